What follows belongs to an exercise in optimizing a design on an open flow for small area; a production flow would make more cautious choices. The RTL was checked by simulation tests, not by an equivalence proof against the original design. The runs stand in the order in which they began. Some may have run side by side, so a run need not build on the results above it, and the first need not be the original design. Some runs may be left out. An edit can pass the tests and still lose a function that they never use. In runs 17 to 21 the design's own scripts or RTL, not TritonCTS, make the clock network. No driver is modelled on the clock port, so clock power and skew are understated where the tree is cut down; a real chip needs a root buffer or a tree.

**design/flow/config.mk**
```make
export PLATFORM = sky130hd
export DESIGN_NAME = ChipInterface
export DESIGN_NICKNAME = ChipInterface
export VERILOG_FILES = /design/flow/design.v
export SDC_FILE = /design/flow/constraint.sdc
export NUM_CORES = 4
export LEC_CHECK = 0
export CAP_MARGIN = 20
export CORE_MARGIN = 2
export CORE_UTILIZATION = 40
export SLEW_MARGIN = 20
```
**design/flow/constraint.sdc**
```tcl
create_clock -name core_clock -period 12.0 [get_ports {CLOCK_50}]
set_input_delay 2.4000 -clock core_clock [delete_from_list [all_inputs] [get_ports {CLOCK_50}]]
set_output_delay 2.4000 -clock core_clock [all_outputs]
set_load 0.01 [all_outputs]
```
**design/flow/design.v**
```verilog
`default_nettype none
module BCDOneDigitAdd
  (input logic [3:0] A, B,
  input logic Cin,
  output logic [3:0] Sum,
  output logic Cout);
  logic [4:0] temp_sum;
  assign temp_sum = A + B + Cin;
  always_comb begin
    if (temp_sum >= 10) begin
      Sum = temp_sum - 4'd10;  
      Cout = 1'b1;  
    end
    else begin
      Sum = temp_sum;  
      Cout = 1'b0;  
    end
  end
endmodule
module BCDThreeDigitAdd
  (input logic [3:0] A, B, C,
  output logic [7:0] Sum);
  logic [3:0] ab, abc_no_carry;
  logic temp_carry1, temp_carry2;
  BCDOneDigitAdd ad0(.A, .B, .Sum(ab), .Cin('0), .Cout(temp_carry1));
  BCDOneDigitAdd ad1(.A(ab), .B(C), .Cin('0),
                .Sum(abc_no_carry), .Cout(temp_carry2));
  logic [3:0] tens;
  assign tens = temp_carry1 + temp_carry2;
  assign Sum = {tens,abc_no_carry};
  endmodule
module Comparator
  (input logic [7:0] A, B,
  output logic equal);
  assign equal = (A == B);
  endmodule
module ThreeValueComparator
  (input logic [7:0] A, B, C,
  output logic equal);
  always_comb begin
    if(A==B && A==C) begin
      equal = 1;
    end
    else begin
      equal = 0;
    end
  end
endmodule
module FullComparator
  (input logic [7:0] c1,c2,c3,
  input logic [7:0] r1,r2,r3,
  input logic [7:0] d1,d2,
  output logic equal);
  logic c,r,d,cdr;
  ThreeValueComparator col(.equal(c),.A(c1),.B(c2),.C(c3));
  ThreeValueComparator row(.equal(r),.A(r1),.B(r2),.C(r3));
  Comparator diag(.equal(d),.A(d1),.B(d2));
  ThreeValueComparator all(.equal(cdr),.A(c1),.B(r1),.C(d1));
  always_comb begin
    if(cdr && r && c && d)begin
      equal = 1'b1;
    end
    else begin
      equal = 1'b0;
    end
  end
endmodule
module EquivalenceChecker
  (input logic [35:0] values,
  output logic [7:0] magic_constant,
  output logic equal);
  logic [7:0] r1, r2, r3, c1, c2, c3, d1, d2;
  logic carry1, carry2, carry3, carry4, carry5, carry6, carry7, carry8;
  BCDThreeDigitAdd row1(.A(values[3:0]), .B(values[7:4]),
  .C(values[11:8]), .Sum(magic_constant));
  BCDThreeDigitAdd row2(.A(values[15:12]), .B(values[19:16]),
  .C(values[23:20]), .Sum(r2));
  BCDThreeDigitAdd row3(.A(values[27:24]), .B(values[31:28]),
  .C(values[35:32]), .Sum(r3));
  BCDThreeDigitAdd col1(.A(values[3:0]), .B(values[15:12]),
  .C(values[27:24]), .Sum(c1));
  BCDThreeDigitAdd col2(.A(values[7:4]), .B(values[19:16]),
  .C(values[31:28]), .Sum(c2));
  BCDThreeDigitAdd col3(.A(values[11:8]), .B(values[23:20]),
  .C(values[35:32]), .Sum(c3));
  BCDThreeDigitAdd diag1(.A(values[3:0]), .B(values[19:16]),
  .C(values[35:32]), .Sum(d1));
  BCDThreeDigitAdd diag2(.A(values[27:24]), .B(values[19:16]),
  .C(values[11:8]), .Sum(d2));
  FullComparator fc0(.r1(magic_constant), .r2, .r3, .c1, .c2,
  .c3, .d1, .d2, .equal);
  endmodule
module OneDigitInputValidator
  (input logic [3:0]D,
  input logic [8:0] found_in,
  output logic [8:0] found_out);
    always_comb begin
    case (D)
      4'd1: begin
        if (found_in[0] == 1) begin
          found_out=found_in;
        end
        else begin
        found_out = found_in+9'b000_000_001;
        end
      end
      4'd2: begin
        if (found_in[1] == 1) begin
          found_out=found_in;
        end
        else begin
          found_out = found_in+9'b000_000_010;
        end
      end
      4'd3: begin
        if (found_in[2] == 1)begin
          found_out=found_in;
        end
        else begin
          found_out = found_in+9'b000_000_100;
        end
      end
      4'd4: begin
        if (found_in[3] == 1)begin
          found_out=found_in;
        end
        else begin
          found_out = found_in+9'b000_001_000;
        end
      end
      4'd5: begin
        if (found_in[4] == 1)begin
          found_out=found_in;
        end
        else begin
          found_out = found_in+9'b000_010_000;
        end
      end
      4'd6: begin
        if (found_in[5] == 1)begin
          found_out=found_in;
        end
        else begin
          found_out = found_in+9'b000_100_000;
        end
      end
      4'd7: begin
        if (found_in[6] == 1)begin
          found_out=found_in;
        end
        else begin
          found_out = found_in+9'b001_000_000;
        end
      end
      4'd8: begin
        if (found_in[7] == 1)begin
          found_out=found_in;
        end
        else begin
          found_out = found_in+9'b010_000_000;
        end
      end
      4'd9: begin
        if (found_in[8] == 1)begin
          found_out=found_in;
        end
        else begin
          found_out = found_in+9'b100_000_000;
        end
      end
      default: begin
        found_out = found_in;
      end
    endcase
  end
endmodule
module InputValidator
  (input logic [35:0] values,
  output logic invalid);
  logic [8:0] found1, found2, found3, found4, found5, found6, found7,
              found8, found9;
  OneDigitInputValidator iv0(
                            .D(values[3:0]),
                            .found_in('0),
                            .found_out(found1)
                            );
  OneDigitInputValidator iv1(
                            .D(values[7:4]),
                            .found_in(found1),
                            .found_out(found2)
                            );
  OneDigitInputValidator iv2(
                            .D(values[11:8]),
                            .found_in(found2),
                            .found_out(found3)
                            );
  OneDigitInputValidator iv3(
                            .D(values[15:12]),
                            .found_in(found3),
                            .found_out(found4)
                            );
  OneDigitInputValidator iv4(
                            .D(values[19:16]),
                            .found_in(found4),
                            .found_out(found5)
                            );
OneDigitInputValidator iv5(
                            .D(values[23:20]),
                            .found_in(found5),
                            .found_out(found6)
                            );
  OneDigitInputValidator iv6(
                            .D(values[27:24]),
                            .found_in(found6),
                            .found_out(found7)
                            );
  OneDigitInputValidator iv7(
                            .D(values[31:28]),
                            .found_in(found7),
                            .found_out(found8)
                            );
  OneDigitInputValidator iv8(
                            .D(values[35:32]),
                            .found_in(found8),
                            .found_out(found9)
                            );
  assign invalid =(found9===9'b111_111_111) ? 0:1;
endmodule
module IsMagic
  (input logic [3:0] num1, num2, num3,  
  input logic [3:0] num4, num5, num6,  
  input logic [3:0] num7, num8, num9,  
  output logic [7:0] magic_constant,  
  output logic it_is_magic);
  logic equal, invalid;
  logic [35:0] values;
  assign values = ({num1, num2, num3, num4, num5, num6, num7, num8, num9});
  EquivalenceChecker ec0(.values, .equal, .magic_constant);
  InputValidator iv0(.values, .invalid);
  assign it_is_magic = (~invalid) & (equal);
  endmodule
module MagicLEDs
  (input logic it_is_magic,
  output logic [7:0] LEDG);
  always_comb begin
    if (it_is_magic) LEDG = 8'b1111_1111;
    else LEDG = 8'b0000_0000;
  end
endmodule
module BCDToSevenSegment
  (input logic [3:0] BCD,
  output logic [6:0] seg);
  always_comb begin
    case (BCD)
      4'd0: seg = 7'b100_0000;
      4'd1: seg = 7'b111_1001;
      4'd2: seg = 7'b010_0100;
      4'd3: seg = 7'b011_0000;
      4'd4: seg = 7'b001_1001;
      4'd5: seg = 7'b001_0010;
      4'd6: seg = 7'b000_0010;
      4'd7: seg = 7'b111_1000;
      4'd8: seg = 7'b000_0000;
      4'd9: seg = 7'b001_1000;
      default: seg = 7'b111_1111;
    endcase
  end
endmodule
module ChipInterface
  (output logic [6:0] HEX7, HEX6,  
  output logic [7:0] LEDG,
  input logic [17:0] SW,
  input logic [3:0] KEY,
  input logic CLOCK_50);  
  logic [3:0] num1, num2, num3,
  num4, num5, num6,
  num7, num8, num9;
  logic [7:0] magic_constant;
  logic it_is_magic;
  enter_9_bcd e(.entry(SW[3:0]),
  .selector(SW[7:4]),
  .enableL(KEY[0]),
  .zeroL(KEY[2]),
  .set_defaultL(KEY[1]),
  .clock(CLOCK_50),
  .*);
  IsMagic im(.*);
  MagicLEDs ml0(.it_is_magic, .LEDG);
  BCDToSevenSegment b0(.BCD(magic_constant[3:0]), .seg(HEX6));  
  BCDToSevenSegment b1(.BCD(magic_constant[7:4]), .seg(HEX7));  
endmodule
module enter_9_bcd
  (input logic [3:0] entry,
  input logic [3:0] selector,
  input logic enableL, zeroL, set_defaultL, clock,
  output logic [3:0] num1, num2, num3, num4, num5, num6, num7, num8, num9);
  logic enableL_async, enableL_sync;
  logic zeroL_async, zeroL_sync;
  logic set_defaultL_async, set_defaultL_sync;
  always_ff @(posedge clock) begin
    enableL_async <= enableL;
    enableL_sync <= enableL_async;
    zeroL_async <= zeroL;
    zeroL_sync <= zeroL_async;
    set_defaultL_async <= set_defaultL;
    set_defaultL_sync <= set_defaultL_async;
  end
  always_ff @(posedge clock) begin
    if (~zeroL_sync) begin
      num1 <= 4'b0000;
      num2 <= 4'b0000;
      num3 <= 4'b0000;
      num4 <= 4'b0000;
      num5 <= 4'b0000;
      num6 <= 4'b0000;
      num7 <= 4'b0000;
      num8 <= 4'b0000;
      num9 <= 4'b0000;
    end
    else if (~set_defaultL_sync) begin
      num1 <= 4'b1000;
      num2 <= 4'b0001;
      num3 <= 4'b0110;
      num4 <= 4'b0011;
      num5 <= 4'b0101;
      num6 <= 4'b0111;
      num7 <= 4'b0100;
      num8 <= 4'b1001;
      num9 <= 4'b0010;
    end
    else if (~enableL_sync)
      case (selector)
        4'b0001: num1 <= entry;
        4'b0010: num2 <= entry;
        4'b0011: num3 <= entry;
        4'b0100: num4 <= entry;
        4'b0101: num5 <= entry;
        4'b0110: num6 <= entry;
        4'b0111: num7 <= entry;
        4'b1000: num8 <= entry;
        4'b1001: num9 <= entry;
        default: ;
      endcase
  end
endmodule
```
**design/flow/run.sh**
```bash
#!/bin/bash
# synth_recipe.tcl (not shown) runs the flow's synth.tcl, then flattens the netlist and writes it again
# the make line also repeats each setting of config.mk as NAME=value (left out here)
make -C /OpenROAD-flow-scripts/flow DESIGN_CONFIG=/design/flow/config.mk WORK_HOME=/design/flow/orfs CLKGATE_MAP_FILE= SYNTH_SCRIPT=/design/flow/synth_recipe.tcl finish
```
==> results.txt, run 1 <==
upper clock frequency limit=between 0.09 and 0.1 GHz; hold path start=e.zeroL_async; asr flop ratio synth=0%; crit path launch=e.num9[0]; RSZ-0062 raised after global routing=false; ranking of synthesized cells by area=ha_1, dfxtp_1, mux2i_1; Startpoint Class=flip-flop; Fin Clk Skew=6.71 ps; CTS Buffer Depth=2; WHS Endpoint=e.zeroL_sync; Worst Tran Pin Value=763 ps; HP Class=flip-flop to flip-flop; layout cells sized above 1=4.66%; Crit path required time=9600 ps; DP Cell Count=a little over 1,000; slowest cell on the critical path=dfxtp_1; sequential fraction of the synthesis area=12.5%; vias in the first global route=5,641; largest net degree at the start of global routing=22; drt via density=5.71; clock-pin transition on the worst setup and hold timing paths=60 ps; GRT Total Usage=20.8%; max_slew headroom=49.1%; # nets final=948; hold depth=0; syn_area_per_cell=8.25 um2; most common library cells after synthesis=ha_1, inv_1, nor2_1; Post-DP HPWL=13.9 mm; yosys warns=7; FF-to-FF setup slack=between 10,000 and 15,000 ps; FP Rows=47; fillers=1,666; die area=17,900 um2; share of the synthesized area in the top cell type=17.7%; post-synth cell types=78; router iterations before antenna repair=8; setup tns final=0 ps; post-route ant nets=0; Detailed Route WL=between 15 and 20 mm; period utilization=87.4%; # Max-Cap Violations=0; Setup Buffers After CTS=0; R2R cell count=2; mean routed wirelength per cell=17.8 um; r2r startpoint=e.set_defaultL_sync; commonest register cell after synthesis=dfxtp_1; area growth from synthesis to layout=8.42%; overflow left after global routing=0; PortBufs=32; 1st-iter DRT viols=450; count leader, synth=ha_1; core box area=approximately 17,000 um2; crit path capture type=primary output; # IOs=45; Mapped Nets=between 900 and 1,000; Clk Latency, worst-skew pair=~280 ps; Post-Syn Area=just under 7000 um2; DRC=0; Clock Sinks=42; Die Y=between 100 and 150 um; routed via count=5,908; Seq cells post-synth=42; diodes inserted=0; first-pass GRT wire length=~30 mm; Num CTS Buffers=5; Die W=134 um; WP data arrival=between 8000 and 9000 ps; CTS resizes=0; initial antenna violation count=0; non-filler cells, final=1,035; root buf cell=clkbuf_16; Hold Buf Count CTS=0; CTS tree=done; Final setup viols=0; WS Path Type=flip-flop to primary output; reg2reg end=e.num1[0]; # H-tree levels=2; Post-synth EDFFs=0; GPL Wtd Cong=roughly 0.86; Synth Instances=816; Crit Path Max Fanout=13; final hold vios=0; leading area contributor after synthesis=ha_1; Slew Limit Fails=0; Initial Util=between 40% and 50%; fin crit period=10,490 ps; critical path's largest stage delay=700 ps; status=timing/DRC/antenna clean
==> routing by layer <==
metal  GRT usage (%)  up-vias  wire (um)
li1                -     2999          -
met5               0        -          0
met1            28.6     2711       8850
met2            34.8      173       8420
met4            4.43        0        204
met3            2.78       25        984
==> area by class of cell <==
type / instances / area (um2) / area share [%]
Clock inverter: 2 / 37.5 / 0.514
Tap cell: 220 / 275 / 3.77
Inverter: 61 / 231 / 3.17
Clock buffer: 6 / 129 / 1.77
Multi-Input combinational cell: 662 / 5390 / 73.9
Timing Repair Buffer: 42 / 393 / 5.38
Sequential cell: 42 / 841 / 11.5
==> registers in the layout, summed over array words and instances (netlist names) <==
name,flops
e.enableL_sync,1
e.num1,4
e.num4,4
e.num5,4
e.zeroL_async,1
e.num9,4
e.set_defaultL_async,1
e.num2,4
e.num3,4
e.num8,4
e.set_defaultL_sync,1
e.num6,4
e.num7,4
e.zeroL_sync,1
e.enableL_async,1
==> logic make-up after synthesis <==
family / after synthesis / synth area share, %
AO/OA/AOI/OAI: 170 / 17.2
flip-flops: 42 / 12.5
multiplexers: 55 / 8.27
buffers and inverters: 112 / 7.51
AND/OR/NAND/NOR: 276 / 25.6
XOR/XNOR: 49 / 6.49
adder cells (fa/ha/maj): 111 / 22.4
other: 1 / 0.0557
==> cells in the final DEF (no fill, tap or decap), types with 6 or more instances in the layout <==
| cell type | Yosys | routed |
|---|---|---|
| a21boi_0 | 22 | 22 |
| a31oi_1 | 8 | 8 |
| nor4_1 | 12 | 11 |
| mux2i_1 | 50 | 50 |
| clkdlybuf4s50_1 | 0 | 32 |
| o211ai_1 | 7 | 7 |
| nand4_1 | 8 | 8 |
| a21o_1 | 24 | 24 |
| nor4bb_1 | 25 | 25 |
| nand2_1 | 34 | 34 |
| a21boi_1 | 6 | 6 |
| nor2_1 | 58 | 58 |
| fa_1 | 16 | 16 |
| nand3b_1 | 9 | 9 |
| nand2b_1 | 10 | 10 |
| dfxtp_1 | 42 | 42 |
| nor4b_1 | 31 | 31 |
| nand3_1 | 14 | 14 |
| inv_1 | 59 | 59 |
| nor2b_1 | 13 | 13 |
| buf_4 | 11 | 9 |
| xnor2_1 | 31 | 31 |
| nor3_1 | 21 | 21 |
| o21ai_0 | 22 | 22 |
| nand4b_1 | 6 | 6 |
| a21oi_1 | 39 | 39 |
| ha_1 | 95 | 95 |
| xor2_1 | 17 | 17 |
==> worst max-delay path by stage <==
stage	end	slack, ps	depth (start not counted)
2_1_floorplan	LEDG[0]	3130	25
3_3_place_gp	LEDG[6]	1590	25
3_5_place_dp	LEDG[5]	1540	25
4_1_cts	LEDG[5]	1190	25
5_1_grt	LEDG[3]	830	26
6_report	LEDG[5]	1510	26
==> per-stage QoR <==
stage               worst slack, ps  cell area [um2]  utilization (%)  hold WS (ps)
floorplan                      3130             6730                -           310
global placement               1590             7120             43.1           310
detailed placement             1540             7120             43.1           312
CTS                            1190             7290             44.1           326
global route                    835             7300             44.2           334
finish                         1510             7300             44.2           326
==> critical path: cells and delay by family (launching register included) <==
family	cells	cell delay [ps]
simple gates	6	1950
compound gates	5	1300
fa+ha+maj	6	1960
flops	1	700
buf+inv	6	1140
xor+xnor	3	760
Power of run 1 is not shown: the default activity estimate is doubtful for this run.
==> inputs of run 2 (changes only) <==
==> design/flow/design.v (replaced) <==
`default_nettype none
module ChipInterface
  (output logic [6:0] HEX7, HEX6,
  output logic [7:0] LEDG,
  input logic [17:0] SW,
  input logic [3:0] KEY,
  input logic CLOCK_50);
  logic [1:0] act_a, act_s;
  always_ff @(posedge CLOCK_50) begin
    act_a <= {~(KEY[2] & KEY[1]), (KEY[2] & KEY[1]) ? ~KEY[0] : KEY[2]};
    act_s <= act_a;
  end
  logic force_s, y_s;
  assign force_s = act_s[1];
  assign y_s = act_s[0];
  function automatic logic [2:0] corner_code(input logic [3:0] v);
    case (v)
      4'd2: corner_code = 3'b101;
      4'd4: corner_code = 3'b100;
      4'd6: corner_code = 3'b110;
      4'd8: corner_code = 3'b111;
      default: corner_code = 3'b000;
    endcase
  endfunction
  function automatic logic [2:0] edge_code(input logic [3:0] v);
    case (v)
      4'd1: edge_code = 3'b101;
      4'd3: edge_code = 3'b100;
      4'd7: edge_code = 3'b110;
      4'd9: edge_code = 3'b111;
      default: edge_code = 3'b000;
    endcase
  endfunction
  logic [2:0] c1, c3, e2, e4, e6;
  logic m5;
  logic [3:0] n7, n8, n9;
  logic [3:0] entry, sel;
  assign entry = SW[3:0];
  assign sel = SW[7:4];
  logic [2:0] entry_c, entry_e;
  assign entry_c = corner_code(entry);
  assign entry_e = edge_code(entry);
  always_ff @(posedge CLOCK_50) begin
    if (force_s) begin
      if (y_s) begin
        c1 <= corner_code(4'd8);
        e2 <= edge_code(4'd1);
        c3 <= corner_code(4'd6);
        e4 <= edge_code(4'd3);
        m5 <= 1'b1;
        e6 <= edge_code(4'd7);
        n7 <= 4'd4;
        n8 <= 4'd9;
        n9 <= 4'd2;
      end
      else begin
        c1 <= 3'b000;
        e2 <= 3'b000;
        c3 <= 3'b000;
        e4 <= 3'b000;
        m5 <= 1'b0;
        e6 <= 3'b000;
        n7 <= 4'd0;
        n8 <= 4'd0;
        n9 <= 4'd0;
      end
    end
    else if (y_s) begin
      case (sel)
        4'd1: c1 <= entry_c;
        4'd2: e2 <= entry_e;
        4'd3: c3 <= entry_c;
        4'd4: e4 <= entry_e;
        4'd5: m5 <= (entry == 4'd5);
        4'd6: e6 <= entry_e;
        4'd7: n7 <= entry;
        4'd8: n8 <= entry;
        4'd9: n9 <= entry;
        default: ;
      endcase
    end
  end
  logic [2:0] c7, c9, e8;
  assign c7 = corner_code(n7);
  assign c9 = corner_code(n9);
  assign e8 = edge_code(n8);
  logic s1, g1, s3, g3;
  assign {s1, g1} = c1[1:0];
  assign {s3, g3} = c3[1:0];
  logic [1:0] want2, want4;
  assign want2 = {~(g1 ? s1 : s3), ~(s1 ^ s3)};
  assign want4 = {~(g1 ? s1 : ~s3), s1 ^ s3};
  logic it_is_magic;
  assign it_is_magic = m5 & c1[2] & c3[2] & (g1 != g3)
                     & (c9 == {1'b1, ~s1, g1})
                     & (c7 == {1'b1, ~s3, g3})
                     & (e2 == {1'b1, want2})
                     & (e8 == {1'b1, ~want2[1], want2[0]})
                     & (e4 == {1'b1, want4})
                     & (e6 == {1'b1, ~want4[1], want4[0]});
  assign LEDG = {8{it_is_magic}};
  function automatic logic [4:0] bcd_add(input logic [3:0] a, b);
    logic [3:0] t;
    logic c, ge10;
    c = 1'b0;
    for (int i = 0; i < 4; i++) begin
      t[i] = a[i] ^ b[i] ^ c;
      c = (a[i] & b[i]) | (c & (a[i] ^ b[i]));
    end
    ge10 = c | (t[3] & (t[2] | t[1]));
    if (ge10) bcd_add = {1'b1, t[3] ^ (t[2] | t[1]), ~(t[2] ^ t[1]), ~t[1], t[0]};
    else bcd_add = {1'b0, t};
  endfunction
  function automatic logic [6:0] seg7(input logic [3:0] d);
    case (d)
      4'd0: seg7 = 7'b100_0000;
      4'd1: seg7 = 7'b111_1001;
      4'd2: seg7 = 7'b010_0100;
      4'd3: seg7 = 7'b011_0000;
      4'd4: seg7 = 7'b001_1001;
      4'd5: seg7 = 7'b001_0010;
      4'd6: seg7 = 7'b000_0010;
      4'd7: seg7 = 7'b111_1000;
      4'd8: seg7 = 7'b000_0000;
      4'd9: seg7 = 7'b001_1000;
      default: seg7 = 7'b111_1111;
    endcase
  endfunction
  logic [4:0] s98, s987;
  assign s98 = bcd_add(n9, n8);
  assign s987 = bcd_add(s98[3:0], n7);
  assign HEX6 = seg7(s987[3:0]);
  assign HEX7 = seg7({2'b00, s98[4] & s987[4], s98[4] ^ s987[4]});
endmodule
==> run 2 against run 1 <==
Wire length is 79% lower. Worst hold slack improved by 1.8 ps. Synthesized cell count fell by 75%. Synthesized area shrank 68%. Clock skew decreased by 2.4 ps. Critical endpoint is now HEX6[4].
==> results.txt, run 2 <==
layout cells sized above 1=7.08% (+2.4 points); WS Path Type=flip-flop to primary output; Clk Latency, worst-skew pair=280 ps (about the same); vias in the first global route=1,458 (-74%); crit path capture type=primary output; Detailed Route WL=3.91 mm (-79%); max_slew headroom=44.8% (-4.3 points); period utilization=71.0% (-16 points); core box area=5170 um2 (-69%); Seq cells post-synth=32 (-24%); Final setup viols=0 (unchanged); Synth Area in Adders=13.6% (-8.8 points); largest family of logic cells by synthesized area=adder cells; asr flop ratio synth=0% (unchanged); clock-pin transition on the worst setup and hold timing paths=60 ps (about the same); commonest register cell after synthesis=edfxtp_1; CTS resizes=0 (unchanged); Synth Area in Simple Gates=13.1% (-12 points); largest net degree at the start of global routing=21 (-4.5%); router iterations before antenna repair=4 (-4); Post-synth EDFFs=28 (+28); GRT Total Usage=14.4% (-6.4 points); Clock Sinks=32 (-24%); die area=6040 um2 (-66%); Crit path required time=9600 ps (about the same); count leader, synth=edfxtp_1; setup tns final=0 ps (unchanged); FP Rows=26 (-45%); root buf cell=clkbuf_8; Mapped Nets=246 (-74%); Num CTS Buffers=5 (unchanged); Crit Path Max Fanout=7 (-6); first-pass GRT wire length=6.76 mm (-78%); diodes inserted=0 (unchanged); syn_area_per_cell=10.7 um2 (+30%); routed via count=1,494 (-75%); hold depth=0 (unchanged); Fin Clk Skew=4.32 ps (-2.39 ps); # Max-Cap Violations=0 (unchanged); area growth from synthesis to layout=17.4%; drt via density=5.05 (-12%); leading area contributor after synthesis=edfxtp_1; GPL Wtd Cong=0.824 (-4.0%); share of the synthesized area in the top cell type=38.7% (+21 points); largest registers=n7 x4, n8 x4, n9 x4; Die W=77.7 um (-42%); status=timing/DRC/antenna clean; Die Y=77.7 um (-42%); CTS Buffer Depth=2 (unchanged); sequential fraction of the synthesis area=42.3% (+30 points); PortBufs=32 (unchanged); CTS tree=done; most common library cells after synthesis=edfxtp_1, inv_1, ha_1; Startpoint Class=flip-flop; Hold Buf Count CTS=0 (unchanged); Synth Instances=203 (-75%); 1st-iter DRT viols=64 (-86%); post-route ant nets=0 (unchanged); DRC=0 (unchanged); mux cell area share after synthesis=5.35% (-2.9 points); post-synth cell types=47 (-40%); mean routed wirelength per cell=13.2 um (-26%); Slew Limit Fails=0 (unchanged); Post-Syn Area=2170 um2 (-68%); # H-tree levels=2 (unchanged); upper clock frequency limit=0.117 GHz (+23%); commonest non-fill, non-tap cell in the layout=clkdlybuf4s50_1; Post-DP HPWL=3.11 mm (-78%); # IOs=45 (unchanged); Worst Tran Pin Value=829 ps (+65.8 ps); Synth Area in XOR/XNOR=2.76% (-3.7 points); WP data arrival=6120 ps (-1970 ps); RSZ-0062 raised after global routing=false; HP Class=flip-flop to flip-flop; fin crit period=8520 ps (-1980 ps); Initial Util=42.0% (+1.3 points); # nets final=268 (-72%); R2R cell count=3 (+1); overflow left after global routing=0 (unchanged); ranking of synthesized cells by area=edfxtp_1, ha_1, fa_1; most frequent cells in the layout=clkdlybuf4s50_1, edfxtp_1, inv_1; Setup Buffers After CTS=0 (unchanged); Synth Area in Compound Gates=12.1% (-5.0 points); initial antenna violation count=0 (unchanged); final hold vios=0 (unchanged); yosys warns=1 (-6)
==> run 2: cell type report <==
cell class	count	area, um2
clock buffers	8	100
multi-input cells	129	1020
flip-flops and latches	32	921
inverters	25	98.8
well taps	70	87.6
repair buffers	32	320
fillers	472	2620
==> run 2: worst paths after layout <==
check,startpoint,endpoint,slack (ps)
hold reg to reg,act_a[1],act_s[1],330
setup / recovery,n8[0],HEX6[4],3480
setup reg to reg,act_s[1],e2[0],10430
hold / removal,act_a[1],act_s[1],330
==> run 2: cell families after synthesis <==
group	Yosys count
xor gates and xnor gates	6
DFF	32
adders and majority gates	20
AOI/OAI and AO/OA	39
muxes	11
buffers and inverters	42
and+or+nand+nor	52
other	1
==> run 2: per-layer routing <==
metal	vias to the layer above	routed length (um)	track usage, %
li1	744	-	-
met1	701	1780	18.1
met2	42	1880	24.1
met3	7	169	2.91
met4	0	76	6.07
met5	-	0	0
==> run 2: metrics by stage <==
stage / std cells / hold slack [ps] / setup slack [ps] / cell area [um2] / util [%]
4_1_cts: 296 / 330 / 3470 / 2550 / 49.3
3_5_place_dp: 288 / 315 / 3790 / 2450 / 47.4
6_report: 296 / 328 / 3480 / 2550 / 49.3
3_3_place_gp: 288 / 311 / 3810 / 2450 / 47.4
5_1_grt: 296 / 334 / 3100 / 2550 / 49.3
2_1_floorplan: 203 / 310 / 4740 / 2170 / -
==> run 2: critical path, cell delays in order, from the launching register on <==
cell and delay, ps:
edfxtp_1 400, ha_1 220, fa_1 190, inv_1 50
fa_1 380, fa_1 510, inv_1 40, ha_1 170
nand2b_1 270, xnor2_1 250, fa_1 200, inv_1 50
fa_1 380, fa_1 500, ha_1 230, or2_1 330
xnor2_2 380, inv_1 170, ha_1 210, inv_1 100
mux2i_1 80, a22oi_1 150, clkdlybuf4s50_1 570
Power of run 2 is not shown: the default activity estimate is doubtful for this run.
==> inputs of run 3 (changes only) <==
==> design/flow/flow/run.sh (new file) <==
#!/bin/bash
# Own layout flow: the standard flow, with
#  - synthesis mapped by an area-oriented abc script and no adder-cell extraction
#    (registers are mapped exactly as in the standard synthesis, before abc),
#  - port buffers made of buf_1 cells,
#  - clock tree synthesis without dummy loads.
set -euo pipefail
W=$PWD
export ADDER_MAP_FILE=
export AREA_ABC_SCRIPT=$W/flow/area.abc
export BUFFER_PORTS_ARGS="-buffer_cell sky130_fd_sc_hd__buf_1"
export CTS_ARGS="-sink_clustering_enable -repair_clock_nets -dont_use_dummy_load"
cat flow/abc_override.tcl synth_recipe.tcl > own_synth.tcl
sed "s#SYNTH_SCRIPT=[^ ']*#SYNTH_SCRIPT=$W/own_synth.tcl#" standard.sh > own_standard.sh
grep -q "SYNTH_SCRIPT=$W/own_synth.tcl" own_standard.sh
bash own_standard.sh > own_flow.log 2>&1
==> design/flow/flow/abc_override.tcl (new file) <==
# Run Yosys's abc with an area-oriented script (flow/area.abc) in place of ORFS's speed script.
proc abc {args} {
  set i [lsearch -exact $args -script]
  if { $i >= 0 } {
    lset args [expr { $i + 1 }] $::env(AREA_ABC_SCRIPT)
  }
  yosys abc {*}$args
}
==> design/flow/flow/area.abc (new file) <==
strash
&get -n
&st
&dch -f
&nf -R 1000
&put
topo
==> design/flow/standard.sh (new file) <==
#!/bin/bash
# synth_recipe.tcl (not shown) runs the flow's synth.tcl, then flattens the netlist and writes it again
# the make line also repeats each setting of config.mk as NAME=value (left out here)
make -C /OpenROAD-flow-scripts/flow DESIGN_CONFIG=/design/flow/config.mk WORK_HOME=/design/flow/orfs CLKGATE_MAP_FILE= SYNTH_SCRIPT=/design/flow/synth_recipe.tcl "${@:-finish}"
removed: design/flow/run.sh
==> run 3 against run 2 <==
Still clean. Clock-buffer cell count is 3 lower. Synthesized area down 11%. Worst hold slack worse by 1.5 ps. Via count rose by 0.74%. Worst setup slack improved by 1600 ps. Clock skew increased by 7.4 ps. Cell count is 3.4% lower. Maximum frequency rose by 24%. Highest routed layer unchanged.
==> results.txt, run 3 <==
area growth from synthesis to layout=9.27%; Multi-input gate area=886 um2 (-14%); slowest cell on the critical path=edfxtp_1; reg2reg end=e4[2]; Clock Sinks=32 (unchanged); hold depth=0 (unchanged); # H-tree levels=2 (unchanged); mean routed wirelength per cell=12.8 um (-3.5%); Die Y=73.7 um (-5.2%); Post-DP HPWL=2.92 mm (-6.4%); Top cell by count, worst path=xnor2_1; Startpoint Class=flip-flop; crit path capture type=primary output; post-route ant nets=0 (unchanged); ranking of synthesized cells by area=edfxtp_1, xnor2_1, nand2_1; share of the synthesized area in the top cell type=43.3% (+4.6 points); Die W=73.7 um (-5.2%); Synth Instances=206 (+1.5%); Layout Cell Area excl Fill=2120 um2 (-17%); FF-to-FF setup slack=10,240 ps (-190 ps); root buf cell=clkbuf_8; post-synth cell types=35 (-26%); largest net degree at the start of global routing=21 (unchanged); Mapped Nets=229 (-6.9%); Initial Util=41.4% (-0.63 points); Detailed Route WL=3.65 mm (-6.8%); die area=5430 um2 (-10%); Final setup viols=0 (unchanged); GPL Wtd Cong=0.842 (+2.2%); # Max-Cap Violations=0 (unchanged); Slew Limit Fails=0 (unchanged); CP cell instances=xnor2_1 > o21ai_0 > maj3_1 > xnor2_1 > nand2b_1 > nand3_1 > xnor2_1 > maj3_1 > a21oi_1 > xor2_1 > nand2_1 > a21oi_1 > xnor2_1 > o21ai_0 > o311ai_0 > buf_1; PortBufs=32 (unchanged); stages on the worst setup path=16 (-27%); fin crit period=6890 ps (-1630 ps); critical path's largest stage delay=470 ps (-100 ps); most frequent cells in the layout=buf_1, edfxtp_1, nand2_1; CTS tree=done; diodes inserted=0 (unchanged); asr flop ratio synth=0% (unchanged); DRC=0 (unchanged); commonest non-fill, non-tap cell in the layout=buf_1; # nets final=257 (-4.1%); max_slew headroom=60.9% (+16 points); Clk Latency, worst-skew pair=280 ps (about the same); syn_area_per_cell=9.43 um2 (-12%); CTS Buffer Depth=2 (unchanged); drt via density=5.26 (+4.3%); Hold Buf Count CTS=0 (unchanged); r2r startpoint=act_s[1]; WP data arrival=4490 ps (-1630 ps); initial antenna violation count=0 (unchanged); setup tns final=0 ps (unchanged); count leader, synth=edfxtp_1; yosys warns=1 (unchanged); first-pass GRT wire length=5.87 mm (-13%); Post-synth EDFFs=28 (unchanged); R2R cell count=3 (unchanged); commonest register cell after synthesis=edfxtp_1; sequential fraction of the synthesis area=47.4% (+5.0 points); Num CTS Buffers=5 (unchanged); largest registers=n7 x4, n8 x4, n9 x4; # IOs=45 (unchanged); Worst Tran Pin Value=586 ps (-243 ps); CTS resizes=0 (unchanged); GRT Total Usage=14.3% (-0.13 points); Reg area=921 um2 (unchanged); layout cells sized above 1=2.59% (-4.5 points); FP Rows=25 (-3.8%); hold path start=act_a[0]; router iterations before antenna repair=4 (unchanged); overflow left after global routing=0 (unchanged); final hold vios=0 (unchanged); RSZ-0062 raised after global routing=false; upper clock frequency limit=0.145 GHz (+24%); core box area=4690 um2 (-9.3%); dpl cell area=2050 um2 (-16%); cell family with the largest share of critical-path delay=compound AO/OA/AOI/OAI gates; Crit path required time=9600 ps (about the same); CP bufs+invs=1 (-5); vias in the first global route=1,332 (-8.6%); Seq cells post-synth=32 (unchanged); WHS Endpoint=act_s[0]; clock-pin transition on the worst setup and hold timing paths=60 ps (about the same); WS Path Type=flip-flop to primary output; leading area contributor after synthesis=edfxtp_1; Setup Buffers After CTS=0 (unchanged); 1st-iter DRT viols=50 (-22%); Crit Path Max Fanout=6 (-1); period utilization=57.4% (-14 points); HP Class=flip-flop to flip-flop; status=timing/DRC/antenna clean; most common library cells after synthesis=edfxtp_1, nand2_1, nor2_1; fillers=464 (-1.7%); Fin Clk Skew=11.8 ps (+7.44 ps); Post-Syn Area=1940 um2 (-11%); routed via count=1,505 (+0.74%)
==> run 3: how the worst max path moves through the flow <==
stage | start | end
3_3_place_gp | n8[1] | HEX6[3]
4_1_cts | n8[1] | HEX6[3]
2_1_floorplan | n8[1] | HEX6[3]
6_report | n8[1] | HEX6[3]
5_1_grt | n8[1] | HEX6[3]
3_5_place_dp | n8[1] | HEX6[3]
==> run 3: through the flow <==
stage	worst slack, ps	utilization (%)	hold WS [ps]	instances
2_1_floorplan	5770	-	310	206
3_3_place_gp	5400	43.7	310	281
3_5_place_dp	5370	43.7	315	281
4_1_cts	5070	45.1	329	286
5_1_grt	4560	45.3	332	286
6_report	5110	45.3	327	286
==> run 3: area by class of cell <==
class | instances | area share, %
multi-input combinational | 147 | 41.7
clock buffer | 5 | 3.24
tap | 54 | 3.18
sequential | 32 | 43.4
inverter | 16 | 2.83
timing repair buffer | 32 | 5.66
==> run 3: layer usage <==
| metal | vias up | share of wire, % | GRT usage [%] |
|---|---|---|---|
| met2 | 46 | 47 | 23.8 |
| li1 | 783 | - | - |
| met4 | 0 | 3.2 | 7.47 |
| met3 | 10 | 3.9 | 3.02 |
| met5 | - | 0 | 0 |
| met1 | 666 | 46 | 17.3 |
==> run 3: cells by family after synthesis <==
logic type	count (synthesis)	synth area share [%]
simple gates	73	17.1
compound gates	51	17.8
flops	32	47.4
buf+inv	27	7.34
xor+xnor	19	8.56
fa+ha+maj	3	1.55
other cells	1	0.193
Power of run 3 is not shown: the default activity estimate is doubtful for this run.
==> inputs of run 4 (changes only) <==
--- a/design/flow/flow/run.sh
+++ b/design/flow/flow/run.sh
@@ -11,3 +11,3 @@
 export BUFFER_PORTS_ARGS="-buffer_cell sky130_fd_sc_hd__buf_1"
-export CTS_ARGS="-sink_clustering_enable -repair_clock_nets -dont_use_dummy_load"
+export CTS_ARGS="-sink_clustering_enable -repair_clock_nets -dont_use_dummy_load -sink_clustering_size 40 -sink_clustering_max_diameter 300 -buf_list sky130_fd_sc_hd__clkbuf_8"
 cat flow/abc_override.tcl synth_recipe.tcl > own_synth.tcl
==> run 4 against run 3 <==
Non-clock buffer count did not move. Cell area did not move. Clock-buffer cell count did not move. Wire length did not move. Clock skew did not move. Synthesized area did not move. Worst setup slack did not move. Highest routed layer unchanged.
==> results.txt, run 4 <==
status=timing/DRC/antenna clean; crit path capture type=primary output; RSZ-0062 raised after global routing=false; Clock Sinks=32 (unchanged); CP bufs+invs=1 (unchanged); first-pass GRT wire length=5.87 mm (unchanged); Initial Util=41.4% (unchanged); Slew Limit Fails=0 (unchanged); Hold Buf Count CTS=0 (unchanged); router iterations before antenna repair=4 (unchanged); Crit Path Max Fanout=6 (unchanged); reg2reg end=e4[2]; leading area contributor after synthesis=edfxtp_1; Die W=73.7 um (unchanged); Mapped Nets=229 (unchanged); die area=5430 um2 (unchanged); most frequent cells in the layout=buf_1, edfxtp_1, nand2_1; yosys warns=1 (unchanged); Detailed Route WL=3.65 mm (unchanged); Startpoint Class=flip-flop; Fin Clk Skew=11.8 ps (unchanged); count leader, synth=edfxtp_1; drt via density=5.26 (unchanged); # IOs=45 (unchanged); setup tns final=0 ps (unchanged); # Max-Cap Violations=0 (unchanged); root buf cell=clkbuf_8; GRT Total Usage=14.3% (unchanged); final hold vios=0 (unchanged); stages on the worst setup path=16 (unchanged); PortBufs=32 (unchanged); critical path's largest stage delay=470 ps (about the same); Reg area=921 um2 (unchanged); upper clock frequency limit=0.145 GHz (unchanged); vias in the first global route=1,332 (unchanged); Crit path required time=9600 ps (about the same); slowest cell on the critical path=edfxtp_1; Num CTS Buffers=5 (unchanged); Post-Syn Area=1940 um2 (unchanged); non-filler cells, final=286 (unchanged); post-route ant nets=0 (unchanged); routed via count=1,505 (unchanged); hold depth=0 (unchanged); commonest non-fill, non-tap cell in the layout=buf_1; WS Path Type=flip-flop to primary output; cell family with the largest share of critical-path delay=compound AO/OA/AOI/OAI gates; # H-tree levels=2 (unchanged); Synth Instances=206 (unchanged); hold path start=act_a[0]; FF-to-FF setup slack=10,240 ps (about the same); WHS Endpoint=act_s[0]; overflow left after global routing=0 (unchanged); Seq cells post-synth=32 (unchanged); FP Rows=25 (unchanged); period utilization=57.4% (unchanged); area growth from synthesis to layout=9.27% (unchanged); max_slew headroom=60.9% (unchanged); Post-synth EDFFs=28 (unchanged); HP Class=flip-flop to flip-flop; asr flop ratio synth=0% (unchanged); post-synth cell types=35 (unchanged); Clk Latency, worst-skew pair=280 ps (about the same); DRC=0 (unchanged); largest registers=n7 x4, n8 x4, n9 x4; Final setup viols=0 (unchanged); diodes inserted=0 (unchanged); pre-CTS setup slack=5370 ps (unchanged); DP Cell Count=281 (unchanged); Top cell by count, worst path=xnor2_1; CTS resizes=0 (unchanged); R2R cell count=3 (unchanged); Setup Buffers After CTS=0 (unchanged); most common library cells after synthesis=edfxtp_1, nand2_1, nor2_1; worst setup margin=5110 ps (unchanged); mean routed wirelength per cell=12.8 um (unchanged); syn_area_per_cell=9.43 um2 (unchanged); WP data arrival=4490 ps (about the same); CP cell instances=xnor2_1 > o21ai_0 > maj3_1 > xnor2_1 > nand2b_1 > nand3_1 > xnor2_1 > maj3_1 > a21oi_1 > xor2_1 > nand2_1 > a21oi_1 > xnor2_1 > o21ai_0 > o311ai_0 > buf_1; 1st-iter DRT viols=50 (unchanged); initial antenna violation count=0 (unchanged); Die Y=73.7 um (unchanged); CTS Buffer Depth=2 (unchanged); GPL Wtd Cong=0.842 (unchanged); Multi-input gate area=886 um2 (unchanged); clock-pin transition on the worst setup and hold timing paths=60 ps (about the same); Worst Tran Pin Value=586 ps (unchanged); CTS tree=done; fin crit period=6890 ps (unchanged); core box area=4690 um2 (unchanged); Post-DP HPWL=2.92 mm (unchanged); ranking of synthesized cells by area=edfxtp_1, xnor2_1, nand2_1; dpl cell area=2050 um2 (unchanged); Layout Cell Area excl Fill=2120 um2 (unchanged); fillers=464 (unchanged); layout cells sized above 1=2.59% (unchanged); share of the synthesized area in the top cell type=43.3% (unchanged); sequential fraction of the synthesis area=47.4% (unchanged); # nets final=257 (unchanged); largest net degree at the start of global routing=21 (unchanged); commonest register cell after synthesis=edfxtp_1; r2r startpoint=act_s[1]
-- run 4: cell counts in the layout (fill, tap and decap cells not counted) --
No cell type changed its count.
-- run 4: worst register-to-register path, cell delays in order (launching register included) --
cell	delay, ps
dfxtp_1	690
nand2b_1	330
clkinv_1	190
a31o_1	280
-- run 4: final cells by class --
| cell class | count | share of cell area, % |
|---|---|---|
| sequential | 32 | 43.4 |
| clock buffer | 5 | 3.24 |
| inverter | 16 | 2.83 |
| timing repair buffer | 32 | 5.66 |
| multi-input combinational | 147 | 41.7 |
| tap | 54 | 3.18 |
-- run 4: worst max path at each step --
stage	slack (ps)	end	from
floorplan	5770	HEX6[3]	n8[1]
global placement	5400	HEX6[3]	n8[1]
detailed placement	5370	HEX6[3]	n8[1]
CTS	5070	HEX6[3]	n8[1]
global route	4560	HEX6[3]	n8[1]
finish	5110	HEX6[3]	n8[1]
-- run 4: metrics by stage --
| stage | hold slack [ps] | utilization (%) |
|---|---|---|
| floorplan | 310 | - |
| global placement | 310 | 43.7 |
| detailed placement | 315 | 43.7 |
| CTS | 329 | 45.1 |
| global route | 332 | 45.3 |
| finish | 327 | 45.3 |
-- run 4: logic make-up after synthesis --
kind of cell,Yosys count,share of synthesized area (%)
AOI/OAI and AO/OA,51,17.8
xor gates and xnor gates,19,8.56
adders and majority gates,3,1.55
buffers and inverters,27,7.34
DFF,32,47.4
other,1,0.193
and+or+nand+nor,73,17.1
-- run 4: per-layer routing --
| layer | vias up | wire length [um] | global-route usage, % |
|---|---|---|---|
| met1 | 666 | 1670 | 17.3 |
| met2 | 46 | 1720 | 23.8 |
| met5 | - | 0 | 0 |
| met3 | 10 | 143 | 3.02 |
| met4 | 0 | 116 | 7.47 |
| li1 | 783 | - | - |
Power of run 4 is not shown: the default activity estimate is doubtful for this run.
==> inputs of run 5 (changes only) <==
--- a/design/flow/flow/run.sh
+++ b/design/flow/flow/run.sh
@@ -11,3 +11,3 @@
 export BUFFER_PORTS_ARGS="-buffer_cell sky130_fd_sc_hd__buf_1"
-export CTS_ARGS="-sink_clustering_enable -repair_clock_nets -dont_use_dummy_load -sink_clustering_size 40 -sink_clustering_max_diameter 300 -buf_list sky130_fd_sc_hd__clkbuf_8"
+export CTS_ARGS="-repair_clock_nets -dont_use_dummy_load -buf_list sky130_fd_sc_hd__clkbuf_8 -root_buf sky130_fd_sc_hd__clkbuf_8"
 cat flow/abc_override.tcl synth_recipe.tcl > own_synth.tcl
==> run 5 against run 4 <==
Clock-buffer cell count did not move. Critical path depth did not move. Synthesized area did not move. Wire length did not move. Cell count did not move. Global-route usage did not move. Sequential cell count did not move. Utilization did not move. Cell area did not move. Non-clock buffer count did not move. Clock skew did not move. Worst setup slack did not move.
==> results.txt, run 5 <==
period utilization=57.4% (unchanged); Initial Util=41.4% (unchanged); Setup Buffers After CTS=0 (unchanged); core box area=4690 um2 (unchanged); WS Path Type=flip-flop to primary output; most frequent cells in the layout=buf_1, edfxtp_1, nand2_1; Post-Syn Area=1940 um2 (unchanged); WP data arrival=4490 ps (about the same); mean routed wirelength per cell=12.8 um (unchanged); Clk Latency, worst-skew pair=280 ps (about the same); Synth Instances=206 (unchanged); drt via density=5.26 (unchanged); Fin Clk Skew=11.8 ps (unchanged); Die Y=73.7 um (unchanged); Top cell by count, worst path=xnor2_1; final hold vios=0 (unchanged); Die W=73.7 um (unchanged); Post-synth EDFFs=28 (unchanged); diodes inserted=0 (unchanged); vias in the first global route=1,332 (unchanged); GPL Wtd Cong=0.842 (unchanged); 1st-iter DRT viols=50 (unchanged); crit path capture type=primary output; RSZ-0062 raised after global routing=false; CP bufs+invs=1 (unchanged); leading area contributor after synthesis=edfxtp_1; area growth from synthesis to layout=9.27% (unchanged); cell family with the largest share of critical-path delay=compound AO/OA/AOI/OAI gates; Final setup viols=0 (unchanged); HP Class=flip-flop to flip-flop; status=timing/DRC/antenna clean; post-synth cell types=35 (unchanged); router iterations before antenna repair=4 (unchanged); upper clock frequency limit=0.145 GHz (unchanged); Post-DP HPWL=2.92 mm (unchanged); overflow left after global routing=0 (unchanged); Mapped Nets=229 (unchanged); Reg area=921 um2 (unchanged); setup tns final=0 ps (unchanged); commonest non-fill, non-tap cell in the layout=buf_1; Seq cells post-synth=32 (unchanged); clock-pin transition on the worst setup and hold timing paths=60 ps (about the same); Crit path required time=9600 ps (about the same); ranking of synthesized cells by area=edfxtp_1, xnor2_1, nand2_1; largest registers=n7 x4, n8 x4, n9 x4; sequential fraction of the synthesis area=47.4% (unchanged); CTS resizes=0 (unchanged); asr flop ratio synth=0% (unchanged); count leader, synth=edfxtp_1; post-route ant nets=0 (unchanged); # nets final=257 (unchanged); most common library cells after synthesis=edfxtp_1, nand2_1, nor2_1; CP cell instances=xnor2_1 > o21ai_0 > maj3_1 > xnor2_1 > nand2b_1 > nand3_1 > xnor2_1 > maj3_1 > a21oi_1 > xor2_1 > nand2_1 > a21oi_1 > xnor2_1 > o21ai_0 > o311ai_0 > buf_1; FP Rows=25 (unchanged); slowest cell on the critical path=edfxtp_1; Multi-input gate area=886 um2 (unchanged); layout cells sized above 1=2.59% (unchanged); Crit Path Max Fanout=6 (unchanged); CTS tree=done; # IOs=45 (unchanged); die area=5430 um2 (unchanged); # Max-Cap Violations=0 (unchanged); Startpoint Class=flip-flop; GRT Total Usage=14.3% (unchanged); commonest register cell after synthesis=edfxtp_1; Hold Buf Count CTS=0 (unchanged); first-pass GRT wire length=5.87 mm (unchanged); fillers=464 (unchanged); Worst Tran Pin Value=586 ps (unchanged); Slew Limit Fails=0 (unchanged); PortBufs=32 (unchanged); Num CTS Buffers=5 (unchanged); critical path's largest stage delay=470 ps (about the same); initial antenna violation count=0 (unchanged); routed via count=1,505 (unchanged); Clock Sinks=32 (unchanged); DRC=0 (unchanged); FF-to-FF setup slack=10,240 ps (about the same); share of the synthesized area in the top cell type=43.3% (unchanged); max_slew headroom=60.9% (unchanged); syn_area_per_cell=9.43 um2 (unchanged); CTS Buffer Depth=2 (unchanged); # H-tree levels=2 (unchanged); root buf cell=clkbuf_8; largest net degree at the start of global routing=21 (unchanged); Detailed Route WL=3.65 mm (unchanged); yosys warns=1 (unchanged); fin crit period=6890 ps (unchanged)
## run 5: cell counts after synthesis
No cell type changed its count.
## run 5: path summary, 6_finish.rpt
path / from / to / cells after the start
max: n8[1] / HEX6[3] / 16
min: act_a[0] / act_s[0] / 0
max reg2reg: act_s[1] / e4[2] / 3
min reg2reg: act_a[0] / act_s[0] / 0
## run 5: worst register-to-register path: stages, from the launching register on
cell      delay [ps]
dfxtp_1          690
nand2b_1         330
clkinv_1         190
a31o_1           280
## run 5: metal layers
| metal | GRT usage, % | vias to the layer above | wire length (um) |
|---|---|---|---|
| met1 | 17.3 | 666 | 1670 |
| met3 | 3.02 | 10 | 143 |
| met2 | 23.8 | 46 | 1720 |
| met5 | 0 | - | 0 |
| met4 | 7.47 | 0 | 116 |
| li1 | - | 783 | - |
## run 5: cell families after synthesis
kind of cell    after synthesis  synth area share, %
compound gates               51                 17.8
xor+xnor                     19                 8.56
fa+ha+maj                     3                 1.55
buf+inv                      27                 7.34
flops                        32                 47.4
other cells                   1                0.193
simple gates                 73                 17.1
## run 5: cell type report
cell class	count	area share, %
Timing Repair Buffer	32	5.66
Tap cell	54	3.18
Multi-Input combinational cell	147	41.7
Sequential cell	32	43.4
Inverter	16	2.83
Clock buffer	5	3.24
## run 5: metrics by stage
stage                     utilization, %  setup slack, ps  hold WS [ps]  instances  instance area (um2)
final                               45.3             5110           327        286                 2120
after global routing                45.3             4560           332        286                 2120
after detailed placement            43.7             5370           315        281                 2050
after global placement              43.7             5400           310        281                 2050
after floorplan                        -             5770           310        206                 1940
after CTS                           45.1             5070           329        286                 2120
Power of run 5 is not shown: the default activity estimate is doubtful for this run.
==> inputs of run 6 (changes only) <==
--- a/design/flow/flow/run.sh
+++ b/design/flow/flow/run.sh
@@ -11,3 +11,3 @@
 export BUFFER_PORTS_ARGS="-buffer_cell sky130_fd_sc_hd__buf_1"
-export CTS_ARGS="-repair_clock_nets -dont_use_dummy_load -buf_list sky130_fd_sc_hd__clkbuf_8 -root_buf sky130_fd_sc_hd__clkbuf_8"
+export CTS_ARGS="-sink_clustering_enable -repair_clock_nets -dont_use_dummy_load -buf_list sky130_fd_sc_hd__clkbuf_4"
 cat flow/abc_override.tcl synth_recipe.tcl > own_synth.tcl
==> design/flow/flow/abc_override.tcl (replaced) <==
# Run Yosys's abc with an area-oriented script (flow/area.abc) in place of ORFS's speed script,
# and without a delay target, so that abc maps for area.
proc abc {args} {
  set i [lsearch -exact $args -script]
  if { $i >= 0 } {
    lset args [expr { $i + 1 }] $::env(AREA_ABC_SCRIPT)
  }
  set i [lsearch -exact $args -D]
  if { $i >= 0 } {
    set args [lreplace $args $i [expr { $i + 1 }]]
  }
  puts "abc override: $args"
  yosys abc {*}$args
}
==> run 6 against run 5 <==
Critical endpoint unchanged. Die area did not move. Clock skew up 3.4 ps. Cell area down 1.5%. Critical path depth unchanged. Non-clock buffer count unchanged. First-iteration DRC count up 8.0%. Still clean. Synthesized area unchanged. Global-route usage is essentially flat. Register-to-register slack about the same. Clock-buffer cell count unchanged.
==> results.txt, run 6 <==
status=timing/DRC/antenna clean; largest registers=n7 x4, n8 x4, n9 x4; PortBufs=32 (unchanged); vias in the first global route=1,324 (-0.60%); initial antenna violation count=0 (unchanged); Crit Path Max Fanout=6 (unchanged); Detailed Route WL=3.64 mm (-0.25%); leading area contributor after synthesis=edfxtp_1; root buf cell=clkbuf_4; Initial Util=41.4% (unchanged); WP data arrival=4560 ps (+70 ps); Post-Syn Area=1940 um2 (unchanged); FF-to-FF setup slack=10,250 ps (about the same); GRT Total Usage=14.3% (-0.029 points); upper clock frequency limit=0.144 GHz (-1.1%); DRC=0 (unchanged); area growth from synthesis to layout=7.66%; max_slew headroom=61.6% (+0.69 points); diodes inserted=0 (unchanged); crit path capture type=primary output; Die W=73.7 um (unchanged); CTS tree=done; CTS resizes=0 (unchanged); Clk Latency, worst-skew pair=330 ps (+50 ps); stages on the worst setup path=16 (unchanged); share of the synthesized area in the top cell type=43.3% (unchanged); Post-DP HPWL=2.92 mm (unchanged); # H-tree levels=2 (unchanged); Mapped Nets=229 (unchanged); commonest non-fill, non-tap cell in the layout=buf_1; # IOs=45 (unchanged); Setup crit end=HEX6[3]; # Max-Cap Violations=0 (unchanged); worst setup margin=5040 ps (-76.3 ps); setup tns final=0 ps (unchanged); most frequent cells in the layout=buf_1, edfxtp_1, nand2_1; die area=5430 um2 (unchanged); cell family with the largest share of critical-path delay=compound AO/OA/AOI/OAI gates; period utilization=58.0% (+0.64 points); crit path launch=n8[1]; R2R cell count=3 (unchanged); Setup Buffers After CTS=0 (unchanged); Startpoint Class=flip-flop; critical path's largest stage delay=470 ps (about the same); # nets final=257 (unchanged); most common library cells after synthesis=edfxtp_1, nand2_1, nor2_1; Die Y=73.7 um (unchanged); commonest register cell after synthesis=edfxtp_1; largest net degree at the start of global routing=21 (unchanged); Slew Limit Fails=0 (unchanged); fin crit period=6960 ps (+76.3 ps); CP bufs+invs=1 (unchanged); Clock Sinks=32 (unchanged); HP Class=flip-flop to flip-flop; Fin Clk Skew=15.2 ps (+3.42 ps); yosys warns=1 (unchanged); Synth Instances=206 (unchanged); FP Rows=25 (unchanged); mean routed wirelength per cell=12.7 um (-0.25%); router iterations before antenna repair=5 (+1); Post-synth EDFFs=28 (unchanged); ranking of synthesized cells by area=edfxtp_1, xnor2_1, nand2_1; Seq cells post-synth=32 (unchanged); slowest cell on the critical path=edfxtp_1; clock-pin transition on the worst setup and hold timing paths=80 ps (+20 ps); CP cell instances=xnor2_1 > o21ai_0 > maj3_1 > xnor2_1 > nand2b_1 > nand3_1 > xnor2_1 > maj3_1 > a21oi_1 > xor2_1 > nand2_1 > a21oi_1 > xnor2_1 > o21ai_0 > o311ai_0 > buf_1; syn_area_per_cell=9.43 um2 (unchanged); RSZ-0062 raised after global routing=false; Final setup viols=0 (unchanged); post-route ant nets=0 (unchanged); Top cell by count, worst path=xnor2_1; overflow left after global routing=0 (unchanged); sequential fraction of the synthesis area=47.4% (unchanged); post-synth cell types=35 (unchanged); count leader, synth=edfxtp_1; first-pass GRT wire length=5.87 mm (unchanged); asr flop ratio synth=0% (unchanged); hold depth=0 (unchanged); Num CTS Buffers=5 (unchanged); CTS Buffer Depth=2 (unchanged); Hold Buf Count CTS=0 (unchanged); reg2reg end=e4[2]; drt via density=5.31 (+0.86%); final hold vios=0 (unchanged); pre-CTS setup slack=5370 ps (unchanged); 1st-iter DRT viols=54 (+8.0%); core box area=4690 um2 (unchanged); layout cells sized above 1=2.59% (unchanged); r2r startpoint=act_s[1]; routed via count=1,518 (+0.86%); Crit path required time=9600 ps (about the same); GPL Wtd Cong=0.842 (unchanged); Worst Tran Pin Value=576 ps (-10.3 ps); WS Path Type=flip-flop to primary output
-- run 6: cell counts after synthesis --
Identical to the previous run, type by type.
-- run 6: through the flow --
step                utilization [%]  hold slack (ps)  cells  cell area [um2]
floorplan                         -              310    206             1940
global placement               43.7              310    281             2050
detailed placement             43.7              315    281             2050
CTS                            44.5              336    286             2090
global route                   44.6              340    286             2090
finish                         44.6              333    286             2090
-- run 6: how the worst min path moves through the flow --
| stage | from | endpoint | slack [ps] |
|---|---|---|---|
| finish | act_a[0] | act_s[0] | 330 |
| global route | act_a[1] | act_s[1] | 340 |
| CTS | act_a[0] | act_s[0] | 340 |
| detailed placement | act_a[0] | act_s[0] | 310 |
| global placement | act_a[0] | act_s[0] | 310 |
| floorplan | act_a[0] | act_s[0] | 310 |
-- run 6: worst register-to-register path: stages, from the launching register on --
cell and delay [ps]:
dfxtp_1 690, nand2b_1 330, clkinv_1 190, a31o_1 280
-- run 6: cell families after synthesis --
logic type                 count (synthesis)  share of synthesized area (%)
AOI/OAI and AO/OA                         51                           17.8
xor gates and xnor gates                  19                           8.56
DFF                                       32                           47.4
buffers and inverters                     27                           7.34
other                                      1                          0.193
adders and majority gates                  3                           1.55
and+or+nand+nor                           73                           17.1
-- run 6: final cells by class --
| type | instances | area (um2) |
|---|---|---|
| sequential | 32 | 921 |
| tap | 54 | 67.6 |
| inverter | 16 | 60.1 |
| timing repair buffer | 32 | 120 |
| clock buffer | 5 | 37.5 |
| fill | 473 | 2600 |
| multi-input combinational | 147 | 886 |
-- run 6: layer usage --
metal / wire length, um / track usage, %
met4: 81 / 6.26
met1: 1660 / 17.4
met5: 0 / 0
met2: 1770 / 24.5
met3: 133 / 2.61
Power of run 6 is not shown: the default activity estimate is doubtful for this run.
==> inputs of run 7 (changes only) <==
--- a/design/flow/design.v
+++ b/design/flow/design.v
@@ -16,18 +16,10 @@
   function automatic logic [2:0] corner_code(input logic [3:0] v);
-    case (v)
-      4'd2: corner_code = 3'b101;
-      4'd4: corner_code = 3'b100;
-      4'd6: corner_code = 3'b110;
-      4'd8: corner_code = 3'b111;
-      default: corner_code = 3'b000;
-    endcase
+    corner_code[2] = (v == 4'd2) | (v == 4'd4) | (v == 4'd6) | (v == 4'd8);
+    corner_code[1] = v[3] | (v[2] & v[1]);    
+    corner_code[0] = v[3] | ~v[2];            
   endfunction
   function automatic logic [2:0] edge_code(input logic [3:0] v);
-    case (v)
-      4'd1: edge_code = 3'b101;
-      4'd3: edge_code = 3'b100;
-      4'd7: edge_code = 3'b110;
-      4'd9: edge_code = 3'b111;
-      default: edge_code = 3'b000;
-    endcase
+    edge_code[2] = (v == 4'd1) | (v == 4'd3) | (v == 4'd7) | (v == 4'd9);
+    edge_code[1] = v[3] | v[2];               
+    edge_code[0] = ~v[1];                     
   endfunction
@@ -56,8 +48,8 @@
       else begin
-        c1 <= 3'b000;
-        e2 <= 3'b000;
-        c3 <= 3'b000;
-        e4 <= 3'b000;
+        c1 <= {1'b0, corner_code(4'd8) & 2'b11};
+        e2 <= {1'b0, edge_code(4'd1) & 2'b11};
+        c3 <= {1'b0, corner_code(4'd6) & 2'b11};
+        e4 <= {1'b0, edge_code(4'd3) & 2'b11};
         m5 <= 1'b0;
-        e6 <= 3'b000;
+        e6 <= {1'b0, edge_code(4'd7) & 2'b11};
         n7 <= 4'd0;
@@ -82,6 +74,24 @@
   end
+  function automatic logic [2:0] corner_class(input logic [3:0] v);
+    case (v)
+      4'd2: corner_class = 3'b101;
+      4'd4: corner_class = 3'b100;
+      4'd6: corner_class = 3'b110;
+      4'd8: corner_class = 3'b111;
+      default: corner_class = 3'b000;
+    endcase
+  endfunction
+  function automatic logic [2:0] edge_class(input logic [3:0] v);
+    case (v)
+      4'd1: edge_class = 3'b101;
+      4'd3: edge_class = 3'b100;
+      4'd7: edge_class = 3'b110;
+      4'd9: edge_class = 3'b111;
+      default: edge_class = 3'b000;
+    endcase
+  endfunction
   logic [2:0] c7, c9, e8;
-  assign c7 = corner_code(n7);
-  assign c9 = corner_code(n9);
-  assign e8 = edge_code(n8);
+  assign c7 = corner_class(n7);
+  assign c9 = corner_class(n9);
+  assign e8 = edge_class(n8);
   logic s1, g1, s3, g3;
==> design/flow/flow/area.abc (replaced) <==
strash
&get -n
&st
&deepsyn -T 120
&dch -f
&nf -R 1000
&put
topo
==> run 7 against run 6 <==
Still clean on timing, DRC and antenna. Wire length fell by 4.4%. Sequential share of layout area rose by 2.8 points. Utilization grew 0.25 points. Clock-buffer cell count is the same. First-iteration DRC count up 31%. Synthesized cell count shrank 8.3%. Cell count fell by 6.6%. Worst setup slack worse by 200 ps. Critical path type unchanged. Largest cell class unchanged.
==> results.txt, run 7 <==
max_slew headroom=62.1% (+0.59 points); period utilization=59.7% (+1.7 points); root buf cell=clkbuf_4; Mapped Nets=212 (-7.4%); worst setup margin=4830 ps (-203 ps); Setup Buffers After CTS=0 (unchanged); GRT Total Usage=15.0% (+0.69 points); drt via density=5.33 (+0.48%); count leader, synth=edfxtp_1; fillers=438 (-7.4%); WP data arrival=4770 ps (+210 ps); commonest register cell after synthesis=edfxtp_1; hold slack=332 ps (-0.275 ps); overflow left after global routing=0 (unchanged); routed via count=1,424 (-6.2%); Post-Syn Area=1830 um2 (-6.1%); Clock Sinks=32 (unchanged); fin crit period=7170 ps (+203 ps); GPL Wtd Cong=0.776 (-7.9%); commonest non-fill, non-tap cell in the layout=buf_1; Fin Clk Skew=14.5 ps (-0.659 ps); Post-DP HPWL=2.76 mm (-5.2%); clock-pin transition on the worst setup and hold timing paths=90 ps (about the same); mean routed wirelength per cell=13.0 um (+2.4%); CTS tree=done; Multi-input gate area=781 um2 (-12%); area growth from synthesis to layout=7.68% (about the same); Seq cells post-synth=32 (unchanged); Hold Buf Count CTS=0 (unchanged); setup tns final=0 ps (unchanged); 1st-iter DRT viols=71 (+31%); FP Rows=24 (-4.0%); RSZ-0062 raised after global routing=false; most common library cells after synthesis=edfxtp_1, nor2_1, nand2_1; Die Y=71.6 um (-2.9%); asr flop ratio synth=0% (unchanged); router iterations before antenna repair=5 (unchanged); upper clock frequency limit=0.140 GHz (-2.8%); Clk Latency, worst-skew pair=320 ps (about the same); syn_area_per_cell=9.66 um2 (+2.4%); post-synth cell types=36 (+2.9%); diodes inserted=0 (unchanged); Worst Tran Pin Value=567 ps (-8.86 ps); Die W=71.6 um (-2.9%); die area=5120 um2 (-5.7%); PortBufs=32 (unchanged); Startpoint Class=flip-flop; crit path capture type=primary output; status=timing/DRC/antenna clean; Final setup viols=0 (unchanged); # H-tree levels=2 (unchanged); # nets final=240 (-6.6%); # Max-Cap Violations=0 (unchanged); core box area=4380 um2 (-6.6%); Detailed Route WL=3.48 mm (-4.4%); Slew Limit Fails=0 (unchanged); sequential fraction of the synthesis area=50.4% (+3.1 points); CTS resizes=0 (unchanged); WS Path Type=flip-flop to primary output; Synth Instances=189 (-8.3%); # IOs=45 (unchanged); Num CTS Buffers=5 (unchanged); pre-CTS setup slack=5160 ps (-207 ps); post-route ant nets=0 (unchanged); largest net degree at the start of global routing=20 (-4.8%); largest registers=n7 x4, n8 x4, n9 x4; CTS Buffer Depth=2 (unchanged); Post-synth EDFFs=28 (unchanged); HP Class=flip-flop to flip-flop; first-pass GRT wire length=5.88 mm (+0.22%); vias in the first global route=1,295 (-2.2%); most frequent cells in the layout=buf_1, edfxtp_1, nor2_1; Initial Util=41.6% (+0.22 points); ranking of synthesized cells by area=edfxtp_1, a21oi_1, buf_4; DRC=0 (unchanged); yosys warns=1 (unchanged); Crit Path Max Fanout=5 (-1); leading area contributor after synthesis=edfxtp_1; share of the synthesized area in the top cell type=46.1% (+2.8 points); Reg area=921 um2 (unchanged); Crit path required time=9600 ps (about the same); layout cells sized above 1=2.33% (-0.26 points); final hold vios=0 (unchanged); initial antenna violation count=0 (unchanged)
-- run 7: worst max-delay path, cell delays in order, from the launching register on --
cell and delay (ps):
edfxtp_1 500, a211oi_1 450, and2_0 210, nor2_1 60, and2_0 160, o21ai_0 410
a21boi_0 160, a21oi_1 210, xor2_1 270, xnor2_1 120, o21ai_0 140, a21oi_1 130
a21oi_1 320, nand2b_1 90, a21o_1 220, nand2b_1 190, a211o_1 320, nor2b_1 160
a21oi_1 160, buf_1 160
-- run 7: cell families (layout without fill, tap and decap cells) --
logic type	count (synthesis)	after routing	share of synthesized area, %
simple gates	73	73	19.7
compound gates	53	53	19.1
flops	32	32	50.4
buf+inv	22	48	6.79
xor+xnor	8	8	3.84
other cells	1	1	0.205
-- run 7: area by class of cell --
type	count	area share [%]
flip-flops and latches	32	46.8
multi-input cells	135	39.7
repair buffers	32	6.11
well taps	52	3.31
inverters	11	2.10
clock buffers	5	1.91
-- run 7: final timing paths --
path,from,slack [ps],depth (start not counted),to
setup / recovery,n8[0],4830,19,HEX6[6]
hold reg to reg,act_a[1],330,0,act_s[1]
hold / removal,act_a[1],330,0,act_s[1]
setup reg to reg,act_s[1],10260,5,c3[2]
-- run 7: routing by layer --
| layer | part of all wire (%) | GRT usage (%) |
|---|---|---|
| met5 | 0 | 0 |
| met4 | 1.0 | 7.34 |
| met3 | 5.6 | 3.38 |
| met2 | 48 | 24.2 |
| met1 | 45 | 19.0 |
-- run 7: per-stage QoR --
step	util (%)	cells	instance area, um2
after floorplan	-	189	1830
after global placement	44.0	262	1930
after detailed placement	44.0	262	1930
after CTS	44.8	267	1970
after global routing	44.8	267	1970
final	44.8	267	1970
Power of run 7 is not shown: the default activity estimate is doubtful for this run.
==> inputs of run 8 (changes only) <==
--- a/design/flow/flow/run.sh
+++ b/design/flow/flow/run.sh
@@ -2,6 +2,7 @@
 # Own layout flow: the standard flow, with
-#  - synthesis mapped by an area-oriented abc script and no adder-cell extraction
-#    (registers are mapped exactly as in the standard synthesis, before abc),
+#  - synthesis mapped by several area-oriented abc scripts (flow/cand*.abc), keeping the
+#    smallest mapping, and no adder-cell extraction; registers are mapped exactly as in the
+#    standard synthesis, before abc runs,
 #  - port buffers made of buf_1 cells,
-#  - clock tree synthesis without dummy loads.
+#  - clock tree synthesis without dummy loads, with clkbuf_4 buffers.
 set -euo pipefail
@@ -9,3 +10,3 @@
 export ADDER_MAP_FILE=
-export AREA_ABC_SCRIPT=$W/flow/area.abc
+export OWN_ABC_DIR=$W/flow
 export BUFFER_PORTS_ARGS="-buffer_cell sky130_fd_sc_hd__buf_1"
==> design/flow/flow/abc_override.tcl (replaced) <==
# Map with several area-oriented abc scripts (flow/cand*.abc) in place of ORFS's speed script,
# without a delay target, and keep the mapping with the smallest cell area.
proc abc {args} {
  set i [lsearch -exact $args -D]
  if { $i >= 0 } {
    set args [lreplace $args $i [expr { $i + 1 }]]
  }
  set si [lsearch -exact $args -script]
  set lib [lindex $args [expr { [lsearch -exact $args -liberty] + 1 }]]
  yosys design -save own_pre_abc
  set best ""
  foreach script [lsort [glob $::env(OWN_ABC_DIR)/cand*.abc]] {
    yosys design -load own_pre_abc
    lset args [expr { $si + 1 }] $script
    yosys abc {*}$args
    set out [yosys tee -q -s result.string stat -liberty $lib]
    regexp {Chip area for module[^:]*:\s*([0-9.]+)} $out -> area
    puts "abc candidate $script: area $area"
    if { $best eq "" || $area < $best } {
      set best $area
      yosys design -save own_best_abc
    }
  }
  yosys design -load own_best_abc
  puts "abc best area: $best"
}
==> design/flow/flow/cand00.abc (new file) <==
strash
&get -n
&st
&deepsyn -T 60 -S 0
&put
dch -f
amap
topo
==> design/flow/flow/cand01.abc (new file) <==
strash
&get -n
&st
&deepsyn -T 60 -S 1
&put
dch -f
amap
topo
==> design/flow/flow/cand02.abc (new file) <==
strash
&get -n
&st
&deepsyn -T 60 -S 2
&put
dch -f
amap
topo
==> design/flow/flow/cand03.abc (new file) <==
strash
&get -n
&st
&deepsyn -T 60 -S 3
&put
dch -f
amap
topo
==> design/flow/flow/cand04.abc (new file) <==
strash
&get -n
&st
&deepsyn -T 60 -S 4
&put
dch -f
amap
topo
==> design/flow/flow/cand05.abc (new file) <==
strash
&get -n
&st
&deepsyn -T 60 -S 5
&put
dch -f
amap
topo
==> design/flow/flow/cand06.abc (new file) <==
strash
&get -n
&st
&deepsyn -T 60 -S 6
&put
dch -f
amap
topo
==> design/flow/flow/cand07.abc (new file) <==
strash
&get -n
&st
&deepsyn -T 60 -S 7
&put
dch -f
amap
topo
==> design/flow/flow/cand08.abc (new file) <==
strash
&get -n
&st
&deepsyn -T 60 -S 11
&dch -f
&nf -R 1000
&put
topo
==> design/flow/flow/cand09.abc (new file) <==
strash
dch -f
amap
topo
removed: design/flow/flow/area.abc
==> run 8 against run 7 <==
Critical path depth grew 8. First-iteration DRC count grew 20%. Sequential share of layout area increased by 1.1 points. Critical path type unchanged. Critical endpoint is now LEDG[6]. Worst hold slack got worse by 1.3 ps.
==> results.txt, run 8 <==
status=timing/DRC/antenna clean; area growth from synthesis to layout=8.25%; Slew Limit Fails=0 (unchanged); Die W=70.6 um (-1.3%); yosys warns=1 (unchanged); Post-synth EDFFs=28 (unchanged); Crit path required time=9600 ps (about the same); share of the synthesized area in the top cell type=47.4% (+1.3 points); layout cells sized above 1=2.67% (+0.34 points); diodes inserted=0 (unchanged); Clk Latency, worst-skew pair=310 ps (about the same); drt via density=5.21 (-2.4%); Num CTS Buffers=5 (unchanged); setup tns final=0 ps (unchanged); vias in the first global route=1,298 (+0.23%); WP data arrival=5640 ps (+870 ps); post-synth cell types=32 (-11%); # Max-Cap Violations=0 (unchanged); Seq cells post-synth=32 (unchanged); Startpoint Class=flip-flop; Die Y=70.6 um (-1.3%); GRT Total Usage=15.1% (+0.089 points); CTS resizes=0 (unchanged); routed via count=1,442 (+1.3%); Hold Buf Count CTS=0 (unchanged); Synth Instances=199 (+5.3%); clock-pin transition on the worst setup and hold timing paths=80 ps (about the same); Setup Buffers After CTS=0 (unchanged); fin crit period=8040 ps (+874 ps); 1st-iter DRT viols=85 (+20%); largest registers=n7 x4, n8 x4, n9 x4; CTS Buffer Depth=2 (unchanged); Post-DP HPWL=2.77 mm (about the same); core box area=4320 um2 (-1.4%); crit path capture type=primary output; non-filler cells, final=277 (+3.7%); sequential fraction of the synthesis area=51.9% (+1.4 points); upper clock frequency limit=0.124 GHz (-11%); GPL Wtd Cong=0.788 (+1.6%); count leader, synth=edfxtp_1; CTS tree=done; largest net degree at the start of global routing=18 (-10%); overflow left after global routing=0 (unchanged); Mapped Nets=222 (+4.7%); final hold vios=0 (unchanged); commonest register cell after synthesis=edfxtp_1; asr flop ratio synth=0% (unchanged); # H-tree levels=2 (unchanged); RSZ-0062 raised after global routing=false; post-route ant nets=0 (unchanged); initial antenna violation count=0 (unchanged); Crit Path Max Fanout=8 (+3); ranking of synthesized cells by area=edfxtp_1, o21ai_0, nor2_1; Fin Clk Skew=9.71 ps (-4.81 ps); Post-Syn Area=1780 um2 (-2.7%); root buf cell=clkbuf_4; die area=4990 um2 (-2.6%); leading area contributor after synthesis=edfxtp_1; max_slew headroom=47.0% (-15 points); most frequent cells in the layout=buf_1, edfxtp_1, nor2_1, o21ai_0, clkinv_1; Worst Tran Pin Value=788 ps (+221 ps); most common library cells after synthesis=edfxtp_1, nor2_1, o21ai_0; PortBufs=32 (unchanged); mean routed wirelength per cell=12.4 um (-4.9%); Clock Sinks=32 (unchanged); Initial Util=41.1% (-0.58 points); DP Cell Count=272 (+3.8%); Final setup viols=0 (unchanged); # IOs=45 (unchanged); Detailed Route WL=3.43 mm (-1.4%); FP Rows=24 (unchanged); period utilization=67.0% (+7.3 points); DRC=0 (unchanged); WS Path Type=flip-flop to primary output; # nets final=250 (+4.2%); router iterations before antenna repair=5 (unchanged); syn_area_per_cell=8.92 um2 (-7.6%); first-pass GRT wire length=5.87 mm (-0.12%); commonest non-fill, non-tap cell in the layout=buf_1; HP Class=flip-flop to flip-flop
[run 8: logic make-up (layout without fill, tap and decap cells)]
kind of cell	count (synthesis)	count (layout)	share of synthesized area [%]
AO/OA/AOI/OAI	63	63	20.9
buffers and inverters	35	61	9.73
AND/OR/NAND/NOR	68	68	17.3
flip-flops	32	32	51.9
other	1	1	0.211
[run 8: worst paths after layout]
check,startpoint,end,slack [ps],cells after the start
hold / removal,act_a[0],act_s[0],330,0
setup reg to reg,act_s[0],n7[2],9960,3
setup / recovery,n9[1],LEDG[6],3960,27
hold reg to reg,act_a[0],act_s[0],330,0
[run 8: area by class of cell]
type,instances,area [um2]
clock buffers,5,37.5
fillers,443,2400
inverters,24,90.1
multi-input cells,132,688
flip-flops and latches,32,921
well taps,52,65.1
repair buffers,32,120
[run 8: layer usage]
layer	vias to the layer above	GRT usage, %	wire (um)
li1	763	-	-
met2	47	25.5	1580
met1	626	19.5	1620
met5	-	0	0
met4	0	4.40	44
met3	6	3.42	185
[run 8: metrics by stage]
stage / setup WS (ps) / cell area (um2) / hold slack (ps) / util (%)
2_1_floorplan: 4400 / 1780 / 310 / -
3_3_place_gp: 4050 / 1880 / 310 / 43.5
3_5_place_dp: 3980 / 1880 / 315 / 43.5
4_1_cts: 3620 / 1920 / 334 / 44.3
5_1_grt: 3160 / 1920 / 341 / 44.4
6_report: 3960 / 1920 / 331 / 44.4
[run 8: critical path, stage by stage, from the launching register on]
cell,delay [ps]
edfxtp_1,470
nor2_1,140
a21oi_1,50
nand2_1,80
o21ai_0,140
a21oi_1,250
o21ai_0,140
and2_0,240
nor2_1,150
o22ai_1,110
nor2_1,170
a21oi_1,70
o21ai_0,360
nor2_1,140
nand2_1,110
clkinv_1,60
o21ai_0,290
nand3_1,140
o21ai_0,230
nand2_1,150
o21ai_0,200
o21ai_0,230
nor2_1,230
a21oi_1,60
a21oi_1,220
clkinv_1,170
a2111oi_2,530
buf_1,210
Power of run 8 is not shown: the default activity estimate is doubtful for this run.
==> inputs of run 9 (changes only) <==
--- a/design/flow/flow/run.sh
+++ b/design/flow/flow/run.sh
@@ -12,3 +12,3 @@
 export BUFFER_PORTS_ARGS="-buffer_cell sky130_fd_sc_hd__buf_1"
-export CTS_ARGS="-sink_clustering_enable -repair_clock_nets -dont_use_dummy_load -buf_list sky130_fd_sc_hd__clkbuf_4"
+export CTS_ARGS="-sink_clustering_enable -repair_clock_nets -dont_use_dummy_load -buf_list {sky130_fd_sc_hd__clkbuf_2 sky130_fd_sc_hd__clkbuf_4}"
 cat flow/abc_override.tcl synth_recipe.tcl > own_synth.tcl
removed: design/flow/flow/cand00.abc
removed: design/flow/flow/cand01.abc
removed: design/flow/flow/cand02.abc
removed: design/flow/flow/cand03.abc
removed: design/flow/flow/cand04.abc
removed: design/flow/flow/cand05.abc
removed: design/flow/flow/cand06.abc
removed: design/flow/flow/cand07.abc
removed: design/flow/flow/cand08.abc
==> run 9 against run 8 <==
Still clean. Utilization decreased by 0.55 points. Register-to-register slack improved by 160 ps. Via count increased by 13%. Die area increased by 6.8%. Sequential cell count unchanged. Non-clock buffer count unchanged. Synthesized cell count increased by 11%. First-iteration DRC count decreased by 29%. Clock-buffer cell count unchanged. Cell area increased by 6.4%. Wire length increased by 9.9%. Critical endpoint is now HEX6[3]. Largest cell class unchanged. Highest routed layer unchanged.
==> results.txt, run 9 <==
# nets final=272 (+8.8%); first-pass GRT wire length=6.44 mm (+9.8%); Num CTS Buffers=5 (unchanged); Reg area=921 um2 (unchanged); commonest register cell after synthesis=edfxtp_1; leading area contributor after synthesis=edfxtp_1; 1st-iter DRT viols=60 (-29%); clock-pin transition on the worst setup and hold timing paths=70 ps (about the same); CP bufs+invs=7 (+4); non-filler cells, final=301 (+8.7%); Fin Clk Skew=16.8 ps (+7.10 ps); Clk Latency, worst-skew pair=330 ps (+20 ps); mean routed wirelength per cell=12.5 um (+1.2%); worst setup margin=4630 ps (+670 ps); yosys warns=1 (unchanged); Initial Util=40.8% (-0.23 points); Mapped Nets=244 (+9.9%); area growth from synthesis to layout=7.49%; largest net degree at the start of global routing=13 (-5); routed via count=1,625 (+13%); PortBufs=32 (unchanged); core box area=4660 um2 (+7.8%); WP data arrival=4970 ps (-670 ps); root buf cell=clkbuf_4; DRT met1 WL=1.74 mm (+7.5%); routed wl met2=1.82 mm (+15%); commonest non-fill, non-tap cell in the layout=clkinv_1; Setup Buffers After CTS=0 (unchanged); # H-tree levels=2 (unchanged); # IOs=45 (unchanged); upper clock frequency limit=0.136 GHz (+9.1%); cell family with the largest share of critical-path delay=compound AO/OA/AOI/OAI gates; critical path's largest stage delay=390 ps (-140 ps); CTS resizes=0 (unchanged); most frequent cells in the layout=clkinv_1, buf_1, nor2_1; CTS tree=done; Crit Path Max Fanout=6 (-2); HP Class=flip-flop to flip-flop; GPL Wtd Cong=0.861 (+9.3%); Multi-input gate area=776 um2 (+13%); slowest cell on the critical path=edfxtp_1; # Max-Cap Violations=0 (unchanged); router iterations before antenna repair=4 (-1); initial antenna violation count=0 (unchanged); sequential fraction of the synthesis area=48.4% (-3.5 points); period utilization=61.4% (-5.6 points); pre-CTS setup slack=4990 ps (+1010 ps); WS Path Type=flip-flop to primary output; FP Rows=25 (+4.2%); Startpoint Class=flip-flop; Die Y=73.0 um (+3.3%); Post-DP HPWL=3.06 mm (+10%); GRT Total Usage=15.8% (+0.72 points); syn_area_per_cell=8.61 um2 (-3.5%); RSZ-0062 raised after global routing=false; overflow left after global routing=0 (unchanged); setup tns final=0 ps (unchanged); count leader, synth=clkinv_1; Detailed Route WL=3.77 mm (+9.9%); Hold Buf Count CTS=0 (unchanged); fillers=464 (+4.7%); Seq cells post-synth=32 (unchanged); metal3 WL=140 um (-24%); Post-synth EDFFs=28 (unchanged); layout cells sized above 1=2.02% (-0.64 points); CTS Buffer Depth=2 (unchanged); max_slew headroom=30.3% (-17 points); fin crit period=7370 ps (-670 ps); DRC=0 (unchanged); top layer in use=met4; Die W=73.0 um (+3.3%); Clock Sinks=32 (unchanged); share of the synthesized area in the top cell type=44.2% (-3.2 points); post-synth cell types=33 (+3.1%); DP Cell Count=296 (+8.8%); status=timing/DRC/antenna clean; diodes inserted=0 (unchanged); crit path capture type=primary output; Slew Limit Fails=0 (unchanged); asr flop ratio synth=0% (unchanged); post-route ant nets=0 (unchanged); most common library cells after synthesis=clkinv_1, nor2_1, edfxtp_1; Worst Tran Pin Value=1030 ps (+244 ps); Post-Syn Area=1900 um2 (+7.2%); Crit path required time=9600 ps (about the same); Final setup viols=0 (unchanged); ranking of synthesized cells by area=edfxtp_1, o21ai_0, clkinv_1; Synth Instances=221 (+11%); final hold vios=0 (unchanged); drt via density=5.40 (+3.7%); hold slack=329 ps (-2.31 ps); vias in the first global route=1,443 (+11%); die area=5330 um2 (+6.8%); largest registers=n7 x4, n8 x4, n9 x4
==> run 9: cell count changes in the layout (fill, tap and decap cells not counted), moves of 2 or more <==
cell,before,now
nor3_1,3,1
o41ai_1,0,4
nor2_1,26,29
o21a_1,0,3
nor4b_1,2,0
clkinv_1,24,33
a31oi_1,1,4
a22oi_1,1,4
a221oi_1,2,0
nor2b_1,1,3
==> run 9: cell type report <==
type,instances,area share (%)
inverters,33,6.06
multi-input cells,145,37.9
repair buffers,32,5.87
flip-flops and latches,32,45.0
well taps,54,3.30
clock buffers,5,1.83
==> run 9: metal layers <==
layer	vias to the layer above	track usage (%)
met5	-	0
met2	35	26.2
met4	0	5.76
li1	852	-
met1	730	20.6
met3	8	2.90
==> run 9: cells by family (layout without fill, tap and decap cells) <==
group / count (synthesis) / count (layout) / synth area share (%)
AOI/OAI and AO/OA: 75 / 75 / 24.3
and+or+nand+nor: 68 / 68 / 15.8
buffers and inverters: 44 / 70 / 10.8
DFF: 32 / 32 / 48.4
other: 1 / 1 / 0.197
xor gates and xnor gates: 1 / 1 / 0.460
==> run 9: worst paths after layout <==
path,startpoint,to,slack [ps],cells past startpoint
max reg2reg,act_s[1],e6[2],10120,4
max,n8[1],HEX6[3],4630,25
min,act_a[0],act_s[0],330,0
min reg2reg,act_a[0],act_s[0],330,0
==> run 9: metrics by stage <==
stage	area [um2]	util (%)
6_report	2050	43.9
5_1_grt	2050	43.9
4_1_cts	2050	43.9
3_5_place_dp	2010	43.1
3_3_place_gp	2010	43.1
2_1_floorplan	1900	-
Power of run 9 is not shown: the default activity estimate is doubtful for this run.
==> inputs of run 10 (changes only) <==
--- a/design/flow/flow/run.sh
+++ b/design/flow/flow/run.sh
@@ -12,3 +12,3 @@
 export BUFFER_PORTS_ARGS="-buffer_cell sky130_fd_sc_hd__buf_1"
-export CTS_ARGS="-sink_clustering_enable -repair_clock_nets -dont_use_dummy_load -buf_list {sky130_fd_sc_hd__clkbuf_2 sky130_fd_sc_hd__clkbuf_4}"
+export CTS_ARGS="-sink_clustering_enable -repair_clock_nets -dont_use_dummy_load -buf_list sky130_fd_sc_hd__clkbuf_4"
 cat flow/abc_override.tcl synth_recipe.tcl > own_synth.tcl
==> run 10 against run 9 <==
Global-route usage did not move. Die area unchanged. Clock-buffer cell count unchanged. Synthesized cell count unchanged. Cell area stayed put. Sequential share of layout area did not move. Highest routed layer unchanged.
==> results.txt, run 10 <==
mean routed wirelength per cell=12.5 um (unchanged); diodes inserted=0 (unchanged); Fin Clk Skew=16.8 ps (unchanged); final hold vios=0 (unchanged); setup tns final=0 ps (unchanged); drt via density=5.40 (unchanged); CP bufs+invs=7 (unchanged); non-filler cells, final=301 (unchanged); crit path capture type=primary output; CTS resizes=0 (unchanged); HP Class=flip-flop to flip-flop; CTS Buffer Depth=2 (unchanged); post-synth cell types=33 (unchanged); largest registers=n7 x4, n8 x4, n9 x4; ranking of synthesized cells by area=edfxtp_1, o21ai_0, clkinv_1; largest net degree at the start of global routing=13 (unchanged); post-route ant nets=0 (unchanged); FP Rows=25 (unchanged); GPL Wtd Cong=0.861 (unchanged); most common library cells after synthesis=clkinv_1, nor2_1, edfxtp_1; RSZ-0062 raised after global routing=false; Initial Util=40.8% (unchanged); Num CTS Buffers=5 (unchanged); Post-Syn Area=1900 um2 (unchanged); # IOs=45 (unchanged); overflow left after global routing=0 (unchanged); commonest non-fill, non-tap cell in the layout=clkinv_1; Slew Limit Fails=0 (unchanged); first-pass GRT wire length=6.44 mm (unchanged); yosys warns=1 (unchanged); final core occ=43.9% (unchanged); slowest cell on the critical path=edfxtp_1; router iterations before antenna repair=4 (unchanged); commonest register cell after synthesis=edfxtp_1; CTS tree=done; Detailed Route WL=3.77 mm (unchanged); Startpoint Class=flip-flop; period utilization=61.4% (unchanged); # Max-Cap Violations=0 (unchanged); Mapped Nets=244 (unchanged); most frequent cells in the layout=clkinv_1, buf_1, nor2_1; Die Y=73.0 um (unchanged); Synth Instances=221 (unchanged); upper clock frequency limit=0.136 GHz (unchanged); leading area contributor after synthesis=edfxtp_1; die area=5330 um2 (unchanged); asr flop ratio synth=0% (unchanged); Worst Tran Pin Value=1030 ps (unchanged); fin crit period=7370 ps (unchanged); DRC=0 (unchanged); vias in the first global route=1,443 (unchanged); Hold Buf Count CTS=0 (unchanged); Crit path required time=9600 ps (about the same); critical path's largest stage delay=390 ps (about the same); status=timing/DRC/antenna clean; Die W=73.0 um (unchanged); area growth from synthesis to layout=7.49% (unchanged); clock-pin transition on the worst setup and hold timing paths=70 ps (about the same); cell family with the largest share of critical-path delay=compound AO/OA/AOI/OAI gates; WP data arrival=4970 ps (about the same); Post-DP HPWL=3.06 mm (unchanged); syn_area_per_cell=8.61 um2 (unchanged); share of the synthesized area in the top cell type=44.2% (unchanged); DP Cell Count=296 (unchanged); core box area=4660 um2 (unchanged); initial antenna violation count=0 (unchanged); Seq cells post-synth=32 (unchanged); Clk Latency, worst-skew pair=330 ps (about the same); sequential fraction of the synthesis area=48.4% (unchanged); layout cells sized above 1=2.02% (unchanged); count leader, synth=clkinv_1; GRT Total Usage=15.8% (unchanged); hold slack=329 ps (unchanged); # nets final=272 (unchanged); Clock Sinks=32 (unchanged); Crit Path Max Fanout=6 (unchanged); root buf cell=clkbuf_4; Setup Buffers After CTS=0 (unchanged); PortBufs=32 (unchanged); # H-tree levels=2 (unchanged); Final setup viols=0 (unchanged); Post-synth EDFFs=28 (unchanged); WS Path Type=flip-flop to primary output; 1st-iter DRT viols=60 (unchanged); max_slew headroom=30.3% (unchanged); routed via count=1,625 (unchanged)
## run 10: cell counts after synthesis
No cell type changed its count.
## run 10: final cells by class
class	instances	area, um2
sequential	32	921
tap	54	67.6
timing repair buffer	32	120
inverter	33	124
clock buffer	5	37.5
multi-input combinational	145	776
fill	464	2620
## run 10: final timing paths
check	startpoint	end	slack, ps	cells after the start
min reg2reg	act_a[0]	act_s[0]	330	0
max reg2reg	act_s[1]	e6[2]	10120	4
max	n8[1]	HEX6[3]	4630	25
min	act_a[0]	act_s[0]	330	0
## run 10: metal layers
metal | part of all wire (%) | track usage (%) | vias up
met4 | 1.9 | 5.76 | 0
met2 | 48 | 26.2 | 35
met1 | 46 | 20.6 | 730
met5 | 0 | 0 | -
met3 | 3.7 | 2.90 | 8
li1 | - | - | 852
## run 10: stage by stage
step | area, um2 | worst slack (ps)
2_1_floorplan | 1900 | 5520
3_3_place_gp | 2010 | 5040
3_5_place_dp | 2010 | 4990
4_1_cts | 2050 | 4630
5_1_grt | 2050 | 3780
6_report | 2050 | 4630
## run 10: cells by family after synthesis
group                  share of synthesized area [%]
other                                          0.197
flip-flops                                      48.4
AND/OR/NAND/NOR                                 15.8
buffers and inverters                           10.8
AO/OA/AOI/OAI                                   24.3
XOR/XNOR                                       0.460
Power of run 10 is not shown: the default activity estimate is doubtful for this run.
==> inputs of run 11 (changes only) <==
--- a/design/flow/flow/run.sh
+++ b/design/flow/flow/run.sh
@@ -12,3 +12,3 @@
 export BUFFER_PORTS_ARGS="-buffer_cell sky130_fd_sc_hd__buf_1"
-export CTS_ARGS="-sink_clustering_enable -repair_clock_nets -dont_use_dummy_load -buf_list sky130_fd_sc_hd__clkbuf_4"
+export CTS_ARGS="-repair_clock_nets -dont_use_dummy_load -buf_list sky130_fd_sc_hd__clkbuf_16 -root_buf sky130_fd_sc_hd__clkbuf_16 -sink_clustering_enable -sink_clustering_size 40 -sink_clustering_max_diameter 2000 -sink_clustering_levels 1"
 cat flow/abc_override.tcl synth_recipe.tcl > own_synth.tcl
==> run 11 against run 10 <==
Via count up 0.12%. Wire length up 1.1%. Worst hold slack worse by 7.2 ps. Maximum frequency up 0.63%. Cell area up 4.3%. First-iteration DRC count up 32%. Register-to-register slack about the same. Synthesized area unchanged. Cell count unchanged. Sequential share of layout area down 1.8 points. Synthesized cell count unchanged. Worst setup slack better by 46 ps.
==> results.txt, run 11 <==
PortBufs=32 (unchanged); DRC=0 (unchanged); status=timing/DRC/antenna clean; drt via density=5.41 (+0.12%); GRT Total Usage=16.0% (+0.23 points); Mapped Nets=244 (unchanged); GPL Wtd Cong=0.861 (unchanged); root buf cell=clkbuf_16; Fin Clk Skew=7.01 ps (-9.80 ps); overflow left after global routing=0 (unchanged); CP cell instances=clkinv_1 > o22ai_1 > o22ai_1 > o21ai_0 > clkinv_1 > o21ai_0 > nand2_1 > clkinv_1 > o22ai_1 > o21ai_0 > o21ai_0 > nand2_1 > nand2_1 > o21ai_0 > o221ai_1 > clkinv_1 > nor2_1 > a21oi_1 > clkinv_1 > o21ai_0 > o21ai_0 > clkinv_1 > o211ai_1 > buf_1; most common library cells after synthesis=clkinv_1, nor2_1, edfxtp_1; area growth from synthesis to layout=12.1%; Top cell by count, worst path=o21ai_0; asr flop ratio synth=0% (unchanged); fillers=453 (-2.4%); max_slew headroom=32.0% (+1.7 points); Startpoint Class=flip-flop; # nets final=272 (unchanged); FF-to-FF setup slack=10,110 ps (about the same); post-synth cell types=33 (unchanged); crit path capture type=primary output; Die Y=73.0 um (unchanged); CTS Buffer Depth=2 (unchanged); first-pass GRT wire length=6.47 mm (+0.33%); Worst Tran Pin Value=1010 ps (-25.4 ps); largest net degree at the start of global routing=13 (unchanged); CTS resizes=0 (unchanged); clock-pin transition on the worst setup and hold timing paths=40 ps (-30 ps); setup tns final=0 ps (unchanged); core box area=4660 um2 (unchanged); yosys warns=1 (unchanged); period utilization=61.0% (-0.38 points); R2R cell count=4 (unchanged); Clk Latency, worst-skew pair=270 ps (-60 ps); vias in the first global route=1,450 (+0.49%); # Max-Cap Violations=0 (unchanged); CTS tree=done; Synth Instances=221 (unchanged); Crit Path Max Fanout=6 (unchanged); Clock Sinks=32 (unchanged); WP data arrival=4930 ps (-40 ps); router iterations before antenna repair=5 (+1); Detailed Route WL=3.81 mm (+1.1%); diodes inserted=0 (unchanged); 1st-iter DRT viols=79 (+32%); upper clock frequency limit=0.137 GHz (+0.63%); die area=5330 um2 (unchanged); # IOs=45 (unchanged); mean routed wirelength per cell=12.7 um (+1.1%); Final setup viols=0 (unchanged); leading area contributor after synthesis=edfxtp_1; Crit path required time=9600 ps (about the same); Setup crit end=HEX6[3]; ranking of synthesized cells by area=edfxtp_1, o21ai_0, clkinv_1; Post-Syn Area=1900 um2 (unchanged); crit path launch=n8[1]; hold slack=322 ps (-7.24 ps); slowest cell on the critical path=o21ai_0; FP Rows=25 (unchanged); reg2reg end=e6[2]; Hold Buf Count CTS=0 (unchanged); share of the synthesized area in the top cell type=44.2% (unchanged); Post-DP HPWL=3.06 mm (unchanged); Seq cells post-synth=32 (unchanged); Die W=73.0 um (unchanged); commonest register cell after synthesis=edfxtp_1; count leader, synth=clkinv_1; initial antenna violation count=0 (unchanged); commonest non-fill, non-tap cell in the layout=clkinv_1; Initial Util=40.8% (unchanged); # H-tree levels=2 (unchanged); Num CTS Buffers=5 (unchanged); r2r startpoint=act_s[1]; WS Path Type=flip-flop to primary output; Post-synth EDFFs=28 (unchanged); largest registers=n7 x4, n8 x4, n9 x4; HP Class=flip-flop to flip-flop; most frequent cells in the layout=clkinv_1, buf_1, nor2_1; Setup Buffers After CTS=0 (unchanged); Slew Limit Fails=0 (unchanged); syn_area_per_cell=8.61 um2 (unchanged); final hold vios=0 (unchanged); layout cells sized above 1=2.02% (unchanged); critical path's largest stage delay=420 ps (+30 ps); post-route ant nets=0 (unchanged); RSZ-0062 raised after global routing=false; routed via count=1,627 (+0.12%); sequential fraction of the synthesis area=48.4% (unchanged); fin crit period=7330 ps (-45.9 ps)
[run 11: changes by cell type in the layout (fill, tap and decap cells not counted)]
cell       delta
clkbuf_4      -5
clkbuf_16     +5
[run 11: per-layer routing]
metal | track usage (%) | part of all wire (%) | wire (um)
met5 | 0 | 0 | 0
met2 | 26.2 | 47 | 1800
met1 | 20.8 | 47 | 1780
met4 | 6.38 | 2.2 | 85
met3 | 3.31 | 3.8 | 145
[run 11: how the worst min path moves through the flow]
| stage | from | end | slack [ps] | cells after the start |
|---|---|---|---|---|
| after floorplan | act_a[0] | act_s[0] | 310 | 0 |
| after global placement | act_a[0] | act_s[0] | 310 | 0 |
| after detailed placement | act_a[1] | act_s[1] | 310 | 0 |
| after CTS | act_a[1] | act_s[1] | 320 | 0 |
| after global routing | act_a[0] | act_s[0] | 330 | 0 |
| final | act_a[0] | act_s[0] | 320 | 0 |
[run 11: cells by family (layout without fill, tap and decap cells)]
family / after synthesis / in the layout / share of synthesized area [%]
xor+xnor: 1 / 1 / 0.460
compound gates: 75 / 75 / 24.3
buf+inv: 44 / 70 / 10.8
flops: 32 / 32 / 48.4
other cells: 1 / 1 / 0.197
simple gates: 68 / 68 / 15.8
[run 11: critical path: cells and delay by family (launching register included)]
kind | cells | cell delay [ps]
AOI/OAI and AO/OA | 13 | 2950
buffers and inverters | 7 | 990
DFF | 1 | 380
and+or+nand+nor | 4 | 350
[run 11: layout make-up]
| class | count | area [um2] | area share, % |
|---|---|---|---|
| inverters | 33 | 124 | 5.81 |
| flip-flops and latches | 32 | 921 | 43.2 |
| repair buffers | 32 | 120 | 5.63 |
| clock buffers | 5 | 125 | 5.87 |
| multi-input cells | 145 | 776 | 36.4 |
| well taps | 54 | 67.6 | 3.17 |
[run 11: through the flow]
| stage | util [%] | area [um2] | setup slack, ps | std cells |
|---|---|---|---|---|
| finish | 45.8 | 2130 | 4670 | 301 |
| detailed placement | 43.1 | 2010 | 4990 | 296 |
| CTS | 45.8 | 2130 | 4690 | 301 |
| floorplan | - | 1900 | 5520 | 221 |
| global route | 45.8 | 2130 | 3840 | 301 |
| global placement | 43.1 | 2010 | 5040 | 296 |
Power of run 11 is not shown: the default activity estimate is doubtful for this run.
==> inputs of run 12 (changes only) <==
--- a/design/flow/flow/run.sh
+++ b/design/flow/flow/run.sh
@@ -12,3 +12,3 @@
 export BUFFER_PORTS_ARGS="-buffer_cell sky130_fd_sc_hd__buf_1"
-export CTS_ARGS="-repair_clock_nets -dont_use_dummy_load -buf_list sky130_fd_sc_hd__clkbuf_16 -root_buf sky130_fd_sc_hd__clkbuf_16 -sink_clustering_enable -sink_clustering_size 40 -sink_clustering_max_diameter 2000 -sink_clustering_levels 1"
+export CTS_ARGS="-repair_clock_nets -dont_use_dummy_load -buf_list sky130_fd_sc_hd__clkbuf_8 -distance_between_buffers 1000 -wire_unit 100"
 cat flow/abc_override.tcl synth_recipe.tcl > own_synth.tcl
==> run 12 against run 11 <==
Sequential share of layout area increased by 1.2 points. Global-route usage decreased by 0.15 points. Synthesized cell count unchanged. First-iteration DRC count decreased by 13%. Via count decreased by 0.92%. Critical path depth unchanged. Critical endpoint unchanged. Largest cell class unchanged. Highest routed layer unchanged.
==> results.txt, run 12 <==
Initial Util=40.8% (unchanged); fin crit period=7330 ps (+9.19 ps); commonest non-fill, non-tap cell in the layout=clkinv_1; GPL Wtd Cong=0.861 (unchanged); Post-DP HPWL=3.06 mm (unchanged); Mapped Nets=244 (unchanged); Slew Limit Fails=0 (unchanged); Clock Sinks=32 (unchanged); area growth from synthesis to layout=9.14%; # nets final=272 (unchanged); Fin Clk Skew=9.26 ps (+2.25 ps); PortBufs=32 (unchanged); 1st-iter DRT viols=69 (-13%); syn_area_per_cell=8.61 um2 (unchanged); Setup Buffers After CTS=0 (unchanged); HP Class=flip-flop to flip-flop; post-synth cell types=33 (unchanged); most common library cells after synthesis=clkinv_1, nor2_1, edfxtp_1; router iterations before antenna repair=4 (-1); largest family of logic cells by synthesized area=compound AO/OA/AOI/OAI gates; final hold vios=0 (unchanged); yosys warns=1 (unchanged); Worst Tran Pin Value=1020 ps (+8.76 ps); post-route ant nets=0 (unchanged); # H-tree levels=2 (unchanged); initial antenna violation count=0 (unchanged); CTS Buffer Depth=2 (unchanged); hold path start=act_a[0]; largest registers=n7 x4, n8 x4, n9 x4; Clk Latency, worst-skew pair=280 ps (about the same); Synth Instances=221 (unchanged); Detailed Route WL=3.81 mm (about the same); share of the synthesized area in the top cell type=44.2% (unchanged); FP Rows=25 (unchanged); leading area contributor after synthesis=edfxtp_1; CTS tree=done; Post-synth EDFFs=28 (unchanged); Synth Area in Compound Gates=24.3% (unchanged); commonest register cell after synthesis=edfxtp_1; layout cells sized above 1=2.02% (unchanged); largest net degree at the start of global routing=13 (unchanged); gr busiest metal=met2; # Max-Cap Violations=0 (unchanged); Die Y=73.0 um (unchanged); # IOs=45 (unchanged); Die W=73.0 um (unchanged); vias in the first global route=1,457 (+0.48%); Synth Area in Simple Gates=15.8% (unchanged); crit path launch=n8[1]; WP data arrival=4930 ps (about the same); Final setup viols=0 (unchanged); Startpoint Class=flip-flop; Seq cells post-synth=32 (unchanged); diodes inserted=0 (unchanged); period utilization=61.1% (+0.077 points); max_slew headroom=31.4% (-0.59 points); DRC=0 (unchanged); r2r startpoint=act_s[1]; routed via count=1,612 (-0.92%); RSZ-0062 raised after global routing=false; overflow left after global routing=0 (unchanged); setup tns final=0 ps (unchanged); sequential fraction of the synthesis area=48.4% (unchanged); met3 GRT Util=2.90% (-0.41 points); Synth Area in XOR/XNOR=0.460% (unchanged); GRT Total Usage=15.9% (-0.15 points); CTS resizes=0 (unchanged); crit path capture type=primary output; first-pass GRT wire length=6.47 mm (unchanged); hold slack=323 ps (+1.95 ps); met2 Resource Use GR=26.3% (+0.10 points); Post-Syn Area=1900 um2 (unchanged); root buf cell=clkbuf_8; upper clock frequency limit=0.136 GHz (-0.13%); clock-pin transition on the worst setup and hold timing paths=50 ps (about the same); asr flop ratio synth=0% (unchanged); Crit path required time=9600 ps (about the same); mean routed wirelength per cell=12.7 um (about the same); drt via density=5.36 (-0.92%); mux cell area share after synthesis=0% (unchanged); met1 Use GR=20.8% (unchanged); core box area=4660 um2 (unchanged); die area=5330 um2 (unchanged); WS Path Type=flip-flop to primary output; Crit Path Max Fanout=6 (unchanged); Num CTS Buffers=5 (unchanged); status=timing/DRC/antenna clean; count leader, synth=clkinv_1; most frequent cells in the layout=clkinv_1, buf_1, nor2_1; ranking of synthesized cells by area=edfxtp_1, o21ai_0, clkinv_1; Hold Buf Count CTS=0 (unchanged); Synth Area in Adders=0% (unchanged)
## run 12: cell count changes in the layout (fill, tap and decap cells not counted)
cell       previous run  this run
clkbuf_16             5         0
clkbuf_8              0         5
## run 12: layer usage
layer  vias up  part of all wire [%]
li1        849                     -
met1       721                    47
met2        36                    49
met3         6                   3.1
met4         0                   1.3
met5         -                     0
## run 12: worst paths after layout
kind	endpoint	slack, ps	cells after the start
max	HEX6[3]	4670	24
min	act_s[0]	320	0
max reg2reg	e6[2]	10120	4
min reg2reg	act_s[0]	320	0
## run 12: kinds of logic after synthesis
logic type,after synthesis
AO/OA/AOI/OAI,75
other,1
AND/OR/NAND/NOR,68
flip-flops,32
XOR/XNOR,1
buffers and inverters,44
## run 12: final cells by class
| cell class | instances | area [um2] |
|---|---|---|
| tap | 54 | 67.6 |
| sequential | 32 | 921 |
| timing repair buffer | 32 | 120 |
| fill | 467 | 2580 |
| inverter | 33 | 124 |
| clock buffer | 5 | 68.8 |
| multi-input combinational | 145 | 776 |
## run 12: through the flow
stage / worst slack [ps] / cells / utilization [%] / cell area [um2]
2_1_floorplan: 5520 / 221 / - / 1900
6_report: 4670 / 301 / 44.6 / 2080
3_3_place_gp: 5040 / 296 / 43.1 / 2010
5_1_grt: 3830 / 301 / 44.6 / 2080
3_5_place_dp: 4990 / 296 / 43.1 / 2010
4_1_cts: 4680 / 301 / 44.6 / 2080
## run 12: critical path: stages (launching register included)
cell,delay (ps)
edfxtp_1,380
clkinv_1,160
o22ai_1,260
o22ai_1,120
o21ai_0,320
clkinv_1,140
o21ai_0,220
nand2_1,120
clkinv_1,110
o22ai_1,100
o21ai_0,280
o21ai_0,150
nand2_1,90
nand2_1,60
o21ai_0,340
o221ai_1,200
clkinv_1,140
nor2_1,80
a21oi_1,280
clkinv_1,210
o21ai_0,420
o21ai_0,210
clkinv_1,80
o211ai_1,70
buf_1,150
Power of run 12 is not shown: the default activity estimate is doubtful for this run.
==> inputs of run 13 (changes only) <==
--- a/design/flow/flow/run.sh
+++ b/design/flow/flow/run.sh
@@ -12,3 +12,3 @@
 export BUFFER_PORTS_ARGS="-buffer_cell sky130_fd_sc_hd__buf_1"
-export CTS_ARGS="-repair_clock_nets -dont_use_dummy_load -buf_list sky130_fd_sc_hd__clkbuf_8 -distance_between_buffers 1000 -wire_unit 100"
+export CTS_ARGS="-sink_clustering_enable -repair_clock_nets -dont_use_dummy_load -buf_list sky130_fd_sc_hd__clkbuf_4 -sink_buffer_max_cap_derate 1.0"
 cat flow/abc_override.tcl synth_recipe.tcl > own_synth.tcl
==> run 13 against run 12 <==
Cell area decreased by 1.5%. Via count up 0.81%. Global-route usage down 0.087 points. Synthesized cell count did not move. Die area unchanged. Clock-buffer cell count unchanged. Clock skew rose by 7.5 ps. Worst hold slack gained 5.3 ps. Sequential cell count is the same. Worst setup slack worse by 37 ps. Highest routed layer unchanged.
==> results.txt, run 13 <==
status=timing/DRC/antenna clean; area growth from synthesis to layout=7.49%; # Max-Cap Violations=0 (unchanged); largest net degree at the start of global routing=13 (unchanged); RSZ-0062 raised after global routing=false; largest registers=n7 x4, n8 x4, n9 x4; die area=5330 um2 (unchanged); 1st-iter DRT viols=60 (-13%); # IOs=45 (unchanged); core box area=4660 um2 (unchanged); Seq cells post-synth=32 (unchanged); count leader, synth=clkinv_1; Startpoint Class=flip-flop; share of the synthesized area in the top cell type=44.2% (unchanged); # nets final=272 (unchanged); root buf cell=clkbuf_4; layout cells sized above 1=2.02% (unchanged); vias in the first global route=1,443 (-0.96%); final hold vios=0 (unchanged); clock-pin transition on the worst setup and hold timing paths=70 ps (+20 ps); Crit path required time=9600 ps (about the same); leading area contributor after synthesis=edfxtp_1; Die W=73.0 um (unchanged); most frequent cells in the layout=clkinv_1, buf_1, nor2_1; r2r startpoint=act_s[1]; Setup Buffers After CTS=0 (unchanged); setup tns final=0 ps (unchanged); critical path's largest stage delay=390 ps (-30 ps); ranking of synthesized cells by area=edfxtp_1, o21ai_0, clkinv_1; WS Path Type=flip-flop to primary output; Slew Limit Fails=0 (unchanged); Multi-input gate area=776 um2 (unchanged); routed via count=1,625 (+0.81%); Num CTS Buffers=5 (unchanged); post-route ant nets=0 (unchanged); fillers=464 (-0.64%); fin crit period=7370 ps (+36.7 ps); upper clock frequency limit=0.136 GHz (-0.50%); CTS Buffer Depth=2 (unchanged); GRT Total Usage=15.8% (-0.087 points); crit path capture type=primary output; mean routed wirelength per cell=12.5 um (-0.97%); hold slack=329 ps (+5.29 ps); Detailed Route WL=3.77 mm (-0.97%); Clock Sinks=32 (unchanged); most common library cells after synthesis=clkinv_1, nor2_1, edfxtp_1; drt via density=5.40 (+0.81%); Reg area=921 um2 (unchanged); slowest cell on the critical path=edfxtp_1; HP Class=flip-flop to flip-flop; Die Y=73.0 um (unchanged); diodes inserted=0 (unchanged); router iterations before antenna repair=4 (unchanged); FP Rows=25 (unchanged); initial antenna violation count=0 (unchanged); CTS resizes=0 (unchanged); Worst Tran Pin Value=1030 ps (+16.6 ps); Crit Path Max Fanout=6 (unchanged); Initial Util=40.8% (unchanged); DRC=0 (unchanged); sequential fraction of the synthesis area=48.4% (unchanged); max_slew headroom=30.3% (-1.1 points); crit path launch=n8[1]; # H-tree levels=2 (unchanged); Post-Syn Area=1900 um2 (unchanged); hold path start=act_a[0]; overflow left after global routing=0 (unchanged); Clk Latency, worst-skew pair=330 ps (+50 ps); yosys warns=1 (unchanged); Post-DP HPWL=3.06 mm (unchanged); WP data arrival=4970 ps (+40 ps); PortBufs=32 (unchanged); Synth Instances=221 (unchanged); CTS tree=done; commonest non-fill, non-tap cell in the layout=clkinv_1; commonest register cell after synthesis=edfxtp_1; cell family with the largest share of critical-path delay=compound AO/OA/AOI/OAI gates; asr flop ratio synth=0% (unchanged); period utilization=61.4% (+0.31 points); syn_area_per_cell=8.61 um2 (unchanged); Hold Buf Count CTS=0 (unchanged); first-pass GRT wire length=6.44 mm (-0.32%); Mapped Nets=244 (unchanged); Fin Clk Skew=16.8 ps (+7.54 ps); Post-synth EDFFs=28 (unchanged); Final setup viols=0 (unchanged); CP bufs+invs=7 (unchanged); post-synth cell types=33 (unchanged); GPL Wtd Cong=0.861 (unchanged)
## run 13: logic make-up after synthesis
kind of cell	share of synthesized area, %
buffers and inverters	10.8
AO/OA/AOI/OAI	24.3
AND/OR/NAND/NOR	15.8
other	0.197
XOR/XNOR	0.460
flip-flops	48.4
## run 13: path summary, 6_finish.rpt
path | end | slack [ps] | cells past startpoint
min | act_s[0] | 330 | 0
max | HEX6[3] | 4630 | 25
min reg2reg | act_s[0] | 330 | 0
max reg2reg | e6[2] | 10120 | 4
## run 13: worst register-to-register path, cell delays in order (launching register included)
cell and delay (ps):
dfxtp_1 550, clkinv_1 380, nor2_1 230, clkinv_1 200, a31oi_1 310
## run 13: final cells by class
class | instances | area share (%)
clock buffers | 5 | 1.83
inverters | 33 | 6.06
multi-input cells | 145 | 37.9
flip-flops and latches | 32 | 45.0
well taps | 54 | 3.30
repair buffers | 32 | 5.87
## run 13: metrics by stage
stage               setup slack (ps)  std cells  instance area [um2]  utilization [%]
floorplan                       5520        221                 1900                -
global placement                5040        296                 2010             43.1
detailed placement              4990        296                 2010             43.1
CTS                             4630        301                 2050             43.9
global route                    3780        301                 2050             43.9
finish                          4630        301                 2050             43.9
## run 13: layer usage
layer / up-vias / wire [um] / global-route usage [%]
met5: - / 0 / 0
met4: 0 / 71 / 5.76
met3: 8 / 140 / 2.90
met2: 35 / 1820 / 26.2
met1: 730 / 1740 / 20.6
li1: 852 / - / -
Power of run 13 is not shown: the default activity estimate is doubtful for this run.
==> inputs of run 14 (changes only) <==
==> design/flow/flow/run.sh (replaced) <==
#!/bin/bash
# Own layout flow: the standard flow, with
#  - synthesis mapped for area: ORFS's synthesis (synth_recipe.tcl) is run four times in
#    parallel, each trying eight area-oriented abc scripts (written to abc_cands/) in place of ORFS's
#    speed script and without adder-cell extraction; the smallest mapping found is then used
#    by the layout's own synthesis run. Registers are mapped exactly as in the standard
#    synthesis, before abc runs.
#  - port buffers made of buf_1 cells,
#  - clock tree synthesis without dummy loads, with clkbuf_4 buffers.
# Each tool's output goes to a log file in this folder (explore_N.log, own_flow.log) and to
# ORFS's own logs under orfs*/logs.
set -euo pipefail
W=$PWD
export ADDER_MAP_FILE=
export BUFFER_PORTS_ARGS="-buffer_cell sky130_fd_sc_hd__buf_1"
export CTS_ARGS="-sink_clustering_enable -repair_clock_nets -dont_use_dummy_load -buf_list sky130_fd_sc_hd__clkbuf_4"
cat flow/abc_override.tcl synth_recipe.tcl > own_synth.tcl
# the abc scripts tried: deepsyn with 32 seeds, then amap or (every fourth) nf mapping
mkdir -p abc_cands
for k in $(seq 0 31); do
  f=abc_cands/c$(printf %02d $k).abc
  if (( k % 4 == 3 )); then
    printf 'strash\n&get -n\n&st\n&deepsyn -T 5 -S %d\n&dch -f\n&nf -R 1000\n&put\ntopo\n' $k > $f
  else
    printf 'strash\n&get -n\n&st\n&deepsyn -T 5 -S %d\n&put\ndch -f\namap\ntopo\n' $k > $f
  fi
done
SYNTH_ARG="SYNTH_SCRIPT=$W/own_synth.tcl"
sed "s#SYNTH_SCRIPT=[^ ']*#$SYNTH_ARG#" standard.sh > own_standard.sh
grep -q "$SYNTH_ARG" own_standard.sh
# exploration: four synthesis runs in their own ORFS work folders
pids=()
for n in 0 1 2 3; do
  mkdir -p explore_$n
  sed "s#WORK_HOME=[^ ']*#WORK_HOME=$W/explore_$n/orfs#" own_standard.sh > explore_$n/standard.sh
  cands=""
  for k in $(seq $n 4 31); do cands="$cands $W/abc_cands/c$(printf %02d $k).abc"; done
  ( export OWN_ABC_MODE=explore OWN_ABC_CANDS="$cands" OWN_ABC_OUT=$W/explore_$n
    bash explore_$n/standard.sh synth > explore_$n.log 2>&1 ) &
  pids+=($!)
done
for p in "${pids[@]}"; do wait $p || true; done
best=""
best_area=""
for n in 0 1 2 3; do
  [[ -f explore_$n/best.txt && -f explore_$n/best.il ]] || continue
  a=$(cat explore_$n/best.txt)
  if [[ -z "$best" ]] || python3 -c "import sys; sys.exit(0 if float('$a') < float('$best_area') else 1)"; then
    best=$W/explore_$n/best.il
    best_area=$a
  fi
done
echo "best mapping: $best ($best_area)" > own_choice.log
if [[ -n "$best" ]]; then
  export OWN_ABC_MODE=replay OWN_ABC_BEST=$best
else
  export OWN_ABC_MODE=explore OWN_ABC_CANDS="$W/abc_cands/c00.abc" OWN_ABC_OUT=$W
fi
bash own_standard.sh > own_flow.log 2>&1
--- a/design/flow/flow/abc_override.tcl
+++ b/design/flow/flow/abc_override.tcl
@@ -1,4 +1,14 @@
-# Map with several area-oriented abc scripts (flow/cand*.abc) in place of ORFS's speed script,
-# without a delay target, and keep the mapping with the smallest cell area.
+# Technology mapping for area. ORFS's synthesis calls abc once, after the registers are mapped;
+# this replaces that call.
+#  explore mode (OWN_ABC_MODE=explore): map with each abc script in OWN_ABC_CANDS (area-oriented,
+#    no delay target), keep the mapping with the smallest cell area, and save it with its area
+#    to OWN_ABC_OUT/best.il and OWN_ABC_OUT/best.txt.
+#  replay mode (OWN_ABC_MODE=replay): load the mapping saved in OWN_ABC_BEST in place of abc.
 proc abc {args} {
+  if { $::env(OWN_ABC_MODE) eq "replay" } {
+    puts "abc replay: $::env(OWN_ABC_BEST)"
+    yosys design -reset
+    yosys read_rtlil $::env(OWN_ABC_BEST)
+    return
+  }
   set i [lsearch -exact $args -D]
@@ -11,3 +21,3 @@
   set best ""
-  foreach script [lsort [glob $::env(OWN_ABC_DIR)/cand*.abc]] {
+  foreach script $::env(OWN_ABC_CANDS) {
     yosys design -load own_pre_abc
@@ -24,2 +34,6 @@
   yosys design -load own_best_abc
+  yosys write_rtlil $::env(OWN_ABC_OUT)/best.il
+  set f [open $::env(OWN_ABC_OUT)/best.txt w]
+  puts $f $best
+  close $f
   puts "abc best area: $best"
removed: design/flow/flow/cand09.abc
==> run 14 against run 13 <==
Highest routed layer unchanged. Utilization rose by 0.73 points. Via count is 8.7% lower. Global-route usage fell by 1.3 points. Worst setup slack worse by 680 ps. Synthesized cell count fell by 3.6%.
==> results.txt, run 14 <==
Top cell by count, worst path=nor2_1; final hold vios=0 (unchanged); Clk Latency, worst-skew pair=330 ps (about the same); Die W=71.1 um (-2.5%); Startpoint Class=flip-flop; sequential fraction of the synthesis area=51.1% (+2.7 points); clock-pin transition on the worst setup and hold timing paths=90 ps (+20 ps); root buf cell=clkbuf_4; GPL Wtd Cong=0.882 (+2.5%); Hold Buf Count CTS=0 (unchanged); Die Y=71.1 um (-2.5%); Setup Buffers After CTS=0 (unchanged); share of the synthesized area in the top cell type=46.6% (+2.5 points); Worst Tran Pin Value=802 ps (-230 ps); # IOs=45 (unchanged); GRT Total Usage=14.5% (-1.3 points); drt via density=5.10 (-5.6%); CTS Buffer Depth=2 (unchanged); vias in the first global route=1,323 (-8.3%); Post-Syn Area=1800 um2 (-5.3%); routed via count=1,483 (-8.7%); CTS resizes=0 (unchanged); Fin Clk Skew=20.6 ps (+3.79 ps); slowest cell on the critical path=nor3_1; Slew Limit Fails=0 (unchanged); Post-DP HPWL=2.75 mm (-10%); WP data arrival=5650 ps (+680 ps); first-pass GRT wire length=5.71 mm (-11%); # nets final=264 (-2.9%); 1st-iter DRT viols=73 (+22%); count leader, synth=clkinv_1; # Max-Cap Violations=0 (unchanged); RSZ-0062 raised after global routing=false; leading area contributor after synthesis=edfxtp_1; Post-synth EDFFs=28 (unchanged); setup tns final=0 ps (unchanged); Clock Sinks=32 (unchanged); post-synth cell types=30 (-9.1%); # H-tree levels=2 (unchanged); Detailed Route WL=3.40 mm (-10%); post-route ant nets=0 (unchanged); CP bufs+invs=5 (-2); initial antenna violation count=0 (unchanged); fillers=434 (-6.5%); Crit Path Max Fanout=8 (+2); router iterations before antenna repair=4 (unchanged); period utilization=67.1% (+5.7 points); largest net degree at the start of global routing=11 (-2); Final setup viols=0 (unchanged); overflow left after global routing=0 (unchanged); Crit path required time=9600 ps (about the same); area growth from synthesis to layout=7.77%; status=timing/DRC/antenna clean; mean routed wirelength per cell=11.7 um (-6.9%); Seq cells post-synth=32 (unchanged); upper clock frequency limit=0.124 GHz (-8.5%); layout cells sized above 1=2.09% (+0.068 points); yosys warns=1 (unchanged); DRC=0 (unchanged); PortBufs=32 (unchanged); Initial Util=41.4% (+0.58 points); largest registers=n7 x4, n8 x4, n9 x4; FP Rows=24 (-4.0%); most frequent cells in the layout=clkinv_1, buf_1, nor2_1; commonest non-fill, non-tap cell in the layout=clkinv_1; Mapped Nets=236 (-3.3%); critical path's largest stage delay=510 ps (+120 ps); CTS tree=done; diodes inserted=0 (unchanged); asr flop ratio synth=0% (unchanged); die area=5060 um2 (-5.0%); crit path capture type=primary output; HP Class=flip-flop to flip-flop; ranking of synthesized cells by area=edfxtp_1, o21ai_0, clkinv_1; most common library cells after synthesis=clkinv_1, nor2_1, o21ai_0; Synth Instances=213 (-3.6%); fin crit period=8050 ps (+683 ps); hold slack=335 ps (+6.15 ps); final core occ=44.6% (+0.73 points); syn_area_per_cell=8.46 um2 (-1.7%); core box area=4350 um2 (-6.6%); commonest register cell after synthesis=edfxtp_1; max_slew headroom=45.8% (+16 points); cell family with the largest share of critical-path delay=compound AO/OA/AOI/OAI gates; Num CTS Buffers=5 (unchanged); WS Path Type=flip-flop to primary output
run 14: final timing paths:
kind             from       end  slack, ps  cells past startpoint
max             n8[1]   LEDG[4]       3950                     32
min          act_a[0]  act_s[0]        330                      0
max reg2reg  act_s[1]     e2[2]      10260                      4
min reg2reg  act_a[0]  act_s[0]        330                      0
run 14: layout make-up:
cell class	count	area [um2]	area share [%]
Sequential cell	32	921	47.4
Multi-Input combinational cell	136	672	34.6
Inverter	34	128	6.57
Timing Repair Buffer	32	120	6.18
Tap cell	52	65.1	3.35
Clock buffer	5	37.5	1.93
run 14: stage by stage:
stage / cell area, um2 / cells / worst slack, ps
floorplan: 1800 / 213 / 4840
global placement: 1910 / 286 / 4390
detailed placement: 1910 / 286 / 4240
CTS: 1940 / 291 / 3880
global route: 1940 / 291 / 2990
finish: 1940 / 291 / 3950
run 14: routing by layer:
metal	global-route usage, %	part of all wire (%)
met1	18.2	45
met2	24.0	47
met3	2.56	5.0
met4	7.55	2.9
met5	0	0
run 14: kinds of logic after synthesis:
kind of cell,share of synthesized area (%)
and+or+nand+nor,17.1
AOI/OAI and AO/OA,19.9
DFF,51.1
other,0.208
buffers and inverters,11.7
run 14: worst register-to-register path, cell delays in order, from the launching register on:
cell	delay, ps
dfxtp_1	540
clkinv_1	290
nor2_1	200
nor2_1	110
a221oi_1	350
Power of run 14 is not shown: the default activity estimate is doubtful for this run.
==> inputs of run 15 (changes only) <==
--- a/design/flow/flow/run.sh
+++ b/design/flow/flow/run.sh
@@ -22,5 +22,5 @@
   if (( k % 4 == 3 )); then
-    printf 'strash\n&get -n\n&st\n&deepsyn -T 5 -S %d\n&dch -f\n&nf -R 1000\n&put\ntopo\n' $k > $f
+    printf 'strash\n&get -n\n&st\n&deepsyn -T 60 -S %d\n&dch -f\n&nf -R 1000\n&put\ntopo\n' $k > $f
   else
-    printf 'strash\n&get -n\n&st\n&deepsyn -T 5 -S %d\n&put\ndch -f\namap\ntopo\n' $k > $f
+    printf 'strash\n&get -n\n&st\n&deepsyn -T 60 -S %d\n&put\ndch -f\namap\ntopo\n' $k > $f
   fi
==> run 15 against run 14 <==
Still clean. First-iteration DRC count decreased by 15%. Utilization is essentially flat. Wire length grew 8.0%. Clock-buffer cell count unchanged. Worst hold slack worse by 1.4 ps. Via count up 1.1%. Non-clock buffer count is the same. Cell count fell by 1.0%. Critical path depth shrank 6. Sequential cell count did not move. Critical endpoint is now LEDG[3]. Largest cell class unchanged. Highest routed layer unchanged.
==> results.txt, run 15 <==
status=timing/DRC/antenna clean; upper clock frequency limit=0.133 GHz (+7.0%); die area=5030 um2 (-0.59%); WHS Endpoint=act_s[1]; area growth from synthesis to layout=7.82% (about the same); post-route ant nets=0 (unchanged); # nets final=261 (-1.1%); largest registers=n7 x4, n8 x4, n9 x4; 1st-iter DRT viols=62 (-15%); Post-DP HPWL=2.92 mm (+6.2%); final hold vios=0 (unchanged); diodes inserted=0 (unchanged); PortBufs=32 (unchanged); FF-to-FF setup slack=10,110 ps (-150 ps); met1 Use GR=18.2% (about the same); vias in the first global route=1,393 (+5.3%); router iterations before antenna repair=4 (unchanged); Post-Syn Area=1790 um2 (-0.62%); Synth Instances=210 (-1.4%); largest net degree at the start of global routing=16 (+5); Startpoint Class=flip-flop; commonest non-fill, non-tap cell in the layout=nor2_1; Hold Buf Count CTS=0 (unchanged); root buf cell=clkbuf_4; first-pass GRT wire length=6.11 mm (+7.0%); gr busiest metal=met2; Worst Tran Pin Value=936 ps (+134 ps); # IOs=45 (unchanged); hold depth=0 (unchanged); Num CTS Buffers=5 (unchanged); Die W=70.9 um (-0.30%); # Max-Cap Violations=0 (unchanged); pre-CTS setup slack=4850 ps (+605 ps); met3 GRT Util=3.42% (+0.85 points); Clock Sinks=32 (unchanged); CTS Buffer Depth=2 (unchanged); commonest register cell after synthesis=edfxtp_1; most frequent cells in the layout=nor2_1, clkinv_1, buf_1; hold path start=act_a[1]; setup tns final=0 ps (unchanged); Fin Clk Skew=15.7 ps (-4.91 ps); Crit path required time=9600 ps (about the same); Initial Util=41.4% (about the same); clock-pin transition on the worst setup and hold timing paths=90 ps (about the same); Detailed Route WL=3.67 mm (+8.0%); CTS tree=done; Clk Latency, worst-skew pair=330 ps (about the same); FP Rows=24 (unchanged); Die Y=70.9 um (-0.30%); Slew Limit Fails=0 (unchanged); yosys warns=1 (unchanged); HP Class=flip-flop to flip-flop; CTS resizes=0 (unchanged); count leader, synth=nor2_1; leading area contributor after synthesis=edfxtp_1; Setup Buffers After CTS=0 (unchanged); r2r startpoint=act_s[0]; layout cells sized above 1=2.12% (+0.027 points); Post-synth EDFFs=28 (unchanged); post-synth cell types=29 (-3.3%); DRC=0 (unchanged); share of the synthesized area in the top cell type=46.9% (+0.29 points); period utilization=62.7% (-4.4 points); routed via count=1,499 (+1.1%); asr flop ratio synth=0% (unchanged); met2 Resource Use GR=27.7% (+3.7 points); Final setup viols=0 (unchanged); syn_area_per_cell=8.53 um2 (+0.80%); # H-tree levels=2 (unchanged); max_slew headroom=37.0% (-8.8 points); mean routed wirelength per cell=12.7 um (+9.1%); WS Path Type=flip-flop to primary output; sequential fraction of the synthesis area=51.4% (+0.32 points); R2R cell count=3 (-1); fin crit period=7530 ps (-529 ps); core box area=4320 um2 (-0.69%); reg2reg end=n7[0]; worst setup margin=4470 ps (+529 ps); drt via density=5.20 (+2.1%); WP data arrival=5130 ps (-520 ps); most common library cells after synthesis=nor2_1, clkinv_1, edfxtp_1; GRT Total Usage=15.7% (+1.2 points); ranking of synthesized cells by area=edfxtp_1, nor2_1, clkinv_1; RSZ-0062 raised after global routing=false; crit path capture type=primary output; GPL Wtd Cong=0.862 (-2.2%); initial antenna violation count=0 (unchanged); overflow left after global routing=0 (unchanged); fillers=455 (+4.8%); Crit Path Max Fanout=8 (unchanged); Mapped Nets=233 (-1.3%); Seq cells post-synth=32 (unchanged)
run 15: cell count changes after synthesis, sizes merged, moves of 2 or more:
cell | previous run | this run
a311oi | 0 | 2
and2 | 0 | 2
clkinv | 34 | 32
nand2 | 27 | 25
nand2b | 2 | 0
nor2 | 30 | 35
o21ai | 29 | 22
o22ai | 3 | 1
o31ai | 0 | 6
or2 | 2 | 0
run 15: per-stage QoR:
stage	hold slack (ps)	utilization, %	cells	cell area, um2
2_1_floorplan	310	-	210	1790
3_3_place_gp	313	43.8	283	1890
3_5_place_dp	318	43.8	283	1890
4_1_cts	339	44.7	288	1930
5_1_grt	347	44.7	288	1930
6_report	334	44.7	288	1930
run 15: routing by layer:
layer	up-vias	routed length, um	part of all wire [%]
li1	775	-	-
met1	670	1640	45
met2	46	1770	48
met3	8	184	5.0
met4	0	76	2.1
met5	-	0	0
run 15: kinds of logic (layout without fill, tap and decap cells):
| logic type | after synthesis | count (layout) | share of synthesized area, % |
|---|---|---|---|
| AO/OA/AOI/OAI | 57 | 57 | 19.0 |
| buffers and inverters | 43 | 69 | 11.3 |
| flip-flops | 32 | 32 | 51.4 |
| other | 1 | 1 | 0.209 |
| AND/OR/NAND/NOR | 77 | 77 | 18.1 |
run 15: critical path, stage by stage (launching register included):
cell and delay, ps:
edfxtp_1 340, clkinv_1 90, nor2_1 150, clkinv_1 140, nor3_1 210, a21oi_1 50, o21ai_0 140, nor2_1 110
a31oi_1 270, nor2_1 90, a21oi_1 220, nor2_1 90, nor2_1 110, o22ai_1 80, o21ai_0 330, nor2_1 100
and2_0 190, nor2_1 180, nor2_1 50, o21ai_0 180, o21ai_0 220, nand2_1 170, nor2_1 60, nor2_1 130
nand2_1 120, nor4_1 730, buf_1 220
run 15: worst max-delay path by stage:
stage	slack, ps	end	cells past startpoint	from
final	4470	LEDG[3]	26	n9[0]
after detailed placement	4850	LEDG[3]	26	n8[0]
after global placement	4900	LEDG[1]	23	n8[1]
after floorplan	5520	LEDG[0]	26	n9[0]
after global routing	3600	LEDG[4]	26	n8[0]
after CTS	4450	LEDG[3]	26	n8[0]
run 15: area by class of cell:
class	count	area, um2	area share [%]
tap	52	65.1	3.37
inverter	32	120	6.22
timing repair buffer	32	120	6.22
sequential	32	921	47.7
multi-input combinational	135	668	34.6
clock buffer	5	37.5	1.94
Power of run 15 is not shown: the default activity estimate is doubtful for this run.
==> inputs of run 16 (changes only) <==
--- a/design/flow/design.v
+++ b/design/flow/design.v
@@ -16,10 +16,6 @@
   function automatic logic [2:0] corner_code(input logic [3:0] v);
-    corner_code[2] = (v == 4'd2) | (v == 4'd4) | (v == 4'd6) | (v == 4'd8);
-    corner_code[1] = v[3] | (v[2] & v[1]);    
-    corner_code[0] = v[3] | ~v[2];            
+    corner_code = {(v == 4'd2) | (v == 4'd4) | (v == 4'd6) | (v == 4'd8), v[2], v[1]};
   endfunction
   function automatic logic [2:0] edge_code(input logic [3:0] v);
-    edge_code[2] = (v == 4'd1) | (v == 4'd3) | (v == 4'd7) | (v == 4'd9);
-    edge_code[1] = v[3] | v[2];               
-    edge_code[0] = ~v[1];                     
+    edge_code = {(v == 4'd1) | (v == 4'd3) | (v == 4'd7) | (v == 4'd9), v[1], v[3] | v[2]};
   endfunction
@@ -48,8 +44,8 @@
       else begin
-        c1 <= {1'b0, corner_code(4'd8) & 2'b11};
-        e2 <= {1'b0, edge_code(4'd1) & 2'b11};
-        c3 <= {1'b0, corner_code(4'd6) & 2'b11};
-        e4 <= {1'b0, edge_code(4'd3) & 2'b11};
+        c1 <= corner_code(4'd8) & 3'b011;
+        e2 <= edge_code(4'd1) & 3'b011;
+        c3 <= corner_code(4'd6) & 3'b011;
+        e4 <= edge_code(4'd3) & 3'b011;
         m5 <= 1'b0;
-        e6 <= {1'b0, edge_code(4'd7) & 2'b11};
+        e6 <= edge_code(4'd7) & 3'b011;
         n7 <= 4'd0;
@@ -74,39 +70,2 @@
   end
-  function automatic logic [2:0] corner_class(input logic [3:0] v);
-    case (v)
-      4'd2: corner_class = 3'b101;
-      4'd4: corner_class = 3'b100;
-      4'd6: corner_class = 3'b110;
-      4'd8: corner_class = 3'b111;
-      default: corner_class = 3'b000;
-    endcase
-  endfunction
-  function automatic logic [2:0] edge_class(input logic [3:0] v);
-    case (v)
-      4'd1: edge_class = 3'b101;
-      4'd3: edge_class = 3'b100;
-      4'd7: edge_class = 3'b110;
-      4'd9: edge_class = 3'b111;
-      default: edge_class = 3'b000;
-    endcase
-  endfunction
-  logic [2:0] c7, c9, e8;
-  assign c7 = corner_class(n7);
-  assign c9 = corner_class(n9);
-  assign e8 = edge_class(n8);
-  logic s1, g1, s3, g3;
-  assign {s1, g1} = c1[1:0];
-  assign {s3, g3} = c3[1:0];
-  logic [1:0] want2, want4;
-  assign want2 = {~(g1 ? s1 : s3), ~(s1 ^ s3)};
-  assign want4 = {~(g1 ? s1 : ~s3), s1 ^ s3};
-  logic it_is_magic;
-  assign it_is_magic = m5 & c1[2] & c3[2] & (g1 != g3)
-                     & (c9 == {1'b1, ~s1, g1})
-                     & (c7 == {1'b1, ~s3, g3})
-                     & (e2 == {1'b1, want2})
-                     & (e8 == {1'b1, ~want2[1], want2[0]})
-                     & (e4 == {1'b1, want4})
-                     & (e6 == {1'b1, ~want4[1], want4[0]});
-  assign LEDG = {8{it_is_magic}};
   function automatic logic [4:0] bcd_add(input logic [3:0] a, b);
@@ -143,2 +102,16 @@
   assign HEX7 = seg7({2'b00, s98[4] & s987[4], s98[4] ^ s987[4]});
+  logic even9, even7, sum15, x4, y4, it_is_magic;
+  assign even9 = ~n9[0] & (n9[3] == ~(n9[2] | n9[1]));
+  assign even7 = ~n7[0] & (n7[3] == ~(n7[2] | n7[1]));
+  assign sum15 = (s98[4] ^ s987[4]) & (s987[3:0] == 4'd5);
+  assign x4 = n9[1] ^ n7[1];
+  assign y4 = n9[2] ? n7[1] : ~n9[1];
+  assign it_is_magic = m5 & c1[2] & c3[2] & e2[2] & e4[2] & e6[2]
+                     & even9 & even7 & (n9[2] ^ n7[2]) & sum15
+                     & (c1[1] == n9[2]) & (c1[0] != n9[1])
+                     & (c3[1] == n7[2]) & (c3[0] != n7[1])
+                     & (e2[1] == n8[1]) & (e2[0] == ~(n8[3] | n8[2]))
+                     & (e4[1:0] == {x4, y4})
+                     & (e6[1:0] == {x4, ~y4});
+  assign LEDG = {8{it_is_magic}};
 endmodule
==> run 16 against run 15 <==
Highest routed layer unchanged. Die area down 0.32%. Via count decreased by 5.4%. Worst hold slack improved by 5.0 ps. Worst setup slack worse by 2100 ps. First-iteration DRC count is 24% lower. Register-to-register slack better by 30 ps. Clock-buffer cell count did not move. Sequential share of layout area rose by 0.15 points. Clock skew fell by 10 ps. Cell area is 0.32% lower. Maximum frequency is 22% lower.
==> results.txt, run 16 <==
status=timing/DRC/antenna clean; most common library cells after synthesis=clkinv_1, edfxtp_1, nor2_1; # IOs=45 (unchanged); yosys warns=1 (unchanged); # Max-Cap Violations=0 (unchanged); layout cells sized above 1=2.22% (+0.10 points); Hold Buf Count CTS=0 (unchanged); hold slack=339 ps (+5.00 ps); R2R cell count=3 (unchanged); WHS Endpoint=act_s[0]; Clock Sinks=32 (unchanged); FF-to-FF setup slack=10,140 ps (+30 ps); GRT Total Usage=15.3% (-0.37 points); hold depth=0 (unchanged); syn_area_per_cell=8.97 um2 (+5.2%); crit path capture type=primary output; area growth from synthesis to layout=7.85% (about the same); Die Y=70.8 um (-0.16%); Post-Syn Area=1790 um2 (-0.35%); Mapped Nets=222 (-4.7%); Layout Cell Area excl Fill=1930 um2 (-0.32%); fillers=440 (-3.3%); post-route ant nets=0 (unchanged); CTS tree=done; Synth Instances=199 (-5.2%); fin crit period=9670 ps (+2140 ps); leading area contributor after synthesis=edfxtp_1; ranking of synthesized cells by area=edfxtp_1, clkinv_1, nor2_1; slowest cell on the critical path=nor3_1; r2r startpoint=act_s[0]; Initial Util=41.3% (-0.14 points); sequential fraction of the synthesis area=51.6% (+0.18 points); reg2reg end=n8[0]; setup tns final=0 ps (unchanged); post-synth cell types=30 (+3.4%); Crit path required time=9600 ps (about the same); critical path's largest stage delay=510 ps (-220 ps); Post-synth EDFFs=28 (unchanged); GPL Wtd Cong=0.834 (-3.3%); largest registers=n7 x4, n8 x4, n9 x4; vias in the first global route=1,264 (-9.3%); Clk Latency, worst-skew pair=320 ps (about the same); dpl cell area=1890 um2 (-0.33%); drt via density=5.12 (-1.6%); asr flop ratio synth=0% (unchanged); diodes inserted=0 (unchanged); mean routed wirelength per cell=12.9 um (+1.2%); Worst Tran Pin Value=767 ps (-169 ps); largest net degree at the start of global routing=15 (-1); Final setup viols=0 (unchanged); non-filler cells, final=277 (-3.8%); CTS resizes=0 (unchanged); Startpoint Class=flip-flop; Detailed Route WL=3.57 mm (-2.7%); Setup Buffers After CTS=0 (unchanged); DRC=0 (unchanged); Die W=70.8 um (-0.16%); clock-pin transition on the worst setup and hold timing paths=80 ps (about the same); WS Path Type=flip-flop to primary output; PortBufs=32 (unchanged); initial antenna violation count=0 (unchanged); max_slew headroom=48.4% (+11 points); overflow left after global routing=0 (unchanged); Fin Clk Skew=5.39 ps (-10.3 ps); 1st-iter DRT viols=47 (-24%); WP data arrival=7270 ps (+2140 ps); # nets final=250 (-4.2%); Seq cells post-synth=32 (unchanged); DP Cell Count=272 (-3.9%); # H-tree levels=2 (unchanged); most frequent cells in the layout=buf_1, clkinv_1, nor2_1, edfxtp_1, nand2_1; FP Rows=24 (unchanged); Top cell by count, worst path=nor2_1; final hold vios=0 (unchanged); Slew Limit Fails=0 (unchanged); CTS Buffer Depth=2 (unchanged); core box area=4320 um2 (unchanged); RSZ-0062 raised after global routing=false; hold path start=act_a[0]; Crit Path Max Fanout=8 (unchanged); first-pass GRT wire length=5.88 mm (-3.8%); Num CTS Buffers=5 (unchanged); Post-DP HPWL=2.91 mm (-0.45%); commonest non-fill, non-tap cell in the layout=buf_1; HP Class=flip-flop to flip-flop; upper clock frequency limit=0.103 GHz (-22%); routed via count=1,418 (-5.4%); router iterations before antenna repair=4 (unchanged); share of the synthesized area in the top cell type=47.1% (+0.16 points); root buf cell=clkbuf_4; die area=5010 um2 (-0.32%); period utilization=80.6% (+18 points); commonest register cell after synthesis=edfxtp_1
-- run 16: logic make-up after synthesis --
kind of cell | after synthesis | share of synthesized area, %
buf+inv | 39 | 10.5
other cells | 1 | 0.210
simple gates | 75 | 19.1
compound gates | 52 | 18.6
flops | 32 | 51.6
-- run 16: stage by stage --
step	setup slack (ps)	utilization [%]
after floorplan	3200	-
after global placement	2780	43.7
after detailed placement	2630	43.7
after CTS	2260	44.5
after global routing	1140	44.5
final	2330	44.5
-- run 16: metal layers --
metal / vias to the layer above / global-route usage, % / part of all wire [%] / wire length (um)
met3: 9 / 2.99 / 4.5 / 159
met1: 615 / 17.9 / 45 / 1620
met4: 0 / 6.71 / 2.0 / 72
met5: - / 0 / 0 / 0
li1: 752 / - / - / -
met2: 42 / 27.3 / 48 / 1720
-- run 16: worst max-delay path: cells and delay by family (launching register included) --
family / cells / cell delay [ps]
flops: 1 / 410
buf+inv: 7 / 1000
compound gates: 12 / 2440
simple gates: 17 / 3110
-- run 16: final cells by class --
cell class                 instances  area, um2  share of cell area [%]
sequential                        32        921                    47.8
tap                               52       65.1                    3.38
clock buffer                       5       37.5                    1.95
multi-input combinational        128        677                    35.2
timing repair buffer              32        120                    6.24
inverter                          28        105                    5.46
-- run 16: worst max-delay path by stage --
stage / cells after the start / from / endpoint / slack, ps
after floorplan: 36 / n8[0] / LEDG[0] / 3200
after global placement: 36 / n9[0] / LEDG[2] / 2780
after detailed placement: 36 / n9[0] / LEDG[1] / 2630
after CTS: 36 / n9[0] / LEDG[1] / 2260
after global routing: 36 / n9[0] / LEDG[0] / 1140
final: 36 / n8[0] / LEDG[1] / 2330
Power of run 16 is not shown: the default activity estimate is doubtful for this run.
==> inputs of run 17 (changes only) <==
==> design/flow/design.v: back to that of run 7 <==
==> design/flow/flow/run.sh (replaced) <==
#!/bin/bash
# Own layout flow: the standard flow, with
#  - synthesis mapped by several area-oriented abc scripts (flow/cand*.abc), keeping the
#    smallest mapping, and no adder-cell extraction; registers are mapped exactly as in the
#    standard synthesis, before abc runs,
#  - port buffers made of buf_1 cells,
#  - clock tree synthesis without dummy loads, with clkbuf_4 buffers.
set -euo pipefail
W=$PWD
export ADDER_MAP_FILE=
export OWN_ABC_DIR=$W/flow
export BUFFER_PORTS_ARGS="-buffer_cell sky130_fd_sc_hd__buf_1"
export CTS_ARGS="-sink_clustering_enable -repair_clock_nets -dont_use_dummy_load -buf_list sky130_fd_sc_hd__clkbuf_4"
export POST_CTS_TCL=$W/flow/post_cts.tcl
export OWN_CLOCK_PORT=CLOCK_50
export OWN_CLOCK_BUFS=2
export OWN_CLOCK_BUF=sky130_fd_sc_hd__clkbuf_8
cat flow/abc_override.tcl synth_recipe.tcl > own_synth.tcl
sed "s#SYNTH_SCRIPT=[^ ']*#SYNTH_SCRIPT=$W/own_synth.tcl#" standard.sh > own_standard.sh
grep -q "SYNTH_SCRIPT=$W/own_synth.tcl" own_standard.sh
bash own_standard.sh > own_flow.log 2>&1
==> design/flow/flow/abc_override.tcl (replaced) <==
# Map with several area-oriented abc scripts (flow/cand*.abc) in place of ORFS's speed script,
# without a delay target, and keep the mapping with the smallest cell area.
proc abc {args} {
  set i [lsearch -exact $args -D]
  if { $i >= 0 } {
    set args [lreplace $args $i [expr { $i + 1 }]]
  }
  set si [lsearch -exact $args -script]
  set lib [lindex $args [expr { [lsearch -exact $args -liberty] + 1 }]]
  yosys design -save own_pre_abc
  set best ""
  foreach script [lsort [glob $::env(OWN_ABC_DIR)/cand*.abc]] {
    yosys design -load own_pre_abc
    lset args [expr { $si + 1 }] $script
    yosys abc {*}$args
    set out [yosys tee -q -s result.string stat -liberty $lib]
    regexp {Chip area for module[^:]*:\s*([0-9.]+)} $out -> area
    puts "abc candidate $script: area $area"
    if { $best eq "" || $area < $best } {
      set best $area
      yosys design -save own_best_abc
    }
  }
  yosys design -load own_best_abc
  puts "abc best area: $best"
}
==> design/flow/flow/cand09.abc (new file) <==
strash
dch -f
amap
topo
==> design/flow/flow/post_cts.tcl (new file) <==
# Rebuild the clock tree that CTS made as one level: the clock port drives a few clkbuf_8
# buffers directly, and each buffer drives a share of the registers.
set block [ord::get_db_block]
set db [ord::get_db]
set port_net [$block findNet $::env(OWN_CLOCK_PORT)]
set bufs {}
set sinks {}
set todo [list $port_net]
while { [llength $todo] > 0 } {
  set net [lindex $todo 0]
  set todo [lrange $todo 1 end]
  foreach it [$net getITerms] {
    if { ![$it isInputSignal] } { continue }
    set inst [$it getInst]
    set mname [[$inst getMaster] getName]
    if { [string match "sky130_fd_sc_hd__clkbuf_*" $mname] } {
      lappend bufs $inst
      lappend todo [[$inst findITerm X] getNet]
    } else {
      lappend sinks $it
    }
  }
}
puts "own clock tree: [llength $bufs] CTS buffers, [llength $sinks] sinks"
set old_nets {}
foreach b $bufs {
  set n [[$b findITerm X] getNet]
  lappend old_nets $n
  foreach it [$b getITerms] { if { [$it getNet] ne "NULL" } { $it disconnect } }
  odb::dbInst_destroy $b
}
foreach it $sinks { $it disconnect }
foreach n $old_nets { odb::dbNet_destroy $n }
# split the sinks into groups by x position
set nbuf $::env(OWN_CLOCK_BUFS)
set master [$db findMaster $::env(OWN_CLOCK_BUF)]
set sorted [lsort -command { apply {{a b} {
  expr { [lindex [[$a getInst] getLocation] 0] - [lindex [[$b getInst] getLocation] 0] } } } } $sinks]
set per [expr { int(ceil([llength $sorted] / double($nbuf))) }]
for { set g 0 } { $g < $nbuf } { incr g } {
  set group [lrange $sorted [expr { $g * $per }] [expr { ($g + 1) * $per - 1 }]]
  if { [llength $group] == 0 } { continue }
  set net [odb::dbNet_create $block "clknet_own_$g"]
  $net setSigType CLOCK
  set inst [odb::dbInst_create $block $master "clkbuf_own_$g"]
  [$inst findITerm A] connect $port_net
  [$inst findITerm X] connect $net
  set sx 0
  set sy 0
  foreach it $group {
    $it connect $net
    lassign [[$it getInst] getLocation] x y
    set sx [expr { $sx + $x }]
    set sy [expr { $sy + $y }]
  }
  $inst setLocation [expr { int($sx / [llength $group]) }] [expr { int($sy / [llength $group]) }]
  $inst setPlacementStatus PLACED
  puts "own clock buffer $g: [llength $group] sinks"
}
detailed_placement
check_placement -verbose
estimate_parasitics -placement
==> run 17 against run 16 <==
Global-route usage down 0.29 points. Critical path depth decreased by 12. Largest cell class unchanged. Worst hold slack lost 5.2 ps. Maximum frequency increased by 34%. Synthesized cell count is 11% higher. Synthesized area grew 6.6%. Cell area increased by 5.7%. Highest routed layer unchanged. Worst setup slack gained 2400 ps.
==> results.txt, run 17 <==
FF-to-FF setup slack=10,090 ps (-50 ps); mux cell area share after synthesis=0% (unchanged); Synth Area in Adders=0% (unchanged); GPL Wtd Cong=0.861 (+3.2%); leading area contributor after synthesis=edfxtp_1; share of the synthesized area in the top cell type=44.2% (-2.9 points); setup tns final=0 ps (unchanged); commonest non-fill, non-tap cell in the layout=clkinv_1; commonest register cell after synthesis=edfxtp_1; largest net degree at the start of global routing=17 (+2); cell family with the largest share of critical-path delay=compound AO/OA/AOI/OAI gates; slowest cell on the critical path=o21ai_0; hold depth=0 (unchanged); post-route ant nets=0 (unchanged); largest family of logic cells by synthesized area=compound AO/OA/AOI/OAI gates; Synth Area in XOR/XNOR=0.460% (+0.46 points); syn_area_per_cell=8.61 um2 (-4.0%); Mapped Nets=244 (+9.9%); yosys warns=1 (unchanged); crit path launch=n8[1]; Startpoint Class=flip-flop; Detailed Route WL=3.75 mm (+5.0%); routed via count=1,603 (+13%); first-pass GRT wire length=6.32 mm (+7.5%); area growth from synthesis to layout=6.97%; FP Rows=25 (+4.2%); most frequent cells in the layout=clkinv_1, buf_1, nor2_1; CP bufs+invs=7 (unchanged); max_slew headroom=29.3% (-19 points); Clk Latency, worst-skew pair=150 ps (-170 ps); Seq cells post-synth=32 (unchanged); WP data arrival=4820 ps (-2450 ps); R2R cell count=4 (+1); fin crit period=7220 ps (-2440 ps); 1st-iter DRT viols=78 (+66%); fillers=466 (+5.9%); # nets final=269 (+7.6%); Reg area=921 um2 (unchanged); WHS Endpoint=act_s[0]; Top cell by count, worst path=o21ai_0; core box area=4660 um2 (+7.8%); critical path's largest stage delay=420 ps (-90 ps); Post-Syn Area=1900 um2 (+6.6%); asr flop ratio synth=0% (unchanged); count leader, synth=clkinv_1; Post-synth EDFFs=28 (unchanged); sequential fraction of the synthesis area=48.4% (-3.2 points); router iterations before antenna repair=4 (unchanged); Synth Area in Compound Gates=24.3% (+5.8 points); RSZ-0062 raised after global routing=false; CP cell instances=clkinv_1 > o22ai_1 > o22ai_1 > o21ai_0 > clkinv_1 > o21ai_0 > nand2_1 > clkinv_1 > o22ai_1 > o21ai_0 > o21ai_0 > nand2_1 > nand2_1 > o21ai_0 > o221ai_1 > clkinv_1 > nor2_1 > a21oi_1 > clkinv_1 > o21ai_0 > o21ai_0 > clkinv_1 > o211ai_1 > buf_1; diodes inserted=0 (unchanged); WS Path Type=flip-flop to primary output; most common library cells after synthesis=clkinv_1, nor2_1, edfxtp_1; overflow left after global routing=0 (unchanged); initial antenna violation count=0 (unchanged); Synth Instances=221 (+11%); status=timing/DRC/antenna clean; Final setup viols=0 (unchanged); hold path start=act_a[0]; Multi-input gate area=776 um2 (+15%); post-synth cell types=33 (+10%); GRT Total Usage=15.0% (-0.29 points); period utilization=60.2% (-20 points); r2r startpoint=act_s[1]; Die Y=73.0 um (+3.1%); Crit Path Max Fanout=6 (-2); Clock Sinks=32 (unchanged); PortBufs=32 (unchanged); die area=5330 um2 (+6.2%); Post-DP HPWL=3.06 mm (+5.1%); # Max-Cap Violations=0 (unchanged); drt via density=5.38 (+5.1%); # IOs=45 (unchanged); largest registers=n7 x4, n8 x4, n9 x4; upper clock frequency limit=0.138 GHz (+34%); reg2reg end=e4[2]; layout cells sized above 1=0.820% (-1.4 points); Slew Limit Fails=0 (unchanged); HP Class=flip-flop to flip-flop; crit path capture type=primary output; Initial Util=40.8% (-0.46 points); Synth Area in Simple Gates=15.8% (-3.4 points); final hold vios=0 (unchanged); DRC=0 (unchanged); vias in the first global route=1,405 (+11%); Die W=73.0 um (+3.1%); Crit path required time=9600 ps (about the same); clock-pin transition on the worst setup and hold timing paths=90 ps (about the same); Fin Clk Skew=2.16 ps (-3.23 ps); mean routed wirelength per cell=12.6 um (-2.4%); ranking of synthesized cells by area=edfxtp_1, o21ai_0, clkinv_1; Worst Tran Pin Value=1050 ps (+280 ps)
run 17: metrics by stage:
stage	area [um2]	instances	util [%]	hold WS, ps	setup WS [ps]
3_3_place_gp	2010	296	43.1	311	5040
3_5_place_dp	2010	296	43.1	312	4990
6_report	2040	298	43.7	333	4780
5_1_grt	2040	298	43.7	345	3950
2_1_floorplan	1900	221	-	310	5520
run 17: kinds of logic after synthesis:
kind of cell    count (synthesis)
buf+inv                        44
compound gates                 75
xor+xnor                        1
flops                          32
other cells                     1
simple gates                   68
run 17: area by class of cell:
cell class / instances / area share (%)
buffer: 2 / 1.35
multi-input combinational: 145 / 38.1
timing repair buffer: 32 / 5.90
sequential: 32 / 45.2
tap: 54 / 3.32
inverter: 33 / 6.08
run 17: routing by layer:
| metal | global-route usage [%] | vias to the layer above | wire, um |
|---|---|---|---|
| li1 | - | 841 | - |
| met1 | 20.5 | 717 | 1760 |
| met2 | 26.2 | 41 | 1810 |
| met3 | 1.66 | 4 | 133 |
| met4 | 2.67 | 0 | 41 |
| met5 | 0 | - | 0 |
run 17: worst max path at each step:
stage	to	slack (ps)	cells after the start
after global routing	HEX6[3]	3950	24
final	HEX6[3]	4780	24
after floorplan	HEX6[3]	5520	24
after detailed placement	HEX6[3]	4990	24
after global placement	HEX6[3]	5040	24
run 17: worst register-to-register path, delay by kind of cell (launching register included):
| kind | cells | cell delay, ps |
|---|---|---|
| buf+inv | 2 | 600 |
| flops | 1 | 550 |
| compound gates | 1 | 320 |
| simple gates | 1 | 230 |
Power of run 17 is not shown: the default activity estimate is doubtful for this run.
==> inputs of run 18 (changes only) <==
--- a/design/flow/flow/run.sh
+++ b/design/flow/flow/run.sh
@@ -15,4 +15,4 @@
 export OWN_CLOCK_PORT=CLOCK_50
-export OWN_CLOCK_BUFS=2
-export OWN_CLOCK_BUF=sky130_fd_sc_hd__clkbuf_8
+export OWN_CLOCK_BUFS=3
+export OWN_CLOCK_BUF=sky130_fd_sc_hd__clkbuf_4
 cat flow/abc_override.tcl synth_recipe.tcl > own_synth.tcl
==> run 18 against run 17 <==
Worst hold slack improved by 5.0 ps. Critical path depth did not move. Cell area fell by 0.25%. Synthesized area did not move. Maximum frequency barely moved. Sequential cell count did not move. Highest routed layer unchanged.
==> results.txt, run 18 <==
Slew Limit Fails=0 (unchanged); hold depth=0 (unchanged); fin crit period=7230 ps (+5.60 ps); # nets final=270 (+0.37%); post-route ant nets=0 (unchanged); Startpoint Class=flip-flop; 1st-iter DRT viols=77 (-1.3%); Crit Path Max Fanout=6 (unchanged); WHS Endpoint=act_s[0]; period utilization=60.2% (about the same); Fin Clk Skew=12.1 ps (+9.93 ps); Worst Tran Pin Value=1050 ps (+5.01 ps); Synth Instances=221 (unchanged); Multi-input gate area=776 um2 (unchanged); setup tns final=0 ps (unchanged); reg2reg end=e2[2]; routed via count=1,615 (+0.75%); gr busiest metal=met2; Synth Area in XOR/XNOR=0.460% (unchanged); Synth Area in Compound Gates=24.3% (unchanged); router iterations before antenna repair=4 (unchanged); met3 GRT Util=1.66% (unchanged); FF-to-FF setup slack=10,100 ps (about the same); overflow left after global routing=0 (unchanged); hold path start=act_a[0]; post-synth cell types=33 (unchanged); core box area=4660 um2 (unchanged); crit path capture type=primary output; Clock Sinks=32 (unchanged); Crit path required time=9600 ps (about the same); FP Rows=25 (unchanged); Detailed Route WL=3.80 mm (+1.4%); upper clock frequency limit=0.138 GHz (about the same); R2R cell count=4 (unchanged); Synth Area in Adders=0% (unchanged); die area=5330 um2 (unchanged); hold slack=338 ps (+5.03 ps); GRT Total Usage=15.3% (+0.26 points); initial antenna violation count=0 (unchanged); diodes inserted=0 (unchanged); r2r startpoint=act_s[1]; met2 Resource Use GR=27.0% (+0.81 points); largest family of logic cells by synthesized area=compound AO/OA/AOI/OAI gates; Seq cells post-synth=32 (unchanged); count leader, synth=clkinv_1; RSZ-0062 raised after global routing=false; commonest non-fill, non-tap cell in the layout=clkinv_1; Post-synth EDFFs=28 (unchanged); Final setup viols=0 (unchanged); Reg area=921 um2 (unchanged); share of the synthesized area in the top cell type=44.2% (unchanged); asr flop ratio synth=0% (unchanged); vias in the first global route=1,426 (+1.5%); ranking of synthesized cells by area=edfxtp_1, o21ai_0, clkinv_1; met1 Use GR=20.8% (+0.27 points); status=timing/DRC/antenna clean; clock-pin transition on the worst setup and hold timing paths=110 ps (+20 ps); GPL Wtd Cong=0.861 (unchanged); Die Y=73.0 um (unchanged); mux cell area share after synthesis=0% (unchanged); # Max-Cap Violations=0 (unchanged); commonest register cell after synthesis=edfxtp_1; yosys warns=1 (unchanged); Initial Util=40.8% (unchanged); Synth Area in Simple Gates=15.8% (unchanged); area growth from synthesis to layout=6.71%; leading area contributor after synthesis=edfxtp_1; Mapped Nets=244 (unchanged); Clk Latency, worst-skew pair=170 ps (+20 ps); sequential fraction of the synthesis area=48.4% (unchanged); PortBufs=32 (unchanged); max_slew headroom=29.0% (-0.34 points); layout cells sized above 1=1.22% (+0.40 points); most common library cells after synthesis=clkinv_1, nor2_1, edfxtp_1; Die W=73.0 um (unchanged); most frequent cells in the layout=clkinv_1, buf_1, nor2_1; WP data arrival=4830 ps (about the same); HP Class=flip-flop to flip-flop; syn_area_per_cell=8.61 um2 (unchanged); fillers=468 (+0.43%); largest net degree at the start of global routing=13 (-4); WS Path Type=flip-flop to primary output; mean routed wirelength per cell=12.7 um (+1.0%); Post-Syn Area=1900 um2 (unchanged); drt via density=5.40 (+0.41%); crit path launch=n8[1]; DRC=0 (unchanged); first-pass GRT wire length=6.46 mm (+2.2%); # IOs=45 (unchanged); final hold vios=0 (unchanged); Post-DP HPWL=3.06 mm (unchanged); largest registers=n7 x4, n8 x4, n9 x4
[run 18: cell counts after synthesis]
No cell type changed its count.
[run 18: how the worst max path moves through the flow]
stage,slack [ps],endpoint,cells past startpoint
after floorplan,5520,HEX6[3],24
after global placement,5040,HEX6[3],24
after detailed placement,4990,HEX6[3],24
after global routing,3940,HEX6[3],24
final,4770,HEX6[3],24
[run 18: cell type report]
type | instances | share of cell area [%]
Timing Repair Buffer | 32 | 5.91
Tap cell | 54 | 3.33
Sequential cell | 32 | 45.3
Multi-Input combinational cell | 145 | 38.2
Buffer | 3 | 1.11
Inverter | 33 | 6.10
[run 18: logic make-up (layout without fill, tap and decap cells)]
group / after synthesis / in the layout
other: 1 / 1
DFF: 32 / 32
AOI/OAI and AO/OA: 75 / 75
buffers and inverters: 44 / 68
xor gates and xnor gates: 1 / 1
and+or+nand+nor: 68 / 68
[run 18: through the flow]
step / util [%] / instances / setup WS (ps) / cell area, um2
floorplan: - / 221 / 5520 / 1900
global placement: 43.1 / 296 / 5040 / 2010
detailed placement: 43.1 / 296 / 4990 / 2010
global route: 43.6 / 299 / 3940 / 2030
finish: 43.6 / 299 / 4770 / 2030
[run 18: worst max-delay path, stage by stage (launching register included)]
cell and delay, ps:
edfxtp_1 390, clkinv_1 150, o22ai_1 260, o22ai_1 120, o21ai_0 320, clkinv_1 140
o21ai_0 220, nand2_1 120, clkinv_1 110, o22ai_1 100, o21ai_0 280, o21ai_0 150
nand2_1 90, nand2_1 60, o21ai_0 340, o221ai_1 200, clkinv_1 140, nor2_1 80
a21oi_1 270, clkinv_1 210, o21ai_0 420, o21ai_0 200, clkinv_1 80, o211ai_1 70
buf_1 150
[run 18: per-layer routing]
layer / vias to the layer above / part of all wire [%]
li1: 840 / -
met1: 731 / 47
met2: 41 / 49
met3: 3 / 3.5
met4: 0 / 0.55
met5: - / 0
Power of run 18 is not shown: the default activity estimate is doubtful for this run.
==> inputs of run 19 (changes only) <==
--- a/design/flow/flow/run.sh
+++ b/design/flow/flow/run.sh
@@ -15,4 +15,4 @@
 export OWN_CLOCK_PORT=CLOCK_50
-export OWN_CLOCK_BUFS=3
-export OWN_CLOCK_BUF=sky130_fd_sc_hd__clkbuf_4
+export OWN_CLOCK_BUFS=1
+export OWN_CLOCK_BUF=sky130_fd_sc_hd__clkbuf_16
 cat flow/abc_override.tcl synth_recipe.tcl > own_synth.tcl
==> run 19 against run 18 <==
First-iteration DRC count grew 23%. Sequential cell count stayed put. Largest cell class unchanged. Maximum frequency fell by 0.27%. Global-route usage fell by 0.35 points. Clock skew down 8.3 ps. Via count down 0.12%. Utilization is 0.054 points higher. Worst hold slack worse by 0.70 ps. Synthesized area is the same. Cell area rose by 0.12%. Sequential share of layout area fell by 0.056 points.
==> results.txt, run 19 <==
largest net degree at the start of global routing=33 (+20); post-route ant nets=0 (unchanged); WHS Endpoint=act_s[0]; RSZ-0062 raised after global routing=false; reg2reg end=e2[2]; vias in the first global route=1,403 (-1.6%); Synth Instances=221 (unchanged); drt via density=5.43 (+0.55%); # Max-Cap Violations=0 (unchanged); Initial Util=40.8% (unchanged); Die Y=73.0 um (unchanged); Post-Syn Area=1900 um2 (unchanged); critical path's largest stage delay=420 ps (about the same); Post-DP HPWL=3.06 mm (unchanged); mean routed wirelength per cell=12.7 um (+0.12%); HP Class=flip-flop to flip-flop; GRT Total Usage=15.0% (-0.35 points); FF-to-FF setup slack=10,090 ps (about the same); DRC=0 (unchanged); R2R cell count=4 (unchanged); # IOs=45 (unchanged); Top cell by count, worst path=o21ai_0; Final setup viols=0 (unchanged); Clock Sinks=32 (unchanged); most frequent cells in the layout=clkinv_1, buf_1, nor2_1; DP Cell Count=296 (unchanged); Slew Limit Fails=0 (unchanged); Worst Tran Pin Value=1010 ps (-38.0 ps); fin crit period=7250 ps (+19.9 ps); Fin Clk Skew=3.82 ps (-8.28 ps); WS Path Type=flip-flop to primary output; CP cell instances=clkinv_1 > o22ai_1 > o22ai_1 > o21ai_0 > clkinv_1 > o21ai_0 > nand2_1 > clkinv_1 > o22ai_1 > o21ai_0 > o21ai_0 > nand2_1 > nand2_1 > o21ai_0 > o221ai_1 > clkinv_1 > nor2_1 > a21oi_1 > clkinv_1 > o21ai_0 > o21ai_0 > clkinv_1 > o211ai_1 > buf_1; Layout Cell Area excl Fill=2030 um2 (+0.12%); Crit Path Max Fanout=6 (unchanged); Crit path required time=9600 ps (about the same); final hold vios=0 (unchanged); clock-pin transition on the worst setup and hold timing paths=110 ps (about the same); Seq cells post-synth=32 (unchanged); first-pass GRT wire length=6.35 mm (-1.7%); max_slew headroom=31.6% (+2.6 points); commonest non-fill, non-tap cell in the layout=clkinv_1; Mapped Nets=244 (unchanged); FP Rows=25 (unchanged); period utilization=60.4% (+0.17 points); Post-synth EDFFs=28 (unchanged); layout cells sized above 1=0.412% (-0.81 points); count leader, synth=clkinv_1; sequential fraction of the synthesis area=48.4% (unchanged); # nets final=268 (-0.74%); r2r startpoint=act_s[1]; hold path start=act_a[0]; WP data arrival=4850 ps (+20 ps); routed via count=1,613 (-0.12%); Detailed Route WL=3.78 mm (-0.55%); CP bufs+invs=7 (unchanged); upper clock frequency limit=0.138 GHz (-0.27%); PortBufs=32 (unchanged); share of the synthesized area in the top cell type=44.2% (unchanged); most common library cells after synthesis=clkinv_1, nor2_1, edfxtp_1; ranking of synthesized cells by area=edfxtp_1, o21ai_0, clkinv_1; hold depth=0 (unchanged); status=timing/DRC/antenna clean; core box area=4660 um2 (unchanged); overflow left after global routing=0 (unchanged); slowest cell on the critical path=o21ai_0; leading area contributor after synthesis=edfxtp_1; commonest register cell after synthesis=edfxtp_1; syn_area_per_cell=8.61 um2 (unchanged); crit path capture type=primary output; Clk Latency, worst-skew pair=170 ps (about the same); dpl cell area=2010 um2 (unchanged); die area=5330 um2 (unchanged); Die W=73.0 um (unchanged); fillers=464 (-0.85%); router iterations before antenna repair=4 (unchanged); 1st-iter DRT viols=95 (+23%); asr flop ratio synth=0% (unchanged); initial antenna violation count=0 (unchanged); post-synth cell types=33 (unchanged); largest registers=n7 x4, n8 x4, n9 x4; yosys warns=1 (unchanged); setup tns final=0 ps (unchanged); GPL Wtd Cong=0.861 (unchanged); non-filler cells, final=297 (-0.67%); cell family with the largest share of critical-path delay=compound AO/OA/AOI/OAI gates; diodes inserted=0 (unchanged); Startpoint Class=flip-flop; area growth from synthesis to layout=6.84%
run 19: metal layers:
metal	up-vias	GRT usage (%)	part of all wire (%)
met1	725	20.9	47
met4	0	1.85	0.95
li1	838	-	-
met3	4	0.829	4.2
met2	46	26.5	48
met5	-	0	0
run 19: cell families after synthesis:
group,synth area share [%]
AO/OA/AOI/OAI,24.3
AND/OR/NAND/NOR,15.8
buffers and inverters,10.8
flip-flops,48.4
XOR/XNOR,0.460
other,0.197
run 19: cell type report:
class	instances	area, um2	area share, %
Buffer	1	25.0	1.23
Tap cell	54	67.6	3.32
Timing Repair Buffer	32	120	5.91
Sequential cell	32	921	45.3
Inverter	33	124	6.09
Multi-Input combinational cell	145	776	38.2
run 19: how the worst max path moves through the flow:
stage,slack (ps),endpoint,start,cells after the start
2_1_floorplan,5520,HEX6[3],n8[1],24
3_3_place_gp,5040,HEX6[3],n8[1],24
3_5_place_dp,4990,HEX6[3],n8[1],24
5_1_grt,3910,HEX6[3],n8[1],24
6_report,4750,HEX6[3],n8[1],24
run 19: worst register-to-register path, cell delays in order, from the launching register on:
cell and delay, ps:
dfxtp_1 570, clkinv_1 390, nor2_1 230, clkinv_1 200
a31oi_1 320
run 19: metrics by stage:
stage                     setup WS, ps  utilization [%]  hold slack, ps
after floorplan                   5520                -             310
after global placement            5040             43.1             311
after detailed placement          4990             43.1             312
after global routing              3910             43.6             348
final                             4750             43.6             338
Power of run 19 is not shown: the default activity estimate is doubtful for this run.
==> inputs of run 20 (changes only) <==
==> design/flow/design.v: back to that of run 16 <==
==> design/flow/flow/run.sh (replaced) <==
#!/bin/bash
# Own layout flow: the standard flow, with
#  - synthesis mapped for area: ORFS's synthesis (synth_recipe.tcl) is run four times in
#    parallel, each trying ten area-oriented abc scripts (written to abc_cands/) in place of ORFS's
#    speed script and without adder-cell extraction; the smallest mapping found is then used
#    by the layout's own synthesis run. Registers are mapped exactly as in the standard
#    synthesis, before abc runs.
#  - port buffers made of buf_1 cells,
#  - a one-level clock tree: after CTS, flow/post_cts.tcl replaces the tree CTS made with three
#    clkbuf_4 buffers driven by the clock port, each driving a third of the registers.
# Each tool's output goes to a log file in this folder (explore_N.log, own_flow.log) and to
# ORFS's own logs under orfs*/logs.
set -euo pipefail
W=$PWD
export ADDER_MAP_FILE=
export BUFFER_PORTS_ARGS="-buffer_cell sky130_fd_sc_hd__buf_1"
export CTS_ARGS="-sink_clustering_enable -repair_clock_nets -dont_use_dummy_load -buf_list sky130_fd_sc_hd__clkbuf_4"
export POST_CTS_TCL=$W/flow/post_cts.tcl
export OWN_CLOCK_PORT=CLOCK_50
export OWN_CLOCK_BUFS=3
export OWN_CLOCK_BUF=sky130_fd_sc_hd__clkbuf_4
cat flow/abc_override.tcl synth_recipe.tcl > own_synth.tcl
# the abc scripts tried: deepsyn with 40 seeds, then amap or (every fourth) nf mapping
mkdir -p abc_cands
for k in $(seq 0 39); do
  f=abc_cands/c$(printf %02d $k).abc
  if (( k % 4 == 3 )); then
    printf 'strash\n&get -n\n&st\n&deepsyn -T 45 -S %d\n&dch -f\n&nf -R 1000\n&put\ntopo\n' $k > $f
  else
    printf 'strash\n&get -n\n&st\n&deepsyn -T 45 -S %d\n&put\ndch -f\namap\ntopo\n' $k > $f
  fi
done
SYNTH_ARG="SYNTH_SCRIPT=$W/own_synth.tcl"
sed "s#SYNTH_SCRIPT=[^ ']*#$SYNTH_ARG#" standard.sh > own_standard.sh
grep -q "$SYNTH_ARG" own_standard.sh
# exploration: four synthesis runs in their own ORFS work folders
pids=()
for n in 0 1 2 3; do
  mkdir -p explore_$n
  sed "s#WORK_HOME=[^ ']*#WORK_HOME=$W/explore_$n/orfs#" own_standard.sh > explore_$n/standard.sh
  cands=""
  for k in $(seq $n 4 39); do cands="$cands $W/abc_cands/c$(printf %02d $k).abc"; done
  ( export OWN_ABC_MODE=explore OWN_ABC_CANDS="$cands" OWN_ABC_OUT=$W/explore_$n
    bash explore_$n/standard.sh synth > explore_$n.log 2>&1 ) &
  pids+=($!)
done
for p in "${pids[@]}"; do wait $p || true; done
best=""
best_area=""
for n in 0 1 2 3; do
  [[ -f explore_$n/best.txt && -f explore_$n/best.il ]] || continue
  a=$(cat explore_$n/best.txt)
  if [[ -z "$best" ]] || python3 -c "import sys; sys.exit(0 if float('$a') < float('$best_area') else 1)"; then
    best=$W/explore_$n/best.il
    best_area=$a
  fi
done
echo "best mapping: $best ($best_area)" > own_choice.log
if [[ -n "$best" ]]; then
  export OWN_ABC_MODE=replay OWN_ABC_BEST=$best
else
  export OWN_ABC_MODE=explore OWN_ABC_CANDS="$W/abc_cands/c00.abc" OWN_ABC_OUT=$W
fi
bash own_standard.sh > own_flow.log 2>&1
--- a/design/flow/flow/abc_override.tcl
+++ b/design/flow/flow/abc_override.tcl
@@ -1,4 +1,14 @@
-# Map with several area-oriented abc scripts (flow/cand*.abc) in place of ORFS's speed script,
-# without a delay target, and keep the mapping with the smallest cell area.
+# Technology mapping for area. ORFS's synthesis calls abc once, after the registers are mapped;
+# this replaces that call.
+#  explore mode (OWN_ABC_MODE=explore): map with each abc script in OWN_ABC_CANDS (area-oriented,
+#    no delay target), keep the mapping with the smallest cell area, and save it with its area
+#    to OWN_ABC_OUT/best.il and OWN_ABC_OUT/best.txt.
+#  replay mode (OWN_ABC_MODE=replay): load the mapping saved in OWN_ABC_BEST in place of abc.
 proc abc {args} {
+  if { $::env(OWN_ABC_MODE) eq "replay" } {
+    puts "abc replay: $::env(OWN_ABC_BEST)"
+    yosys design -reset
+    yosys read_rtlil $::env(OWN_ABC_BEST)
+    return
+  }
   set i [lsearch -exact $args -D]
@@ -11,6 +21,9 @@
   set best ""
-  foreach script [lsort [glob $::env(OWN_ABC_DIR)/cand*.abc]] {
+  foreach script $::env(OWN_ABC_CANDS) {
     yosys design -load own_pre_abc
     lset args [expr { $si + 1 }] $script
-    yosys abc {*}$args
+    if { [catch { yosys abc {*}$args } msg] } {
+      puts "abc candidate $script failed: $msg"
+      continue
+    }
     set out [yosys tee -q -s result.string stat -liberty $lib]
@@ -24,2 +37,6 @@
   yosys design -load own_best_abc
+  yosys write_rtlil $::env(OWN_ABC_OUT)/best.il
+  set f [open $::env(OWN_ABC_OUT)/best.txt w]
+  puts $f $best
+  close $f
   puts "abc best area: $best"
--- a/design/flow/flow/post_cts.tcl
+++ b/design/flow/flow/post_cts.tcl
@@ -1,3 +1,3 @@
-# Rebuild the clock tree that CTS made as one level: the clock port drives a few clkbuf_8
-# buffers directly, and each buffer drives a share of the registers.
+# Rebuild the clock tree that CTS made as one level: the clock port drives OWN_CLOCK_BUFS
+# buffers of type OWN_CLOCK_BUF directly, and each buffer drives a share of the registers.
 set block [ord::get_db_block]
removed: design/flow/flow/cand09.abc
==> run 20 against run 19 <==
Cell area down 6.1%. Register-to-register slack better by 70 ps. Wire length is 10% lower. Critical path type unchanged.
==> results.txt, run 20 <==
count leader, synth=edfxtp_1; status=timing/DRC/antenna clean; RSZ-0062 raised after global routing=false; commonest non-fill, non-tap cell in the layout=buf_1; slowest cell on the critical path=a2111oi_0; largest net degree at the start of global routing=13 (-61%); met1 Use GR=17.0% (-3.8 points); Crit Path Max Fanout=8 (+2); Die W=70.8 um (-3.0%); upper clock frequency limit=0.111 GHz (-20%); GRT Total Usage=13.8% (-1.2 points); asr flop ratio synth=0% (unchanged); DRC=0 (unchanged); syn_area_per_cell=9.15 um2 (+6.3%); Synth Instances=195 (-12%); Post-synth EDFFs=28 (unchanged); Startpoint Class=flip-flop; share of the synthesized area in the top cell type=47.1% (+2.9 points); diodes inserted=0 (unchanged); FP Rows=24 (-4.0%); vias in the first global route=1,213 (-14%); Fin Clk Skew=7.88 ps (+4.06 ps); clock-pin transition on the worst setup and hold timing paths=100 ps (about the same); core box area=4320 um2 (-7.2%); drt via density=5.17 (-4.9%); PortBufs=32 (unchanged); Seq cells post-synth=32 (unchanged); commonest register cell after synthesis=edfxtp_1; sequential fraction of the synthesis area=51.6% (+3.2 points); Clk Latency, worst-skew pair=160 ps (about the same); yosys warns=1 (unchanged); Clock Sinks=32 (unchanged); routed via count=1,400 (-13%); non-filler cells, final=271 (-8.8%); Top cell by count, worst path=o21ai_0; layout cells sized above 1=1.37% (+0.96 points); initial antenna violation count=0 (unchanged); mean routed wirelength per cell=12.5 um (-1.5%); Detailed Route WL=3.40 mm (-10%); period utilization=75.0% (+15 points); FF-to-FF setup slack=10,160 ps (+70 ps); die area=5010 um2 (-5.9%); 1st-iter DRT viols=101 (+6.3%); # nets final=244 (-9.0%); largest registers=n7 x4, n8 x4, n9 x4; first-pass GRT wire length=5.46 mm (-14%); setup tns final=0 ps (unchanged); most frequent cells in the layout=buf_1, edfxtp_1, clkinv_1; critical path's largest stage delay=560 ps (+140 ps); GPL Wtd Cong=0.773 (-10%); most common library cells after synthesis=edfxtp_1, clkinv_1, nor2_1; Initial Util=41.3% (+0.43 points); Mapped Nets=218 (-11%); ranking of synthesized cells by area=edfxtp_1, clkinv_1, nor2_1; Final setup viols=0 (unchanged); crit path capture type=primary output; Post-DP HPWL=2.76 mm (-9.8%); final hold vios=0 (unchanged); WS Path Type=flip-flop to primary output; Crit path required time=9600 ps (about the same); Post-Syn Area=1780 um2 (-6.2%); post-synth cell types=34 (+3.0%); Worst Tran Pin Value=816 ps (-197 ps); HP Class=flip-flop to flip-flop; gr busiest metal=met2; met3 GRT Util=1.71% (+0.88 points); max_slew headroom=45.1% (+14 points); Die Y=70.8 um (-3.0%); leading area contributor after synthesis=edfxtp_1; WP data arrival=6610 ps (+1760 ps); # IOs=45 (unchanged); post-route ant nets=0 (unchanged); fin crit period=9010 ps (+1760 ps); # Max-Cap Violations=0 (unchanged); overflow left after global routing=0 (unchanged); DP Cell Count=268 (-9.5%); met2 Resource Use GR=25.1% (-1.3 points); area growth from synthesis to layout=7.01%; router iterations before antenna repair=4 (unchanged); Slew Limit Fails=0 (unchanged)
-- run 20: path summary, 6_finish.rpt --
| path | end | startpoint | cells after the start |
|---|---|---|---|
| hold reg to reg | act_s[1] | act_a[1] | 0 |
| setup / recovery | LEDG[1] | n9[1] | 29 |
| setup reg to reg | n8[1] | act_s[0] | 3 |
| hold / removal | act_s[1] | act_a[1] | 0 |
-- run 20: layer usage --
layer	wire length, um	part of all wire (%)
met1	1580	46
met2	1670	49
met3	84	2.5
met4	67	2.0
met5	0	0
-- run 20: cell type report --
type / count / area (um2)
fill: 426 / 2410
timing repair buffer: 32 / 120
tap: 52 / 65.1
multi-input combinational: 125 / 679
inverter: 27 / 101
sequential: 32 / 921
buffer: 3 / 22.5
-- run 20: through the flow --
| stage | hold WS (ps) | cell area [um2] | utilization, % | setup slack, ps |
|---|---|---|---|---|
| after floorplan | 310 | 1780 | - | 3960 |
| after global placement | 313 | 1890 | 43.6 | 3270 |
| after detailed placement | 318 | 1890 | 43.6 | 3230 |
| after global routing | 348 | 1910 | 44.2 | 1870 |
| final | 339 | 1910 | 44.2 | 2990 |
-- run 20: cells by family (layout without fill, tap and decap cells) --
logic type | Yosys count | in the layout | synth area share [%]
and+or+nand+nor | 72 | 72 | 18.5
AOI/OAI and AO/OA | 52 | 52 | 19.4
other | 1 | 1 | 0.210
buffers and inverters | 38 | 62 | 10.3
DFF | 32 | 32 | 51.6
-- run 20: critical path, delay by kind of cell, from the launching register on --
family          cells  cell delay [ps]
compound gates     13             3600
simple gates       12             1840
buf+inv             4              550
flops               1              450
Power of run 20 is not shown: the default activity estimate is doubtful for this run.
==> inputs of run 21 (changes only) <==
--- a/design/flow/flow/run.sh
+++ b/design/flow/flow/run.sh
@@ -3,3 +3,3 @@
 #  - synthesis mapped for area: ORFS's synthesis (synth_recipe.tcl) is run four times in
-#    parallel, each trying ten area-oriented abc scripts (written to abc_cands/) in place of ORFS's
+#    parallel, each trying twelve area-oriented abc scripts (written to abc_cands/) in place of ORFS's
 #    speed script and without adder-cell extraction; the smallest mapping found is then used
@@ -22,10 +22,13 @@
 cat flow/abc_override.tcl synth_recipe.tcl > own_synth.tcl
-# the abc scripts tried: deepsyn with 40 seeds, then amap or (every fourth) nf mapping
+# the abc scripts tried: deepsyn with 48 seeds, then nf mapping (every fourth) or amap, with
+# more area-recovery iterations for half of the amap runs
 mkdir -p abc_cands
-for k in $(seq 0 39); do
+for k in $(seq 0 47); do
   f=abc_cands/c$(printf %02d $k).abc
   if (( k % 4 == 3 )); then
-    printf 'strash\n&get -n\n&st\n&deepsyn -T 45 -S %d\n&dch -f\n&nf -R 1000\n&put\ntopo\n' $k > $f
+    printf 'strash\n&get -n\n&st\n&deepsyn -T 40 -S %d\n&dch -f\n&nf -R 1000\n&put\ntopo\n' $k > $f
+  elif (( k % 2 == 0 )); then
+    printf 'strash\n&get -n\n&st\n&deepsyn -T 40 -S %d\n&put\ndch -f\namap -F 200 -A 400\ntopo\n' $k > $f
   else
-    printf 'strash\n&get -n\n&st\n&deepsyn -T 45 -S %d\n&put\ndch -f\namap\ntopo\n' $k > $f
+    printf 'strash\n&get -n\n&st\n&deepsyn -T 40 -S %d\n&put\ndch -f\namap\ntopo\n' $k > $f
   fi
@@ -41,3 +44,3 @@
   cands=""
-  for k in $(seq $n 4 39); do cands="$cands $W/abc_cands/c$(printf %02d $k).abc"; done
+  for k in $(seq $n 4 47); do cands="$cands $W/abc_cands/c$(printf %02d $k).abc"; done
   ( export OWN_ABC_MODE=explore OWN_ABC_CANDS="$cands" OWN_ABC_OUT=$W/explore_$n
==> run 21 against run 20 <==
Still clean. Global-route usage grew 0.91 points. Cell area about the same. First-iteration DRC count is 43% lower. Synthesized cell count grew 2.6%. Critical path type unchanged.
==> results.txt, run 21 <==
upper clock frequency limit=0.136 GHz (+22%); Seq cells post-synth=32 (unchanged); asr flop ratio synth=0% (unchanged); Mapped Nets=223 (+2.3%); # IOs=45 (unchanged); first-pass GRT wire length=5.87 mm (+7.4%); Startpoint Class=flip-flop; Post-Syn Area=1780 um2 (about the same); yosys warns=1 (unchanged); slowest cell on the critical path=nor4_1; mean routed wirelength per cell=12.5 um (-0.16%); leading area contributor after synthesis=edfxtp_1; ranking of synthesized cells by area=edfxtp_1, o21ai_0, clkinv_1; drt via density=5.25 (+1.6%); routed via count=1,448 (+3.4%); count leader, synth=clkinv_1; # nets final=249 (+2.0%); post-route ant nets=0 (unchanged); post-synth cell types=31 (-8.8%); critical path's largest stage delay=720 ps (+160 ps); largest net degree at the start of global routing=14 (+1); sequential fraction of the synthesis area=51.6% (about the same); clock-pin transition on the worst setup and hold timing paths=100 ps (about the same); diodes inserted=0 (unchanged); vias in the first global route=1,301 (+7.3%); syn_area_per_cell=8.91 um2 (-2.6%); Crit path required time=9600 ps (about the same); initial antenna violation count=0 (unchanged); core box area=4320 um2 (unchanged); 1st-iter DRT viols=58 (-43%); top layer in use=met4; GPL Wtd Cong=0.831 (+7.5%); layout cells sized above 1=1.34% (-0.031 points); largest registers=n7 x4, n8 x4, n9 x4; Post-DP HPWL=2.83 mm (+2.6%); GRT Total Usage=14.7% (+0.91 points); router iterations before antenna repair=4 (unchanged); fin crit period=7380 ps (-1630 ps); routed wl met2=1.67 mm (about the same); Fin Clk Skew=5.65 ps (-2.23 ps); PortBufs=32 (unchanged); FP Rows=24 (unchanged); most common library cells after synthesis=clkinv_1, edfxtp_1, nor2_1, o21ai_0, nand2_1; metal3 WL=174 um (+110%); overflow left after global routing=0 (unchanged); crit path capture type=primary output; Slew Limit Fails=0 (unchanged); RSZ-0062 raised after global routing=false; Detailed Route WL=3.45 mm (+1.7%); Post-synth EDFFs=28 (unchanged); Synth Instances=200 (+2.6%); Die W=70.8 um (about the same); status=timing/DRC/antenna clean; Clk Latency, worst-skew pair=170 ps (about the same); Die Y=70.8 um (about the same); max_slew headroom=43.5% (-1.6 points); DRC=0 (unchanged); die area=5010 um2 (about the same); Final setup viols=0 (unchanged); share of the synthesized area in the top cell type=47.2% (about the same); final hold vios=0 (unchanged); DRT met1 WL=1.52 mm (-3.9%); WS Path Type=flip-flop to primary output; Crit Path Max Fanout=8 (unchanged); Clock Sinks=32 (unchanged); WP data arrival=4980 ps (-1630 ps); Initial Util=41.2% (about the same); period utilization=61.5% (-14 points); area growth from synthesis to layout=7.02% (about the same); commonest register cell after synthesis=edfxtp_1; HP Class=flip-flop to flip-flop; Top cell by count, worst path=nor2_1; commonest non-fill, non-tap cell in the layout=buf_1; Worst Tran Pin Value=840 ps (+23.1 ps); # Max-Cap Violations=0 (unchanged); setup tns final=0 ps (unchanged); most frequent cells in the layout=buf_1, clkinv_1, edfxtp_1
==> run 21: final timing paths <==
path / slack (ps) / end / cells past startpoint / from
max: 4620 / LEDG[5] / 26 / n9[1]
min: 340 / act_s[1] / 0 / act_a[1]
max reg2reg: 10160 / n8[2] / 3 / act_s[0]
min reg2reg: 340 / act_s[1] / 0 / act_a[1]
==> run 21: worst max-delay path: cells and delay by family (launching register included) <==
kind            cells  cell delay, ps
compound gates     11            1780
buf+inv             2             400
flops               1             510
simple gates       13            2130
==> run 21: layout make-up <==
type                    instances  area (um2)
multi-input cells             126         663
well taps                      52        65.1
flip-flops and latches         32         921
inverters                      31         116
fillers                       456        2420
repair buffers                 32         120
plain buffers                   3        22.5
==> run 21: routing by layer <==
layer,GRT usage [%],up-vias
li1,-,761
met1,17.7,633
met2,26.6,44
met3,2.42,10
met4,5.03,0
met5,0,-
==> run 21: cells by family (layout without fill, tap and decap cells) <==
kind of cell,after synthesis,in the layout,share of synthesized area [%]
buffers and inverters,42,66,11.2
DFF,32,32,51.6
and+or+nand+nor,62,62,15.0
other,1,1,0.210
AOI/OAI and AO/OA,63,63,22.0
==> run 21: metrics by stage <==
stage / util, % / cell area, um2 / hold slack, ps / std cells / setup slack, ps
6_report: 44.1 / 1910 / 337 / 276 / 4620
3_5_place_dp: 43.6 / 1890 / 315 / 273 / 4790
2_1_floorplan: - / 1780 / 310 / 200 / 5300
3_3_place_gp: 43.6 / 1890 / 311 / 273 / 4850
5_1_grt: 44.1 / 1910 / 348 / 276 / 3990
Power of run 21 is not shown: the default activity estimate is doubtful for this run.

re-timing with driven ports:
The flow's constraints put no driver on any port. The routed layouts listed below were extracted and timed again, unchanged, in two steps.
Step 1 assumes that a clkbuf_16 drives the clock port and a buf_2 every other input.
Step 2, shift: input delay + t, output delay - t, t = (earliest + latest rising clock arrival at the registers) / 2. This alone moves slack from input paths to output paths.
Slacks: ideal / step 1 / step 2; pairs: ideal / step 1.
run	t, ns	slack for setup (ns)	worst setup path at the end	cell pins on the clock port's net
run 1	0.310	1.509 / 1.478 / 1.788	register to output	1
run 2	0.303	3.484 / 3.461 / 3.764	register to output	1
run 3	0.294	5.112 / 5.088 / 5.382	register to output	1
run 4	0.294	5.112 / 5.088 / 5.382	register to output	1
run 5	0.294	5.112 / 5.088 / 5.382	register to output	1
run 6	0.345	5.036 / 5.013 / 5.358	register to output	1
run 7	0.332	4.833 / 4.812 / 5.144	register to output	1
run 8	0.332	3.958 / 3.939 / 4.270	register to output	1
run 9	0.339	4.629 / 4.609 / 4.947	register to output	1
run 10	0.339	4.629 / 4.609 / 4.947	register to output	1
run 11	0.297	4.675 / 4.647 / 4.944	register to output	1
run 12	0.293	4.665 / 4.643 / 4.936	register to output	1
run 13	0.339	4.629 / 4.609 / 4.947	register to output	1
run 14	0.336	3.945 / 3.926 / 4.261	register to output	1
run 15	0.344	4.475 / 4.454 / 4.798	register to output	1
run 16	0.336	2.331 / 2.311 / 2.646	register to output	1
run 17	0.180	4.776 / 4.743 / 4.924	register to output	2
run 18	0.194	4.770 / 4.739 / 4.933	register to output	3
run 19	0.193	4.751 / 4.722 / 4.915	register to output	1
run 20	0.192	2.994 / 2.965 / 3.157	register to output	3
run 21	0.196	4.624 / 4.594 / 4.789	register to output	3
After both steps setup and hold are still met in every run listed.
